Background: an optimization exercise with open tools, aiming at small area and a short achievable clock period. Do not read the settings as production practice. Only simulation tests tie the RTL to the original design; equivalence was not proved. The runs stand in the order in which they began. Some may have run side by side, so a run need not build on the results above it, and the first need not be the original design. The series may have gaps, and a smaller design here may also do less where the tests do not look. No activity file was given, so power comes from the tool's default toggle rates.

<file path="flow/constraint.sdc">
create_clock -name core_clock -period 70.0 [get_ports {clk}]
set_input_delay 14.0000 -clock core_clock [delete_from_list [all_inputs] [get_ports {clk}]]
set_output_delay 14.0000 -clock core_clock [all_outputs]
set_load 0.01 [all_outputs]
</file>
<file path="flow/config.mk">
export PLATFORM = sky130hd
export DESIGN_NAME = processing_element
export DESIGN_NICKNAME = processing_element
export VERILOG_FILES = /design/flow/design.v
export SDC_FILE = /design/flow/constraint.sdc
export NUM_CORES = 4
export LEC_CHECK = 0
export ABC_AREA = 1
export CAP_MARGIN = 20
export CORE_MARGIN = 2
export CORE_UTILIZATION = 40
export PLACE_DENSITY = 0.6
export SLEW_MARGIN = 20
export SYNTH_HIERARCHICAL = 1
</file>
<file path="flow/run.sh">
#!/bin/bash
# synth_recipe.tcl (not shown) runs the flow's synth.tcl, then flattens the netlist and writes it again
# the make line also repeats each setting of config.mk as NAME=value (left out here)
make -C /OpenROAD-flow-scripts/flow DESIGN_CONFIG=/design/flow/config.mk WORK_HOME=/design/flow/orfs CLKGATE_MAP_FILE= SYNTH_SCRIPT=/design/flow/synth_recipe.tcl finish
</file>
<file path="flow/design.v">
module fa (input a, input b, input c, output s, output co);
    assign s = a ^ b ^ c;
    assign co = (a & b) | (a & c) | (b & c);
endmodule
module ha (input a, input b, output s, output co);
    assign s = a ^ b;
    assign co = a & b;
endmodule
module mul32lo (
    input  [31:0] x,
    input  [31:0] y,
    output [31:0] p
);
    wire one0 = y[0] ^ 1'b0;
    wire two0 = (y[1] & ~y[0] & ~1'b0) | (~y[1] & y[0] & 1'b0);
    wire neg0 = y[1];
    wire pp0_0 = (one0 & x[0]) ^ neg0;
    wire pp0_1 = ((one0 & x[1]) | (two0 & x[0])) ^ neg0;
    wire pp0_2 = ((one0 & x[2]) | (two0 & x[1])) ^ neg0;
    wire pp0_3 = ((one0 & x[3]) | (two0 & x[2])) ^ neg0;
    wire pp0_4 = ((one0 & x[4]) | (two0 & x[3])) ^ neg0;
    wire pp0_5 = ((one0 & x[5]) | (two0 & x[4])) ^ neg0;
    wire pp0_6 = ((one0 & x[6]) | (two0 & x[5])) ^ neg0;
    wire pp0_7 = ((one0 & x[7]) | (two0 & x[6])) ^ neg0;
    wire pp0_8 = ((one0 & x[8]) | (two0 & x[7])) ^ neg0;
    wire pp0_9 = ((one0 & x[9]) | (two0 & x[8])) ^ neg0;
    wire pp0_10 = ((one0 & x[10]) | (two0 & x[9])) ^ neg0;
    wire pp0_11 = ((one0 & x[11]) | (two0 & x[10])) ^ neg0;
    wire pp0_12 = ((one0 & x[12]) | (two0 & x[11])) ^ neg0;
    wire pp0_13 = ((one0 & x[13]) | (two0 & x[12])) ^ neg0;
    wire pp0_14 = ((one0 & x[14]) | (two0 & x[13])) ^ neg0;
    wire pp0_15 = ((one0 & x[15]) | (two0 & x[14])) ^ neg0;
    wire pp0_16 = ((one0 & x[16]) | (two0 & x[15])) ^ neg0;
    wire pp0_17 = ((one0 & x[17]) | (two0 & x[16])) ^ neg0;
    wire pp0_18 = ((one0 & x[18]) | (two0 & x[17])) ^ neg0;
    wire pp0_19 = ((one0 & x[19]) | (two0 & x[18])) ^ neg0;
    wire pp0_20 = ((one0 & x[20]) | (two0 & x[19])) ^ neg0;
    wire pp0_21 = ((one0 & x[21]) | (two0 & x[20])) ^ neg0;
    wire pp0_22 = ((one0 & x[22]) | (two0 & x[21])) ^ neg0;
    wire pp0_23 = ((one0 & x[23]) | (two0 & x[22])) ^ neg0;
    wire pp0_24 = ((one0 & x[24]) | (two0 & x[23])) ^ neg0;
    wire pp0_25 = ((one0 & x[25]) | (two0 & x[24])) ^ neg0;
    wire pp0_26 = ((one0 & x[26]) | (two0 & x[25])) ^ neg0;
    wire pp0_27 = ((one0 & x[27]) | (two0 & x[26])) ^ neg0;
    wire pp0_28 = ((one0 & x[28]) | (two0 & x[27])) ^ neg0;
    wire pp0_29 = ((one0 & x[29]) | (two0 & x[28])) ^ neg0;
    wire pp0_30 = ((one0 & x[30]) | (two0 & x[29])) ^ neg0;
    wire pp0_31 = ((one0 & x[31]) | (two0 & x[30])) ^ neg0;
    wire one1 = y[2] ^ y[1];
    wire two1 = (y[3] & ~y[2] & ~y[1]) | (~y[3] & y[2] & y[1]);
    wire neg1 = y[3];
    wire pp1_0 = (one1 & x[0]) ^ neg1;
    wire pp1_1 = ((one1 & x[1]) | (two1 & x[0])) ^ neg1;
    wire pp1_2 = ((one1 & x[2]) | (two1 & x[1])) ^ neg1;
    wire pp1_3 = ((one1 & x[3]) | (two1 & x[2])) ^ neg1;
    wire pp1_4 = ((one1 & x[4]) | (two1 & x[3])) ^ neg1;
    wire pp1_5 = ((one1 & x[5]) | (two1 & x[4])) ^ neg1;
    wire pp1_6 = ((one1 & x[6]) | (two1 & x[5])) ^ neg1;
    wire pp1_7 = ((one1 & x[7]) | (two1 & x[6])) ^ neg1;
    wire pp1_8 = ((one1 & x[8]) | (two1 & x[7])) ^ neg1;
    wire pp1_9 = ((one1 & x[9]) | (two1 & x[8])) ^ neg1;
    wire pp1_10 = ((one1 & x[10]) | (two1 & x[9])) ^ neg1;
    wire pp1_11 = ((one1 & x[11]) | (two1 & x[10])) ^ neg1;
    wire pp1_12 = ((one1 & x[12]) | (two1 & x[11])) ^ neg1;
    wire pp1_13 = ((one1 & x[13]) | (two1 & x[12])) ^ neg1;
    wire pp1_14 = ((one1 & x[14]) | (two1 & x[13])) ^ neg1;
    wire pp1_15 = ((one1 & x[15]) | (two1 & x[14])) ^ neg1;
    wire pp1_16 = ((one1 & x[16]) | (two1 & x[15])) ^ neg1;
    wire pp1_17 = ((one1 & x[17]) | (two1 & x[16])) ^ neg1;
    wire pp1_18 = ((one1 & x[18]) | (two1 & x[17])) ^ neg1;
    wire pp1_19 = ((one1 & x[19]) | (two1 & x[18])) ^ neg1;
    wire pp1_20 = ((one1 & x[20]) | (two1 & x[19])) ^ neg1;
    wire pp1_21 = ((one1 & x[21]) | (two1 & x[20])) ^ neg1;
    wire pp1_22 = ((one1 & x[22]) | (two1 & x[21])) ^ neg1;
    wire pp1_23 = ((one1 & x[23]) | (two1 & x[22])) ^ neg1;
    wire pp1_24 = ((one1 & x[24]) | (two1 & x[23])) ^ neg1;
    wire pp1_25 = ((one1 & x[25]) | (two1 & x[24])) ^ neg1;
    wire pp1_26 = ((one1 & x[26]) | (two1 & x[25])) ^ neg1;
    wire pp1_27 = ((one1 & x[27]) | (two1 & x[26])) ^ neg1;
    wire pp1_28 = ((one1 & x[28]) | (two1 & x[27])) ^ neg1;
    wire pp1_29 = ((one1 & x[29]) | (two1 & x[28])) ^ neg1;
    wire one2 = y[4] ^ y[3];
    wire two2 = (y[5] & ~y[4] & ~y[3]) | (~y[5] & y[4] & y[3]);
    wire neg2 = y[5];
    wire pp2_0 = (one2 & x[0]) ^ neg2;
    wire pp2_1 = ((one2 & x[1]) | (two2 & x[0])) ^ neg2;
    wire pp2_2 = ((one2 & x[2]) | (two2 & x[1])) ^ neg2;
    wire pp2_3 = ((one2 & x[3]) | (two2 & x[2])) ^ neg2;
    wire pp2_4 = ((one2 & x[4]) | (two2 & x[3])) ^ neg2;
    wire pp2_5 = ((one2 & x[5]) | (two2 & x[4])) ^ neg2;
    wire pp2_6 = ((one2 & x[6]) | (two2 & x[5])) ^ neg2;
    wire pp2_7 = ((one2 & x[7]) | (two2 & x[6])) ^ neg2;
    wire pp2_8 = ((one2 & x[8]) | (two2 & x[7])) ^ neg2;
    wire pp2_9 = ((one2 & x[9]) | (two2 & x[8])) ^ neg2;
    wire pp2_10 = ((one2 & x[10]) | (two2 & x[9])) ^ neg2;
    wire pp2_11 = ((one2 & x[11]) | (two2 & x[10])) ^ neg2;
    wire pp2_12 = ((one2 & x[12]) | (two2 & x[11])) ^ neg2;
    wire pp2_13 = ((one2 & x[13]) | (two2 & x[12])) ^ neg2;
    wire pp2_14 = ((one2 & x[14]) | (two2 & x[13])) ^ neg2;
    wire pp2_15 = ((one2 & x[15]) | (two2 & x[14])) ^ neg2;
    wire pp2_16 = ((one2 & x[16]) | (two2 & x[15])) ^ neg2;
    wire pp2_17 = ((one2 & x[17]) | (two2 & x[16])) ^ neg2;
    wire pp2_18 = ((one2 & x[18]) | (two2 & x[17])) ^ neg2;
    wire pp2_19 = ((one2 & x[19]) | (two2 & x[18])) ^ neg2;
    wire pp2_20 = ((one2 & x[20]) | (two2 & x[19])) ^ neg2;
    wire pp2_21 = ((one2 & x[21]) | (two2 & x[20])) ^ neg2;
    wire pp2_22 = ((one2 & x[22]) | (two2 & x[21])) ^ neg2;
    wire pp2_23 = ((one2 & x[23]) | (two2 & x[22])) ^ neg2;
    wire pp2_24 = ((one2 & x[24]) | (two2 & x[23])) ^ neg2;
    wire pp2_25 = ((one2 & x[25]) | (two2 & x[24])) ^ neg2;
    wire pp2_26 = ((one2 & x[26]) | (two2 & x[25])) ^ neg2;
    wire pp2_27 = ((one2 & x[27]) | (two2 & x[26])) ^ neg2;
    wire one3 = y[6] ^ y[5];
    wire two3 = (y[7] & ~y[6] & ~y[5]) | (~y[7] & y[6] & y[5]);
    wire neg3 = y[7];
    wire pp3_0 = (one3 & x[0]) ^ neg3;
    wire pp3_1 = ((one3 & x[1]) | (two3 & x[0])) ^ neg3;
    wire pp3_2 = ((one3 & x[2]) | (two3 & x[1])) ^ neg3;
    wire pp3_3 = ((one3 & x[3]) | (two3 & x[2])) ^ neg3;
    wire pp3_4 = ((one3 & x[4]) | (two3 & x[3])) ^ neg3;
    wire pp3_5 = ((one3 & x[5]) | (two3 & x[4])) ^ neg3;
    wire pp3_6 = ((one3 & x[6]) | (two3 & x[5])) ^ neg3;
    wire pp3_7 = ((one3 & x[7]) | (two3 & x[6])) ^ neg3;
    wire pp3_8 = ((one3 & x[8]) | (two3 & x[7])) ^ neg3;
    wire pp3_9 = ((one3 & x[9]) | (two3 & x[8])) ^ neg3;
    wire pp3_10 = ((one3 & x[10]) | (two3 & x[9])) ^ neg3;
    wire pp3_11 = ((one3 & x[11]) | (two3 & x[10])) ^ neg3;
    wire pp3_12 = ((one3 & x[12]) | (two3 & x[11])) ^ neg3;
    wire pp3_13 = ((one3 & x[13]) | (two3 & x[12])) ^ neg3;
    wire pp3_14 = ((one3 & x[14]) | (two3 & x[13])) ^ neg3;
    wire pp3_15 = ((one3 & x[15]) | (two3 & x[14])) ^ neg3;
    wire pp3_16 = ((one3 & x[16]) | (two3 & x[15])) ^ neg3;
    wire pp3_17 = ((one3 & x[17]) | (two3 & x[16])) ^ neg3;
    wire pp3_18 = ((one3 & x[18]) | (two3 & x[17])) ^ neg3;
    wire pp3_19 = ((one3 & x[19]) | (two3 & x[18])) ^ neg3;
    wire pp3_20 = ((one3 & x[20]) | (two3 & x[19])) ^ neg3;
    wire pp3_21 = ((one3 & x[21]) | (two3 & x[20])) ^ neg3;
    wire pp3_22 = ((one3 & x[22]) | (two3 & x[21])) ^ neg3;
    wire pp3_23 = ((one3 & x[23]) | (two3 & x[22])) ^ neg3;
    wire pp3_24 = ((one3 & x[24]) | (two3 & x[23])) ^ neg3;
    wire pp3_25 = ((one3 & x[25]) | (two3 & x[24])) ^ neg3;
    wire one4 = y[8] ^ y[7];
    wire two4 = (y[9] & ~y[8] & ~y[7]) | (~y[9] & y[8] & y[7]);
    wire neg4 = y[9];
    wire pp4_0 = (one4 & x[0]) ^ neg4;
    wire pp4_1 = ((one4 & x[1]) | (two4 & x[0])) ^ neg4;
    wire pp4_2 = ((one4 & x[2]) | (two4 & x[1])) ^ neg4;
    wire pp4_3 = ((one4 & x[3]) | (two4 & x[2])) ^ neg4;
    wire pp4_4 = ((one4 & x[4]) | (two4 & x[3])) ^ neg4;
    wire pp4_5 = ((one4 & x[5]) | (two4 & x[4])) ^ neg4;
    wire pp4_6 = ((one4 & x[6]) | (two4 & x[5])) ^ neg4;
    wire pp4_7 = ((one4 & x[7]) | (two4 & x[6])) ^ neg4;
    wire pp4_8 = ((one4 & x[8]) | (two4 & x[7])) ^ neg4;
    wire pp4_9 = ((one4 & x[9]) | (two4 & x[8])) ^ neg4;
    wire pp4_10 = ((one4 & x[10]) | (two4 & x[9])) ^ neg4;
    wire pp4_11 = ((one4 & x[11]) | (two4 & x[10])) ^ neg4;
    wire pp4_12 = ((one4 & x[12]) | (two4 & x[11])) ^ neg4;
    wire pp4_13 = ((one4 & x[13]) | (two4 & x[12])) ^ neg4;
    wire pp4_14 = ((one4 & x[14]) | (two4 & x[13])) ^ neg4;
    wire pp4_15 = ((one4 & x[15]) | (two4 & x[14])) ^ neg4;
    wire pp4_16 = ((one4 & x[16]) | (two4 & x[15])) ^ neg4;
    wire pp4_17 = ((one4 & x[17]) | (two4 & x[16])) ^ neg4;
    wire pp4_18 = ((one4 & x[18]) | (two4 & x[17])) ^ neg4;
    wire pp4_19 = ((one4 & x[19]) | (two4 & x[18])) ^ neg4;
    wire pp4_20 = ((one4 & x[20]) | (two4 & x[19])) ^ neg4;
    wire pp4_21 = ((one4 & x[21]) | (two4 & x[20])) ^ neg4;
    wire pp4_22 = ((one4 & x[22]) | (two4 & x[21])) ^ neg4;
    wire pp4_23 = ((one4 & x[23]) | (two4 & x[22])) ^ neg4;
    wire one5 = y[10] ^ y[9];
    wire two5 = (y[11] & ~y[10] & ~y[9]) | (~y[11] & y[10] & y[9]);
    wire neg5 = y[11];
    wire pp5_0 = (one5 & x[0]) ^ neg5;
    wire pp5_1 = ((one5 & x[1]) | (two5 & x[0])) ^ neg5;
    wire pp5_2 = ((one5 & x[2]) | (two5 & x[1])) ^ neg5;
    wire pp5_3 = ((one5 & x[3]) | (two5 & x[2])) ^ neg5;
    wire pp5_4 = ((one5 & x[4]) | (two5 & x[3])) ^ neg5;
    wire pp5_5 = ((one5 & x[5]) | (two5 & x[4])) ^ neg5;
    wire pp5_6 = ((one5 & x[6]) | (two5 & x[5])) ^ neg5;
    wire pp5_7 = ((one5 & x[7]) | (two5 & x[6])) ^ neg5;
    wire pp5_8 = ((one5 & x[8]) | (two5 & x[7])) ^ neg5;
    wire pp5_9 = ((one5 & x[9]) | (two5 & x[8])) ^ neg5;
    wire pp5_10 = ((one5 & x[10]) | (two5 & x[9])) ^ neg5;
    wire pp5_11 = ((one5 & x[11]) | (two5 & x[10])) ^ neg5;
    wire pp5_12 = ((one5 & x[12]) | (two5 & x[11])) ^ neg5;
    wire pp5_13 = ((one5 & x[13]) | (two5 & x[12])) ^ neg5;
    wire pp5_14 = ((one5 & x[14]) | (two5 & x[13])) ^ neg5;
    wire pp5_15 = ((one5 & x[15]) | (two5 & x[14])) ^ neg5;
    wire pp5_16 = ((one5 & x[16]) | (two5 & x[15])) ^ neg5;
    wire pp5_17 = ((one5 & x[17]) | (two5 & x[16])) ^ neg5;
    wire pp5_18 = ((one5 & x[18]) | (two5 & x[17])) ^ neg5;
    wire pp5_19 = ((one5 & x[19]) | (two5 & x[18])) ^ neg5;
    wire pp5_20 = ((one5 & x[20]) | (two5 & x[19])) ^ neg5;
    wire pp5_21 = ((one5 & x[21]) | (two5 & x[20])) ^ neg5;
    wire one6 = y[12] ^ y[11];
    wire two6 = (y[13] & ~y[12] & ~y[11]) | (~y[13] & y[12] & y[11]);
    wire neg6 = y[13];
    wire pp6_0 = (one6 & x[0]) ^ neg6;
    wire pp6_1 = ((one6 & x[1]) | (two6 & x[0])) ^ neg6;
    wire pp6_2 = ((one6 & x[2]) | (two6 & x[1])) ^ neg6;
    wire pp6_3 = ((one6 & x[3]) | (two6 & x[2])) ^ neg6;
    wire pp6_4 = ((one6 & x[4]) | (two6 & x[3])) ^ neg6;
    wire pp6_5 = ((one6 & x[5]) | (two6 & x[4])) ^ neg6;
    wire pp6_6 = ((one6 & x[6]) | (two6 & x[5])) ^ neg6;
    wire pp6_7 = ((one6 & x[7]) | (two6 & x[6])) ^ neg6;
    wire pp6_8 = ((one6 & x[8]) | (two6 & x[7])) ^ neg6;
    wire pp6_9 = ((one6 & x[9]) | (two6 & x[8])) ^ neg6;
    wire pp6_10 = ((one6 & x[10]) | (two6 & x[9])) ^ neg6;
    wire pp6_11 = ((one6 & x[11]) | (two6 & x[10])) ^ neg6;
    wire pp6_12 = ((one6 & x[12]) | (two6 & x[11])) ^ neg6;
    wire pp6_13 = ((one6 & x[13]) | (two6 & x[12])) ^ neg6;
    wire pp6_14 = ((one6 & x[14]) | (two6 & x[13])) ^ neg6;
    wire pp6_15 = ((one6 & x[15]) | (two6 & x[14])) ^ neg6;
    wire pp6_16 = ((one6 & x[16]) | (two6 & x[15])) ^ neg6;
    wire pp6_17 = ((one6 & x[17]) | (two6 & x[16])) ^ neg6;
    wire pp6_18 = ((one6 & x[18]) | (two6 & x[17])) ^ neg6;
    wire pp6_19 = ((one6 & x[19]) | (two6 & x[18])) ^ neg6;
    wire one7 = y[14] ^ y[13];
    wire two7 = (y[15] & ~y[14] & ~y[13]) | (~y[15] & y[14] & y[13]);
    wire neg7 = y[15];
    wire pp7_0 = (one7 & x[0]) ^ neg7;
    wire pp7_1 = ((one7 & x[1]) | (two7 & x[0])) ^ neg7;
    wire pp7_2 = ((one7 & x[2]) | (two7 & x[1])) ^ neg7;
    wire pp7_3 = ((one7 & x[3]) | (two7 & x[2])) ^ neg7;
    wire pp7_4 = ((one7 & x[4]) | (two7 & x[3])) ^ neg7;
    wire pp7_5 = ((one7 & x[5]) | (two7 & x[4])) ^ neg7;
    wire pp7_6 = ((one7 & x[6]) | (two7 & x[5])) ^ neg7;
    wire pp7_7 = ((one7 & x[7]) | (two7 & x[6])) ^ neg7;
    wire pp7_8 = ((one7 & x[8]) | (two7 & x[7])) ^ neg7;
    wire pp7_9 = ((one7 & x[9]) | (two7 & x[8])) ^ neg7;
    wire pp7_10 = ((one7 & x[10]) | (two7 & x[9])) ^ neg7;
    wire pp7_11 = ((one7 & x[11]) | (two7 & x[10])) ^ neg7;
    wire pp7_12 = ((one7 & x[12]) | (two7 & x[11])) ^ neg7;
    wire pp7_13 = ((one7 & x[13]) | (two7 & x[12])) ^ neg7;
    wire pp7_14 = ((one7 & x[14]) | (two7 & x[13])) ^ neg7;
    wire pp7_15 = ((one7 & x[15]) | (two7 & x[14])) ^ neg7;
    wire pp7_16 = ((one7 & x[16]) | (two7 & x[15])) ^ neg7;
    wire pp7_17 = ((one7 & x[17]) | (two7 & x[16])) ^ neg7;
    wire one8 = y[16] ^ y[15];
    wire two8 = (y[17] & ~y[16] & ~y[15]) | (~y[17] & y[16] & y[15]);
    wire neg8 = y[17];
    wire pp8_0 = (one8 & x[0]) ^ neg8;
    wire pp8_1 = ((one8 & x[1]) | (two8 & x[0])) ^ neg8;
    wire pp8_2 = ((one8 & x[2]) | (two8 & x[1])) ^ neg8;
    wire pp8_3 = ((one8 & x[3]) | (two8 & x[2])) ^ neg8;
    wire pp8_4 = ((one8 & x[4]) | (two8 & x[3])) ^ neg8;
    wire pp8_5 = ((one8 & x[5]) | (two8 & x[4])) ^ neg8;
    wire pp8_6 = ((one8 & x[6]) | (two8 & x[5])) ^ neg8;
    wire pp8_7 = ((one8 & x[7]) | (two8 & x[6])) ^ neg8;
    wire pp8_8 = ((one8 & x[8]) | (two8 & x[7])) ^ neg8;
    wire pp8_9 = ((one8 & x[9]) | (two8 & x[8])) ^ neg8;
    wire pp8_10 = ((one8 & x[10]) | (two8 & x[9])) ^ neg8;
    wire pp8_11 = ((one8 & x[11]) | (two8 & x[10])) ^ neg8;
    wire pp8_12 = ((one8 & x[12]) | (two8 & x[11])) ^ neg8;
    wire pp8_13 = ((one8 & x[13]) | (two8 & x[12])) ^ neg8;
    wire pp8_14 = ((one8 & x[14]) | (two8 & x[13])) ^ neg8;
    wire pp8_15 = ((one8 & x[15]) | (two8 & x[14])) ^ neg8;
    wire one9 = y[18] ^ y[17];
    wire two9 = (y[19] & ~y[18] & ~y[17]) | (~y[19] & y[18] & y[17]);
    wire neg9 = y[19];
    wire pp9_0 = (one9 & x[0]) ^ neg9;
    wire pp9_1 = ((one9 & x[1]) | (two9 & x[0])) ^ neg9;
    wire pp9_2 = ((one9 & x[2]) | (two9 & x[1])) ^ neg9;
    wire pp9_3 = ((one9 & x[3]) | (two9 & x[2])) ^ neg9;
    wire pp9_4 = ((one9 & x[4]) | (two9 & x[3])) ^ neg9;
    wire pp9_5 = ((one9 & x[5]) | (two9 & x[4])) ^ neg9;
    wire pp9_6 = ((one9 & x[6]) | (two9 & x[5])) ^ neg9;
    wire pp9_7 = ((one9 & x[7]) | (two9 & x[6])) ^ neg9;
    wire pp9_8 = ((one9 & x[8]) | (two9 & x[7])) ^ neg9;
    wire pp9_9 = ((one9 & x[9]) | (two9 & x[8])) ^ neg9;
    wire pp9_10 = ((one9 & x[10]) | (two9 & x[9])) ^ neg9;
    wire pp9_11 = ((one9 & x[11]) | (two9 & x[10])) ^ neg9;
    wire pp9_12 = ((one9 & x[12]) | (two9 & x[11])) ^ neg9;
    wire pp9_13 = ((one9 & x[13]) | (two9 & x[12])) ^ neg9;
    wire one10 = y[20] ^ y[19];
    wire two10 = (y[21] & ~y[20] & ~y[19]) | (~y[21] & y[20] & y[19]);
    wire neg10 = y[21];
    wire pp10_0 = (one10 & x[0]) ^ neg10;
    wire pp10_1 = ((one10 & x[1]) | (two10 & x[0])) ^ neg10;
    wire pp10_2 = ((one10 & x[2]) | (two10 & x[1])) ^ neg10;
    wire pp10_3 = ((one10 & x[3]) | (two10 & x[2])) ^ neg10;
    wire pp10_4 = ((one10 & x[4]) | (two10 & x[3])) ^ neg10;
    wire pp10_5 = ((one10 & x[5]) | (two10 & x[4])) ^ neg10;
    wire pp10_6 = ((one10 & x[6]) | (two10 & x[5])) ^ neg10;
    wire pp10_7 = ((one10 & x[7]) | (two10 & x[6])) ^ neg10;
    wire pp10_8 = ((one10 & x[8]) | (two10 & x[7])) ^ neg10;
    wire pp10_9 = ((one10 & x[9]) | (two10 & x[8])) ^ neg10;
    wire pp10_10 = ((one10 & x[10]) | (two10 & x[9])) ^ neg10;
    wire pp10_11 = ((one10 & x[11]) | (two10 & x[10])) ^ neg10;
    wire one11 = y[22] ^ y[21];
    wire two11 = (y[23] & ~y[22] & ~y[21]) | (~y[23] & y[22] & y[21]);
    wire neg11 = y[23];
    wire pp11_0 = (one11 & x[0]) ^ neg11;
    wire pp11_1 = ((one11 & x[1]) | (two11 & x[0])) ^ neg11;
    wire pp11_2 = ((one11 & x[2]) | (two11 & x[1])) ^ neg11;
    wire pp11_3 = ((one11 & x[3]) | (two11 & x[2])) ^ neg11;
    wire pp11_4 = ((one11 & x[4]) | (two11 & x[3])) ^ neg11;
    wire pp11_5 = ((one11 & x[5]) | (two11 & x[4])) ^ neg11;
    wire pp11_6 = ((one11 & x[6]) | (two11 & x[5])) ^ neg11;
    wire pp11_7 = ((one11 & x[7]) | (two11 & x[6])) ^ neg11;
    wire pp11_8 = ((one11 & x[8]) | (two11 & x[7])) ^ neg11;
    wire pp11_9 = ((one11 & x[9]) | (two11 & x[8])) ^ neg11;
    wire one12 = y[24] ^ y[23];
    wire two12 = (y[25] & ~y[24] & ~y[23]) | (~y[25] & y[24] & y[23]);
    wire neg12 = y[25];
    wire pp12_0 = (one12 & x[0]) ^ neg12;
    wire pp12_1 = ((one12 & x[1]) | (two12 & x[0])) ^ neg12;
    wire pp12_2 = ((one12 & x[2]) | (two12 & x[1])) ^ neg12;
    wire pp12_3 = ((one12 & x[3]) | (two12 & x[2])) ^ neg12;
    wire pp12_4 = ((one12 & x[4]) | (two12 & x[3])) ^ neg12;
    wire pp12_5 = ((one12 & x[5]) | (two12 & x[4])) ^ neg12;
    wire pp12_6 = ((one12 & x[6]) | (two12 & x[5])) ^ neg12;
    wire pp12_7 = ((one12 & x[7]) | (two12 & x[6])) ^ neg12;
    wire one13 = y[26] ^ y[25];
    wire two13 = (y[27] & ~y[26] & ~y[25]) | (~y[27] & y[26] & y[25]);
    wire neg13 = y[27];
    wire pp13_0 = (one13 & x[0]) ^ neg13;
    wire pp13_1 = ((one13 & x[1]) | (two13 & x[0])) ^ neg13;
    wire pp13_2 = ((one13 & x[2]) | (two13 & x[1])) ^ neg13;
    wire pp13_3 = ((one13 & x[3]) | (two13 & x[2])) ^ neg13;
    wire pp13_4 = ((one13 & x[4]) | (two13 & x[3])) ^ neg13;
    wire pp13_5 = ((one13 & x[5]) | (two13 & x[4])) ^ neg13;
    wire one14 = y[28] ^ y[27];
    wire two14 = (y[29] & ~y[28] & ~y[27]) | (~y[29] & y[28] & y[27]);
    wire neg14 = y[29];
    wire pp14_0 = (one14 & x[0]) ^ neg14;
    wire pp14_1 = ((one14 & x[1]) | (two14 & x[0])) ^ neg14;
    wire pp14_2 = ((one14 & x[2]) | (two14 & x[1])) ^ neg14;
    wire pp14_3 = ((one14 & x[3]) | (two14 & x[2])) ^ neg14;
    wire one15 = y[30] ^ y[29];
    wire two15 = (y[31] & ~y[30] & ~y[29]) | (~y[31] & y[30] & y[29]);
    wire neg15 = y[31];
    wire pp15_0 = (one15 & x[0]) ^ neg15;
    wire pp15_1 = ((one15 & x[1]) | (two15 & x[0])) ^ neg15;
    wire w1, w2;
    ha uw1 (.a(pp0_24), .b(pp1_22), .s(w1), .co(w2));
    wire w3, w4;
    ha uw3 (.a(pp0_25), .b(pp1_23), .s(w3), .co(w4));
    wire w5, w6;
    fa uw5 (.a(pp0_26), .b(pp1_24), .c(pp2_22), .s(w5), .co(w6));
    wire w7, w8;
    ha uw7 (.a(pp3_20), .b(pp4_18), .s(w7), .co(w8));
    wire w9, w10;
    fa uw9 (.a(pp0_27), .b(pp1_25), .c(pp2_23), .s(w9), .co(w10));
    wire w11, w12;
    ha uw11 (.a(pp3_21), .b(pp4_19), .s(w11), .co(w12));
    wire w13, w14;
    fa uw13 (.a(pp0_28), .b(pp1_26), .c(pp2_24), .s(w13), .co(w14));
    wire w15, w16;
    fa uw15 (.a(pp3_22), .b(pp4_20), .c(pp5_18), .s(w15), .co(w16));
    wire w17, w18;
    ha uw17 (.a(pp6_16), .b(pp7_14), .s(w17), .co(w18));
    wire w19, w20;
    fa uw19 (.a(pp0_29), .b(pp1_27), .c(pp2_25), .s(w19), .co(w20));
    wire w21, w22;
    fa uw21 (.a(pp3_23), .b(pp4_21), .c(pp5_19), .s(w21), .co(w22));
    wire w23, w24;
    ha uw23 (.a(pp6_17), .b(pp7_15), .s(w23), .co(w24));
    wire w25, w26;
    fa uw25 (.a(pp0_30), .b(pp1_28), .c(pp2_26), .s(w25), .co(w26));
    wire w27, w28;
    fa uw27 (.a(pp3_24), .b(pp4_22), .c(pp5_20), .s(w27), .co(w28));
    wire w29, w30;
    fa uw29 (.a(pp6_18), .b(pp7_16), .c(pp8_14), .s(w29), .co(w30));
    wire w31, w32;
    ha uw31 (.a(pp9_12), .b(pp10_10), .s(w31), .co(w32));
    wire w33 = pp0_31 ^ pp1_29 ^ pp2_27;
    wire w34 = pp3_25 ^ pp4_23 ^ pp5_21;
    wire w35 = pp6_19 ^ pp7_17 ^ pp8_15;
    wire w36 = pp9_13 ^ pp10_11;
    wire w37, w38;
    ha uw37 (.a(pp0_16), .b(pp1_14), .s(w37), .co(w38));
    wire w39, w40;
    ha uw39 (.a(pp0_17), .b(pp1_15), .s(w39), .co(w40));
    wire w41, w42;
    fa uw41 (.a(pp0_18), .b(pp1_16), .c(pp2_14), .s(w41), .co(w42));
    wire w43, w44;
    ha uw43 (.a(pp3_12), .b(pp4_10), .s(w43), .co(w44));
    wire w45, w46;
    fa uw45 (.a(pp0_19), .b(pp1_17), .c(pp2_15), .s(w45), .co(w46));
    wire w47, w48;
    ha uw47 (.a(pp3_13), .b(pp4_11), .s(w47), .co(w48));
    wire w49, w50;
    fa uw49 (.a(pp0_20), .b(pp1_18), .c(pp2_16), .s(w49), .co(w50));
    wire w51, w52;
    fa uw51 (.a(pp3_14), .b(pp4_12), .c(pp5_10), .s(w51), .co(w52));
    wire w53, w54;
    ha uw53 (.a(pp6_8), .b(pp7_6), .s(w53), .co(w54));
    wire w55, w56;
    fa uw55 (.a(pp0_21), .b(pp1_19), .c(pp2_17), .s(w55), .co(w56));
    wire w57, w58;
    fa uw57 (.a(pp3_15), .b(pp4_13), .c(pp5_11), .s(w57), .co(w58));
    wire w59, w60;
    ha uw59 (.a(pp6_9), .b(pp7_7), .s(w59), .co(w60));
    wire w61, w62;
    fa uw61 (.a(pp0_22), .b(pp1_20), .c(pp2_18), .s(w61), .co(w62));
    wire w63, w64;
    fa uw63 (.a(pp3_16), .b(pp4_14), .c(pp5_12), .s(w63), .co(w64));
    wire w65, w66;
    fa uw65 (.a(pp6_10), .b(pp7_8), .c(pp8_6), .s(w65), .co(w66));
    wire w67, w68;
    ha uw67 (.a(pp9_4), .b(pp10_2), .s(w67), .co(w68));
    wire w69, w70;
    fa uw69 (.a(pp0_23), .b(pp1_21), .c(pp2_19), .s(w69), .co(w70));
    wire w71, w72;
    fa uw71 (.a(pp3_17), .b(pp4_15), .c(pp5_13), .s(w71), .co(w72));
    wire w73, w74;
    fa uw73 (.a(pp6_11), .b(pp7_9), .c(pp8_7), .s(w73), .co(w74));
    wire w75, w76;
    ha uw75 (.a(pp9_5), .b(pp10_3), .s(w75), .co(w76));
    wire w77, w78;
    fa uw77 (.a(pp2_20), .b(pp3_18), .c(pp4_16), .s(w77), .co(w78));
    wire w79, w80;
    fa uw79 (.a(pp5_14), .b(pp6_12), .c(pp7_10), .s(w79), .co(w80));
    wire w81, w82;
    fa uw81 (.a(pp8_8), .b(pp9_6), .c(pp10_4), .s(w81), .co(w82));
    wire w83, w84;
    fa uw83 (.a(pp11_2), .b(pp12_0), .c(neg12), .s(w83), .co(w84));
    wire w85, w86;
    fa uw85 (.a(pp2_21), .b(pp3_19), .c(pp4_17), .s(w85), .co(w86));
    wire w87, w88;
    fa uw87 (.a(pp5_15), .b(pp6_13), .c(pp7_11), .s(w87), .co(w88));
    wire w89, w90;
    fa uw89 (.a(pp8_9), .b(pp9_7), .c(pp10_5), .s(w89), .co(w90));
    wire w91, w92;
    fa uw91 (.a(pp11_3), .b(pp12_1), .c(w3), .s(w91), .co(w92));
    wire w93, w94;
    fa uw93 (.a(pp5_16), .b(pp6_14), .c(pp7_12), .s(w93), .co(w94));
    wire w95, w96;
    fa uw95 (.a(pp8_10), .b(pp9_8), .c(pp10_6), .s(w95), .co(w96));
    wire w97, w98;
    fa uw97 (.a(pp11_4), .b(pp12_2), .c(pp13_0), .s(w97), .co(w98));
    wire w99, w100;
    fa uw99 (.a(neg13), .b(w5), .c(w7), .s(w99), .co(w100));
    wire w101, w102;
    fa uw101 (.a(pp5_17), .b(pp6_15), .c(pp7_13), .s(w101), .co(w102));
    wire w103, w104;
    fa uw103 (.a(pp8_11), .b(pp9_9), .c(pp10_7), .s(w103), .co(w104));
    wire w105, w106;
    fa uw105 (.a(pp11_5), .b(pp12_3), .c(pp13_1), .s(w105), .co(w106));
    wire w107, w108;
    fa uw107 (.a(w9), .b(w11), .c(w6), .s(w107), .co(w108));
    wire w109, w110;
    fa uw109 (.a(pp8_12), .b(pp9_10), .c(pp10_8), .s(w109), .co(w110));
    wire w111, w112;
    fa uw111 (.a(pp11_6), .b(pp12_4), .c(pp13_2), .s(w111), .co(w112));
    wire w113, w114;
    fa uw113 (.a(pp14_0), .b(neg14), .c(w13), .s(w113), .co(w114));
    wire w115, w116;
    fa uw115 (.a(w15), .b(w17), .c(w10), .s(w115), .co(w116));
    wire w117, w118;
    fa uw117 (.a(pp8_13), .b(pp9_11), .c(pp10_9), .s(w117), .co(w118));
    wire w119, w120;
    fa uw119 (.a(pp11_7), .b(pp12_5), .c(pp13_3), .s(w119), .co(w120));
    wire w121, w122;
    fa uw121 (.a(pp14_1), .b(w19), .c(w21), .s(w121), .co(w122));
    wire w123, w124;
    fa uw123 (.a(w23), .b(w14), .c(w16), .s(w123), .co(w124));
    wire w125, w126;
    fa uw125 (.a(pp11_8), .b(pp12_6), .c(pp13_4), .s(w125), .co(w126));
    wire w127, w128;
    fa uw127 (.a(pp14_2), .b(pp15_0), .c(neg15), .s(w127), .co(w128));
    wire w129, w130;
    fa uw129 (.a(w25), .b(w27), .c(w29), .s(w129), .co(w130));
    wire w131, w132;
    fa uw131 (.a(w31), .b(w20), .c(w22), .s(w131), .co(w132));
    wire w133 = pp11_9 ^ pp12_7 ^ pp13_5;
    wire w134 = pp14_3 ^ pp15_1 ^ w33;
    wire w135 = w34 ^ w35 ^ w36;
    wire w136 = w26 ^ w28 ^ w30;
    wire w137, w138;
    ha uw137 (.a(pp0_10), .b(pp1_8), .s(w137), .co(w138));
    wire w139, w140;
    ha uw139 (.a(pp0_11), .b(pp1_9), .s(w139), .co(w140));
    wire w141, w142;
    fa uw141 (.a(pp0_12), .b(pp1_10), .c(pp2_8), .s(w141), .co(w142));
    wire w143, w144;
    ha uw143 (.a(pp3_6), .b(pp4_4), .s(w143), .co(w144));
    wire w145, w146;
    fa uw145 (.a(pp0_13), .b(pp1_11), .c(pp2_9), .s(w145), .co(w146));
    wire w147, w148;
    ha uw147 (.a(pp3_7), .b(pp4_5), .s(w147), .co(w148));
    wire w149, w150;
    fa uw149 (.a(pp0_14), .b(pp1_12), .c(pp2_10), .s(w149), .co(w150));
    wire w151, w152;
    fa uw151 (.a(pp3_8), .b(pp4_6), .c(pp5_4), .s(w151), .co(w152));
    wire w153, w154;
    ha uw153 (.a(pp6_2), .b(pp7_0), .s(w153), .co(w154));
    wire w155, w156;
    fa uw155 (.a(pp0_15), .b(pp1_13), .c(pp2_11), .s(w155), .co(w156));
    wire w157, w158;
    fa uw157 (.a(pp3_9), .b(pp4_7), .c(pp5_5), .s(w157), .co(w158));
    wire w159, w160;
    ha uw159 (.a(pp6_3), .b(pp7_1), .s(w159), .co(w160));
    wire w161, w162;
    fa uw161 (.a(pp2_12), .b(pp3_10), .c(pp4_8), .s(w161), .co(w162));
    wire w163, w164;
    fa uw163 (.a(pp5_6), .b(pp6_4), .c(pp7_2), .s(w163), .co(w164));
    wire w165, w166;
    fa uw165 (.a(pp8_0), .b(neg8), .c(w37), .s(w165), .co(w166));
    wire w167, w168;
    fa uw167 (.a(pp2_13), .b(pp3_11), .c(pp4_9), .s(w167), .co(w168));
    wire w169, w170;
    fa uw169 (.a(pp5_7), .b(pp6_5), .c(pp7_3), .s(w169), .co(w170));
    wire w171, w172;
    fa uw171 (.a(pp8_1), .b(w39), .c(w38), .s(w171), .co(w172));
    wire w173, w174;
    fa uw173 (.a(pp5_8), .b(pp6_6), .c(pp7_4), .s(w173), .co(w174));
    wire w175, w176;
    fa uw175 (.a(pp8_2), .b(pp9_0), .c(neg9), .s(w175), .co(w176));
    wire w177, w178;
    fa uw177 (.a(w41), .b(w43), .c(w40), .s(w177), .co(w178));
    wire w179, w180;
    fa uw179 (.a(pp5_9), .b(pp6_7), .c(pp7_5), .s(w179), .co(w180));
    wire w181, w182;
    fa uw181 (.a(pp8_3), .b(pp9_1), .c(w45), .s(w181), .co(w182));
    wire w183, w184;
    fa uw183 (.a(w47), .b(w42), .c(w44), .s(w183), .co(w184));
    wire w185, w186;
    fa uw185 (.a(pp8_4), .b(pp9_2), .c(pp10_0), .s(w185), .co(w186));
    wire w187, w188;
    fa uw187 (.a(neg10), .b(w49), .c(w51), .s(w187), .co(w188));
    wire w189, w190;
    fa uw189 (.a(w53), .b(w46), .c(w48), .s(w189), .co(w190));
    wire w191, w192;
    fa uw191 (.a(pp8_5), .b(pp9_3), .c(pp10_1), .s(w191), .co(w192));
    wire w193, w194;
    fa uw193 (.a(w55), .b(w57), .c(w59), .s(w193), .co(w194));
    wire w195, w196;
    fa uw195 (.a(w50), .b(w52), .c(w54), .s(w195), .co(w196));
    wire w197, w198;
    fa uw197 (.a(pp11_0), .b(neg11), .c(w61), .s(w197), .co(w198));
    wire w199, w200;
    fa uw199 (.a(w63), .b(w65), .c(w67), .s(w199), .co(w200));
    wire w201, w202;
    fa uw201 (.a(w56), .b(w58), .c(w60), .s(w201), .co(w202));
    wire w203, w204;
    fa uw203 (.a(pp11_1), .b(w69), .c(w71), .s(w203), .co(w204));
    wire w205, w206;
    fa uw205 (.a(w73), .b(w75), .c(w62), .s(w205), .co(w206));
    wire w207, w208;
    fa uw207 (.a(w64), .b(w66), .c(w68), .s(w207), .co(w208));
    wire w209, w210;
    fa uw209 (.a(w1), .b(w77), .c(w79), .s(w209), .co(w210));
    wire w211, w212;
    fa uw211 (.a(w81), .b(w83), .c(w70), .s(w211), .co(w212));
    wire w213, w214;
    fa uw213 (.a(w72), .b(w74), .c(w76), .s(w213), .co(w214));
    wire w215, w216;
    fa uw215 (.a(w2), .b(w85), .c(w87), .s(w215), .co(w216));
    wire w217, w218;
    fa uw217 (.a(w89), .b(w91), .c(w78), .s(w217), .co(w218));
    wire w219, w220;
    fa uw219 (.a(w80), .b(w82), .c(w84), .s(w219), .co(w220));
    wire w221, w222;
    fa uw221 (.a(w4), .b(w93), .c(w95), .s(w221), .co(w222));
    wire w223, w224;
    fa uw223 (.a(w97), .b(w99), .c(w86), .s(w223), .co(w224));
    wire w225, w226;
    fa uw225 (.a(w88), .b(w90), .c(w92), .s(w225), .co(w226));
    wire w227, w228;
    fa uw227 (.a(w8), .b(w101), .c(w103), .s(w227), .co(w228));
    wire w229, w230;
    fa uw229 (.a(w105), .b(w107), .c(w94), .s(w229), .co(w230));
    wire w231, w232;
    fa uw231 (.a(w96), .b(w98), .c(w100), .s(w231), .co(w232));
    wire w233, w234;
    fa uw233 (.a(w12), .b(w109), .c(w111), .s(w233), .co(w234));
    wire w235, w236;
    fa uw235 (.a(w113), .b(w115), .c(w102), .s(w235), .co(w236));
    wire w237, w238;
    fa uw237 (.a(w104), .b(w106), .c(w108), .s(w237), .co(w238));
    wire w239, w240;
    fa uw239 (.a(w18), .b(w117), .c(w119), .s(w239), .co(w240));
    wire w241, w242;
    fa uw241 (.a(w121), .b(w123), .c(w110), .s(w241), .co(w242));
    wire w243, w244;
    fa uw243 (.a(w112), .b(w114), .c(w116), .s(w243), .co(w244));
    wire w245, w246;
    fa uw245 (.a(w24), .b(w125), .c(w127), .s(w245), .co(w246));
    wire w247, w248;
    fa uw247 (.a(w129), .b(w131), .c(w118), .s(w247), .co(w248));
    wire w249, w250;
    fa uw249 (.a(w120), .b(w122), .c(w124), .s(w249), .co(w250));
    wire w251 = w32 ^ w133 ^ w134;
    wire w252 = w135 ^ w136 ^ w126;
    wire w253 = w128 ^ w130 ^ w132;
    wire w254, w255;
    ha uw254 (.a(pp0_6), .b(pp1_4), .s(w254), .co(w255));
    wire w256, w257;
    ha uw256 (.a(pp0_7), .b(pp1_5), .s(w256), .co(w257));
    wire w258, w259;
    fa uw258 (.a(pp0_8), .b(pp1_6), .c(pp2_4), .s(w258), .co(w259));
    wire w260, w261;
    ha uw260 (.a(pp3_2), .b(pp4_0), .s(w260), .co(w261));
    wire w262, w263;
    fa uw262 (.a(pp0_9), .b(pp1_7), .c(pp2_5), .s(w262), .co(w263));
    wire w264, w265;
    ha uw264 (.a(pp3_3), .b(pp4_1), .s(w264), .co(w265));
    wire w266, w267;
    fa uw266 (.a(pp2_6), .b(pp3_4), .c(pp4_2), .s(w266), .co(w267));
    wire w268, w269;
    fa uw268 (.a(pp5_0), .b(neg5), .c(w137), .s(w268), .co(w269));
    wire w270, w271;
    fa uw270 (.a(pp2_7), .b(pp3_5), .c(pp4_3), .s(w270), .co(w271));
    wire w272, w273;
    fa uw272 (.a(pp5_1), .b(w139), .c(w138), .s(w272), .co(w273));
    wire w274, w275;
    fa uw274 (.a(pp5_2), .b(pp6_0), .c(neg6), .s(w274), .co(w275));
    wire w276, w277;
    fa uw276 (.a(w141), .b(w143), .c(w140), .s(w276), .co(w277));
    wire w278, w279;
    fa uw278 (.a(pp5_3), .b(pp6_1), .c(w145), .s(w278), .co(w279));
    wire w280, w281;
    fa uw280 (.a(w147), .b(w142), .c(w144), .s(w280), .co(w281));
    wire w282, w283;
    fa uw282 (.a(neg7), .b(w149), .c(w151), .s(w282), .co(w283));
    wire w284, w285;
    fa uw284 (.a(w153), .b(w146), .c(w148), .s(w284), .co(w285));
    wire w286, w287;
    fa uw286 (.a(w155), .b(w157), .c(w159), .s(w286), .co(w287));
    wire w288, w289;
    fa uw288 (.a(w150), .b(w152), .c(w154), .s(w288), .co(w289));
    wire w290, w291;
    fa uw290 (.a(w161), .b(w163), .c(w165), .s(w290), .co(w291));
    wire w292, w293;
    fa uw292 (.a(w156), .b(w158), .c(w160), .s(w292), .co(w293));
    wire w294, w295;
    fa uw294 (.a(w167), .b(w169), .c(w171), .s(w294), .co(w295));
    wire w296, w297;
    fa uw296 (.a(w162), .b(w164), .c(w166), .s(w296), .co(w297));
    wire w298, w299;
    fa uw298 (.a(w173), .b(w175), .c(w177), .s(w298), .co(w299));
    wire w300, w301;
    fa uw300 (.a(w168), .b(w170), .c(w172), .s(w300), .co(w301));
    wire w302, w303;
    fa uw302 (.a(w179), .b(w181), .c(w183), .s(w302), .co(w303));
    wire w304, w305;
    fa uw304 (.a(w174), .b(w176), .c(w178), .s(w304), .co(w305));
    wire w306, w307;
    fa uw306 (.a(w185), .b(w187), .c(w189), .s(w306), .co(w307));
    wire w308, w309;
    fa uw308 (.a(w180), .b(w182), .c(w184), .s(w308), .co(w309));
    wire w310, w311;
    fa uw310 (.a(w191), .b(w193), .c(w195), .s(w310), .co(w311));
    wire w312, w313;
    fa uw312 (.a(w186), .b(w188), .c(w190), .s(w312), .co(w313));
    wire w314, w315;
    fa uw314 (.a(w197), .b(w199), .c(w201), .s(w314), .co(w315));
    wire w316, w317;
    fa uw316 (.a(w192), .b(w194), .c(w196), .s(w316), .co(w317));
    wire w318, w319;
    fa uw318 (.a(w203), .b(w205), .c(w207), .s(w318), .co(w319));
    wire w320, w321;
    fa uw320 (.a(w198), .b(w200), .c(w202), .s(w320), .co(w321));
    wire w322, w323;
    fa uw322 (.a(w209), .b(w211), .c(w213), .s(w322), .co(w323));
    wire w324, w325;
    fa uw324 (.a(w204), .b(w206), .c(w208), .s(w324), .co(w325));
    wire w326, w327;
    fa uw326 (.a(w215), .b(w217), .c(w219), .s(w326), .co(w327));
    wire w328, w329;
    fa uw328 (.a(w210), .b(w212), .c(w214), .s(w328), .co(w329));
    wire w330, w331;
    fa uw330 (.a(w221), .b(w223), .c(w225), .s(w330), .co(w331));
    wire w332, w333;
    fa uw332 (.a(w216), .b(w218), .c(w220), .s(w332), .co(w333));
    wire w334, w335;
    fa uw334 (.a(w227), .b(w229), .c(w231), .s(w334), .co(w335));
    wire w336, w337;
    fa uw336 (.a(w222), .b(w224), .c(w226), .s(w336), .co(w337));
    wire w338, w339;
    fa uw338 (.a(w233), .b(w235), .c(w237), .s(w338), .co(w339));
    wire w340, w341;
    fa uw340 (.a(w228), .b(w230), .c(w232), .s(w340), .co(w341));
    wire w342, w343;
    fa uw342 (.a(w239), .b(w241), .c(w243), .s(w342), .co(w343));
    wire w344, w345;
    fa uw344 (.a(w234), .b(w236), .c(w238), .s(w344), .co(w345));
    wire w346, w347;
    fa uw346 (.a(w245), .b(w247), .c(w249), .s(w346), .co(w347));
    wire w348, w349;
    fa uw348 (.a(w240), .b(w242), .c(w244), .s(w348), .co(w349));
    wire w350 = w251 ^ w252 ^ w253;
    wire w351 = w246 ^ w248 ^ w250;
    wire w352, w353;
    ha uw352 (.a(pp0_4), .b(pp1_2), .s(w352), .co(w353));
    wire w354, w355;
    ha uw354 (.a(pp0_5), .b(pp1_3), .s(w354), .co(w355));
    wire w356, w357;
    fa uw356 (.a(pp2_2), .b(pp3_0), .c(neg3), .s(w356), .co(w357));
    wire w358, w359;
    fa uw358 (.a(pp2_3), .b(pp3_1), .c(w256), .s(w358), .co(w359));
    wire w360, w361;
    fa uw360 (.a(neg4), .b(w258), .c(w260), .s(w360), .co(w361));
    wire w362, w363;
    fa uw362 (.a(w262), .b(w264), .c(w259), .s(w362), .co(w363));
    wire w364, w365;
    fa uw364 (.a(w266), .b(w268), .c(w263), .s(w364), .co(w365));
    wire w366, w367;
    fa uw366 (.a(w270), .b(w272), .c(w267), .s(w366), .co(w367));
    wire w368, w369;
    fa uw368 (.a(w274), .b(w276), .c(w271), .s(w368), .co(w369));
    wire w370, w371;
    fa uw370 (.a(w278), .b(w280), .c(w275), .s(w370), .co(w371));
    wire w372, w373;
    fa uw372 (.a(w282), .b(w284), .c(w279), .s(w372), .co(w373));
    wire w374, w375;
    fa uw374 (.a(w286), .b(w288), .c(w283), .s(w374), .co(w375));
    wire w376, w377;
    fa uw376 (.a(w290), .b(w292), .c(w287), .s(w376), .co(w377));
    wire w378, w379;
    fa uw378 (.a(w294), .b(w296), .c(w291), .s(w378), .co(w379));
    wire w380, w381;
    fa uw380 (.a(w298), .b(w300), .c(w295), .s(w380), .co(w381));
    wire w382, w383;
    fa uw382 (.a(w302), .b(w304), .c(w299), .s(w382), .co(w383));
    wire w384, w385;
    fa uw384 (.a(w306), .b(w308), .c(w303), .s(w384), .co(w385));
    wire w386, w387;
    fa uw386 (.a(w310), .b(w312), .c(w307), .s(w386), .co(w387));
    wire w388, w389;
    fa uw388 (.a(w314), .b(w316), .c(w311), .s(w388), .co(w389));
    wire w390, w391;
    fa uw390 (.a(w318), .b(w320), .c(w315), .s(w390), .co(w391));
    wire w392, w393;
    fa uw392 (.a(w322), .b(w324), .c(w319), .s(w392), .co(w393));
    wire w394, w395;
    fa uw394 (.a(w326), .b(w328), .c(w323), .s(w394), .co(w395));
    wire w396, w397;
    fa uw396 (.a(w330), .b(w332), .c(w327), .s(w396), .co(w397));
    wire w398, w399;
    fa uw398 (.a(w334), .b(w336), .c(w331), .s(w398), .co(w399));
    wire w400, w401;
    fa uw400 (.a(w338), .b(w340), .c(w335), .s(w400), .co(w401));
    wire w402, w403;
    fa uw402 (.a(w342), .b(w344), .c(w339), .s(w402), .co(w403));
    wire w404, w405;
    fa uw404 (.a(w346), .b(w348), .c(w343), .s(w404), .co(w405));
    wire w406 = w350 ^ w351 ^ w347;
    wire w407, w408;
    ha uw407 (.a(pp0_2), .b(pp1_0), .s(w407), .co(w408));
    wire w409, w410;
    ha uw409 (.a(pp0_3), .b(pp1_1), .s(w409), .co(w410));
    wire w411, w412;
    fa uw411 (.a(pp2_0), .b(neg2), .c(w352), .s(w411), .co(w412));
    wire w413, w414;
    fa uw413 (.a(pp2_1), .b(w354), .c(w353), .s(w413), .co(w414));
    wire w415, w416;
    fa uw415 (.a(w254), .b(w356), .c(w355), .s(w415), .co(w416));
    wire w417, w418;
    fa uw417 (.a(w255), .b(w358), .c(w357), .s(w417), .co(w418));
    wire w419, w420;
    fa uw419 (.a(w257), .b(w360), .c(w359), .s(w419), .co(w420));
    wire w421, w422;
    fa uw421 (.a(w261), .b(w362), .c(w361), .s(w421), .co(w422));
    wire w423, w424;
    fa uw423 (.a(w265), .b(w364), .c(w363), .s(w423), .co(w424));
    wire w425, w426;
    fa uw425 (.a(w269), .b(w366), .c(w365), .s(w425), .co(w426));
    wire w427, w428;
    fa uw427 (.a(w273), .b(w368), .c(w367), .s(w427), .co(w428));
    wire w429, w430;
    fa uw429 (.a(w277), .b(w370), .c(w369), .s(w429), .co(w430));
    wire w431, w432;
    fa uw431 (.a(w281), .b(w372), .c(w371), .s(w431), .co(w432));
    wire w433, w434;
    fa uw433 (.a(w285), .b(w374), .c(w373), .s(w433), .co(w434));
    wire w435, w436;
    fa uw435 (.a(w289), .b(w376), .c(w375), .s(w435), .co(w436));
    wire w437, w438;
    fa uw437 (.a(w293), .b(w378), .c(w377), .s(w437), .co(w438));
    wire w439, w440;
    fa uw439 (.a(w297), .b(w380), .c(w379), .s(w439), .co(w440));
    wire w441, w442;
    fa uw441 (.a(w301), .b(w382), .c(w381), .s(w441), .co(w442));
    wire w443, w444;
    fa uw443 (.a(w305), .b(w384), .c(w383), .s(w443), .co(w444));
    wire w445, w446;
    fa uw445 (.a(w309), .b(w386), .c(w385), .s(w445), .co(w446));
    wire w447, w448;
    fa uw447 (.a(w313), .b(w388), .c(w387), .s(w447), .co(w448));
    wire w449, w450;
    fa uw449 (.a(w317), .b(w390), .c(w389), .s(w449), .co(w450));
    wire w451, w452;
    fa uw451 (.a(w321), .b(w392), .c(w391), .s(w451), .co(w452));
    wire w453, w454;
    fa uw453 (.a(w325), .b(w394), .c(w393), .s(w453), .co(w454));
    wire w455, w456;
    fa uw455 (.a(w329), .b(w396), .c(w395), .s(w455), .co(w456));
    wire w457, w458;
    fa uw457 (.a(w333), .b(w398), .c(w397), .s(w457), .co(w458));
    wire w459, w460;
    fa uw459 (.a(w337), .b(w400), .c(w399), .s(w459), .co(w460));
    wire w461, w462;
    fa uw461 (.a(w341), .b(w402), .c(w401), .s(w461), .co(w462));
    wire w463, w464;
    fa uw463 (.a(w345), .b(w404), .c(w403), .s(w463), .co(w464));
    wire w465 = w349 ^ w406 ^ w405;
    wire w466, w467;
    ha uw466 (.a(pp0_0), .b(neg0), .s(w466), .co(w467));
    wire w468, w469;
    ha uw468 (.a(pp0_1), .b(w467), .s(w468), .co(w469));
    wire w470, w471;
    fa uw470 (.a(neg1), .b(w407), .c(w469), .s(w470), .co(w471));
    wire w472, w473;
    fa uw472 (.a(w409), .b(w408), .c(w471), .s(w472), .co(w473));
    wire w474, w475;
    fa uw474 (.a(w411), .b(w410), .c(w473), .s(w474), .co(w475));
    wire w476, w477;
    fa uw476 (.a(w413), .b(w412), .c(w475), .s(w476), .co(w477));
    wire w478, w479;
    fa uw478 (.a(w415), .b(w414), .c(w477), .s(w478), .co(w479));
    wire w480, w481;
    fa uw480 (.a(w417), .b(w416), .c(w479), .s(w480), .co(w481));
    wire w482, w483;
    fa uw482 (.a(w419), .b(w418), .c(w481), .s(w482), .co(w483));
    wire w484, w485;
    fa uw484 (.a(w421), .b(w420), .c(w483), .s(w484), .co(w485));
    wire w486, w487;
    fa uw486 (.a(w423), .b(w422), .c(w485), .s(w486), .co(w487));
    wire w488, w489;
    fa uw488 (.a(w425), .b(w424), .c(w487), .s(w488), .co(w489));
    wire w490, w491;
    fa uw490 (.a(w427), .b(w426), .c(w489), .s(w490), .co(w491));
    wire w492, w493;
    fa uw492 (.a(w429), .b(w428), .c(w491), .s(w492), .co(w493));
    wire w494, w495;
    fa uw494 (.a(w431), .b(w430), .c(w493), .s(w494), .co(w495));
    wire w496, w497;
    fa uw496 (.a(w433), .b(w432), .c(w495), .s(w496), .co(w497));
    wire w498, w499;
    fa uw498 (.a(w435), .b(w434), .c(w497), .s(w498), .co(w499));
    wire w500, w501;
    fa uw500 (.a(w437), .b(w436), .c(w499), .s(w500), .co(w501));
    wire w502, w503;
    fa uw502 (.a(w439), .b(w438), .c(w501), .s(w502), .co(w503));
    wire w504, w505;
    fa uw504 (.a(w441), .b(w440), .c(w503), .s(w504), .co(w505));
    wire w506, w507;
    fa uw506 (.a(w443), .b(w442), .c(w505), .s(w506), .co(w507));
    wire w508, w509;
    fa uw508 (.a(w445), .b(w444), .c(w507), .s(w508), .co(w509));
    wire w510, w511;
    fa uw510 (.a(w447), .b(w446), .c(w509), .s(w510), .co(w511));
    wire w512, w513;
    fa uw512 (.a(w449), .b(w448), .c(w511), .s(w512), .co(w513));
    wire w514, w515;
    fa uw514 (.a(w451), .b(w450), .c(w513), .s(w514), .co(w515));
    wire w516, w517;
    fa uw516 (.a(w453), .b(w452), .c(w515), .s(w516), .co(w517));
    wire w518, w519;
    fa uw518 (.a(w455), .b(w454), .c(w517), .s(w518), .co(w519));
    wire w520, w521;
    fa uw520 (.a(w457), .b(w456), .c(w519), .s(w520), .co(w521));
    wire w522, w523;
    fa uw522 (.a(w459), .b(w458), .c(w521), .s(w522), .co(w523));
    wire w524, w525;
    fa uw524 (.a(w461), .b(w460), .c(w523), .s(w524), .co(w525));
    wire w526, w527;
    fa uw526 (.a(w463), .b(w462), .c(w525), .s(w526), .co(w527));
    wire w528 = w465 ^ w464 ^ w527;
    assign p = {w528, w526, w524, w522, w520, w518, w516, w514, w512, w510, w508, w506, w504, w502, w500, w498, w496, w494, w492, w490, w488, w486, w484, w482, w480, w478, w476, w474, w472, w470, w468, w466};
endmodule
module processing_element (
    input clk,
    input [31:0] PCin,
    input [31:0] instruction,
    input mem_ack,
    input data_Ready,
    input [31:0] AmuxIn,
    input [31:0] BmuxIn,
    input        reset,
    output [31:0] mem_address,
    output reg reg_select,
    output reg mem_read,
    output [4:0] rs1Out,
    output [4:0] rs2Out,
    output [4:0] rdOut,
    output reg rdWrite,
    output reg mem_write,
    output [31:0] result_out,
    output reg read_en,
    output reg [31:0] PCout,
    output reg execution_complete
);
    reg        first;       
    reg        go;          
    reg [31:7] ir;
    reg cLD, cIMM, cOP, cLUI, cST, cBR, cJAL;
    always @(posedge clk or posedge reset) begin
        if (reset) begin
            first <= 1'b1;
            go    <= 1'b0;
            {cLD, cIMM, cOP, cLUI, cST, cBR, cJAL} <= 7'b0;
        end else begin
            first <= 1'b0;
            go    <= ~first;
            if (first) begin
                cLD  <= instruction[6:0] == 7'b0000011;
                cIMM <= instruction[6:0] == 7'b0010011;
                cOP  <= instruction[6:0] == 7'b0110011;
                cLUI <= instruction[6:0] == 7'b0110111;
                cST  <= instruction[6:0] == 7'b0100011;
                cBR  <= instruction[6:0] == 7'b1100011;
                cJAL <= instruction[6:0] == 7'b1101111;
            end
        end
    end
    always @(posedge clk)
        if (first) ir <= instruction[31:7];
    wire [4:0] rd  = ir[11:7];
    wire [2:0] f3  = ir[14:12];
    wire [4:0] rs1 = ir[19:15];
    wire [4:0] rs2 = ir[24:20];
    wire [6:0] f7  = ir[31:25];
    wire shimm = (f3 == 3'b001) || (f3 == 3'b101);
    wire [31:0] imm_i = {{20{ir[31]}}, ir[31:20]};
    wire [31:0] imm_s = {{20{ir[31]}}, ir[31:25], ir[11:7]};
    wire [31:0] imm_b = {{20{ir[31]}}, ir[7], ir[30:25], ir[11:8], 1'b0};
    wire [31:0] imm_u = {ir[31:12], 12'b0};
    wire [31:0] imm_j = {{12{ir[31]}}, ir[19:12], ir[20], ir[30:21], 1'b0};
    wire [31:0] immv = cLUI ? imm_u :
                       cST  ? imm_s :
                       cBR  ? imm_b :
                       cJAL ? imm_j :
                       (cIMM & shimm) ? {27'b0, ir[24:20]} : imm_i;
    reg        drs;         
    reg        acs;         
    reg        brtk;        
    reg        Aen, Ben;
    reg        osA, osB;    
    reg        st_rs2;
    reg [4:0]  ALUsel;
    reg        bimmf;       
    reg        brta;        
    reg [31:0] A, ALU_Out;
    reg        ac;
    reg  [31:0] Breg;
    wire st_nz = |Breg;
    wire ta_nz = cST ? st_nz : brta;
    wire brcond = (f3 == 3'b000) ? ALU_Out[0] :
                  (f3 == 3'b001) ? ~ALU_Out[0] : 1'b0;
    wire taken = cBR & drs & acs & ~ta_nz & brcond;
    reg [4:0] ldop, imop, rrop, stop;
    always @(*) begin
        case (f3)
            3'b000: ldop = 5'b10000;
            3'b001: ldop = 5'b10001;
            3'b100: ldop = 5'b10010;
            3'b101: ldop = 5'b10011;
            default: ldop = 5'b00000;
        endcase
        case (f3)
            3'b000: imop = 5'b00000;
            3'b001: imop = 5'b00100;
            3'b010: imop = 5'b01110;
            3'b011: imop = 5'b01101;
            3'b100: imop = 5'b01010;
            3'b101: imop = (f7 == 7'b0000000) ? 5'b00101 :
                           (f7 == 7'b0100000) ? 5'b01111 : ALUsel;
            3'b110: imop = 5'b01001;
            default: imop = 5'b01000;
        endcase
        case (f3)
            3'b000: rrop = (f7 == 7'b0000000) ? 5'b00000 :
                           (f7 == 7'b0100000) ? 5'b00001 :
                           (f7 == 7'b0000001) ? 5'b00010 : ALUsel;
            3'b001: rrop = 5'b00100;
            3'b010: rrop = 5'b01110;
            3'b011: rrop = 5'b01101;
            3'b100: rrop = 5'b01010;
            3'b101: rrop = (f7 == 7'b0000000) ? 5'b00101 :
                           (f7 == 7'b0100000) ? 5'b01111 : ALUsel;
            3'b110: rrop = 5'b01001;
            default: rrop = 5'b01000;
        endcase
        case (f3)
            3'b000: stop = 5'b10010;
            3'b001: stop = 5'b10011;
            3'b010: stop = 5'b10100;
            default: stop = ALUsel;
        endcase
    end
    always @(posedge clk or posedge reset) begin
        if (reset) begin
            drs <= 0; acs <= 0; brtk <= 0; Aen <= 0; Ben <= 0;
            osA <= 0; osB <= 0; st_rs2 <= 0; ALUsel <= 5'b11111; brta <= 0;
            reg_select <= 0; mem_read <= 0; rdWrite <= 0; mem_write <= 0;
            read_en <= 0; PCout <= 0; execution_complete <= 0;
        end else begin
            drs <= data_Ready;
            acs <= ac;
            brtk <= taken;
            read_en <= ((cLD | cIMM | cOP | cST) & ~drs) | cBR;
            reg_select <= cOP | cBR | (cST & ~drs & ta_nz);
            if (cST & ~drs & ta_nz) st_rs2 <= 1'b1;
            if (cLD) begin
                Aen <= drs & (~acs | mem_ack);
                Ben <= drs & ~acs;
                if (drs) begin
                    osA <= acs & mem_ack & (f3 == 3'b010);
                    ALUsel <= (acs & mem_ack) ? ldop : 5'b00000;
                end
                execution_complete <= drs & acs & mem_ack;
                rdWrite <= drs & acs & mem_ack;
                mem_read <= drs & acs & ~mem_ack;
                PCout <= PCin;
            end
            if (cIMM) begin
                Aen <= drs;
                Ben <= drs;
                if (drs) ALUsel <= imop;
                if (drs & acs) execution_complete <= 1'b1;
                rdWrite <= drs & acs;
            end
            if (cOP) begin
                Aen <= drs;
                Ben <= drs;
                if (drs) ALUsel <= rrop;
                execution_complete <= drs & acs;
                rdWrite <= drs & acs;
                PCout <= PCin;
            end
            if (cLUI) begin
                Aen <= mem_ack;
                Ben <= ~mem_ack;
                osA <= mem_ack;
                osB <= ~mem_ack;
                execution_complete <= mem_ack;
                rdWrite <= mem_ack;
                mem_read <= ~mem_ack;
                PCout <= PCin;
            end
            if (cST) begin
                Aen <= drs ^ ta_nz;
                Ben <= drs & ~ta_nz;
                if (~drs) ALUsel <= 5'b11111;
                else if (~ta_nz) ALUsel <= 5'b00000;
                else ALUsel <= stop;
                execution_complete <= drs & ta_nz & acs;
                if (drs & ta_nz & acs) mem_write <= 1'b1;
                PCout <= PCin;
            end
            if (cBR) begin
                Aen <= ~(~drs & acs & ta_nz);
                Ben <= ~(~drs & acs & ta_nz);
                if (drs) ALUsel <= taken ? 5'b00000 : 5'b00110;
                if (taken) brta <= 1'b1;
                execution_complete <= ~drs & acs & ta_nz;
                PCout <= (~drs & acs & ta_nz) ? ALU_Out : PCin;
            end
            if (cJAL) begin
                Aen <= 1'b1;
                Ben <= 1'b1;
                if (drs) ALUsel <= 5'b00000;
                if (drs & acs) osA <= 1'b1;
                execution_complete <= drs & acs;
                rdWrite <= drs & acs;
                PCout <= (drs & acs) ? ALU_Out : PCin;
            end
        end
    end
    wire apc  = cJAL | brtk;
    wire bimm = ~cOP & ~(cBR & ~brtk);
    always @(posedge clk or posedge reset) begin
        if (reset) begin
            A <= 0;
            Breg <= 0;
            bimmf <= 0;
        end else begin
            if (Aen) A <= apc ? PCin : AmuxIn;
            if (Ben) bimmf <= bimm;
            if (cST) begin
                if (drs & ~st_nz & acs) Breg <= ALU_Out;
            end else if (Ben & ~bimm)
                Breg <= BmuxIn;
        end
    end
    wire [31:0] B = bimmf ? immv : Breg;
    wire opADD = ALUsel == 5'b00000;
    wire opSUB = ALUsel == 5'b00001;
    wire opMUL = ALUsel == 5'b00010;
    wire opSLL = ALUsel == 5'b00100;
    wire opSRL = ALUsel == 5'b00101;
    wire opEQ  = ALUsel == 5'b00110;
    wire opAND = ALUsel == 5'b01000;
    wire opOR  = ALUsel == 5'b01001;
    wire opXOR = ALUsel == 5'b01010;
    wire opSLTU= ALUsel == 5'b01101;
    wire opSLT = ALUsel == 5'b01110;
    wire opSRA = ALUsel == 5'b01111;
    wire opSB  = ALUsel == 5'b10000;
    wire opSH  = ALUsel == 5'b10001;
    wire opZB  = ALUsel == 5'b10010;
    wire opZH  = ALUsel == 5'b10011;
    wire opW   = ALUsel == 5'b10100;
    wire        sub = ~opADD;
    wire [32:0] sum = {1'b0, A} + {1'b0, B ^ {32{sub}}} + {32'b0, sub};
    wire ltu = ~sum[32];
    wire lt  = (A[31] != B[31]) ? A[31] : ltu;
    wire [31:0] xr = A ^ B;
    wire [31:0] an = A & B;
    wire eq = ~|xr;
    wire shR   = opSRL | opSRA;
    wire shift = opSLL | shR;
    wire ext   = opSB | opSH | opZB | opZH | opW;
    wire sraA  = opSRA & B[31];
    wire big   = |B[31:5];
    wire [4:0]  samt = (sraA | ext) ? 5'd0 : B[4:0];
    wire [31:0] oh = 32'b1 << samt;
    wire        zeroY = shift & big & ~sraA;
    reg  [31:0] Arev;
    integer k;
    always @(*) for (k = 0; k < 32; k = k + 1) Arev[k] = A[31-k];
    wire [31:0] X = shR ? Arev : A;
    wire [31:0] Y = opMUL ? B : ((shift | ext) & ~zeroY) ? oh : 32'b0;
    wire [31:0] P;
    mul32lo mul (.x(X), .y(Y), .p(P));
    reg  [31:0] Prev;
    always @(*) for (k = 0; k < 32; k = k + 1) Prev[k] = P[31-k];
    wire fillbit = opSRA ? A[31] : opSB ? A[7] : A[15];
    reg  [31:0] fillmask, pmask;
    always @(*) begin
        for (k = 0; k < 32; k = k + 1) begin
            fillmask[k] = (opSRA & ~B[31] & (big | (k >= 32 - B[4:0]) & (B[4:0] != 0)))
                        | (opSB & (k >= 8)) | (opSH & (k >= 16));
            pmask[k] = opMUL | opSLL | opW | ((opSB | opZB) & (k < 8))
                     | ((opSH | opZH) & (k < 16));
        end
    end
    wire [31:0] alu_y = (pmask & P) | ({32{shR}} & Prev) | ({32{fillbit}} & fillmask)
                      | ({32{opADD | opSUB}} & sum[31:0])
                      | ({32{opXOR | opOR}} & xr) | ({32{opAND | opOR}} & an)
                      | {31'b0, (opEQ & eq) | (opSLTU & ltu) | (opSLT & lt)};
    always @(posedge clk or posedge reset) begin
        if (reset) begin
            ALU_Out <= 0;
            ac <= 0;
        end else begin
            ALU_Out <= alu_y;
            ac <= (ALUsel != 5'b11111);
        end
    end
    assign result_out  = osA ? A : osB ? B : ALU_Out;
    assign mem_address = mem_write ? Breg : 32'b0;
    assign rdOut  = rdWrite ? rd : 5'b0;
    assign rs1Out = (go & (cLD | cIMM | cOP | cST | cBR)) ? rs1 : 5'b0;
    assign rs2Out = ((go & (cOP | cBR)) | st_rs2) ? rs2 : 5'b0;
endmodule
</file>
==> results.yml, run 1 <==
run_status:
  outcome: "timing/DRC/antenna clean"
critical_path:
  crit_family: "adder cells"
  crit_type: "flop to flop"
  r2r_slack_ns: 51.41
  cp_num_cells: 65
  rr_endpoint: "ALU_Out[0]"
  cp_max_fo: 69
  cpPeakStageDelay_ns: 0.69
  r2r_start: "cST"
  path_common_cell: "fa_1"
  worstSetupStartpointType: "flop"
  crit_slowest_cell: "dfrtp_1"
  critPathArrivalTime_ns: 18.95
  reg2reg_depth: 65
  required_ns: 70.36
  cp_num_buf_inv: 8
  end_kind: "flop"
placed_design:
  io_buffers: 248
  gp_congestion: 1.09
  hpwlAfterDp_um: 116000
  dp_cells: 4752
drt:
  firstDrtPassIters: 7
  drt_iter0_markers: 4203
  dr_total_vias: 29300
  drc_errors: 0
  avgViaCountPerCell: 6.13
  wl_per_cell_um: 30.3
  ant_nets: 0
  wl_um: 145000
synthesis:
  synth-main-ff-cell: "dfrtp_1"
  ys_async_sr_fraction_pct: 86.4
  syn_area_mm2: 0.0276
  yosys-top-cells-area: "fa_1 16%, dfrtp_1 14%, nand2_1 10%"
  yosysUniqueCellTypes: 73
  synth_edf_count: 25
  syn_inst: 3820
  avgSynthCellArea_um2: 7.24
  yosys_warnings: 7
  yosysTopAreaCellShare_pct: 16.4
  synth-seq-area-share_pct: 17.1
  ys_seq_elements: 184
  yosys.area.top_type: "fa_1"
die:
  io_pins: 249
  die_h_um: 267
  core_region_area_mm2: 0.0685
  rows: 96
  die_x_um: 267
  fp.dieArea_mm2: 0.0712
  start_util_pct: 40.4
final_layout:
  fin_nets: 4351
  layout-drive-gt1-share_pct: 6.36
  area_delta_synth_final_pct: 12.7
  fin_cells: 4787
timing:
  fin_worst_skew_ns: 0.0200
  setup_violations: 0
  slew_violations: 0
  tightest_slew_ns: 1.12
  fmax_mhz: 53.8
  finalSetupTns_ns: 0
  rsz0062_at_grt: "false"
  slew_headroom_pct: 24.4
  hold_viol: 0
  fin_crit_sh_pct: 26.6
  fin_crit_ns: 18.59
global_route:
  antenna_found_initial: 13
  grt_pass1_vias: 27700
  grt_first_pass_wirelength_um: 205000
  grt_start_max_net_pins: 71
  track_usage_pct: 40.3
  overflow: 0
clocking:
  numClockSinks: 184
  ctsHoldBuffers: 0
  cts-root-buf: "clkbuf_16"
  clock_insertion_delay_worst_skew_ns: 0.51
  cts_tree: "built"
  ctsResizeCount: 0
  numCtsBuffers: 17
  path_clk_slew_ns: 0.09
  postCtsSetupBuffers: 0
  htree_levels: 4
  cts_max_path_buffers: 2
hold_path:
  holdPathStages: 0
  min_to: "acs"
  min_from: "ac"
  min_path_type: "flop to flop"
job:
  drv_cap: 0
synthesized netlist by cell type, types with 5 or more instances:
cell type  instances
nand2_1          741
inv_1            437
xor2_1           292
o22ai_1          285
o21ai_0          267
nor2_1           239
fa_1             226
a21oi_1          200
clkbuf_1         162
nand3_1          157
dfrtp_1          153
ha_1             104
nand4_1           71
buf_4             43
o21ai_2           41
inv_2             31
nor3_1            28
buf_1             26
edfxtp_1          25
nand2_2           20
a221oi_1          19
buf_2             19
nand3b_1          16
nor4_1            16
buf_6             13
a31oi_1           12
a21o_1            11
a22oi_1           11
o21ai_1           11
a22o_1            10
clkinv_1          10
o211ai_1          10
o21a_1            10
nor2_2             8
and2_1             7
dfstp_2            6
xnor2_1            6
a211oi_1           5
nand2_4            5
nor2_4             5
per-stage QoR:
stage	utilization, %	hold WS, ns	cell area (um2)	setup slack [ns]
CTS	45.5	0.358	31200	51.57
global route	45.5	0.374	31200	50.48
global placement	44.6	0.336	30500	51.82
detailed placement	44.6	0.339	30500	51.61
floorplan	-	0.331	27600	51.72
finish	45.5	0.357	31200	51.41
how the worst max path moves through the flow:
stage               slack, ns  startpoint          to
finish                  51.41         cST  ALU_Out[0]
global route            50.48         cST  ALU_Out[0]
CTS                     51.57         cST  ALU_Out[0]
detailed placement      51.61         cST  ALU_Out[0]
global placement        51.82         cST  ALU_Out[0]
floorplan               51.72       reset  ALU_Out[0]
per-layer routing:
| metal | share of wire (%) | global-route usage (%) |
|---|---|---|
| met5 | 0.066 | 0 |
| met3 | 9.9 | 8.05 |
| met2 | 43 | 60.6 |
| met4 | 5.9 | 20.3 |
| met1 | 41 | 55.0 |
registers in the layout, indices dropped and copies added (netlist names), 5 cells and up:
name / cells
ALU_Out: 32
A: 32
Breg: 32
PCout: 32
ir: 25
ALUsel: 5
cells in the final DEF (no fill, tap or decap), types with 8 or more instances in the layout:
cell type	n
o211ai_1	10
nor3_1	28
clkbuf_16	18
nor2_2	11
inv_2	31
o21ai_2	36
edfxtp_1	25
nor4_1	16
clkinv_1	10
dfrtp_1	152
nand2_1	740
o21ai_0	265
nand4_1	71
a31oi_1	12
nand3b_1	16
o22ai_1	285
a21o_1	11
ha_1	104
a22o_1	10
clkdlybuf4s50_1	248
nand3_1	155
a22oi_1	11
o21ai_1	12
o21ai_4	8
inv_1	436
nand2_2	21
o21a_1	10
xor2_1	292
nor2_1	236
buf_4	65
a21oi_1	200
fa_1	226
a221oi_1	19
cells by family (layout without fill, tap and decap cells):
group	Yosys count	in the layout	synth area share [%]
compound gates	921	921	19.9
flops	184	184	17.1
other cells	1	4	0.0136
xor+xnor	299	299	9.50
buf+inv	744	826	11.1
mux	4	4	0.145
simple gates	1337	1337	21.1
fa+ha+maj	330	330	21.1
modules after synthesis, one instance, submodules excluded:
module              copies in the design  cells
mul32lo                                1   1021
processing_element                     1   2543
ha                                    31      1
fa                                   225      1
layout make-up:
class | count | area [um2]
clock inverters | 13 | 148
inverters | 481 | 1820
clock buffers | 19 | 464
flip-flops and latches | 184 | 4740
well taps | 882 | 1100
repair buffers | 313 | 2970
fillers | 7131 | 37300
multi-input cells | 2892 | 19900
diodes | 3 | 7.51
worst register-to-register path, delay by kind of cell (launching register included):
family	cells	cell delay [ns]
fa+ha+maj	30	11.96
simple gates	20	2.77
buf+inv	8	1.78
compound gates	5	0.90
flops	1	0.69
xor+xnor	2	0.34
Power of run 1 is not shown: the default activity estimate is doubtful for this run.
==> run 2: changes to the inputs <==
--- a/flow/design.v
+++ b/flow/design.v
@@ -8,2 +8,157 @@
 endmodule
+module add32 (input [31:0] a, input [31:0] b, input cin, output [31:0] s, output cout);
+    wire [31:0] p = a ^ b;
+    wire [31:0] g = a & b;
+    wire G0 = g[0] | (p[0] & cin);
+    wire G1 = g[2] | (p[2] & g[1]);
+    wire P1 = p[2] & p[1];
+    wire G2 = g[4] | (p[4] & g[3]);
+    wire P2 = p[4] & p[3];
+    wire G3 = g[6] | (p[6] & g[5]);
+    wire P3 = p[6] & p[5];
+    wire G4 = g[8] | (p[8] & g[7]);
+    wire P4 = p[8] & p[7];
+    wire G5 = g[10] | (p[10] & g[9]);
+    wire P5 = p[10] & p[9];
+    wire G6 = g[12] | (p[12] & g[11]);
+    wire P6 = p[12] & p[11];
+    wire G7 = g[14] | (p[14] & g[13]);
+    wire P7 = p[14] & p[13];
+    wire G8 = g[16] | (p[16] & g[15]);
+    wire P8 = p[16] & p[15];
+    wire G9 = g[18] | (p[18] & g[17]);
+    wire P9 = p[18] & p[17];
+    wire G10 = g[20] | (p[20] & g[19]);
+    wire P10 = p[20] & p[19];
+    wire G11 = g[22] | (p[22] & g[21]);
+    wire P11 = p[22] & p[21];
+    wire G12 = g[24] | (p[24] & g[23]);
+    wire P12 = p[24] & p[23];
+    wire G13 = g[26] | (p[26] & g[25]);
+    wire P13 = p[26] & p[25];
+    wire G14 = g[28] | (p[28] & g[27]);
+    wire P14 = p[28] & p[27];
+    wire G15 = g[30] | (p[30] & g[29]);
+    wire P15 = p[30] & p[29];
+    wire G16 = G1 | (P1 & G0);
+    wire G17 = G3 | (P3 & G2);
+    wire P17 = P3 & P2;
+    wire G18 = G5 | (P5 & G4);
+    wire P18 = P5 & P4;
+    wire G19 = G7 | (P7 & G6);
+    wire P19 = P7 & P6;
+    wire G20 = G9 | (P9 & G8);
+    wire P20 = P9 & P8;
+    wire G21 = G11 | (P11 & G10);
+    wire P21 = P11 & P10;
+    wire G22 = G13 | (P13 & G12);
+    wire P22 = P13 & P12;
+    wire G23 = G15 | (P15 & G14);
+    wire P23 = P15 & P14;
+    wire G24 = G17 | (P17 & G16);
+    wire G25 = G19 | (P19 & G18);
+    wire P25 = P19 & P18;
+    wire G26 = G21 | (P21 & G20);
+    wire P26 = P21 & P20;
+    wire G27 = G23 | (P23 & G22);
+    wire P27 = P23 & P22;
+    wire G28 = G25 | (P25 & G24);
+    wire G29 = G27 | (P27 & G26);
+    wire P29 = P27 & P26;
+    wire G30 = G29 | (P29 & G28);
+    wire G31 = G26 | (P26 & G28);
+    wire G32 = G18 | (P18 & G24);
+    wire G33 = G20 | (P20 & G28);
+    wire G34 = G22 | (P22 & G31);
+    wire G35 = G2 | (P2 & G16);
+    wire G36 = G4 | (P4 & G24);
+    wire G37 = G6 | (P6 & G32);
+    wire G38 = G8 | (P8 & G28);
+    wire G39 = G10 | (P10 & G33);
+    wire G40 = G12 | (P12 & G31);
+    wire G41 = G14 | (P14 & G34);
+    wire G42 = g[1] | (p[1] & G0);
+    wire G43 = g[3] | (p[3] & G16);
+    wire G44 = g[5] | (p[5] & G35);
+    wire G45 = g[7] | (p[7] & G24);
+    wire G46 = g[9] | (p[9] & G36);
+    wire G47 = g[11] | (p[11] & G32);
+    wire G48 = g[13] | (p[13] & G37);
+    wire G49 = g[15] | (p[15] & G28);
+    wire G50 = g[17] | (p[17] & G38);
+    wire G51 = g[19] | (p[19] & G33);
+    wire G52 = g[21] | (p[21] & G39);
+    wire G53 = g[23] | (p[23] & G31);
+    wire G54 = g[25] | (p[25] & G40);
+    wire G55 = g[27] | (p[27] & G34);
+    wire G56 = g[29] | (p[29] & G41);
+    wire G57 = g[31] | (p[31] & G30);
+    assign s = {p[31] ^ G30, p[30] ^ G56, p[29] ^ G41, p[28] ^ G55, p[27] ^ G34, p[26] ^ G54, p[25] ^ G40, p[24] ^ G53, p[23] ^ G31, p[22] ^ G52, p[21] ^ G39, p[20] ^ G51, p[19] ^ G33, p[18] ^ G50, p[17] ^ G38, p[16] ^ G49, p[15] ^ G28, p[14] ^ G48, p[13] ^ G37, p[12] ^ G47, p[11] ^ G32, p[10] ^ G46, p[9] ^ G36, p[8] ^ G45, p[7] ^ G24, p[6] ^ G44, p[5] ^ G35, p[4] ^ G43, p[3] ^ G16, p[2] ^ G42, p[1] ^ G0, p[0] ^ cin};
+    assign cout = G57;
+endmodule
+module alu32 (
+    input  [31:0] A,
+    input  [31:0] B,
+    input  [31:0] Bm,      
+    input  [4:0]  sel,
+    output [31:0] y
+);
+    wire opADD = sel == 5'b00000;
+    wire opSUB = sel == 5'b00001;
+    wire opMUL = sel == 5'b00010;
+    wire opSLL = sel == 5'b00100;
+    wire opSRL = sel == 5'b00101;
+    wire opEQ  = sel == 5'b00110;
+    wire opAND = sel == 5'b01000;
+    wire opOR  = sel == 5'b01001;
+    wire opXOR = sel == 5'b01010;
+    wire opSLTU= sel == 5'b01101;
+    wire opSLT = sel == 5'b01110;
+    wire opSRA = sel == 5'b01111;
+    wire opSB  = sel == 5'b10000;
+    wire opSH  = sel == 5'b10001;
+    wire opZB  = sel == 5'b10010;
+    wire opZH  = sel == 5'b10011;
+    wire opW   = sel == 5'b10100;
+    wire [31:0] sum;
+    wire        cout;
+    wire        sub = ~opADD;
+    add32 add (.a(A), .b(B ^ {32{sub}}), .cin(sub), .s(sum), .cout(cout));
+    wire ltu = ~cout;
+    wire lt  = (A[31] != B[31]) ? A[31] : ltu;
+    wire [31:0] xr = A ^ B;
+    wire [31:0] an = A & B;
+    wire eq = ~|xr;
+    wire shR   = opSRL | opSRA;
+    wire shift = opSLL | shR;
+    wire ext   = opSB | opSH | opZB | opZH | opW;
+    wire sraA  = opSRA & B[31];
+    wire big   = |B[31:5];
+    wire [4:0]  samt = (sraA | ext) ? 5'd0 : B[4:0];
+    wire [31:0] oh = 32'b1 << samt;
+    wire        zeroY = shift & big & ~sraA;
+    reg  [31:0] Arev;
+    integer k;
+    always @(*) for (k = 0; k < 32; k = k + 1) Arev[k] = A[31-k];
+    wire [31:0] X = shR ? Arev : A;
+    wire [31:0] Y = opMUL ? Bm : ((shift | ext) & ~zeroY) ? oh : 32'b0;
+    wire [31:0] P;
+    mul32lo mul (.x(X), .y(Y), .p(P));
+    reg  [31:0] Prev;
+    always @(*) for (k = 0; k < 32; k = k + 1) Prev[k] = P[31-k];
+    wire fillbit = opSRA ? A[31] : opSB ? A[7] : A[15];
+    reg  [31:0] fillmask, pmask;
+    always @(*) begin
+        for (k = 0; k < 32; k = k + 1) begin
+            fillmask[k] = (opSRA & ~B[31] & (big | (k >= 32 - B[4:0]) & (B[4:0] != 0)))
+                        | (opSB & (k >= 8)) | (opSH & (k >= 16));
+            pmask[k] = opMUL | opSLL | opW | ((opSB | opZB) & (k < 8))
+                     | ((opSH | opZH) & (k < 16));
+        end
+    end
+    assign y = (pmask & P) | ({32{shR}} & Prev) | ({32{fillbit}} & fillmask)
+             | ({32{opADD | opSUB}} & sum)
+             | ({32{opXOR | opOR}} & xr) | ({32{opAND | opOR}} & an)
+             | {31'b0, (opEQ & eq) | (opSLTU & ltu) | (opSLT & lt)};
+endmodule
 module mul32lo (
@@ -798,66 +953,8 @@
     wire w465 = w349 ^ w406 ^ w405;
-    wire w466, w467;
-    ha uw466 (.a(pp0_0), .b(neg0), .s(w466), .co(w467));
-    wire w468, w469;
-    ha uw468 (.a(pp0_1), .b(w467), .s(w468), .co(w469));
-    wire w470, w471;
-    fa uw470 (.a(neg1), .b(w407), .c(w469), .s(w470), .co(w471));
-    wire w472, w473;
-    fa uw472 (.a(w409), .b(w408), .c(w471), .s(w472), .co(w473));
-    wire w474, w475;
-    fa uw474 (.a(w411), .b(w410), .c(w473), .s(w474), .co(w475));
-    wire w476, w477;
-    fa uw476 (.a(w413), .b(w412), .c(w475), .s(w476), .co(w477));
-    wire w478, w479;
-    fa uw478 (.a(w415), .b(w414), .c(w477), .s(w478), .co(w479));
-    wire w480, w481;
-    fa uw480 (.a(w417), .b(w416), .c(w479), .s(w480), .co(w481));
-    wire w482, w483;
-    fa uw482 (.a(w419), .b(w418), .c(w481), .s(w482), .co(w483));
-    wire w484, w485;
-    fa uw484 (.a(w421), .b(w420), .c(w483), .s(w484), .co(w485));
-    wire w486, w487;
-    fa uw486 (.a(w423), .b(w422), .c(w485), .s(w486), .co(w487));
-    wire w488, w489;
-    fa uw488 (.a(w425), .b(w424), .c(w487), .s(w488), .co(w489));
-    wire w490, w491;
-    fa uw490 (.a(w427), .b(w426), .c(w489), .s(w490), .co(w491));
-    wire w492, w493;
-    fa uw492 (.a(w429), .b(w428), .c(w491), .s(w492), .co(w493));
-    wire w494, w495;
-    fa uw494 (.a(w431), .b(w430), .c(w493), .s(w494), .co(w495));
-    wire w496, w497;
-    fa uw496 (.a(w433), .b(w432), .c(w495), .s(w496), .co(w497));
-    wire w498, w499;
-    fa uw498 (.a(w435), .b(w434), .c(w497), .s(w498), .co(w499));
-    wire w500, w501;
-    fa uw500 (.a(w437), .b(w436), .c(w499), .s(w500), .co(w501));
-    wire w502, w503;
-    fa uw502 (.a(w439), .b(w438), .c(w501), .s(w502), .co(w503));
-    wire w504, w505;
-    fa uw504 (.a(w441), .b(w440), .c(w503), .s(w504), .co(w505));
-    wire w506, w507;
-    fa uw506 (.a(w443), .b(w442), .c(w505), .s(w506), .co(w507));
-    wire w508, w509;
-    fa uw508 (.a(w445), .b(w444), .c(w507), .s(w508), .co(w509));
-    wire w510, w511;
-    fa uw510 (.a(w447), .b(w446), .c(w509), .s(w510), .co(w511));
-    wire w512, w513;
-    fa uw512 (.a(w449), .b(w448), .c(w511), .s(w512), .co(w513));
-    wire w514, w515;
-    fa uw514 (.a(w451), .b(w450), .c(w513), .s(w514), .co(w515));
-    wire w516, w517;
-    fa uw516 (.a(w453), .b(w452), .c(w515), .s(w516), .co(w517));
-    wire w518, w519;
-    fa uw518 (.a(w455), .b(w454), .c(w517), .s(w518), .co(w519));
-    wire w520, w521;
-    fa uw520 (.a(w457), .b(w456), .c(w519), .s(w520), .co(w521));
-    wire w522, w523;
-    fa uw522 (.a(w459), .b(w458), .c(w521), .s(w522), .co(w523));
-    wire w524, w525;
-    fa uw524 (.a(w461), .b(w460), .c(w523), .s(w524), .co(w525));
-    wire w526, w527;
-    fa uw526 (.a(w463), .b(w462), .c(w525), .s(w526), .co(w527));
-    wire w528 = w465 ^ w464 ^ w527;
-    assign p = {w528, w526, w524, w522, w520, w518, w516, w514, w512, w510, w508, w506, w504, w502, w500, w498, w496, w494, w492, w490, w488, w486, w484, w482, w480, w478, w476, w474, w472, w470, w468, w466};
+    wire [31:0] ra = {w465, w463, w461, w459, w457, w455, w453, w451, w449, w447, w445, w443, w441, w439, w437, w435, w433, w431, w429, w427, w425, w423, w421, w419, w417, w415, w413, w411, w409, neg1, pp0_1, pp0_0};
+    wire [31:0] rb = {w464, w462, w460, w458, w456, w454, w452, w450, w448, w446, w444, w442, w440, w438, w436, w434, w432, w430, w428, w426, w424, w422, w420, w418, w416, w414, w412, w410, w408, w407, 1'b0, neg0};
+    wire [31:0] rs;
+    wire rco;
+    add32 fin (.a(ra), .b(rb), .cin(1'b0), .s(rs), .cout(rco));
+    assign p = rs;
 endmodule
@@ -885,27 +982,19 @@
 );
-    reg        first;       
-    reg        go;          
+    reg first;
+    always @(posedge clk or posedge reset)
+        if (reset) first <= 1'b1;
+        else       first <= 1'b0;
     reg [31:7] ir;
     reg cLD, cIMM, cOP, cLUI, cST, cBR, cJAL;
-    always @(posedge clk or posedge reset) begin
-        if (reset) begin
-            first <= 1'b1;
-            go    <= 1'b0;
-            {cLD, cIMM, cOP, cLUI, cST, cBR, cJAL} <= 7'b0;
-        end else begin
-            first <= 1'b0;
-            go    <= ~first;
-            if (first) begin
-                cLD  <= instruction[6:0] == 7'b0000011;
-                cIMM <= instruction[6:0] == 7'b0010011;
-                cOP  <= instruction[6:0] == 7'b0110011;
-                cLUI <= instruction[6:0] == 7'b0110111;
-                cST  <= instruction[6:0] == 7'b0100011;
-                cBR  <= instruction[6:0] == 7'b1100011;
-                cJAL <= instruction[6:0] == 7'b1101111;
-            end
-        end
-    end
     always @(posedge clk)
-        if (first) ir <= instruction[31:7];
+        if (first) begin
+            ir   <= instruction[31:7];
+            cLD  <= instruction[6:0] == 7'b0000011;
+            cIMM <= instruction[6:0] == 7'b0010011;
+            cOP  <= instruction[6:0] == 7'b0110011;
+            cLUI <= instruction[6:0] == 7'b0110111;
+            cST  <= instruction[6:0] == 7'b0100011;
+            cBR  <= instruction[6:0] == 7'b1100011;
+            cJAL <= instruction[6:0] == 7'b1101111;
+        end
     wire [4:0] rd  = ir[11:7];
@@ -926,19 +1015,22 @@
                        (cIMM & shimm) ? {27'b0, ir[24:20]} : imm_i;
+    reg        go;          
     reg        drs;         
+    reg        ac;          
     reg        acs;         
     reg        brtk;        
+    reg        brta;        
     reg        Aen, Ben;
-    reg        osA, osB;    
-    reg        st_rs2;
-    reg [4:0]  ALUsel;
     reg        bimmf;       
-    reg        brta;        
-    reg [31:0] A, ALU_Out;
-    reg        ac;
-    reg  [31:0] Breg;
+    reg        osA;         
+    reg        rs1en, rs2en;
+    reg [4:0]  ALUsel;
+    reg [31:0] A;
+    reg [31:0] Breg;
+    reg [31:0] R;           
+    wire [31:0] B = bimmf ? immv : Breg;
     wire st_nz = |Breg;
     wire ta_nz = cST ? st_nz : brta;
-    wire brcond = (f3 == 3'b000) ? ALU_Out[0] :
-                  (f3 == 3'b001) ? ~ALU_Out[0] : 1'b0;
-    wire taken = cBR & drs & acs & ~ta_nz & brcond;
+    wire brcond = (f3 == 3'b000) ? R[0] :
+                  (f3 == 3'b001) ? ~R[0] : 1'b0;
+    wire taken = cBR & drs & acs & ~brta & brcond;
     reg [4:0] ldop, imop, rrop, stop;
@@ -983,79 +1075,71 @@
     end
-    always @(posedge clk or posedge reset) begin
-        if (reset) begin
-            drs <= 0; acs <= 0; brtk <= 0; Aen <= 0; Ben <= 0;
-            osA <= 0; osB <= 0; st_rs2 <= 0; ALUsel <= 5'b11111; brta <= 0;
-            reg_select <= 0; mem_read <= 0; rdWrite <= 0; mem_write <= 0;
-            read_en <= 0; PCout <= 0; execution_complete <= 0;
-        end else begin
-            drs <= data_Ready;
-            acs <= ac;
-            brtk <= taken;
-            read_en <= ((cLD | cIMM | cOP | cST) & ~drs) | cBR;
-            reg_select <= cOP | cBR | (cST & ~drs & ta_nz);
-            if (cST & ~drs & ta_nz) st_rs2 <= 1'b1;
-            if (cLD) begin
-                Aen <= drs & (~acs | mem_ack);
-                Ben <= drs & ~acs;
-                if (drs) begin
-                    osA <= acs & mem_ack & (f3 == 3'b010);
-                    ALUsel <= (acs & mem_ack) ? ldop : 5'b00000;
-                end
-                execution_complete <= drs & acs & mem_ack;
-                rdWrite <= drs & acs & mem_ack;
-                mem_read <= drs & acs & ~mem_ack;
-                PCout <= PCin;
-            end
-            if (cIMM) begin
-                Aen <= drs;
-                Ben <= drs;
-                if (drs) ALUsel <= imop;
-                if (drs & acs) execution_complete <= 1'b1;
-                rdWrite <= drs & acs;
-            end
-            if (cOP) begin
-                Aen <= drs;
-                Ben <= drs;
-                if (drs) ALUsel <= rrop;
-                execution_complete <= drs & acs;
-                rdWrite <= drs & acs;
-                PCout <= PCin;
-            end
-            if (cLUI) begin
-                Aen <= mem_ack;
-                Ben <= ~mem_ack;
-                osA <= mem_ack;
-                osB <= ~mem_ack;
-                execution_complete <= mem_ack;
-                rdWrite <= mem_ack;
-                mem_read <= ~mem_ack;
-                PCout <= PCin;
-            end
-            if (cST) begin
-                Aen <= drs ^ ta_nz;
-                Ben <= drs & ~ta_nz;
-                if (~drs) ALUsel <= 5'b11111;
-                else if (~ta_nz) ALUsel <= 5'b00000;
-                else ALUsel <= stop;
-                execution_complete <= drs & ta_nz & acs;
-                if (drs & ta_nz & acs) mem_write <= 1'b1;
-                PCout <= PCin;
-            end
-            if (cBR) begin
-                Aen <= ~(~drs & acs & ta_nz);
-                Ben <= ~(~drs & acs & ta_nz);
-                if (drs) ALUsel <= taken ? 5'b00000 : 5'b00110;
-                if (taken) brta <= 1'b1;
-                execution_complete <= ~drs & acs & ta_nz;
-                PCout <= (~drs & acs & ta_nz) ? ALU_Out : PCin;
-            end
-            if (cJAL) begin
-                Aen <= 1'b1;
-                Ben <= 1'b1;
-                if (drs) ALUsel <= 5'b00000;
-                if (drs & acs) osA <= 1'b1;
-                execution_complete <= drs & acs;
-                rdWrite <= drs & acs;
-                PCout <= (drs & acs) ? ALU_Out : PCin;
+    wire [31:0] alu_y;
+    alu32 alu (.A(A), .B(B), .Bm(Breg), .sel(ALUsel), .y(alu_y));
+    reg        n_Aen, n_Ben, n_osA, n_rdWrite, n_mem_read, n_exec;
+    reg [4:0]  n_ALUsel;
+    reg [1:0]  pcsel;       
+    always @(*) begin
+        n_Aen = Aen; n_Ben = Ben; n_osA = osA; n_ALUsel = ALUsel;
+        n_rdWrite = rdWrite; n_mem_read = mem_read; n_exec = execution_complete;
+        pcsel = 2'd0;
+        if (cLD) begin
+            n_Aen = drs & (~acs | mem_ack);
+            n_Ben = drs & ~acs;
+            if (drs) begin
+                n_osA = acs & mem_ack & (f3 == 3'b010);
+                n_ALUsel = (acs & mem_ack) ? ldop : 5'b00000;
             end
+            n_exec = drs & acs & mem_ack;
+            n_rdWrite = drs & acs & mem_ack;
+            n_mem_read = drs & acs & ~mem_ack;
+            pcsel = 2'd1;
+        end
+        if (cIMM) begin
+            n_Aen = drs;
+            n_Ben = drs;
+            if (drs) n_ALUsel = imop;
+            if (drs & acs) n_exec = 1'b1;
+            n_rdWrite = drs & acs;
+        end
+        if (cOP) begin
+            n_Aen = drs;
+            n_Ben = drs;
+            if (drs) n_ALUsel = rrop;
+            n_exec = drs & acs;
+            n_rdWrite = drs & acs;
+            pcsel = 2'd1;
+        end
+        if (cLUI) begin
+            n_Aen = mem_ack;
+            n_Ben = ~mem_ack;
+            n_osA = mem_ack;
+            n_exec = mem_ack;
+            n_rdWrite = mem_ack;
+            n_mem_read = ~mem_ack;
+            pcsel = 2'd1;
+        end
+        if (cST) begin
+            n_Aen = drs ^ ta_nz;
+            n_Ben = drs & ~ta_nz;
+            if (~drs) n_ALUsel = 5'b11111;
+            else if (~ta_nz) n_ALUsel = 5'b00000;
+            else n_ALUsel = stop;
+            n_exec = drs & ta_nz & acs;
+            pcsel = 2'd1;
+        end
+        if (cBR) begin
+            n_Aen = ~(~drs & acs & ta_nz);
+            n_Ben = ~(~drs & acs & ta_nz);
+            if (drs) n_ALUsel = taken ? 5'b00000 : 5'b00110;
+            n_exec = ~drs & acs & ta_nz;
+            pcsel = (~drs & acs & ta_nz) ? 2'd2 : 2'd1;
+        end
+        if (cJAL) begin
+            n_Aen = 1'b1;
+            n_Ben = 1'b1;
+            if (drs) n_ALUsel = 5'b00000;
+            if (drs & acs) n_osA = 1'b1;
+            n_exec = drs & acs;
+            n_rdWrite = drs & acs;
+            pcsel = (drs & acs) ? 2'd3 : 2'd1;
         end
@@ -1064,86 +1148,52 @@
     wire bimm = ~cOP & ~(cBR & ~brtk);
-    always @(posedge clk or posedge reset) begin
-        if (reset) begin
-            A <= 0;
-            Breg <= 0;
-            bimmf <= 0;
+    wire [31:0] n_A = Aen ? (apc ? PCin : AmuxIn) : A;
+    wire osBI = cLUI & ~mem_ack & (bimmf | Ben);
+    always @(posedge clk) begin
+        drs <= data_Ready;
+        acs <= ac;
+        go  <= ~first;
+        ac  <= ~first & (ALUsel != 5'b11111);
+        R   <= (~first & n_osA) ? n_A : (({32{~first & osBI}} & imm_u) | alu_y);
+        if (first) begin
+            brtk <= 0; brta <= 0; Aen <= 0; Ben <= 0; bimmf <= 0; osA <= 0;
+            rs1en <= 0; rs2en <= 0; ALUsel <= 5'b11111;
+            reg_select <= 0; mem_read <= 0; rdWrite <= 0; mem_write <= 0;
+            read_en <= 0; execution_complete <= 0;
+            A <= 0; Breg <= 0; PCout <= 0;
         end else begin
-            if (Aen) A <= apc ? PCin : AmuxIn;
+            brtk <= taken;
+            if (taken) brta <= 1'b1;
+            Aen <= n_Aen;
+            Ben <= n_Ben;
             if (Ben) bimmf <= bimm;
+            osA <= n_osA;
+            rs1en <= cLD | cIMM | cOP | cST | cBR;
+            if ((cOP | cBR) | (cST & ~drs & ta_nz)) rs2en <= 1'b1;
+            ALUsel <= n_ALUsel;
+            reg_select <= cOP | cBR | (cST & ~drs & ta_nz);
+            mem_read <= n_mem_read;
+            rdWrite <= n_rdWrite;
+            if (cST & drs & ta_nz & acs) mem_write <= 1'b1;
+            read_en <= ((cLD | cIMM | cOP | cST) & ~drs) | cBR;
+            execution_complete <= n_exec;
+            A <= n_A;
             if (cST) begin
-                if (drs & ~st_nz & acs) Breg <= ALU_Out;
-            end else if (Ben & ~bimm)
+                if (drs & ~st_nz & acs) Breg <= R;
+            end else if (cJAL)
+                Breg <= alu_y;
+            else if (Ben & ~bimm)
                 Breg <= BmuxIn;
+            case (pcsel)
+                2'd0: PCout <= 32'b0;
+                2'd1: PCout <= PCin;
+                2'd2: PCout <= R;
+                default: PCout <= Breg;
+            endcase
         end
     end
-    wire [31:0] B = bimmf ? immv : Breg;
-    wire opADD = ALUsel == 5'b00000;
-    wire opSUB = ALUsel == 5'b00001;
-    wire opMUL = ALUsel == 5'b00010;
-    wire opSLL = ALUsel == 5'b00100;
-    wire opSRL = ALUsel == 5'b00101;
-    wire opEQ  = ALUsel == 5'b00110;
-    wire opAND = ALUsel == 5'b01000;
-    wire opOR  = ALUsel == 5'b01001;
-    wire opXOR = ALUsel == 5'b01010;
-    wire opSLTU= ALUsel == 5'b01101;
-    wire opSLT = ALUsel == 5'b01110;
-    wire opSRA = ALUsel == 5'b01111;
-    wire opSB  = ALUsel == 5'b10000;
-    wire opSH  = ALUsel == 5'b10001;
-    wire opZB  = ALUsel == 5'b10010;
-    wire opZH  = ALUsel == 5'b10011;
-    wire opW   = ALUsel == 5'b10100;
-    wire        sub = ~opADD;
-    wire [32:0] sum = {1'b0, A} + {1'b0, B ^ {32{sub}}} + {32'b0, sub};
-    wire ltu = ~sum[32];
-    wire lt  = (A[31] != B[31]) ? A[31] : ltu;
-    wire [31:0] xr = A ^ B;
-    wire [31:0] an = A & B;
-    wire eq = ~|xr;
-    wire shR   = opSRL | opSRA;
-    wire shift = opSLL | shR;
-    wire ext   = opSB | opSH | opZB | opZH | opW;
-    wire sraA  = opSRA & B[31];
-    wire big   = |B[31:5];
-    wire [4:0]  samt = (sraA | ext) ? 5'd0 : B[4:0];
-    wire [31:0] oh = 32'b1 << samt;
-    wire        zeroY = shift & big & ~sraA;
-    reg  [31:0] Arev;
-    integer k;
-    always @(*) for (k = 0; k < 32; k = k + 1) Arev[k] = A[31-k];
-    wire [31:0] X = shR ? Arev : A;
-    wire [31:0] Y = opMUL ? B : ((shift | ext) & ~zeroY) ? oh : 32'b0;
-    wire [31:0] P;
-    mul32lo mul (.x(X), .y(Y), .p(P));
-    reg  [31:0] Prev;
-    always @(*) for (k = 0; k < 32; k = k + 1) Prev[k] = P[31-k];
-    wire fillbit = opSRA ? A[31] : opSB ? A[7] : A[15];
-    reg  [31:0] fillmask, pmask;
-    always @(*) begin
-        for (k = 0; k < 32; k = k + 1) begin
-            fillmask[k] = (opSRA & ~B[31] & (big | (k >= 32 - B[4:0]) & (B[4:0] != 0)))
-                        | (opSB & (k >= 8)) | (opSH & (k >= 16));
-            pmask[k] = opMUL | opSLL | opW | ((opSB | opZB) & (k < 8))
-                     | ((opSH | opZH) & (k < 16));
-        end
-    end
-    wire [31:0] alu_y = (pmask & P) | ({32{shR}} & Prev) | ({32{fillbit}} & fillmask)
-                      | ({32{opADD | opSUB}} & sum[31:0])
-                      | ({32{opXOR | opOR}} & xr) | ({32{opAND | opOR}} & an)
-                      | {31'b0, (opEQ & eq) | (opSLTU & ltu) | (opSLT & lt)};
-    always @(posedge clk or posedge reset) begin
-        if (reset) begin
-            ALU_Out <= 0;
-            ac <= 0;
-        end else begin
-            ALU_Out <= alu_y;
-            ac <= (ALUsel != 5'b11111);
-        end
-    end
-    assign result_out  = osA ? A : osB ? B : ALU_Out;
+    assign result_out  = R;
     assign mem_address = mem_write ? Breg : 32'b0;
     assign rdOut  = rdWrite ? rd : 5'b0;
-    assign rs1Out = (go & (cLD | cIMM | cOP | cST | cBR)) ? rs1 : 5'b0;
-    assign rs2Out = ((go & (cOP | cBR)) | st_rs2) ? rs2 : 5'b0;
+    assign rs1Out = rs1en ? rs1 : 5'b0;
+    assign rs2Out = rs2en ? rs2 : 5'b0;
 endmodule
==> results.yml, run 2 <==
critical_path:
  reg2reg_depth: 42
  end_kind: "primary output"
  rr_endpoint: "Breg[0]"
  cpPeakStageDelay_ns: 0.74
  r2r_slack_ns: 57.51
  worstSetupStartpointType: "flop"
  cp_max_fo: 34
  crit_type: "flop to primary output"
  required_ns: 56.00
  critPathArrivalTime_ns: 1.96
  crit_slowest_cell: "dfxtp_2"
  r2r_start: "cJAL"
  crit_chain: "nand2_1, inv_1, clkdlybuf4s50_1"
clocking:
  numClockSinks: 183
  cts-root-buf: "clkbuf_16"
  ctsResizeCount: 0
  htree_levels: 4
  cts_max_path_buffers: 2
  clock_insertion_delay_worst_skew_ns: 0.48
  cts_tree: "built"
  numCtsBuffers: 17
  postCtsSetupBuffers: 0
  ctsHoldBuffers: 0
  path_clk_slew_ns: 0.08
synthesis:
  syn_area_mm2: 0.0269
  syn_inst: 3796
  yosys_warnings: 8
  avgSynthCellArea_um2: 7.09
final_layout:
  layout-drive-gt1-share_pct: 6.68
  final_common_cell: "nand2_1"
  area_delta_synth_final_pct: 13.2
  fin_nets: 4367
  mostFrequentLayoutCells: "819 x nand2_1, 408 x inv_1, 300 x xor2_1"
timing:
  rsz0062_at_grt: "false"
  fin_crit_ns: 15.96
  slew_headroom_pct: 26.9
  fmax_mhz: 62.7
  slew_violations: 0
  fin_ws_ns: 54.04
  fin_worst_skew_ns: 0.0205
  fin_hold_ws_ns: 0.331
  fin_crit_sh_pct: 22.8
  finalSetupTns_ns: 0
  hold_viol: 0
  setup_violations: 0
  tightest_slew_ns: 1.09
global_route:
  track_usage_pct: 34.7
  overflow: 0
  grt_start_max_net_pins: 69
  grt_first_pass_wirelength_um: 179000
  grt_pass1_vias: 26700
  antenna_found_initial: 7
drt:
  wl_met2_um: 56600
  drt-met1-wl_um: 47600
  wl_um: 123000
  firstDrtPassIters: 7
  drt_iter0_markers: 3392
  dr_total_vias: 28000
  wl_per_cell_um: 25.7
  dr_wl_met3_um: 10800
  drc_errors: 0
  ant_nets: 0
  highest_layer: "met4"
  avgViaCountPerCell: 5.87
run_status:
  outcome: "timing/DRC/antenna clean"
placed_design:
  pre_cts_ws_ns: 53.61
  gp_congestion: 1.01
  io_buffers: 248
  hpwlAfterDp_um: 93800
die:
  io_pins: 249
  die_h_um: 263
  core_region_area_mm2: 0.0669
  fp.dieArea_mm2: 0.0694
  rows: 95
  die_x_um: 263
  start_util_pct: 40.2
hold_path:
  min_path_type: "flop to flop"
  holdPathStages: 0
  min_from: "ac"
  min_to: "acs"
power:
  powerDensity_mw_per_mm2: 9.34
  power_uw: 284
  p_leak_uw: 0.0156
  vdd_drop_max_mv: 0.0193
job:
  drv_cap: 0
==> run 2: routing by layer <==
metal / track usage, % / vias up
met2: 56.7 / 1628
met1: 44.0 / 13400
met4: 18.9 / 0
met5: 0 / -
li1: - / 12600
met3: 5.28 / 329
==> run 2: critical path, delay by kind of cell (launching register included) <==
family / cells / cell delay (ns)
and+or+nand+nor: 1 / 0.12
buffers and inverters: 2 / 0.61
DFF: 1 / 0.74
==> run 2: stage by stage <==
| stage | cells | cell area (um2) | util [%] |
|---|---|---|---|
| CTS | 4763 | 30400 | 45.5 |
| global route | 4769 | 30500 | 45.5 |
| global placement | 4731 | 29800 | 44.6 |
| floorplan | 3798 | 26900 | - |
| detailed placement | 4731 | 29800 | 44.6 |
| finish | 4769 | 30500 | 45.5 |
==> run 2: worst max path at each step <==
stage | from | depth (start not counted) | to
after floorplan | mem_ack | 11 | R[16]
after global placement | mem_ack | 10 | R[24]
after detailed placement | mem_ack | 10 | R[21]
after CTS | mem_write | 3 | mem_address[13]
after global routing | mem_write | 3 | mem_address[6]
final | mem_write | 3 | mem_address[13]
==> run 2: report_power, final <==
group / switching [uW] / total, uW / internal [uW]
sequential: 6.85 / 116 / 110
clock: 51.2 / 103 / 51.6
combinational: 40.8 / 65.2 / 24.4
==> run 2: area by class of cell <==
type / count / area (um2)
Antenna cell: 6 / 15.0
Fill cell: 7001 / 36500
Tap cell: 873 / 1090
Sequential cell: 183 / 4000
Multi-Input combinational cell: 2915 / 20100
Inverter: 461 / 1730
Clock buffer: 18 / 429
Clock inverter: 14 / 176
Timing Repair Buffer: 299 / 2870
==> run 3: changes to the inputs <==
--- a/flow/design.v
+++ b/flow/design.v
@@ -122,11 +122,4 @@
     wire opW   = sel == 5'b10100;
-    wire [31:0] sum;
-    wire        cout;
-    wire        sub = ~opADD;
-    add32 add (.a(A), .b(B ^ {32{sub}}), .cin(sub), .s(sum), .cout(cout));
-    wire ltu = ~cout;
-    wire lt  = (A[31] != B[31]) ? A[31] : ltu;
-    wire [31:0] xr = A ^ B;
-    wire [31:0] an = A & B;
-    wire eq = ~|xr;
+    wire sub   = opSUB | opEQ | opSLT | opSLTU;
+    wire arith = opADD | sub;
     wire shR   = opSRL | opSRA;
@@ -136,3 +129,3 @@
     wire big   = |B[31:5];
-    wire [4:0]  samt = (sraA | ext) ? 5'd0 : B[4:0];
+    wire [4:0]  samt = shift & ~sraA ? B[4:0] : 5'd0;
     wire [31:0] oh = 32'b1 << samt;
@@ -143,7 +136,13 @@
     wire [31:0] X = shR ? Arev : A;
-    wire [31:0] Y = opMUL ? Bm : ((shift | ext) & ~zeroY) ? oh : 32'b0;
+    wire [31:0] Y = opMUL ? Bm : ((shift | ext | arith) & ~zeroY) ? oh : 32'b0;
+    wire [31:0] C = {32{arith}} & (B ^ {32{sub}});
     wire [31:0] P;
-    mul32lo mul (.x(X), .y(Y), .p(P));
+    mul32lo mul (.x(X), .y(Y), .c(C), .cin(sub), .p(P));
     reg  [31:0] Prev;
     always @(*) for (k = 0; k < 32; k = k + 1) Prev[k] = P[31-k];
+    wire ltu = (A[31] != B[31]) ? B[31] : P[31];
+    wire lt  = (A[31] != B[31]) ? A[31] : P[31];
+    wire eq  = ~|P;
+    wire [31:0] xr = A ^ B;
+    wire [31:0] an = A & B;
     wire fillbit = opSRA ? A[31] : opSB ? A[7] : A[15];
@@ -154,4 +153,4 @@
                         | (opSB & (k >= 8)) | (opSH & (k >= 16));
-            pmask[k] = opMUL | opSLL | opW | ((opSB | opZB) & (k < 8))
-                     | ((opSH | opZH) & (k < 16));
+            pmask[k] = opMUL | opSLL | opW | opADD | opSUB
+                     | ((opSB | opZB) & (k < 8)) | ((opSH | opZH) & (k < 16));
         end
@@ -159,3 +158,2 @@
     assign y = (pmask & P) | ({32{shR}} & Prev) | ({32{fillbit}} & fillmask)
-             | ({32{opADD | opSUB}} & sum)
              | ({32{opXOR | opOR}} & xr) | ({32{opAND | opOR}} & an)
@@ -166,2 +164,4 @@
     input  [31:0] y,
+    input  [31:0] c,
+    input         cin,
     output [31:0] p
@@ -489,468 +489,533 @@
     wire w1, w2;
-    ha uw1 (.a(pp0_24), .b(pp1_22), .s(w1), .co(w2));
+    ha uw1 (.a(c[22]), .b(pp0_22), .s(w1), .co(w2));
     wire w3, w4;
-    ha uw3 (.a(pp0_25), .b(pp1_23), .s(w3), .co(w4));
+    ha uw3 (.a(c[23]), .b(pp0_23), .s(w3), .co(w4));
     wire w5, w6;
-    fa uw5 (.a(pp0_26), .b(pp1_24), .c(pp2_22), .s(w5), .co(w6));
+    fa uw5 (.a(c[24]), .b(pp0_24), .c(pp1_22), .s(w5), .co(w6));
     wire w7, w8;
-    ha uw7 (.a(pp3_20), .b(pp4_18), .s(w7), .co(w8));
+    ha uw7 (.a(pp2_20), .b(pp3_18), .s(w7), .co(w8));
     wire w9, w10;
-    fa uw9 (.a(pp0_27), .b(pp1_25), .c(pp2_23), .s(w9), .co(w10));
+    fa uw9 (.a(c[25]), .b(pp0_25), .c(pp1_23), .s(w9), .co(w10));
     wire w11, w12;
-    ha uw11 (.a(pp3_21), .b(pp4_19), .s(w11), .co(w12));
+    ha uw11 (.a(pp2_21), .b(pp3_19), .s(w11), .co(w12));
     wire w13, w14;
-    fa uw13 (.a(pp0_28), .b(pp1_26), .c(pp2_24), .s(w13), .co(w14));
+    fa uw13 (.a(c[26]), .b(pp0_26), .c(pp1_24), .s(w13), .co(w14));
     wire w15, w16;
-    fa uw15 (.a(pp3_22), .b(pp4_20), .c(pp5_18), .s(w15), .co(w16));
+    fa uw15 (.a(pp2_22), .b(pp3_20), .c(pp4_18), .s(w15), .co(w16));
     wire w17, w18;
-    ha uw17 (.a(pp6_16), .b(pp7_14), .s(w17), .co(w18));
+    ha uw17 (.a(pp5_16), .b(pp6_14), .s(w17), .co(w18));
     wire w19, w20;
-    fa uw19 (.a(pp0_29), .b(pp1_27), .c(pp2_25), .s(w19), .co(w20));
+    fa uw19 (.a(c[27]), .b(pp0_27), .c(pp1_25), .s(w19), .co(w20));
     wire w21, w22;
-    fa uw21 (.a(pp3_23), .b(pp4_21), .c(pp5_19), .s(w21), .co(w22));
+    fa uw21 (.a(pp2_23), .b(pp3_21), .c(pp4_19), .s(w21), .co(w22));
     wire w23, w24;
-    ha uw23 (.a(pp6_17), .b(pp7_15), .s(w23), .co(w24));
+    ha uw23 (.a(pp5_17), .b(pp6_15), .s(w23), .co(w24));
     wire w25, w26;
-    fa uw25 (.a(pp0_30), .b(pp1_28), .c(pp2_26), .s(w25), .co(w26));
+    fa uw25 (.a(c[28]), .b(pp0_28), .c(pp1_26), .s(w25), .co(w26));
     wire w27, w28;
-    fa uw27 (.a(pp3_24), .b(pp4_22), .c(pp5_20), .s(w27), .co(w28));
+    fa uw27 (.a(pp2_24), .b(pp3_22), .c(pp4_20), .s(w27), .co(w28));
     wire w29, w30;
-    fa uw29 (.a(pp6_18), .b(pp7_16), .c(pp8_14), .s(w29), .co(w30));
+    fa uw29 (.a(pp5_18), .b(pp6_16), .c(pp7_14), .s(w29), .co(w30));
     wire w31, w32;
-    ha uw31 (.a(pp9_12), .b(pp10_10), .s(w31), .co(w32));
-    wire w33 = pp0_31 ^ pp1_29 ^ pp2_27;
-    wire w34 = pp3_25 ^ pp4_23 ^ pp5_21;
-    wire w35 = pp6_19 ^ pp7_17 ^ pp8_15;
-    wire w36 = pp9_13 ^ pp10_11;
+    ha uw31 (.a(pp8_12), .b(pp9_10), .s(w31), .co(w32));
+    wire w33, w34;
+    fa uw33 (.a(c[29]), .b(pp0_29), .c(pp1_27), .s(w33), .co(w34));
+    wire w35, w36;
+    fa uw35 (.a(pp2_25), .b(pp3_23), .c(pp4_21), .s(w35), .co(w36));
     wire w37, w38;
-    ha uw37 (.a(pp0_16), .b(pp1_14), .s(w37), .co(w38));
+    fa uw37 (.a(pp5_19), .b(pp6_17), .c(pp7_15), .s(w37), .co(w38));
     wire w39, w40;
-    ha uw39 (.a(pp0_17), .b(pp1_15), .s(w39), .co(w40));
+    ha uw39 (.a(pp8_13), .b(pp9_11), .s(w39), .co(w40));
     wire w41, w42;
-    fa uw41 (.a(pp0_18), .b(pp1_16), .c(pp2_14), .s(w41), .co(w42));
+    fa uw41 (.a(c[30]), .b(pp0_30), .c(pp1_28), .s(w41), .co(w42));
     wire w43, w44;
-    ha uw43 (.a(pp3_12), .b(pp4_10), .s(w43), .co(w44));
+    fa uw43 (.a(pp2_26), .b(pp3_24), .c(pp4_22), .s(w43), .co(w44));
     wire w45, w46;
-    fa uw45 (.a(pp0_19), .b(pp1_17), .c(pp2_15), .s(w45), .co(w46));
+    fa uw45 (.a(pp5_20), .b(pp6_18), .c(pp7_16), .s(w45), .co(w46));
     wire w47, w48;
-    ha uw47 (.a(pp3_13), .b(pp4_11), .s(w47), .co(w48));
+    fa uw47 (.a(pp8_14), .b(pp9_12), .c(pp10_10), .s(w47), .co(w48));
     wire w49, w50;
-    fa uw49 (.a(pp0_20), .b(pp1_18), .c(pp2_16), .s(w49), .co(w50));
-    wire w51, w52;
-    fa uw51 (.a(pp3_14), .b(pp4_12), .c(pp5_10), .s(w51), .co(w52));
-    wire w53, w54;
-    ha uw53 (.a(pp6_8), .b(pp7_6), .s(w53), .co(w54));
-    wire w55, w56;
-    fa uw55 (.a(pp0_21), .b(pp1_19), .c(pp2_17), .s(w55), .co(w56));
-    wire w57, w58;
-    fa uw57 (.a(pp3_15), .b(pp4_13), .c(pp5_11), .s(w57), .co(w58));
-    wire w59, w60;
-    ha uw59 (.a(pp6_9), .b(pp7_7), .s(w59), .co(w60));
-    wire w61, w62;
-    fa uw61 (.a(pp0_22), .b(pp1_20), .c(pp2_18), .s(w61), .co(w62));
-    wire w63, w64;
-    fa uw63 (.a(pp3_16), .b(pp4_14), .c(pp5_12), .s(w63), .co(w64));
-    wire w65, w66;
-    fa uw65 (.a(pp6_10), .b(pp7_8), .c(pp8_6), .s(w65), .co(w66));
-    wire w67, w68;
-    ha uw67 (.a(pp9_4), .b(pp10_2), .s(w67), .co(w68));
-    wire w69, w70;
-    fa uw69 (.a(pp0_23), .b(pp1_21), .c(pp2_19), .s(w69), .co(w70));
-    wire w71, w72;
-    fa uw71 (.a(pp3_17), .b(pp4_15), .c(pp5_13), .s(w71), .co(w72));
-    wire w73, w74;
-    fa uw73 (.a(pp6_11), .b(pp7_9), .c(pp8_7), .s(w73), .co(w74));
-    wire w75, w76;
-    ha uw75 (.a(pp9_5), .b(pp10_3), .s(w75), .co(w76));
-    wire w77, w78;
-    fa uw77 (.a(pp2_20), .b(pp3_18), .c(pp4_16), .s(w77), .co(w78));
-    wire w79, w80;
-    fa uw79 (.a(pp5_14), .b(pp6_12), .c(pp7_10), .s(w79), .co(w80));
-    wire w81, w82;
-    fa uw81 (.a(pp8_8), .b(pp9_6), .c(pp10_4), .s(w81), .co(w82));
-    wire w83, w84;
-    fa uw83 (.a(pp11_2), .b(pp12_0), .c(neg12), .s(w83), .co(w84));
-    wire w85, w86;
-    fa uw85 (.a(pp2_21), .b(pp3_19), .c(pp4_17), .s(w85), .co(w86));
-    wire w87, w88;
-    fa uw87 (.a(pp5_15), .b(pp6_13), .c(pp7_11), .s(w87), .co(w88));
-    wire w89, w90;
-    fa uw89 (.a(pp8_9), .b(pp9_7), .c(pp10_5), .s(w89), .co(w90));
-    wire w91, w92;
-    fa uw91 (.a(pp11_3), .b(pp12_1), .c(w3), .s(w91), .co(w92));
-    wire w93, w94;
-    fa uw93 (.a(pp5_16), .b(pp6_14), .c(pp7_12), .s(w93), .co(w94));
-    wire w95, w96;
-    fa uw95 (.a(pp8_10), .b(pp9_8), .c(pp10_6), .s(w95), .co(w96));
-    wire w97, w98;
-    fa uw97 (.a(pp11_4), .b(pp12_2), .c(pp13_0), .s(w97), .co(w98));
-    wire w99, w100;
-    fa uw99 (.a(neg13), .b(w5), .c(w7), .s(w99), .co(w100));
-    wire w101, w102;
-    fa uw101 (.a(pp5_17), .b(pp6_15), .c(pp7_13), .s(w101), .co(w102));
-    wire w103, w104;
-    fa uw103 (.a(pp8_11), .b(pp9_9), .c(pp10_7), .s(w103), .co(w104));
-    wire w105, w106;
-    fa uw105 (.a(pp11_5), .b(pp12_3), .c(pp13_1), .s(w105), .co(w106));
-    wire w107, w108;
-    fa uw107 (.a(w9), .b(w11), .c(w6), .s(w107), .co(w108));
-    wire w109, w110;
-    fa uw109 (.a(pp8_12), .b(pp9_10), .c(pp10_8), .s(w109), .co(w110));
-    wire w111, w112;
-    fa uw111 (.a(pp11_6), .b(pp12_4), .c(pp13_2), .s(w111), .co(w112));
-    wire w113, w114;
-    fa uw113 (.a(pp14_0), .b(neg14), .c(w13), .s(w113), .co(w114));
-    wire w115, w116;
-    fa uw115 (.a(w15), .b(w17), .c(w10), .s(w115), .co(w116));
-    wire w117, w118;
-    fa uw117 (.a(pp8_13), .b(pp9_11), .c(pp10_9), .s(w117), .co(w118));
-    wire w119, w120;
-    fa uw119 (.a(pp11_7), .b(pp12_5), .c(pp13_3), .s(w119), .co(w120));
-    wire w121, w122;
-    fa uw121 (.a(pp14_1), .b(w19), .c(w21), .s(w121), .co(w122));
-    wire w123, w124;
-    fa uw123 (.a(w23), .b(w14), .c(w16), .s(w123), .co(w124));
-    wire w125, w126;
-    fa uw125 (.a(pp11_8), .b(pp12_6), .c(pp13_4), .s(w125), .co(w126));
-    wire w127, w128;
-    fa uw127 (.a(pp14_2), .b(pp15_0), .c(neg15), .s(w127), .co(w128));
-    wire w129, w130;
-    fa uw129 (.a(w25), .b(w27), .c(w29), .s(w129), .co(w130));
-    wire w131, w132;
-    fa uw131 (.a(w31), .b(w20), .c(w22), .s(w131), .co(w132));
-    wire w133 = pp11_9 ^ pp12_7 ^ pp13_5;
-    wire w134 = pp14_3 ^ pp15_1 ^ w33;
-    wire w135 = w34 ^ w35 ^ w36;
-    wire w136 = w26 ^ w28 ^ w30;
-    wire w137, w138;
-    ha uw137 (.a(pp0_10), .b(pp1_8), .s(w137), .co(w138));
-    wire w139, w140;
-    ha uw139 (.a(pp0_11), .b(pp1_9), .s(w139), .co(w140));
-    wire w141, w142;
-    fa uw141 (.a(pp0_12), .b(pp1_10), .c(pp2_8), .s(w141), .co(w142));
-    wire w143, w144;
-    ha uw143 (.a(pp3_6), .b(pp4_4), .s(w143), .co(w144));
-    wire w145, w146;
-    fa uw145 (.a(pp0_13), .b(pp1_11), .c(pp2_9), .s(w145), .co(w146));
-    wire w147, w148;
-    ha uw147 (.a(pp3_7), .b(pp4_5), .s(w147), .co(w148));
-    wire w149, w150;
-    fa uw149 (.a(pp0_14), .b(pp1_12), .c(pp2_10), .s(w149), .co(w150));
-    wire w151, w152;
-    fa uw151 (.a(pp3_8), .b(pp4_6), .c(pp5_4), .s(w151), .co(w152));
-    wire w153, w154;
-    ha uw153 (.a(pp6_2), .b(pp7_0), .s(w153), .co(w154));
-    wire w155, w156;
-    fa uw155 (.a(pp0_15), .b(pp1_13), .c(pp2_11), .s(w155), .co(w156));
-    wire w157, w158;
-    fa uw157 (.a(pp3_9), .b(pp4_7), .c(pp5_5), .s(w157), .co(w158));
-    wire w159, w160;
-    ha uw159 (.a(pp6_3), .b(pp7_1), .s(w159), .co(w160));
-    wire w161, w162;
-    fa uw161 (.a(pp2_12), .b(pp3_10), .c(pp4_8), .s(w161), .co(w162));
-    wire w163, w164;
-    fa uw163 (.a(pp5_6), .b(pp6_4), .c(pp7_2), .s(w163), .co(w164));
-    wire w165, w166;
-    fa uw165 (.a(pp8_0), .b(neg8), .c(w37), .s(w165), .co(w166));
-    wire w167, w168;
-    fa uw167 (.a(pp2_13), .b(pp3_11), .c(pp4_9), .s(w167), .co(w168));
-    wire w169, w170;
-    fa uw169 (.a(pp5_7), .b(pp6_5), .c(pp7_3), .s(w169), .co(w170));
-    wire w171, w172;
-    fa uw171 (.a(pp8_1), .b(w39), .c(w38), .s(w171), .co(w172));
-    wire w173, w174;
-    fa uw173 (.a(pp5_8), .b(pp6_6), .c(pp7_4), .s(w173), .co(w174));
-    wire w175, w176;
-    fa uw175 (.a(pp8_2), .b(pp9_0), .c(neg9), .s(w175), .co(w176));
-    wire w177, w178;
-    fa uw177 (.a(w41), .b(w43), .c(w40), .s(w177), .co(w178));
-    wire w179, w180;
-    fa uw179 (.a(pp5_9), .b(pp6_7), .c(pp7_5), .s(w179), .co(w180));
-    wire w181, w182;
-    fa uw181 (.a(pp8_3), .b(pp9_1), .c(w45), .s(w181), .co(w182));
-    wire w183, w184;
-    fa uw183 (.a(w47), .b(w42), .c(w44), .s(w183), .co(w184));
-    wire w185, w186;
-    fa uw185 (.a(pp8_4), .b(pp9_2), .c(pp10_0), .s(w185), .co(w186));
-    wire w187, w188;
-    fa uw187 (.a(neg10), .b(w49), .c(w51), .s(w187), .co(w188));
-    wire w189, w190;
-    fa uw189 (.a(w53), .b(w46), .c(w48), .s(w189), .co(w190));
-    wire w191, w192;
-    fa uw191 (.a(pp8_5), .b(pp9_3), .c(pp10_1), .s(w191), .co(w192));
-    wire w193, w194;
-    fa uw193 (.a(w55), .b(w57), .c(w59), .s(w193), .co(w194));
-    wire w195, w196;
-    fa uw195 (.a(w50), .b(w52), .c(w54), .s(w195), .co(w196));
-    wire w197, w198;
-    fa uw197 (.a(pp11_0), .b(neg11), .c(w61), .s(w197), .co(w198));
-    wire w199, w200;
-    fa uw199 (.a(w63), .b(w65), .c(w67), .s(w199), .co(w200));
-    wire w201, w202;
-    fa uw201 (.a(w56), .b(w58), .c(w60), .s(w201), .co(w202));
-    wire w203, w204;
-    fa uw203 (.a(pp11_1), .b(w69), .c(w71), .s(w203), .co(w204));
-    wire w205, w206;
-    fa uw205 (.a(w73), .b(w75), .c(w62), .s(w205), .co(w206));
-    wire w207, w208;
-    fa uw207 (.a(w64), .b(w66), .c(w68), .s(w207), .co(w208));
-    wire w209, w210;
-    fa uw209 (.a(w1), .b(w77), .c(w79), .s(w209), .co(w210));
-    wire w211, w212;
-    fa uw211 (.a(w81), .b(w83), .c(w70), .s(w211), .co(w212));
-    wire w213, w214;
-    fa uw213 (.a(w72), .b(w74), .c(w76), .s(w213), .co(w214));
-    wire w215, w216;
-    fa uw215 (.a(w2), .b(w85), .c(w87), .s(w215), .co(w216));
-    wire w217, w218;
-    fa uw217 (.a(w89), .b(w91), .c(w78), .s(w217), .co(w218));
-    wire w219, w220;
-    fa uw219 (.a(w80), .b(w82), .c(w84), .s(w219), .co(w220));
-    wire w221, w222;
-    fa uw221 (.a(w4), .b(w93), .c(w95), .s(w221), .co(w222));
-    wire w223, w224;
-    fa uw223 (.a(w97), .b(w99), .c(w86), .s(w223), .co(w224));
-    wire w225, w226;
-    fa uw225 (.a(w88), .b(w90), .c(w92), .s(w225), .co(w226));
-    wire w227, w228;
-    fa uw227 (.a(w8), .b(w101), .c(w103), .s(w227), .co(w228));
-    wire w229, w230;
-    fa uw229 (.a(w105), .b(w107), .c(w94), .s(w229), .co(w230));
-    wire w231, w232;
-    fa uw231 (.a(w96), .b(w98), .c(w100), .s(w231), .co(w232));
-    wire w233, w234;
-    fa uw233 (.a(w12), .b(w109), .c(w111), .s(w233), .co(w234));
-    wire w235, w236;
-    fa uw235 (.a(w113), .b(w115), .c(w102), .s(w235), .co(w236));
-    wire w237, w238;
-    fa uw237 (.a(w104), .b(w106), .c(w108), .s(w237), .co(w238));
-    wire w239, w240;
-    fa uw239 (.a(w18), .b(w117), .c(w119), .s(w239), .co(w240));
-    wire w241, w242;
-    fa uw241 (.a(w121), .b(w123), .c(w110), .s(w241), .co(w242));
-    wire w243, w244;
-    fa uw243 (.a(w112), .b(w114), .c(w116), .s(w243), .co(w244));
-    wire w245, w246;
-    fa uw245 (.a(w24), .b(w125), .c(w127), .s(w245), .co(w246));
-    wire w247, w248;
-    fa uw247 (.a(w129), .b(w131), .c(w118), .s(w247), .co(w248));
-    wire w249, w250;
-    fa uw249 (.a(w120), .b(w122), .c(w124), .s(w249), .co(w250));
-    wire w251 = w32 ^ w133 ^ w134;
-    wire w252 = w135 ^ w136 ^ w126;
-    wire w253 = w128 ^ w130 ^ w132;
+    ha uw49 (.a(pp11_8), .b(pp12_6), .s(w49), .co(w50));
+    wire w51 = c[31] ^ pp0_31 ^ pp1_29;
+    wire w52 = pp2_27 ^ pp3_25 ^ pp4_23;
+    wire w53 = pp5_21 ^ pp6_19 ^ pp7_17;
+    wire w54 = pp8_15 ^ pp9_13 ^ pp10_11;
+    wire w55 = pp11_9 ^ pp12_7;
+    wire w56, w57;
+    ha uw56 (.a(c[14]), .b(pp0_14), .s(w56), .co(w57));
+    wire w58, w59;
+    ha uw58 (.a(c[15]), .b(pp0_15), .s(w58), .co(w59));
+    wire w60, w61;
+    fa uw60 (.a(c[16]), .b(pp0_16), .c(pp1_14), .s(w60), .co(w61));
+    wire w62, w63;
+    ha uw62 (.a(pp2_12), .b(pp3_10), .s(w62), .co(w63));
+    wire w64, w65;
+    fa uw64 (.a(c[17]), .b(pp0_17), .c(pp1_15), .s(w64), .co(w65));
+    wire w66, w67;
+    ha uw66 (.a(pp2_13), .b(pp3_11), .s(w66), .co(w67));
+    wire w68, w69;
+    fa uw68 (.a(c[18]), .b(pp0_18), .c(pp1_16), .s(w68), .co(w69));
+    wire w70, w71;
+    fa uw70 (.a(pp2_14), .b(pp3_12), .c(pp4_10), .s(w70), .co(w71));
+    wire w72, w73;
+    ha uw72 (.a(pp5_8), .b(pp6_6), .s(w72), .co(w73));
+    wire w74, w75;
+    fa uw74 (.a(c[19]), .b(pp0_19), .c(pp1_17), .s(w74), .co(w75));
+    wire w76, w77;
+    fa uw76 (.a(pp2_15), .b(pp3_13), .c(pp4_11), .s(w76), .co(w77));
+    wire w78, w79;
+    ha uw78 (.a(pp5_9), .b(pp6_7), .s(w78), .co(w79));
+    wire w80, w81;
+    fa uw80 (.a(c[20]), .b(pp0_20), .c(pp1_18), .s(w80), .co(w81));
+    wire w82, w83;
+    fa uw82 (.a(pp2_16), .b(pp3_14), .c(pp4_12), .s(w82), .co(w83));
+    wire w84, w85;
+    fa uw84 (.a(pp5_10), .b(pp6_8), .c(pp7_6), .s(w84), .co(w85));
+    wire w86, w87;
+    ha uw86 (.a(pp8_4), .b(pp9_2), .s(w86), .co(w87));
+    wire w88, w89;
+    fa uw88 (.a(c[21]), .b(pp0_21), .c(pp1_19), .s(w88), .co(w89));
+    wire w90, w91;
+    fa uw90 (.a(pp2_17), .b(pp3_15), .c(pp4_13), .s(w90), .co(w91));
+    wire w92, w93;
+    fa uw92 (.a(pp5_11), .b(pp6_9), .c(pp7_7), .s(w92), .co(w93));
+    wire w94, w95;
+    ha uw94 (.a(pp8_5), .b(pp9_3), .s(w94), .co(w95));
+    wire w96, w97;
+    fa uw96 (.a(pp1_20), .b(pp2_18), .c(pp3_16), .s(w96), .co(w97));
+    wire w98, w99;
+    fa uw98 (.a(pp4_14), .b(pp5_12), .c(pp6_10), .s(w98), .co(w99));
+    wire w100, w101;
+    fa uw100 (.a(pp7_8), .b(pp8_6), .c(pp9_4), .s(w100), .co(w101));
+    wire w102, w103;
+    fa uw102 (.a(pp10_2), .b(pp11_0), .c(neg11), .s(w102), .co(w103));
+    wire w104, w105;
+    fa uw104 (.a(pp1_21), .b(pp2_19), .c(pp3_17), .s(w104), .co(w105));
+    wire w106, w107;
+    fa uw106 (.a(pp4_15), .b(pp5_13), .c(pp6_11), .s(w106), .co(w107));
+    wire w108, w109;
+    fa uw108 (.a(pp7_9), .b(pp8_7), .c(pp9_5), .s(w108), .co(w109));
+    wire w110, w111;
+    fa uw110 (.a(pp10_3), .b(pp11_1), .c(w3), .s(w110), .co(w111));
+    wire w112, w113;
+    fa uw112 (.a(pp4_16), .b(pp5_14), .c(pp6_12), .s(w112), .co(w113));
+    wire w114, w115;
+    fa uw114 (.a(pp7_10), .b(pp8_8), .c(pp9_6), .s(w114), .co(w115));
+    wire w116, w117;
+    fa uw116 (.a(pp10_4), .b(pp11_2), .c(pp12_0), .s(w116), .co(w117));
+    wire w118, w119;
+    fa uw118 (.a(neg12), .b(w5), .c(w7), .s(w118), .co(w119));
+    wire w120, w121;
+    fa uw120 (.a(pp4_17), .b(pp5_15), .c(pp6_13), .s(w120), .co(w121));
+    wire w122, w123;
+    fa uw122 (.a(pp7_11), .b(pp8_9), .c(pp9_7), .s(w122), .co(w123));
+    wire w124, w125;
+    fa uw124 (.a(pp10_5), .b(pp11_3), .c(pp12_1), .s(w124), .co(w125));
+    wire w126, w127;
+    fa uw126 (.a(w9), .b(w11), .c(w6), .s(w126), .co(w127));
+    wire w128, w129;
+    fa uw128 (.a(pp7_12), .b(pp8_10), .c(pp9_8), .s(w128), .co(w129));
+    wire w130, w131;
+    fa uw130 (.a(pp10_6), .b(pp11_4), .c(pp12_2), .s(w130), .co(w131));
+    wire w132, w133;
+    fa uw132 (.a(pp13_0), .b(neg13), .c(w13), .s(w132), .co(w133));
+    wire w134, w135;
+    fa uw134 (.a(w15), .b(w17), .c(w10), .s(w134), .co(w135));
+    wire w136, w137;
+    fa uw136 (.a(pp7_13), .b(pp8_11), .c(pp9_9), .s(w136), .co(w137));
+    wire w138, w139;
+    fa uw138 (.a(pp10_7), .b(pp11_5), .c(pp12_3), .s(w138), .co(w139));
+    wire w140, w141;
+    fa uw140 (.a(pp13_1), .b(w19), .c(w21), .s(w140), .co(w141));
+    wire w142, w143;
+    fa uw142 (.a(w23), .b(w14), .c(w16), .s(w142), .co(w143));
+    wire w144, w145;
+    fa uw144 (.a(pp10_8), .b(pp11_6), .c(pp12_4), .s(w144), .co(w145));
+    wire w146, w147;
+    fa uw146 (.a(pp13_2), .b(pp14_0), .c(neg14), .s(w146), .co(w147));
+    wire w148, w149;
+    fa uw148 (.a(w25), .b(w27), .c(w29), .s(w148), .co(w149));
+    wire w150, w151;
+    fa uw150 (.a(w31), .b(w20), .c(w22), .s(w150), .co(w151));
+    wire w152, w153;
+    fa uw152 (.a(pp10_9), .b(pp11_7), .c(pp12_5), .s(w152), .co(w153));
+    wire w154, w155;
+    fa uw154 (.a(pp13_3), .b(pp14_1), .c(w33), .s(w154), .co(w155));
+    wire w156, w157;
+    fa uw156 (.a(w35), .b(w37), .c(w39), .s(w156), .co(w157));
+    wire w158, w159;
+    fa uw158 (.a(w26), .b(w28), .c(w30), .s(w158), .co(w159));
+    wire w160, w161;
+    fa uw160 (.a(pp13_4), .b(pp14_2), .c(pp15_0), .s(w160), .co(w161));
+    wire w162, w163;
+    fa uw162 (.a(neg15), .b(w41), .c(w43), .s(w162), .co(w163));
+    wire w164, w165;
+    fa uw164 (.a(w45), .b(w47), .c(w49), .s(w164), .co(w165));
+    wire w166, w167;
+    fa uw166 (.a(w34), .b(w36), .c(w38), .s(w166), .co(w167));
+    wire w168 = pp13_5 ^ pp14_3 ^ pp15_1;
+    wire w169 = w51 ^ w52 ^ w53;
+    wire w170 = w54 ^ w55 ^ w42;
+    wire w171 = w44 ^ w46 ^ w48;
+    wire w172, w173;
+    ha uw172 (.a(c[8]), .b(pp0_8), .s(w172), .co(w173));
+    wire w174, w175;
+    ha uw174 (.a(c[9]), .b(pp0_9), .s(w174), .co(w175));
+    wire w176, w177;
+    fa uw176 (.a(c[10]), .b(pp0_10), .c(pp1_8), .s(w176), .co(w177));
+    wire w178, w179;
+    ha uw178 (.a(pp2_6), .b(pp3_4), .s(w178), .co(w179));
+    wire w180, w181;
+    fa uw180 (.a(c[11]), .b(pp0_11), .c(pp1_9), .s(w180), .co(w181));
+    wire w182, w183;
+    ha uw182 (.a(pp2_7), .b(pp3_5), .s(w182), .co(w183));
+    wire w184, w185;
+    fa uw184 (.a(c[12]), .b(pp0_12), .c(pp1_10), .s(w184), .co(w185));
+    wire w186, w187;
+    fa uw186 (.a(pp2_8), .b(pp3_6), .c(pp4_4), .s(w186), .co(w187));
+    wire w188, w189;
+    ha uw188 (.a(pp5_2), .b(pp6_0), .s(w188), .co(w189));
+    wire w190, w191;
+    fa uw190 (.a(c[13]), .b(pp0_13), .c(pp1_11), .s(w190), .co(w191));
+    wire w192, w193;
+    fa uw192 (.a(pp2_9), .b(pp3_7), .c(pp4_5), .s(w192), .co(w193));
+    wire w194, w195;
+    ha uw194 (.a(pp5_3), .b(pp6_1), .s(w194), .co(w195));
+    wire w196, w197;
+    fa uw196 (.a(pp1_12), .b(pp2_10), .c(pp3_8), .s(w196), .co(w197));
+    wire w198, w199;
+    fa uw198 (.a(pp4_6), .b(pp5_4), .c(pp6_2), .s(w198), .co(w199));
+    wire w200, w201;
+    fa uw200 (.a(pp7_0), .b(neg7), .c(w56), .s(w200), .co(w201));
+    wire w202, w203;
+    fa uw202 (.a(pp1_13), .b(pp2_11), .c(pp3_9), .s(w202), .co(w203));
+    wire w204, w205;
+    fa uw204 (.a(pp4_7), .b(pp5_5), .c(pp6_3), .s(w204), .co(w205));
+    wire w206, w207;
+    fa uw206 (.a(pp7_1), .b(w58), .c(w57), .s(w206), .co(w207));
+    wire w208, w209;
+    fa uw208 (.a(pp4_8), .b(pp5_6), .c(pp6_4), .s(w208), .co(w209));
+    wire w210, w211;
+    fa uw210 (.a(pp7_2), .b(pp8_0), .c(neg8), .s(w210), .co(w211));
+    wire w212, w213;
+    fa uw212 (.a(w60), .b(w62), .c(w59), .s(w212), .co(w213));
+    wire w214, w215;
+    fa uw214 (.a(pp4_9), .b(pp5_7), .c(pp6_5), .s(w214), .co(w215));
+    wire w216, w217;
+    fa uw216 (.a(pp7_3), .b(pp8_1), .c(w64), .s(w216), .co(w217));
+    wire w218, w219;
+    fa uw218 (.a(w66), .b(w61), .c(w63), .s(w218), .co(w219));
+    wire w220, w221;
+    fa uw220 (.a(pp7_4), .b(pp8_2), .c(pp9_0), .s(w220), .co(w221));
+    wire w222, w223;
+    fa uw222 (.a(neg9), .b(w68), .c(w70), .s(w222), .co(w223));
+    wire w224, w225;
+    fa uw224 (.a(w72), .b(w65), .c(w67), .s(w224), .co(w225));
+    wire w226, w227;
+    fa uw226 (.a(pp7_5), .b(pp8_3), .c(pp9_1), .s(w226), .co(w227));
+    wire w228, w229;
+    fa uw228 (.a(w74), .b(w76), .c(w78), .s(w228), .co(w229));
+    wire w230, w231;
+    fa uw230 (.a(w69), .b(w71), .c(w73), .s(w230), .co(w231));
+    wire w232, w233;
+    fa uw232 (.a(pp10_0), .b(neg10), .c(w80), .s(w232), .co(w233));
+    wire w234, w235;
+    fa uw234 (.a(w82), .b(w84), .c(w86), .s(w234), .co(w235));
+    wire w236, w237;
+    fa uw236 (.a(w75), .b(w77), .c(w79), .s(w236), .co(w237));
+    wire w238, w239;
+    fa uw238 (.a(pp10_1), .b(w88), .c(w90), .s(w238), .co(w239));
+    wire w240, w241;
+    fa uw240 (.a(w92), .b(w94), .c(w81), .s(w240), .co(w241));
+    wire w242, w243;
+    fa uw242 (.a(w83), .b(w85), .c(w87), .s(w242), .co(w243));
+    wire w244, w245;
+    fa uw244 (.a(w1), .b(w96), .c(w98), .s(w244), .co(w245));
+    wire w246, w247;
+    fa uw246 (.a(w100), .b(w102), .c(w89), .s(w246), .co(w247));
+    wire w248, w249;
+    fa uw248 (.a(w91), .b(w93), .c(w95), .s(w248), .co(w249));
+    wire w250, w251;
+    fa uw250 (.a(w2), .b(w104), .c(w106), .s(w250), .co(w251));
+    wire w252, w253;
+    fa uw252 (.a(w108), .b(w110), .c(w97), .s(w252), .co(w253));
     wire w254, w255;
-    ha uw254 (.a(pp0_6), .b(pp1_4), .s(w254), .co(w255));
+    fa uw254 (.a(w99), .b(w101), .c(w103), .s(w254), .co(w255));
     wire w256, w257;
-    ha uw256 (.a(pp0_7), .b(pp1_5), .s(w256), .co(w257));
+    fa uw256 (.a(w4), .b(w112), .c(w114), .s(w256), .co(w257));
     wire w258, w259;
-    fa uw258 (.a(pp0_8), .b(pp1_6), .c(pp2_4), .s(w258), .co(w259));
+    fa uw258 (.a(w116), .b(w118), .c(w105), .s(w258), .co(w259));
     wire w260, w261;
-    ha uw260 (.a(pp3_2), .b(pp4_0), .s(w260), .co(w261));
+    fa uw260 (.a(w107), .b(w109), .c(w111), .s(w260), .co(w261));
     wire w262, w263;
-    fa uw262 (.a(pp0_9), .b(pp1_7), .c(pp2_5), .s(w262), .co(w263));
+    fa uw262 (.a(w8), .b(w120), .c(w122), .s(w262), .co(w263));
     wire w264, w265;
-    ha uw264 (.a(pp3_3), .b(pp4_1), .s(w264), .co(w265));
+    fa uw264 (.a(w124), .b(w126), .c(w113), .s(w264), .co(w265));
     wire w266, w267;
-    fa uw266 (.a(pp2_6), .b(pp3_4), .c(pp4_2), .s(w266), .co(w267));
+    fa uw266 (.a(w115), .b(w117), .c(w119), .s(w266), .co(w267));
     wire w268, w269;
-    fa uw268 (.a(pp5_0), .b(neg5), .c(w137), .s(w268), .co(w269));
+    fa uw268 (.a(w12), .b(w128), .c(w130), .s(w268), .co(w269));
     wire w270, w271;
-    fa uw270 (.a(pp2_7), .b(pp3_5), .c(pp4_3), .s(w270), .co(w271));
+    fa uw270 (.a(w132), .b(w134), .c(w121), .s(w270), .co(w271));
     wire w272, w273;
-    fa uw272 (.a(pp5_1), .b(w139), .c(w138), .s(w272), .co(w273));
+    fa uw272 (.a(w123), .b(w125), .c(w127), .s(w272), .co(w273));
     wire w274, w275;
-    fa uw274 (.a(pp5_2), .b(pp6_0), .c(neg6), .s(w274), .co(w275));
+    fa uw274 (.a(w18), .b(w136), .c(w138), .s(w274), .co(w275));
     wire w276, w277;
-    fa uw276 (.a(w141), .b(w143), .c(w140), .s(w276), .co(w277));
+    fa uw276 (.a(w140), .b(w142), .c(w129), .s(w276), .co(w277));
     wire w278, w279;
-    fa uw278 (.a(pp5_3), .b(pp6_1), .c(w145), .s(w278), .co(w279));
+    fa uw278 (.a(w131), .b(w133), .c(w135), .s(w278), .co(w279));
     wire w280, w281;
-    fa uw280 (.a(w147), .b(w142), .c(w144), .s(w280), .co(w281));
+    fa uw280 (.a(w24), .b(w144), .c(w146), .s(w280), .co(w281));
     wire w282, w283;
-    fa uw282 (.a(neg7), .b(w149), .c(w151), .s(w282), .co(w283));
+    fa uw282 (.a(w148), .b(w150), .c(w137), .s(w282), .co(w283));
     wire w284, w285;
-    fa uw284 (.a(w153), .b(w146), .c(w148), .s(w284), .co(w285));
+    fa uw284 (.a(w139), .b(w141), .c(w143), .s(w284), .co(w285));
     wire w286, w287;
-    fa uw286 (.a(w155), .b(w157), .c(w159), .s(w286), .co(w287));
+    fa uw286 (.a(w32), .b(w152), .c(w154), .s(w286), .co(w287));
     wire w288, w289;
-    fa uw288 (.a(w150), .b(w152), .c(w154), .s(w288), .co(w289));
+    fa uw288 (.a(w156), .b(w158), .c(w145), .s(w288), .co(w289));
     wire w290, w291;
-    fa uw290 (.a(w161), .b(w163), .c(w165), .s(w290), .co(w291));
+    fa uw290 (.a(w147), .b(w149), .c(w151), .s(w290), .co(w291));
     wire w292, w293;
-    fa uw292 (.a(w156), .b(w158), .c(w160), .s(w292), .co(w293));
+    fa uw292 (.a(w40), .b(w160), .c(w162), .s(w292), .co(w293));
     wire w294, w295;
-    fa uw294 (.a(w167), .b(w169), .c(w171), .s(w294), .co(w295));
+    fa uw294 (.a(w164), .b(w166), .c(w153), .s(w294), .co(w295));
     wire w296, w297;
-    fa uw296 (.a(w162), .b(w164), .c(w166), .s(w296), .co(w297));
-    wire w298, w299;
-    fa uw298 (.a(w173), .b(w175), .c(w177), .s(w298), .co(w299));
-    wire w300, w301;
-    fa uw300 (.a(w168), .b(w170), .c(w172), .s(w300), .co(w301));
-    wire w302, w303;
-    fa uw302 (.a(w179), .b(w181), .c(w183), .s(w302), .co(w303));
-    wire w304, w305;
-    fa uw304 (.a(w174), .b(w176), .c(w178), .s(w304), .co(w305));
-    wire w306, w307;
-    fa uw306 (.a(w185), .b(w187), .c(w189), .s(w306), .co(w307));
-    wire w308, w309;
-    fa uw308 (.a(w180), .b(w182), .c(w184), .s(w308), .co(w309));
-    wire w310, w311;
-    fa uw310 (.a(w191), .b(w193), .c(w195), .s(w310), .co(w311));
-    wire w312, w313;
-    fa uw312 (.a(w186), .b(w188), .c(w190), .s(w312), .co(w313));
-    wire w314, w315;
-    fa uw314 (.a(w197), .b(w199), .c(w201), .s(w314), .co(w315));
-    wire w316, w317;
-    fa uw316 (.a(w192), .b(w194), .c(w196), .s(w316), .co(w317));
-    wire w318, w319;
-    fa uw318 (.a(w203), .b(w205), .c(w207), .s(w318), .co(w319));
-    wire w320, w321;
-    fa uw320 (.a(w198), .b(w200), .c(w202), .s(w320), .co(w321));
-    wire w322, w323;
-    fa uw322 (.a(w209), .b(w211), .c(w213), .s(w322), .co(w323));
-    wire w324, w325;
-    fa uw324 (.a(w204), .b(w206), .c(w208), .s(w324), .co(w325));
-    wire w326, w327;
-    fa uw326 (.a(w215), .b(w217), .c(w219), .s(w326), .co(w327));
-    wire w328, w329;
-    fa uw328 (.a(w210), .b(w212), .c(w214), .s(w328), .co(w329));
-    wire w330, w331;
-    fa uw330 (.a(w221), .b(w223), .c(w225), .s(w330), .co(w331));
-    wire w332, w333;
-    fa uw332 (.a(w216), .b(w218), .c(w220), .s(w332), .co(w333));
-    wire w334, w335;
-    fa uw334 (.a(w227), .b(w229), .c(w231), .s(w334), .co(w335));
-    wire w336, w337;
-    fa uw336 (.a(w222), .b(w224), .c(w226), .s(w336), .co(w337));
-    wire w338, w339;
-    fa uw338 (.a(w233), .b(w235), .c(w237), .s(w338), .co(w339));
-    wire w340, w341;
-    fa uw340 (.a(w228), .b(w230), .c(w232), .s(w340), .co(w341));
-    wire w342, w343;
-    fa uw342 (.a(w239), .b(w241), .c(w243), .s(w342), .co(w343));
-    wire w344, w345;
-    fa uw344 (.a(w234), .b(w236), .c(w238), .s(w344), .co(w345));
-    wire w346, w347;
-    fa uw346 (.a(w245), .b(w247), .c(w249), .s(w346), .co(w347));
-    wire w348, w349;
-    fa uw348 (.a(w240), .b(w242), .c(w244), .s(w348), .co(w349));
-    wire w350 = w251 ^ w252 ^ w253;
-    wire w351 = w246 ^ w248 ^ w250;
-    wire w352, w353;
-    ha uw352 (.a(pp0_4), .b(pp1_2), .s(w352), .co(w353));
-    wire w354, w355;
-    ha uw354 (.a(pp0_5), .b(pp1_3), .s(w354), .co(w355));
-    wire w356, w357;
-    fa uw356 (.a(pp2_2), .b(pp3_0), .c(neg3), .s(w356), .co(w357));
-    wire w358, w359;
-    fa uw358 (.a(pp2_3), .b(pp3_1), .c(w256), .s(w358), .co(w359));
-    wire w360, w361;
-    fa uw360 (.a(neg4), .b(w258), .c(w260), .s(w360), .co(w361));
-    wire w362, w363;
-    fa uw362 (.a(w262), .b(w264), .c(w259), .s(w362), .co(w363));
-    wire w364, w365;
-    fa uw364 (.a(w266), .b(w268), .c(w263), .s(w364), .co(w365));
-    wire w366, w367;
-    fa uw366 (.a(w270), .b(w272), .c(w267), .s(w366), .co(w367));
-    wire w368, w369;
-    fa uw368 (.a(w274), .b(w276), .c(w271), .s(w368), .co(w369));
-    wire w370, w371;
-    fa uw370 (.a(w278), .b(w280), .c(w275), .s(w370), .co(w371));
-    wire w372, w373;
-    fa uw372 (.a(w282), .b(w284), .c(w279), .s(w372), .co(w373));
-    wire w374, w375;
-    fa uw374 (.a(w286), .b(w288), .c(w283), .s(w374), .co(w375));
-    wire w376, w377;
-    fa uw376 (.a(w290), .b(w292), .c(w287), .s(w376), .co(w377));
-    wire w378, w379;
-    fa uw378 (.a(w294), .b(w296), .c(w291), .s(w378), .co(w379));
-    wire w380, w381;
-    fa uw380 (.a(w298), .b(w300), .c(w295), .s(w380), .co(w381));
-    wire w382, w383;
-    fa uw382 (.a(w302), .b(w304), .c(w299), .s(w382), .co(w383));
-    wire w384, w385;
-    fa uw384 (.a(w306), .b(w308), .c(w303), .s(w384), .co(w385));
-    wire w386, w387;
-    fa uw386 (.a(w310), .b(w312), .c(w307), .s(w386), .co(w387));
-    wire w388, w389;
-    fa uw388 (.a(w314), .b(w316), .c(w311), .s(w388), .co(w389));
-    wire w390, w391;
-    fa uw390 (.a(w318), .b(w320), .c(w315), .s(w390), .co(w391));
-    wire w392, w393;
-    fa uw392 (.a(w322), .b(w324), .c(w319), .s(w392), .co(w393));
-    wire w394, w395;
-    fa uw394 (.a(w326), .b(w328), .c(w323), .s(w394), .co(w395));
-    wire w396, w397;
-    fa uw396 (.a(w330), .b(w332), .c(w327), .s(w396), .co(w397));
-    wire w398, w399;
-    fa uw398 (.a(w334), .b(w336), .c(w331), .s(w398), .co(w399));
-    wire w400, w401;
-    fa uw400 (.a(w338), .b(w340), .c(w335), .s(w400), .co(w401));
-    wire w402, w403;
-    fa uw402 (.a(w342), .b(w344), .c(w339), .s(w402), .co(w403));
-    wire w404, w405;
-    fa uw404 (.a(w346), .b(w348), .c(w343), .s(w404), .co(w405));
-    wire w406 = w350 ^ w351 ^ w347;
+    fa uw296 (.a(w155), .b(w157), .c(w159), .s(w296), .co(w297));
+    wire w298 = w50 ^ w168 ^ w169;
+    wire w299 = w170 ^ w171 ^ w161;
+    wire w300 = w163 ^ w165 ^ w167;
+    wire w301, w302;
+    ha uw301 (.a(c[4]), .b(pp0_4), .s(w301), .co(w302));
+    wire w303, w304;
+    ha uw303 (.a(c[5]), .b(pp0_5), .s(w303), .co(w304));
+    wire w305, w306;
+    fa uw305 (.a(c[6]), .b(pp0_6), .c(pp1_4), .s(w305), .co(w306));
+    wire w307, w308;
+    ha uw307 (.a(pp2_2), .b(pp3_0), .s(w307), .co(w308));
+    wire w309, w310;
+    fa uw309 (.a(c[7]), .b(pp0_7), .c(pp1_5), .s(w309), .co(w310));
+    wire w311, w312;
+    ha uw311 (.a(pp2_3), .b(pp3_1), .s(w311), .co(w312));
+    wire w313, w314;
+    fa uw313 (.a(pp1_6), .b(pp2_4), .c(pp3_2), .s(w313), .co(w314));
+    wire w315, w316;
+    fa uw315 (.a(pp4_0), .b(neg4), .c(w172), .s(w315), .co(w316));
+    wire w317, w318;
+    fa uw317 (.a(pp1_7), .b(pp2_5), .c(pp3_3), .s(w317), .co(w318));
+    wire w319, w320;
+    fa uw319 (.a(pp4_1), .b(w174), .c(w173), .s(w319), .co(w320));
+    wire w321, w322;
+    fa uw321 (.a(pp4_2), .b(pp5_0), .c(neg5), .s(w321), .co(w322));
+    wire w323, w324;
+    fa uw323 (.a(w176), .b(w178), .c(w175), .s(w323), .co(w324));
+    wire w325, w326;
+    fa uw325 (.a(pp4_3), .b(pp5_1), .c(w180), .s(w325), .co(w326));
+    wire w327, w328;
+    fa uw327 (.a(w182), .b(w177), .c(w179), .s(w327), .co(w328));
+    wire w329, w330;
+    fa uw329 (.a(neg6), .b(w184), .c(w186), .s(w329), .co(w330));
+    wire w331, w332;
+    fa uw331 (.a(w188), .b(w181), .c(w183), .s(w331), .co(w332));
+    wire w333, w334;
+    fa uw333 (.a(w190), .b(w192), .c(w194), .s(w333), .co(w334));
+    wire w335, w336;
+    fa uw335 (.a(w185), .b(w187), .c(w189), .s(w335), .co(w336));
+    wire w337, w338;
+    fa uw337 (.a(w196), .b(w198), .c(w200), .s(w337), .co(w338));
+    wire w339, w340;
+    fa uw339 (.a(w191), .b(w193), .c(w195), .s(w339), .co(w340));
+    wire w341, w342;
+    fa uw341 (.a(w202), .b(w204), .c(w206), .s(w341), .co(w342));
+    wire w343, w344;
+    fa uw343 (.a(w197), .b(w199), .c(w201), .s(w343), .co(w344));
+    wire w345, w346;
+    fa uw345 (.a(w208), .b(w210), .c(w212), .s(w345), .co(w346));
+    wire w347, w348;
+    fa uw347 (.a(w203), .b(w205), .c(w207), .s(w347), .co(w348));
+    wire w349, w350;
+    fa uw349 (.a(w214), .b(w216), .c(w218), .s(w349), .co(w350));
+    wire w351, w352;
+    fa uw351 (.a(w209), .b(w211), .c(w213), .s(w351), .co(w352));
+    wire w353, w354;
+    fa uw353 (.a(w220), .b(w222), .c(w224), .s(w353), .co(w354));
+    wire w355, w356;
+    fa uw355 (.a(w215), .b(w217), .c(w219), .s(w355), .co(w356));
+    wire w357, w358;
+    fa uw357 (.a(w226), .b(w228), .c(w230), .s(w357), .co(w358));
+    wire w359, w360;
+    fa uw359 (.a(w221), .b(w223), .c(w225), .s(w359), .co(w360));
+    wire w361, w362;
+    fa uw361 (.a(w232), .b(w234), .c(w236), .s(w361), .co(w362));
+    wire w363, w364;
+    fa uw363 (.a(w227), .b(w229), .c(w231), .s(w363), .co(w364));
+    wire w365, w366;
+    fa uw365 (.a(w238), .b(w240), .c(w242), .s(w365), .co(w366));
+    wire w367, w368;
+    fa uw367 (.a(w233), .b(w235), .c(w237), .s(w367), .co(w368));
+    wire w369, w370;
+    fa uw369 (.a(w244), .b(w246), .c(w248), .s(w369), .co(w370));
+    wire w371, w372;
+    fa uw371 (.a(w239), .b(w241), .c(w243), .s(w371), .co(w372));
+    wire w373, w374;
+    fa uw373 (.a(w250), .b(w252), .c(w254), .s(w373), .co(w374));
+    wire w375, w376;
+    fa uw375 (.a(w245), .b(w247), .c(w249), .s(w375), .co(w376));
+    wire w377, w378;
+    fa uw377 (.a(w256), .b(w258), .c(w260), .s(w377), .co(w378));
+    wire w379, w380;
+    fa uw379 (.a(w251), .b(w253), .c(w255), .s(w379), .co(w380));
+    wire w381, w382;
+    fa uw381 (.a(w262), .b(w264), .c(w266), .s(w381), .co(w382));
+    wire w383, w384;
+    fa uw383 (.a(w257), .b(w259), .c(w261), .s(w383), .co(w384));
+    wire w385, w386;
+    fa uw385 (.a(w268), .b(w270), .c(w272), .s(w385), .co(w386));
+    wire w387, w388;
+    fa uw387 (.a(w263), .b(w265), .c(w267), .s(w387), .co(w388));
+    wire w389, w390;
+    fa uw389 (.a(w274), .b(w276), .c(w278), .s(w389), .co(w390));
+    wire w391, w392;
+    fa uw391 (.a(w269), .b(w271), .c(w273), .s(w391), .co(w392));
+    wire w393, w394;
+    fa uw393 (.a(w280), .b(w282), .c(w284), .s(w393), .co(w394));
+    wire w395, w396;
+    fa uw395 (.a(w275), .b(w277), .c(w279), .s(w395), .co(w396));
+    wire w397, w398;
+    fa uw397 (.a(w286), .b(w288), .c(w290), .s(w397), .co(w398));
+    wire w399, w400;
+    fa uw399 (.a(w281), .b(w283), .c(w285), .s(w399), .co(w400));
+    wire w401, w402;
+    fa uw401 (.a(w292), .b(w294), .c(w296), .s(w401), .co(w402));
+    wire w403, w404;
+    fa uw403 (.a(w287), .b(w289), .c(w291), .s(w403), .co(w404));
+    wire w405 = w298 ^ w299 ^ w300;
+    wire w406 = w293 ^ w295 ^ w297;
     wire w407, w408;
-    ha uw407 (.a(pp0_2), .b(pp1_0), .s(w407), .co(w408));
+    ha uw407 (.a(c[0]), .b(cin), .s(w407), .co(w408));
     wire w409, w410;
-    ha uw409 (.a(pp0_3), .b(pp1_1), .s(w409), .co(w410));
+    ha uw409 (.a(c[2]), .b(pp0_2), .s(w409), .co(w410));
     wire w411, w412;
-    fa uw411 (.a(pp2_0), .b(neg2), .c(w352), .s(w411), .co(w412));
+    ha uw411 (.a(c[3]), .b(pp0_3), .s(w411), .co(w412));
     wire w413, w414;
-    fa uw413 (.a(pp2_1), .b(w354), .c(w353), .s(w413), .co(w414));
+    fa uw413 (.a(pp1_2), .b(pp2_0), .c(neg2), .s(w413), .co(w414));
     wire w415, w416;
-    fa uw415 (.a(w254), .b(w356), .c(w355), .s(w415), .co(w416));
+    fa uw415 (.a(pp1_3), .b(pp2_1), .c(w303), .s(w415), .co(w416));
     wire w417, w418;
-    fa uw417 (.a(w255), .b(w358), .c(w357), .s(w417), .co(w418));
+    fa uw417 (.a(neg3), .b(w305), .c(w307), .s(w417), .co(w418));
     wire w419, w420;
-    fa uw419 (.a(w257), .b(w360), .c(w359), .s(w419), .co(w420));
+    fa uw419 (.a(w309), .b(w311), .c(w306), .s(w419), .co(w420));
     wire w421, w422;
-    fa uw421 (.a(w261), .b(w362), .c(w361), .s(w421), .co(w422));
+    fa uw421 (.a(w313), .b(w315), .c(w310), .s(w421), .co(w422));
     wire w423, w424;
-    fa uw423 (.a(w265), .b(w364), .c(w363), .s(w423), .co(w424));
+    fa uw423 (.a(w317), .b(w319), .c(w314), .s(w423), .co(w424));
     wire w425, w426;
-    fa uw425 (.a(w269), .b(w366), .c(w365), .s(w425), .co(w426));
+    fa uw425 (.a(w321), .b(w323), .c(w318), .s(w425), .co(w426));
     wire w427, w428;
-    fa uw427 (.a(w273), .b(w368), .c(w367), .s(w427), .co(w428));
+    fa uw427 (.a(w325), .b(w327), .c(w322), .s(w427), .co(w428));
     wire w429, w430;
-    fa uw429 (.a(w277), .b(w370), .c(w369), .s(w429), .co(w430));
+    fa uw429 (.a(w329), .b(w331), .c(w326), .s(w429), .co(w430));
     wire w431, w432;
-    fa uw431 (.a(w281), .b(w372), .c(w371), .s(w431), .co(w432));
+    fa uw431 (.a(w333), .b(w335), .c(w330), .s(w431), .co(w432));
     wire w433, w434;
-    fa uw433 (.a(w285), .b(w374), .c(w373), .s(w433), .co(w434));
+    fa uw433 (.a(w337), .b(w339), .c(w334), .s(w433), .co(w434));
     wire w435, w436;
-    fa uw435 (.a(w289), .b(w376), .c(w375), .s(w435), .co(w436));
+    fa uw435 (.a(w341), .b(w343), .c(w338), .s(w435), .co(w436));
     wire w437, w438;
-    fa uw437 (.a(w293), .b(w378), .c(w377), .s(w437), .co(w438));
+    fa uw437 (.a(w345), .b(w347), .c(w342), .s(w437), .co(w438));
     wire w439, w440;
-    fa uw439 (.a(w297), .b(w380), .c(w379), .s(w439), .co(w440));
+    fa uw439 (.a(w349), .b(w351), .c(w346), .s(w439), .co(w440));
     wire w441, w442;
-    fa uw441 (.a(w301), .b(w382), .c(w381), .s(w441), .co(w442));
+    fa uw441 (.a(w353), .b(w355), .c(w350), .s(w441), .co(w442));
     wire w443, w444;
-    fa uw443 (.a(w305), .b(w384), .c(w383), .s(w443), .co(w444));
+    fa uw443 (.a(w357), .b(w359), .c(w354), .s(w443), .co(w444));
     wire w445, w446;
-    fa uw445 (.a(w309), .b(w386), .c(w385), .s(w445), .co(w446));
+    fa uw445 (.a(w361), .b(w363), .c(w358), .s(w445), .co(w446));
     wire w447, w448;
-    fa uw447 (.a(w313), .b(w388), .c(w387), .s(w447), .co(w448));
+    fa uw447 (.a(w365), .b(w367), .c(w362), .s(w447), .co(w448));
     wire w449, w450;
-    fa uw449 (.a(w317), .b(w390), .c(w389), .s(w449), .co(w450));
+    fa uw449 (.a(w369), .b(w371), .c(w366), .s(w449), .co(w450));
     wire w451, w452;
-    fa uw451 (.a(w321), .b(w392), .c(w391), .s(w451), .co(w452));
+    fa uw451 (.a(w373), .b(w375), .c(w370), .s(w451), .co(w452));
     wire w453, w454;
-    fa uw453 (.a(w325), .b(w394), .c(w393), .s(w453), .co(w454));
+    fa uw453 (.a(w377), .b(w379), .c(w374), .s(w453), .co(w454));
     wire w455, w456;
-    fa uw455 (.a(w329), .b(w396), .c(w395), .s(w455), .co(w456));
+    fa uw455 (.a(w381), .b(w383), .c(w378), .s(w455), .co(w456));
     wire w457, w458;
-    fa uw457 (.a(w333), .b(w398), .c(w397), .s(w457), .co(w458));
+    fa uw457 (.a(w385), .b(w387), .c(w382), .s(w457), .co(w458));
     wire w459, w460;
-    fa uw459 (.a(w337), .b(w400), .c(w399), .s(w459), .co(w460));
+    fa uw459 (.a(w389), .b(w391), .c(w386), .s(w459), .co(w460));
     wire w461, w462;
-    fa uw461 (.a(w341), .b(w402), .c(w401), .s(w461), .co(w462));
+    fa uw461 (.a(w393), .b(w395), .c(w390), .s(w461), .co(w462));
     wire w463, w464;
-    fa uw463 (.a(w345), .b(w404), .c(w403), .s(w463), .co(w464));
-    wire w465 = w349 ^ w406 ^ w405;
-    wire [31:0] ra = {w465, w463, w461, w459, w457, w455, w453, w451, w449, w447, w445, w443, w441, w439, w437, w435, w433, w431, w429, w427, w425, w423, w421, w419, w417, w415, w413, w411, w409, neg1, pp0_1, pp0_0};
-    wire [31:0] rb = {w464, w462, w460, w458, w456, w454, w452, w450, w448, w446, w444, w442, w440, w438, w436, w434, w432, w430, w428, w426, w424, w422, w420, w418, w416, w414, w412, w410, w408, w407, 1'b0, neg0};
+    fa uw463 (.a(w397), .b(w399), .c(w394), .s(w463), .co(w464));
+    wire w465, w466;
+    fa uw465 (.a(w401), .b(w403), .c(w398), .s(w465), .co(w466));
+    wire w467 = w405 ^ w406 ^ w402;
+    wire w468, w469;
+    ha uw468 (.a(pp0_0), .b(neg0), .s(w468), .co(w469));
+    wire w470, w471;
+    fa uw470 (.a(c[1]), .b(pp0_1), .c(w408), .s(w470), .co(w471));
+    wire w472, w473;
+    fa uw472 (.a(pp1_0), .b(neg1), .c(w409), .s(w472), .co(w473));
+    wire w474, w475;
+    fa uw474 (.a(pp1_1), .b(w411), .c(w410), .s(w474), .co(w475));
+    wire w476, w477;
+    fa uw476 (.a(w301), .b(w413), .c(w412), .s(w476), .co(w477));
+    wire w478, w479;
+    fa uw478 (.a(w302), .b(w415), .c(w414), .s(w478), .co(w479));
+    wire w480, w481;
+    fa uw480 (.a(w304), .b(w417), .c(w416), .s(w480), .co(w481));
+    wire w482, w483;
+    fa uw482 (.a(w308), .b(w419), .c(w418), .s(w482), .co(w483));
+    wire w484, w485;
+    fa uw484 (.a(w312), .b(w421), .c(w420), .s(w484), .co(w485));
+    wire w486, w487;
+    fa uw486 (.a(w316), .b(w423), .c(w422), .s(w486), .co(w487));
+    wire w488, w489;
+    fa uw488 (.a(w320), .b(w425), .c(w424), .s(w488), .co(w489));
+    wire w490, w491;
+    fa uw490 (.a(w324), .b(w427), .c(w426), .s(w490), .co(w491));
+    wire w492, w493;
+    fa uw492 (.a(w328), .b(w429), .c(w428), .s(w492), .co(w493));
+    wire w494, w495;
+    fa uw494 (.a(w332), .b(w431), .c(w430), .s(w494), .co(w495));
+    wire w496, w497;
+    fa uw496 (.a(w336), .b(w433), .c(w432), .s(w496), .co(w497));
+    wire w498, w499;
+    fa uw498 (.a(w340), .b(w435), .c(w434), .s(w498), .co(w499));
+    wire w500, w501;
+    fa uw500 (.a(w344), .b(w437), .c(w436), .s(w500), .co(w501));
+    wire w502, w503;
+    fa uw502 (.a(w348), .b(w439), .c(w438), .s(w502), .co(w503));
+    wire w504, w505;
+    fa uw504 (.a(w352), .b(w441), .c(w440), .s(w504), .co(w505));
+    wire w506, w507;
+    fa uw506 (.a(w356), .b(w443), .c(w442), .s(w506), .co(w507));
+    wire w508, w509;
+    fa uw508 (.a(w360), .b(w445), .c(w444), .s(w508), .co(w509));
+    wire w510, w511;
+    fa uw510 (.a(w364), .b(w447), .c(w446), .s(w510), .co(w511));
+    wire w512, w513;
+    fa uw512 (.a(w368), .b(w449), .c(w448), .s(w512), .co(w513));
+    wire w514, w515;
+    fa uw514 (.a(w372), .b(w451), .c(w450), .s(w514), .co(w515));
+    wire w516, w517;
+    fa uw516 (.a(w376), .b(w453), .c(w452), .s(w516), .co(w517));
+    wire w518, w519;
+    fa uw518 (.a(w380), .b(w455), .c(w454), .s(w518), .co(w519));
+    wire w520, w521;
+    fa uw520 (.a(w384), .b(w457), .c(w456), .s(w520), .co(w521));
+    wire w522, w523;
+    fa uw522 (.a(w388), .b(w459), .c(w458), .s(w522), .co(w523));
+    wire w524, w525;
+    fa uw524 (.a(w392), .b(w461), .c(w460), .s(w524), .co(w525));
+    wire w526, w527;
+    fa uw526 (.a(w396), .b(w463), .c(w462), .s(w526), .co(w527));
+    wire w528, w529;
+    fa uw528 (.a(w400), .b(w465), .c(w464), .s(w528), .co(w529));
+    wire w530 = w404 ^ w467 ^ w466;
+    wire [31:0] ra = {w530, w528, w526, w524, w522, w520, w518, w516, w514, w512, w510, w508, w506, w504, w502, w500, w498, w496, w494, w492, w490, w488, w486, w484, w482, w480, w478, w476, w474, w472, w470, w407};
+    wire [31:0] rb = {w529, w527, w525, w523, w521, w519, w517, w515, w513, w511, w509, w507, w505, w503, w501, w499, w497, w495, w493, w491, w489, w487, w485, w483, w481, w479, w477, w475, w473, w471, w469, w468};
     wire [31:0] rs;
==> flow/flow/run.sh (new file) <==
#!/bin/bash
# The standard layout, with the input and output port buffers made of
# the smallest buffer cell instead of the one buffer_ports picks by itself.
set -euo pipefail
export BUFFER_PORTS_ARGS="-buffer_cell sky130_fd_sc_hd__buf_1"
bash standard.sh > standard.log 2>&1
==> flow/standard.sh (new file) <==
#!/bin/bash
# synth_recipe.tcl (not shown) runs the flow's synth.tcl, then flattens the netlist and writes it again
# the make line also repeats each setting of config.mk as NAME=value (left out here)
make -C /OpenROAD-flow-scripts/flow DESIGN_CONFIG=/design/flow/config.mk WORK_HOME=/design/flow/orfs CLKGATE_MAP_FILE= SYNTH_SCRIPT=/design/flow/synth_recipe.tcl "${@:-finish}"
removed: flow/run.sh
==> results.yml, run 3 <==
timing:
  finalSetupTns_ns: 0
  tightest_slew_ns: 1.23
  fin_worst_skew_ns: 0.0178
  fmax_mhz: 64.3
  fin_crit_ns: 15.54
  slew_headroom_pct: 18.1
  slew_violations: 0
  fin_crit_sh_pct: 22.2
  setup_violations: 0
  fin_hold_ws_ns: 0.329
  rsz0062_at_grt: "false"
  hold_viol: 0
final_layout:
  mostFrequentLayoutCells: "810 x nand2_1, 327 x inv_1, 268 x xor2_1"
  fin_cells: 4529
  fin_nets: 4141
  layout-drive-gt1-share_pct: 6.20
  area_delta_synth_final_pct: 8.46
  final_common_cell: "nand2_1"
placed_design:
  io_buffers: 248
  dp_cells: 4492
  hpwlAfterDp_um: 89200
  gp_congestion: 1.09
critical_path:
  crit_family: "flip-flops"
  cp_num_buf_inv: 2
  crit_start: "mem_write"
  end_kind: "primary output"
  crit_type: "flop to primary output"
  worstSetupStartpointType: "flop"
  cpPeakStageDelay_ns: 0.70
  critPathArrivalTime_ns: 1.54
  r2r_start: "cJAL"
  cp_max_fo: 34
  crit_slowest_cell: "dfxtp_2"
  required_ns: 56.00
  crit_chain: "nand2_1, inv_1, buf_1"
drt:
  wl_um: 115000
  dr_total_vias: 26900
  avgViaCountPerCell: 5.93
  drc_errors: 0
  firstDrtPassIters: 6
  drt_iter0_markers: 3100
  ant_nets: 0
  wl_per_cell_um: 25.5
die:
  die_h_um: 256
  die_x_um: 256
  core_region_area_mm2: 0.0631
  fp.dieArea_mm2: 0.0658
  io_pins: 249
  start_util_pct: 40.4
  rows: 92
global_route:
  grt_start_max_net_pins: 70
  overflow: 0
  antenna_found_initial: 2
  grt_pass1_vias: 25800
  track_usage_pct: 34.4
  grt_first_pass_wirelength_um: 169000
clocking:
  path_clk_slew_ns: 0.08
  ctsResizeCount: 0
  postCtsSetupBuffers: 0
  cts_max_path_buffers: 2
  numCtsBuffers: 17
  htree_levels: 4
  ctsHoldBuffers: 0
  cts_tree: "built"
  clock_insertion_delay_worst_skew_ns: 0.45
  cts-root-buf: "clkbuf_16"
  numClockSinks: 183
synthesis:
  yosys_warnings: 8
  syn_area_mm2: 0.0255
  avgSynthCellArea_um2: 7.14
  syn_inst: 3568
hold_path:
  min_path_type: "flop to flop"
  min_from: "ac"
run_status:
  outcome: "timing/DRC/antenna clean"
power:
  p_leak_uw: 0.0143
  powerDensity_mw_per_mm2: 9.14
  vdd_drop_max_mv: 0.0150
job:
  drv_cap: 0
[run 3: layer usage]
| metal | GRT usage [%] | up-vias | routed length (um) |
|---|---|---|---|
| li1 | - | 12000 | - |
| met1 | 43.7 | 12700 | 43900 |
| met5 | 0 | - | 12 |
| met2 | 53.8 | 1800 | 50300 |
| met3 | 6.57 | 399 | 11900 |
| met4 | 22.0 | 2 | 9170 |
[run 3: worst paths after layout]
path                              endpoint  cells past startpoint  slack (ns)
max                        mem_address[21]                      3       54.46
min                                    acs                      0        0.33
max reg2reg                        Breg[0]                     46       56.54
min reg2reg                            acs                      0        0.33
max in group asynchronous            first                      2       56.47
min in group asynchronous            first                      2       13.51
[run 3: where the power goes]
part	total, uW	internal [uW]	leakage (uW)	switching [uW]
registers	116	110	0.00155	6.15
clock network	99.4	53.4	0.000288	46.0
logic	37.6	9.83	0.0125	27.7
[run 3: layout make-up]
class | instances | area (um2)
Fill cell | 6712 | 35400
Multi-Input combinational cell | 2783 | 19200
Sequential cell | 183 | 4000
Timing Repair Buffer | 317 | 1450
Inverter | 364 | 1370
Tap cell | 846 | 1060
Clock buffer | 17 | 425
Clock inverter | 15 | 161
Antenna cell | 4 | 10.0
[run 3: worst register-to-register path, delay by kind of cell (launching register included)]
family | cells | cell delay (ns)
compound gates | 10 | 3.24
xor+xnor | 1 | 0.21
fa+ha+maj | 8 | 3.85
buf+inv | 6 | 1.60
flops | 1 | 0.36
simple gates | 21 | 4.14
[run 3: through the flow]
step / total power [uW] / area (um2) / setup slack [ns] / util, %
2_1_floorplan: 135 / 25500 / 54.91 / -
4_1_cts: 251 / 27600 / 54.12 / 43.8
3_5_place_dp: 154 / 27000 / 53.97 / 42.9
6_report: 253 / 27600 / 54.46 / 43.8
5_1_grt: 259 / 27600 / 54.32 / 43.8
3_3_place_gp: 154 / 27000 / 54.03 / 42.9
==> run 4: changes to the inputs <==
--- a/flow/design.v
+++ b/flow/design.v
@@ -98,2 +98,5 @@
 endmodule
+module mx2 (input s, input a, input b, output y);
+    assign y = s ? a : b;
+endmodule
 module alu32 (
@@ -1041,3 +1044,3 @@
     output reg rdWrite,
-    output reg mem_write,
+    output mem_write,
     output [31:0] result_out,
@@ -1142,70 +1145,94 @@
     alu32 alu (.A(A), .B(B), .Bm(Breg), .sel(ALUsel), .y(alu_y));
-    reg        n_Aen, n_Ben, n_osA, n_rdWrite, n_mem_read, n_exec;
-    reg [4:0]  n_ALUsel;
-    reg [1:0]  pcsel;       
+    reg [11:0] nx1, nx0;
+    reg        n_Aen_c, n_Ben_c, n_osA_c, n_rdWrite_c, n_mem_read_c, n_exec_c, n_osBI_c;
+    reg [4:0]  n_ALUsel_c;
+    integer    ai;
     always @(*) begin
-        n_Aen = Aen; n_Ben = Ben; n_osA = osA; n_ALUsel = ALUsel;
-        n_rdWrite = rdWrite; n_mem_read = mem_read; n_exec = execution_complete;
-        pcsel = 2'd0;
-        if (cLD) begin
-            n_Aen = drs & (~acs | mem_ack);
-            n_Ben = drs & ~acs;
-            if (drs) begin
-                n_osA = acs & mem_ack & (f3 == 3'b010);
-                n_ALUsel = (acs & mem_ack) ? ldop : 5'b00000;
-            end
-            n_exec = drs & acs & mem_ack;
-            n_rdWrite = drs & acs & mem_ack;
-            n_mem_read = drs & acs & ~mem_ack;
-            pcsel = 2'd1;
-        end
-        if (cIMM) begin
-            n_Aen = drs;
-            n_Ben = drs;
-            if (drs) n_ALUsel = imop;
-            if (drs & acs) n_exec = 1'b1;
-            n_rdWrite = drs & acs;
-        end
-        if (cOP) begin
-            n_Aen = drs;
-            n_Ben = drs;
-            if (drs) n_ALUsel = rrop;
-            n_exec = drs & acs;
-            n_rdWrite = drs & acs;
-            pcsel = 2'd1;
-        end
-        if (cLUI) begin
-            n_Aen = mem_ack;
-            n_Ben = ~mem_ack;
-            n_osA = mem_ack;
-            n_exec = mem_ack;
-            n_rdWrite = mem_ack;
-            n_mem_read = ~mem_ack;
-            pcsel = 2'd1;
+        nx1 = 12'b0;
+        nx0 = 12'b0;
+        for (ai = 0; ai < 2; ai = ai + 1) begin
+                n_Aen_c = Aen; n_Ben_c = Ben; n_osA_c = osA; n_ALUsel_c = ALUsel;
+                n_rdWrite_c = rdWrite; n_mem_read_c = mem_read; n_exec_c = execution_complete;
+                n_osBI_c = cLUI & ~ai[0] & (bimmf | Ben);
+                if (cLD) begin
+                    n_Aen_c = drs & (~acs | ai[0]);
+                    n_Ben_c = drs & ~acs;
+                    if (drs) begin
+                        n_osA_c = acs & ai[0] & (f3 == 3'b010);
+                        n_ALUsel_c = (acs & ai[0]) ? ldop : 5'b00000;
+                    end
+                    n_exec_c = drs & acs & ai[0];
+                    n_rdWrite_c = drs & acs & ai[0];
+                    n_mem_read_c = drs & acs & ~ai[0];
+                end
+                if (cIMM) begin
+                    n_Aen_c = drs;
+                    n_Ben_c = drs;
+                    if (drs) n_ALUsel_c = imop;
+                    if (drs & acs) n_exec_c = 1'b1;
+                    n_rdWrite_c = drs & acs;
+                end
+                if (cOP) begin
+                    n_Aen_c = drs;
+                    n_Ben_c = drs;
+                    if (drs) n_ALUsel_c = rrop;
+                    n_exec_c = drs & acs;
+                    n_rdWrite_c = drs & acs;
+                end
+                if (cLUI) begin
+                    n_Aen_c = ai[0];
+                    n_Ben_c = ~ai[0];
+                    n_osA_c = ai[0];
+                    n_exec_c = ai[0];
+                    n_rdWrite_c = ai[0];
+                    n_mem_read_c = ~ai[0];
+                end
+                if (cST) begin
+                    n_Aen_c = drs ^ ta_nz;
+                    n_Ben_c = drs & ~ta_nz;
+                    if (~drs) n_ALUsel_c = 5'b11111;
+                    else if (~ta_nz) n_ALUsel_c = 5'b00000;
+                    else n_ALUsel_c = stop;
+                    n_exec_c = drs & ta_nz & acs;
+                end
+                if (cBR) begin
+                    n_Aen_c = ~(~drs & acs & ta_nz);
+                    n_Ben_c = ~(~drs & acs & ta_nz);
+                    if (drs) n_ALUsel_c = taken ? 5'b00000 : 5'b00110;
+                    n_exec_c = ~drs & acs & ta_nz;
+                end
+                if (cJAL) begin
+                    n_Aen_c = 1'b1;
+                    n_Ben_c = 1'b1;
+                    if (drs) n_ALUsel_c = 5'b00000;
+                    if (drs & acs) n_osA_c = 1'b1;
+                    n_exec_c = drs & acs;
+                    n_rdWrite_c = drs & acs;
+                end
+                if (first) begin
+                    n_Aen_c = 0; n_Ben_c = 0; n_osA_c = 0; n_ALUsel_c = 5'b11111;
+                    n_rdWrite_c = 0; n_mem_read_c = 0; n_exec_c = 0; n_osBI_c = 0;
+                end
+                if (ai == 1)
+                    nx1 = {n_Aen_c, n_Ben_c, n_osA_c, n_ALUsel_c, n_rdWrite_c, n_mem_read_c, n_exec_c, n_osBI_c};
+                else
+                    nx0 = {n_Aen_c, n_Ben_c, n_osA_c, n_ALUsel_c, n_rdWrite_c, n_mem_read_c, n_exec_c, n_osBI_c};
         end
-        if (cST) begin
-            n_Aen = drs ^ ta_nz;
-            n_Ben = drs & ~ta_nz;
-            if (~drs) n_ALUsel = 5'b11111;
-            else if (~ta_nz) n_ALUsel = 5'b00000;
-            else n_ALUsel = stop;
-            n_exec = drs & ta_nz & acs;
-            pcsel = 2'd1;
-        end
-        if (cBR) begin
-            n_Aen = ~(~drs & acs & ta_nz);
-            n_Ben = ~(~drs & acs & ta_nz);
-            if (drs) n_ALUsel = taken ? 5'b00000 : 5'b00110;
-            n_exec = ~drs & acs & ta_nz;
-            pcsel = (~drs & acs & ta_nz) ? 2'd2 : 2'd1;
-        end
-        if (cJAL) begin
-            n_Aen = 1'b1;
-            n_Ben = 1'b1;
-            if (drs) n_ALUsel = 5'b00000;
-            if (drs & acs) n_osA = 1'b1;
-            n_exec = drs & acs;
-            n_rdWrite = drs & acs;
-            pcsel = (drs & acs) ? 2'd3 : 2'd1;
+    end
+    wire [11:0] nx;
+    genvar gi;
+    generate
+        for (gi = 0; gi < 12; gi = gi + 1) begin : ackmux
+            mx2 m (.s(mem_ack), .a(nx1[gi]), .b(nx0[gi]), .y(nx[gi]));
         end
+    endgenerate
+    wire       n_Aen = nx[11], n_Ben = nx[10], n_osA = nx[9];
+    wire [4:0] n_ALUsel = nx[8:4];
+    wire       n_rdWrite = nx[3], n_mem_read = nx[2], n_exec = nx[1], osBI = nx[0];
+    reg [1:0] pcsel;        
+    always @(*) begin
+        pcsel = 2'd0;
+        if (cLD | cOP | cLUI | cST) pcsel = 2'd1;
+        if (cBR) pcsel = (~drs & acs & ta_nz) ? 2'd2 : 2'd1;
+        if (cJAL) pcsel = (drs & acs) ? 2'd3 : 2'd1;
     end
@@ -1214,3 +1241,4 @@
     wire [31:0] n_A = Aen ? (apc ? PCin : AmuxIn) : A;
-    wire osBI = cLUI & ~mem_ack & (bimmf | Ben);
+    reg  [3:0] mw;
+    wire       mw_set = cST & drs & ta_nz & acs;
     always @(posedge clk) begin
@@ -1220,8 +1248,18 @@
         ac  <= ~first & (ALUsel != 5'b11111);
-        R   <= (~first & n_osA) ? n_A : (({32{~first & osBI}} & imm_u) | alu_y);
+        R   <= n_osA ? n_A : (({32{osBI}} & imm_u) | alu_y);
+        ALUsel <= n_ALUsel;
+        Aen <= n_Aen;
+        Ben <= n_Ben;
+        osA <= n_osA;
+        mem_read <= n_mem_read;
+        rdWrite <= n_rdWrite;
+        execution_complete <= n_exec;
+        mw[0] <= ~first & (mw[0] | mw_set);
+        mw[1] <= ~first & (mw[1] | mw_set);
+        mw[2] <= ~first & (mw[2] | mw_set);
+        mw[3] <= ~first & (mw[3] | mw_set);
         if (first) begin
-            brtk <= 0; brta <= 0; Aen <= 0; Ben <= 0; bimmf <= 0; osA <= 0;
-            rs1en <= 0; rs2en <= 0; ALUsel <= 5'b11111;
-            reg_select <= 0; mem_read <= 0; rdWrite <= 0; mem_write <= 0;
-            read_en <= 0; execution_complete <= 0;
+            brtk <= 0; brta <= 0; bimmf <= 0;
+            rs1en <= 0; rs2en <= 0;
+            reg_select <= 0; read_en <= 0;
             A <= 0; Breg <= 0; PCout <= 0;
@@ -1230,15 +1268,7 @@
             if (taken) brta <= 1'b1;
-            Aen <= n_Aen;
-            Ben <= n_Ben;
             if (Ben) bimmf <= bimm;
-            osA <= n_osA;
             rs1en <= cLD | cIMM | cOP | cST | cBR;
             if ((cOP | cBR) | (cST & ~drs & ta_nz)) rs2en <= 1'b1;
-            ALUsel <= n_ALUsel;
             reg_select <= cOP | cBR | (cST & ~drs & ta_nz);
-            mem_read <= n_mem_read;
-            rdWrite <= n_rdWrite;
-            if (cST & drs & ta_nz & acs) mem_write <= 1'b1;
             read_en <= ((cLD | cIMM | cOP | cST) & ~drs) | cBR;
-            execution_complete <= n_exec;
             A <= n_A;
@@ -1259,3 +1289,5 @@
     assign result_out  = R;
-    assign mem_address = mem_write ? Breg : 32'b0;
+    assign mem_write   = mw[0];
+    assign mem_address = {{8{mw[3]}} & Breg[31:24], {8{mw[2]}} & Breg[23:16],
+                          {8{mw[1]}} & Breg[15:8],  {8{mw[0]}} & Breg[7:0]};
     assign rdOut  = rdWrite ? rd : 5'b0;
==> results.yml, run 4 <==
run_status:
  outcome: "timing/DRC/antenna clean"
placed_design:
  hpwlAfterDp_um: 84100
  gp_congestion: 0.998
  post_dp_cell_area_mm2: 0.0273
  io_buffers: 248
clocking:
  cts-root-buf: "clkbuf_16"
  ctsResizeCount: 0
  htree_levels: 4
  postCtsSetupBuffers: 0
  numClockSinks: 186
  path_clk_slew_ns: 0.08
  numCtsBuffers: 17
  ctsHoldBuffers: 0
  cts_max_path_buffers: 2
  cts_tree: "built"
  clock_insertion_delay_worst_skew_ns: 0.47
timing:
  fin_worst_skew_ns: 0.0215
  tightest_slew_ns: 1.10
  rsz0062_at_grt: "false"
  fin_crit_sh_pct: 22.1
  finalSetupTns_ns: 0
  setup_violations: 0
  fin_crit_ns: 15.49
  hold_viol: 0
  fmax_mhz: 64.6
  slew_violations: 0
  slew_headroom_pct: 26.7
final_layout:
  mostFrequentLayoutCells: "842 x nand2_1, 353 x inv_1, 268 x xor2_1"
  fin_nets: 4215
  area_delta_synth_final_pct: 7.87
  layout-drive-gt1-share_pct: 5.49
  final_common_cell: "nand2_1"
  post-route-util_pct: 43.5
  final_cell_area_mm2: 0.0279
critical_path:
  cp_num_buf_inv: 2
  end_kind: "primary output"
  crit_type: "flop to primary output"
  crit_chain: "nand2_1, inv_1, buf_1"
  worstSetupStartpointType: "flop"
  required_ns: 56.00
  crit_slowest_cell: "edfxtp_1"
  cpPeakStageDelay_ns: 0.63
  critPathArrivalTime_ns: 1.49
  crit_family: "flip-flops"
  r2r_slack_ns: 56.59
  cp_max_fo: 4
power:
  clkPwrFrac_pct: 33.9
  p_leak_uw: 0.0143
  vdd_drop_max_mv: 0.0174
  swShare_pct: 37.5
  p_switching_uw: 110
  comb_power_share_pct: 25.0
  powerDensity_mw_per_mm2: 10.5
  seqPwrFrac_pct: 41.1
  p_int_uw: 183
  power_uw: 293
die:
  start_util_pct: 40.3
  die_h_um: 258
  io_pins: 249
  core_region_area_mm2: 0.0641
  die_x_um: 258
  fp.dieArea_mm2: 0.0667
  rows: 93
synthesis:
  syn_area_mm2: 0.0258
  avgSynthCellArea_um2: 7.09
  yosys_warnings: 8
  syn_inst: 3647
drt:
  avgViaCountPerCell: 5.73
  wl_per_cell_um: 23.5
  drt_iter0_markers: 2689
  dr_total_vias: 26400
  ant_nets: 0
  firstDrtPassIters: 7
  drc_errors: 0
  wl_um: 108000
hold_path:
  min_path_type: "flop to flop"
global_route:
  grt_start_max_net_pins: 74
  track_usage_pct: 32.0
  overflow: 0
  grt_pass1_vias: 25200
  grt_first_pass_wirelength_um: 161000
  antenna_found_initial: 1
job:
  drv_cap: 0
[run 4: final cells by class]
cell class / count / area, um2
clock inverter: 13 / 136
timing repair buffer: 297 / 1300
multi-input combinational: 2837 / 19400
sequential: 186 / 4060
tap: 855 / 1070
fill: 6771 / 36200
clock buffer: 19 / 444
inverter: 401 / 1510
antenna: 1 / 2.50
[run 4: through the flow]
step,instances,hold slack (ns),setup WS (ns)
6_report,4609,0.332,54.51
5_1_grt,4608,0.340,54.51
4_1_cts,4608,0.333,54.52
3_5_place_dp,4576,0.319,54.32
3_3_place_gp,4576,0.311,54.33
2_1_floorplan,3648,0.310,55.00
[run 4: power by group through the flow]
| stage | logic [uW] | registers [uW] | clock network, uW |
|---|---|---|---|
| after CTS | 71.6 | 120 | 99.4 |
| after detailed placement | 71.2 | 122 | 0 |
| after global routing | 79.5 | 120 | 104 |
| after floorplan | 45.6 | 119 | 0 |
| after global placement | 71.2 | 122 | 0 |
| final | 73.2 | 120 | 99.2 |
[run 4: layer usage]
layer | vias to the layer above | wire (um) | GRT usage, %
met5 | - | 0 | 0
met4 | 0 | 6090 | 16.1
met3 | 272 | 9990 | 5.24
met2 | 1518 | 47900 | 50.2
met1 | 12400 | 44400 | 42.6
li1 | 12200 | - | -
[run 4: path summary, 6_finish.rpt]
check / startpoint / endpoint / depth (start not counted)
min in group asynchronous: reset / first / 2
max in group asynchronous: reset / first / 2
worst min register to register: ac / acs / 0
worst min-delay path: ac / acs / 0
worst max-delay path: ir[22] / rs2Out[2] / 3
worst max register to register: cST / Breg[0] / 46
==> run 5: changes to the inputs <==
--- a/flow/config.mk
+++ b/flow/config.mk
@@ -10,4 +10,5 @@
 export CORE_MARGIN = 2
-export CORE_UTILIZATION = 40
-export PLACE_DENSITY = 0.6
+export CORE_UTILIZATION = 60
+export CTS_BUF_LIST = sky130_fd_sc_hd__clkbuf_4 sky130_fd_sc_hd__clkbuf_8
+export PLACE_DENSITY = 0.7
 export SLEW_MARGIN = 20
==> results.yml, run 5 <==
run_status:
  outcome: "timing/DRC/antenna clean"
clocking:
  postCtsSetupBuffers: 0
  htree_levels: 4
  numClockSinks: 186
  ctsHoldBuffers: 0
  numCtsBuffers: 17
  cts_max_path_buffers: 2
  path_clk_slew_ns: 0.11
  cts-root-buf: "clkbuf_8"
  cts_tree: "built"
  clock_insertion_delay_worst_skew_ns: 0.52
  ctsResizeCount: 0
critical_path:
  cp_max_fo: 5
  worstSetupEndpoint: "mem_address[1]"
  critPathArrivalTime_ns: 1.50
  crit_start: "Breg[1]"
  crit_type: "flop to primary output"
  end_kind: "primary output"
  r2r_slack_ns: 56.12
  required_ns: 56.00
  reg2reg_depth: 45
  r2r_start: "cST"
  rr_endpoint: "Breg[0]"
  worstSetupStartpointType: "flop"
job:
  drv_cap: 0
die:
  die_h_um: 212
  start_util_pct: 60.4
  rows: 76
  fp.dieArea_mm2: 0.0448
  core_region_area_mm2: 0.0428
  io_pins: 249
  die_x_um: 212
drt:
  wl_per_cell_um: 26.1
  drc_errors: 0
  drt_iter0_markers: 4615
  ant_nets: 0
  firstDrtPassIters: 8
  wl_um: 112000
  avgViaCountPerCell: 6.62
  dr_total_vias: 28500
placed_design:
  io_buffers: 248
  hpwlAfterDp_um: 84400
  gp_congestion: 1.09
power:
  vdd_drop_max_mv: 0.0214
  p_leak_uw: 0.0142
  powerDensity_mw_per_mm2: 10.0
  power_uw: 273
global_route:
  grt_first_pass_wirelength_um: 166000
  grt_start_max_net_pins: 74
  track_usage_pct: 49.9
  overflow: 0
  grt_pass1_vias: 27300
  antenna_found_initial: 2
synthesis:
  yosys_warnings: 8
  syn_inst: 3647
  syn_area_mm2: 0.0258
  avgSynthCellArea_um2: 7.09
hold_path:
  min_path_type: "flop to flop"
  holdPathStages: 0
final_layout:
  layout-drive-gt1-share_pct: 5.44
  final_common_cell: "nand2_1"
  area_delta_synth_final_pct: 5.64
  fin_nets: 4210
  mostFrequentLayoutCells: "839 x nand2_1, 351 x inv_1, 268 x xor2_1"
timing:
  fmax_mhz: 64.5
  fin_worst_skew_ns: 0.0247
  rsz0062_at_grt: "false"
  tightest_slew_ns: 1.18
  setup_violations: 0
  fin_crit_ns: 15.50
  fin_crit_sh_pct: 22.1
  finalSetupTns_ns: 0
  hold_viol: 0
  slew_violations: 0
  slew_headroom_pct: 21.0
  fin_hold_ws_ns: 0.340
==> run 5: critical path: stages, from the launching register on <==
cell and delay, ns:
dfxtp_1 0.58, nand2_1 0.18, inv_1 0.08, buf_1 0.16
==> run 5: routing by layer <==
layer | up-vias | global-route usage [%] | wire, um
li1 | 12100 | - | -
met1 | 13200 | 62.2 | 39500
met2 | 2470 | 75.3 | 48000
met3 | 625 | 14.6 | 15200
met4 | 2 | 33.0 | 9240
met5 | - | 0 | 15
==> run 5: report_power, final <==
part           leakage [uW]  switching [uW]  internal, uW
combinational        0.0124            53.4          21.1
clock              0.000213            44.5          34.1
sequential          0.00158            7.70           113
total                0.0142             106           168
==> run 5: worst min path at each step <==
| stage | end | start |
|---|---|---|
| after detailed placement | acs | ac |
| after CTS | acs | ac |
| final | acs | ac |
| after global placement | acs | ac |
| after global routing | acs | ac |
| after floorplan | acs | ac |
==> run 5: layout make-up <==
class / count / area [um2]
Multi-Input combinational cell: 2837 / 19400
Sequential cell: 186 / 4060
Antenna cell: 2 / 5.00
Tap cell: 546 / 683
Timing Repair Buffer: 292 / 1280
Inverter: 401 / 1510
Fill cell: 3865 / 15500
Clock inverter: 13 / 155
Clock buffer: 19 / 255
==> run 5: metrics by stage <==
step | util [%] | cells | area, um2 | setup slack (ns)
after global routing | 63.8 | 4294 | 27300 | 54.47
after floorplan | - | 3648 | 25900 | 55.00
final | 63.8 | 4296 | 27300 | 54.50
after CTS | 63.7 | 4292 | 27300 | 54.53
after detailed placement | 62.7 | 4260 | 26800 | 54.33
after global placement | 62.7 | 4260 | 26800 | 54.38
==> run 6: changes to the inputs <==
--- a/flow/config.mk
+++ b/flow/config.mk
@@ -13,3 +13,3 @@
 export PLACE_DENSITY = 0.7
-export SLEW_MARGIN = 20
+export SLEW_MARGIN = 60
 export SYNTH_HIERARCHICAL = 1
==> results.yml, run 6 <==
synthesis:
  avgSynthCellArea_um2: 7.09
  yosys_warnings: 8
  syn_area_mm2: 0.0258
  syn_inst: 3647
drt:
  drt_iter0_markers: 4800
  ant_nets: 0
  firstDrtPassIters: 10
  wl_um: 113000
  wl_per_cell_um: 26.1
  avgViaCountPerCell: 6.64
  dr_total_vias: 28600
  drc_errors: 0
timing:
  rsz0062_at_grt: "false"
  slew_violations: 0
  setup_violations: 0
  hold_viol: 0
  tightest_slew_ns: 0.679
  fin_crit_sh_pct: 22.2
  fmax_mhz: 64.4
  finalSetupTns_ns: 0
  slew_headroom_pct: 54.6
  fin_worst_skew_ns: 0.0152
  fin_crit_ns: 15.53
final_layout:
  final_common_cell: "nand2_1"
  seq_area_mm2: 0.00406
  n_fill_cell: 3772
  layout-drive-gt1-share_pct: 6.96
  multiInputGateArea_mm2: 0.0196
  antennaDiodeCount: 0
  fin_nets: 4224
  mostFrequentLayoutCells: "832 x nand2_1, 339 x inv_1, 267 x xor2_1"
  area_delta_synth_final_pct: 7.23
job:
  drv_cap: 0
critical_path:
  required_ns: 56.00
  reg2reg_depth: 48
  r2r_slack_ns: 57.64
  cp_max_fo: 5
  end_kind: "primary output"
  worstSetupStartpointType: "flop"
  rr_endpoint: "Breg[0]"
  r2r_start: "cST"
  critPathArrivalTime_ns: 1.53
  crit_type: "flop to primary output"
die:
  core_region_area_mm2: 0.0428
  rows: 76
  die_x_um: 212
  start_util_pct: 60.4
  fp.dieArea_mm2: 0.0448
  die_h_um: 212
  io_pins: 249
power:
  powerDensity_mw_per_mm2: 10.2
  power_uw: 282
  p_leak_uw: 0.0144
  vdd_drop_max_mv: 0.0191
global_route:
  track_usage_pct: 50.0
  grt_first_pass_wirelength_um: 167000
  antenna_found_initial: 2
  grt_pass1_vias: 27400
  grt_start_max_net_pins: 74
  overflow: 0
clocking:
  cts_tree: "built"
  postCtsSetupBuffers: 0
  cts_max_path_buffers: 2
  ctsHoldBuffers: 0
  numClockSinks: 186
  clock_insertion_delay_worst_skew_ns: 0.53
  htree_levels: 4
  path_clk_slew_ns: 0.10
  cts-root-buf: "clkbuf_8"
  ctsResizeCount: 0
  numCtsBuffers: 17
hold_path:
  min_from: "ac"
  min_to: "acs"
  holdPathStages: 0
  min_path_type: "flop to flop"
placed_design:
  io_buffers: 248
  gp_congestion: 1.09
  hpwlAfterDp_um: 84800
run_status:
  outcome: "timing/DRC/antenna clean"
## run 6: final cells by class
cell class                      count  area share (%)
Sequential cell                   186            14.6
Tap cell                          546            2.46
Inverter                          401            5.53
Timing Repair Buffer              306            5.18
Multi-Input combinational cell   2837            70.6
Clock buffer                       20           0.971
Clock inverter                     12           0.664
## run 6: layer usage
layer / up-vias / wire length [um] / track usage [%]
met2: 2552 / 48400 / 75.8
met4: 2 / 9370 / 33.5
met1: 13300 / 39500 / 62.2
met5: - / 33 / 0
li1: 12200 / - / -
met3: 602 / 15200 / 14.1
## run 6: worst max-delay path: stages, from the launching register on
cell	delay, ns
dfxtp_1	0.58
nand2_1	0.18
inv_1	0.09
buf_1	0.16
## run 6: through the flow
step	cell area, um2	utilization [%]	worst slack (ns)	hold slack, ns	std cells
floorplan	25900	-	55.00	0.310	3648
global placement	26800	62.7	54.38	0.311	4260
detailed placement	27200	63.5	54.62	0.317	4273
CTS	27600	64.6	54.50	0.340	4305
global route	27700	64.8	54.46	0.343	4308
finish	27700	64.8	54.47	0.338	4308
## run 6: report_power, final
group	switching [uW]	leakage [uW]	internal, uW	total, uW
logic	54.3	0.0126	21.7	76.0
clock network	43.5	0.000235	41.8	85.3
registers	7.62	0.00158	113	120
total	105	0.0144	176	282
## run 6: worst max-delay path by stage
stage,end,from,cells past startpoint
finish,mem_address[1],Breg[1],3
global route,rs2Out[4],ir[24],3
CTS,mem_address[1],Breg[1],3
detailed placement,R[27],mem_ack,7
global placement,R[3],mem_ack,7
floorplan,R[15],mem_ack,6
==> run 7: changes to the inputs <==
==> flow/flow/run.sh (replaced) <==
#!/bin/bash
# The standard layout, with two changes to how it is made:
# - the input and output port buffers are the smallest buffer cell instead of
#   the one buffer_ports picks by itself;
# - ORFS's setup repair (after floorplan, CTS and global routing) works on
#   every path whose slack is under 55 ns, so that it also shortens the
#   paths to and from the ports, instead of stopping at 0 ns slack.
set -euo pipefail
export BUFFER_PORTS_ARGS="-buffer_cell sky130_fd_sc_hd__buf_1"
export SETUP_SLACK_MARGIN=55
bash standard.sh > standard.log 2>&1
--- a/flow/config.mk
+++ b/flow/config.mk
@@ -10,6 +10,5 @@
 export CORE_MARGIN = 2
-export CORE_UTILIZATION = 60
-export CTS_BUF_LIST = sky130_fd_sc_hd__clkbuf_4 sky130_fd_sc_hd__clkbuf_8
-export PLACE_DENSITY = 0.7
-export SLEW_MARGIN = 60
+export CORE_UTILIZATION = 40
+export PLACE_DENSITY = 0.6
+export SLEW_MARGIN = 20
 export SYNTH_HIERARCHICAL = 1
==> results.yml, run 7 <==
critical_path:
  end_kind: "primary output"
  worstSetupStartpointType: "flop"
  cp_num_buf_inv: 2
  r2r_slack_ns: 56.43
  crit_family: "flip-flops"
  crit_chain: "nand2_1, inv_1, buf_1"
  crit_type: "flop to primary output"
  critPathArrivalTime_ns: 1.21
  rr_endpoint: "Breg[0]"
  crit_slowest_cell: "edfxtp_1"
  cp_max_fo: 2
  r2r_start: "cST"
  required_ns: 56.00
  reg2reg_depth: 45
  cp_num_cells: 3
  cpPeakStageDelay_ns: 0.49
hold_path:
  holdPathStages: 0
  min_path_type: "flop to flop"
  min_to: "acs"
  min_from: "ac"
die:
  fp.dieArea_mm2: 0.0667
  die_h_um: 258
  rows: 93
  start_util_pct: 40.3
  io_pins: 249
  die_x_um: 258
  core_region_area_mm2: 0.0641
global_route:
  overflow: 0
  grt_start_max_net_pins: 73
  antenna_found_initial: 0
  grt_first_pass_wirelength_um: 165000
  grt_pass1_vias: 25900
  track_usage_pct: 32.9
placed_design:
  io_buffers: 248
  dp_cells: 4576
  hpwlAfterDp_um: 85100
  post_dp_cell_area_mm2: 0.0273
  gp_congestion: 1.04
final_layout:
  fin_cells: 4649
  final_cell_area_mm2: 0.0285
  fin_nets: 4256
  layout-drive-gt1-share_pct: 10.7
  seq_area_mm2: 0.00422
  antennaDiodeCount: 0
  n_fill_cell: 6647
  post-route-util_pct: 44.5
  final_common_cell: "nand2_1"
  area_delta_synth_final_pct: 10.3
  mostFrequentLayoutCells: "833 x nand2_1, 349 x inv_1, 268 x xor2_1"
  multiInputGateArea_mm2: 0.0194
drt:
  wl_per_cell_um: 23.9
  avgViaCountPerCell: 5.77
  drt_iter0_markers: 2733
  firstDrtPassIters: 6
  drc_errors: 0
  ant_nets: 0
  wl_um: 111000
  dr_total_vias: 26800
timing:
  fmax_mhz: 65.7
  fin_worst_skew_ns: 0.0245
  slew_violations: 0
  finalSetupTns_ns: 0
  setup_violations: 0
  fin_crit_sh_pct: 21.7
  hold_viol: 0
  tightest_slew_ns: 1.17
  slew_headroom_pct: 21.3
  fin_crit_ns: 15.21
  rsz0062_at_grt: "true"
clocking:
  cts_max_path_buffers: 2
  numClockSinks: 186
  htree_levels: 4
  path_clk_slew_ns: 0.07
  ctsHoldBuffers: 0
  cts-root-buf: "clkbuf_16"
  cts_tree: "built"
  numCtsBuffers: 17
  clock_insertion_delay_worst_skew_ns: 0.47
power:
  power_uw: 292
  vdd_drop_max_mv: 0.0152
  p_leak_uw: 0.0149
  powerDensity_mw_per_mm2: 10.2
synthesis:
  avgSynthCellArea_um2: 7.09
  syn_area_mm2: 0.0258
  syn_inst: 3647
  yosys_warnings: 8
job:
  drv_cap: 0
run_status:
  outcome: "timing/DRC/antenna clean"
-- run 7: cell types whose count changed in the layout (fill, tap and decap cells not counted), moves of 7 or more --
cell	delta
dfxtp_1	-69
o21ai_0	+12
dfxtp_2	+39
buf_4	+55
clkinv_2	-14
clkbuf_2	+9
buf_6	-7
clkbuf_16	+17
buf_2	+59
clkbuf_8	-18
o21ai_1	-10
buf_1	-79
inv_1	+10
dfxtp_4	+30
-- run 7: repair_timing --
action                     CTS  global route
pin swaps                   16             1
setup endpoints to repair  114            87
buffers inserted            30            10
cloned                       0             0
gates resized for setup    169            36
-- run 7: layout make-up --
class                           instances  area share, %
Multi-Input combinational cell       2837           68.0
Sequential cell                       186           14.8
Timing Repair Buffer                  338           6.13
Inverter                              401           5.31
Tap cell                              855           3.75
Clock buffer                           19           1.55
Clock inverter                         13          0.443
-- run 7: layer usage --
metal / track usage (%) / share of wire [%] / vias up
met1: 43.7 / 40 / 12700
met4: 15.4 / 5.3 / 0
met2: 52.4 / 45 / 1617
met5: 0 / 0 / -
met3: 5.18 / 9.6 / 282
li1: - / - / 12300
-- run 7: where the power goes --
group	internal [uW]	total, uW	switching, uW
Combinational	22.5	76.0	53.5
Clock	48.1	96.9	48.8
Sequential	112	119	6.80
Total	183	292	109
-- run 7: through the flow --
step	hold WS, ns	setup slack [ns]
after floorplan	0.310	55.11
after global placement	0.310	54.35
after detailed placement	0.320	54.35
after CTS	0.344	54.79
after global routing	0.351	54.77
final	0.344	54.79
-- run 7: how the worst max path moves through the flow --
stage                        from               to
after floorplan           mem_ack            R[25]
after global placement    mem_ack             R[5]
after detailed placement  mem_ack            R[11]
after CTS                  ir[18]        rs1Out[3]
after global routing        mw[1]  mem_address[14]
final                      ir[18]        rs1Out[3]
==> run 8: changes to the inputs <==
--- a/flow/design.v
+++ b/flow/design.v
@@ -98,5 +98,2 @@
 endmodule
-module mx2 (input s, input a, input b, output y);
-    assign y = s ? a : b;
-endmodule
 module alu32 (
@@ -132,2 +129,3 @@
     wire big   = |B[31:5];
+    integer k;
     wire [4:0]  samt = shift & ~sraA ? B[4:0] : 5'd0;
@@ -135,8 +133,10 @@
     wire        zeroY = shift & big & ~sraA;
+    wire [31:0] Y = opMUL ? Bm : ((shift | ext | arith) & ~zeroY) ? oh : 32'b0;
+    wire        sraF = opSRA & ~B[31] & A[31];
     reg  [31:0] Arev;
-    integer k;
     always @(*) for (k = 0; k < 32; k = k + 1) Arev[k] = A[31-k];
     wire [31:0] X = shR ? Arev : A;
-    wire [31:0] Y = opMUL ? Bm : ((shift | ext | arith) & ~zeroY) ? oh : 32'b0;
-    wire [31:0] C = {32{arith}} & (B ^ {32{sub}});
+    reg  [31:0] thermo;
+    always @(*) for (k = 0; k < 32; k = k + 1) thermo[k] = big | (B[4:0] > k);
+    wire [31:0] C = ({32{arith}} & (B ^ {32{sub}})) | ({32{sraF}} & thermo);
     wire [31:0] P;
@@ -150,13 +150,11 @@
     wire [31:0] an = A & B;
-    wire fillbit = opSRA ? A[31] : opSB ? A[7] : A[15];
-    reg  [31:0] fillmask, pmask;
-    always @(*) begin
-        for (k = 0; k < 32; k = k + 1) begin
-            fillmask[k] = (opSRA & ~B[31] & (big | (k >= 32 - B[4:0]) & (B[4:0] != 0)))
-                        | (opSB & (k >= 8)) | (opSH & (k >= 16));
+    wire fb8  = opSB & A[7];
+    wire fb16 = fb8 | (opSH & A[15]);
+    wire [31:0] fill = {{16{fb16}}, {8{fb8}}, 8'b0};
+    reg  [31:0] pmask;
+    always @(*)
+        for (k = 0; k < 32; k = k + 1)
             pmask[k] = opMUL | opSLL | opW | opADD | opSUB
                      | ((opSB | opZB) & (k < 8)) | ((opSH | opZH) & (k < 16));
-        end
-    end
-    assign y = (pmask & P) | ({32{shR}} & Prev) | ({32{fillbit}} & fillmask)
+    assign y = (pmask & P) | ({32{shR}} & Prev) | fill
              | ({32{opXOR | opOR}} & xr) | ({32{opAND | opOR}} & an)
@@ -1044,3 +1042,3 @@
     output reg rdWrite,
-    output mem_write,
+    output reg mem_write,
     output [31:0] result_out,
@@ -1145,94 +1143,70 @@
     alu32 alu (.A(A), .B(B), .Bm(Breg), .sel(ALUsel), .y(alu_y));
-    reg [11:0] nx1, nx0;
-    reg        n_Aen_c, n_Ben_c, n_osA_c, n_rdWrite_c, n_mem_read_c, n_exec_c, n_osBI_c;
-    reg [4:0]  n_ALUsel_c;
-    integer    ai;
+    reg        n_Aen, n_Ben, n_osA, n_rdWrite, n_mem_read, n_exec;
+    reg [4:0]  n_ALUsel;
+    reg [1:0]  pcsel;       
     always @(*) begin
-        nx1 = 12'b0;
-        nx0 = 12'b0;
-        for (ai = 0; ai < 2; ai = ai + 1) begin
-                n_Aen_c = Aen; n_Ben_c = Ben; n_osA_c = osA; n_ALUsel_c = ALUsel;
-                n_rdWrite_c = rdWrite; n_mem_read_c = mem_read; n_exec_c = execution_complete;
-                n_osBI_c = cLUI & ~ai[0] & (bimmf | Ben);
-                if (cLD) begin
-                    n_Aen_c = drs & (~acs | ai[0]);
-                    n_Ben_c = drs & ~acs;
-                    if (drs) begin
-                        n_osA_c = acs & ai[0] & (f3 == 3'b010);
-                        n_ALUsel_c = (acs & ai[0]) ? ldop : 5'b00000;
-                    end
-                    n_exec_c = drs & acs & ai[0];
-                    n_rdWrite_c = drs & acs & ai[0];
-                    n_mem_read_c = drs & acs & ~ai[0];
-                end
-                if (cIMM) begin
-                    n_Aen_c = drs;
-                    n_Ben_c = drs;
-                    if (drs) n_ALUsel_c = imop;
-                    if (drs & acs) n_exec_c = 1'b1;
-                    n_rdWrite_c = drs & acs;
-                end
-                if (cOP) begin
-                    n_Aen_c = drs;
-                    n_Ben_c = drs;
-                    if (drs) n_ALUsel_c = rrop;
-                    n_exec_c = drs & acs;
-                    n_rdWrite_c = drs & acs;
-                end
-                if (cLUI) begin
-                    n_Aen_c = ai[0];
-                    n_Ben_c = ~ai[0];
-                    n_osA_c = ai[0];
-                    n_exec_c = ai[0];
-                    n_rdWrite_c = ai[0];
-                    n_mem_read_c = ~ai[0];
-                end
-                if (cST) begin
-                    n_Aen_c = drs ^ ta_nz;
-                    n_Ben_c = drs & ~ta_nz;
-                    if (~drs) n_ALUsel_c = 5'b11111;
-                    else if (~ta_nz) n_ALUsel_c = 5'b00000;
-                    else n_ALUsel_c = stop;
-                    n_exec_c = drs & ta_nz & acs;
-                end
-                if (cBR) begin
-                    n_Aen_c = ~(~drs & acs & ta_nz);
-                    n_Ben_c = ~(~drs & acs & ta_nz);
-                    if (drs) n_ALUsel_c = taken ? 5'b00000 : 5'b00110;
-                    n_exec_c = ~drs & acs & ta_nz;
-                end
-                if (cJAL) begin
-                    n_Aen_c = 1'b1;
-                    n_Ben_c = 1'b1;
-                    if (drs) n_ALUsel_c = 5'b00000;
-                    if (drs & acs) n_osA_c = 1'b1;
-                    n_exec_c = drs & acs;
-                    n_rdWrite_c = drs & acs;
-                end
-                if (first) begin
-                    n_Aen_c = 0; n_Ben_c = 0; n_osA_c = 0; n_ALUsel_c = 5'b11111;
-                    n_rdWrite_c = 0; n_mem_read_c = 0; n_exec_c = 0; n_osBI_c = 0;
-                end
-                if (ai == 1)
-                    nx1 = {n_Aen_c, n_Ben_c, n_osA_c, n_ALUsel_c, n_rdWrite_c, n_mem_read_c, n_exec_c, n_osBI_c};
-                else
-                    nx0 = {n_Aen_c, n_Ben_c, n_osA_c, n_ALUsel_c, n_rdWrite_c, n_mem_read_c, n_exec_c, n_osBI_c};
+        n_Aen = Aen; n_Ben = Ben; n_osA = osA; n_ALUsel = ALUsel;
+        n_rdWrite = rdWrite; n_mem_read = mem_read; n_exec = execution_complete;
+        pcsel = 2'd0;
+        if (cLD) begin
+            n_Aen = drs & (~acs | mem_ack);
+            n_Ben = drs & ~acs;
+            if (drs) begin
+                n_osA = acs & mem_ack & (f3 == 3'b010);
+                n_ALUsel = (acs & mem_ack) ? ldop : 5'b00000;
+            end
+            n_exec = drs & acs & mem_ack;
+            n_rdWrite = drs & acs & mem_ack;
+            n_mem_read = drs & acs & ~mem_ack;
+            pcsel = 2'd1;
         end
-    end
-    wire [11:0] nx;
-    genvar gi;
-    generate
-        for (gi = 0; gi < 12; gi = gi + 1) begin : ackmux
-            mx2 m (.s(mem_ack), .a(nx1[gi]), .b(nx0[gi]), .y(nx[gi]));
+        if (cIMM) begin
+            n_Aen = drs;
+            n_Ben = drs;
+            if (drs) n_ALUsel = imop;
+            if (drs & acs) n_exec = 1'b1;
+            n_rdWrite = drs & acs;
+        end
+        if (cOP) begin
+            n_Aen = drs;
+            n_Ben = drs;
+            if (drs) n_ALUsel = rrop;
+            n_exec = drs & acs;
+            n_rdWrite = drs & acs;
+            pcsel = 2'd1;
+        end
+        if (cLUI) begin
+            n_Aen = mem_ack;
+            n_Ben = ~mem_ack;
+            n_osA = mem_ack;
+            n_exec = mem_ack;
+            n_rdWrite = mem_ack;
+            n_mem_read = ~mem_ack;
+            pcsel = 2'd1;
+        end
+        if (cST) begin
+            n_Aen = drs ^ ta_nz;
+            n_Ben = drs & ~ta_nz;
+            if (~drs) n_ALUsel = 5'b11111;
+            else if (~ta_nz) n_ALUsel = 5'b00000;
+            else n_ALUsel = stop;
+            n_exec = drs & ta_nz & acs;
+            pcsel = 2'd1;
+        end
+        if (cBR) begin
+            n_Aen = ~(~drs & acs & ta_nz);
+            n_Ben = ~(~drs & acs & ta_nz);
+            if (drs) n_ALUsel = taken ? 5'b00000 : 5'b00110;
+            n_exec = ~drs & acs & ta_nz;
+            pcsel = (~drs & acs & ta_nz) ? 2'd2 : 2'd1;
+        end
+        if (cJAL) begin
+            n_Aen = 1'b1;
+            n_Ben = 1'b1;
+            if (drs) n_ALUsel = 5'b00000;
+            if (drs & acs) n_osA = 1'b1;
+            n_exec = drs & acs;
+            n_rdWrite = drs & acs;
+            pcsel = (drs & acs) ? 2'd3 : 2'd1;
         end
-    endgenerate
-    wire       n_Aen = nx[11], n_Ben = nx[10], n_osA = nx[9];
-    wire [4:0] n_ALUsel = nx[8:4];
-    wire       n_rdWrite = nx[3], n_mem_read = nx[2], n_exec = nx[1], osBI = nx[0];
-    reg [1:0] pcsel;        
-    always @(*) begin
-        pcsel = 2'd0;
-        if (cLD | cOP | cLUI | cST) pcsel = 2'd1;
-        if (cBR) pcsel = (~drs & acs & ta_nz) ? 2'd2 : 2'd1;
-        if (cJAL) pcsel = (drs & acs) ? 2'd3 : 2'd1;
     end
@@ -1241,4 +1215,3 @@
     wire [31:0] n_A = Aen ? (apc ? PCin : AmuxIn) : A;
-    reg  [3:0] mw;
-    wire       mw_set = cST & drs & ta_nz & acs;
+    wire osBI = cLUI & ~mem_ack & (bimmf | Ben);
     always @(posedge clk) begin
@@ -1248,18 +1221,8 @@
         ac  <= ~first & (ALUsel != 5'b11111);
-        R   <= n_osA ? n_A : (({32{osBI}} & imm_u) | alu_y);
-        ALUsel <= n_ALUsel;
-        Aen <= n_Aen;
-        Ben <= n_Ben;
-        osA <= n_osA;
-        mem_read <= n_mem_read;
-        rdWrite <= n_rdWrite;
-        execution_complete <= n_exec;
-        mw[0] <= ~first & (mw[0] | mw_set);
-        mw[1] <= ~first & (mw[1] | mw_set);
-        mw[2] <= ~first & (mw[2] | mw_set);
-        mw[3] <= ~first & (mw[3] | mw_set);
+        R   <= (~first & n_osA) ? n_A : (({32{~first & osBI}} & imm_u) | alu_y);
         if (first) begin
-            brtk <= 0; brta <= 0; bimmf <= 0;
-            rs1en <= 0; rs2en <= 0;
-            reg_select <= 0; read_en <= 0;
+            brtk <= 0; brta <= 0; Aen <= 0; Ben <= 0; bimmf <= 0; osA <= 0;
+            rs1en <= 0; rs2en <= 0; ALUsel <= 5'b11111;
+            reg_select <= 0; mem_read <= 0; rdWrite <= 0; mem_write <= 0;
+            read_en <= 0; execution_complete <= 0;
             A <= 0; Breg <= 0; PCout <= 0;
@@ -1268,7 +1231,15 @@
             if (taken) brta <= 1'b1;
+            Aen <= n_Aen;
+            Ben <= n_Ben;
             if (Ben) bimmf <= bimm;
+            osA <= n_osA;
             rs1en <= cLD | cIMM | cOP | cST | cBR;
             if ((cOP | cBR) | (cST & ~drs & ta_nz)) rs2en <= 1'b1;
+            ALUsel <= n_ALUsel;
             reg_select <= cOP | cBR | (cST & ~drs & ta_nz);
+            mem_read <= n_mem_read;
+            rdWrite <= n_rdWrite;
+            if (cST & drs & ta_nz & acs) mem_write <= 1'b1;
             read_en <= ((cLD | cIMM | cOP | cST) & ~drs) | cBR;
+            execution_complete <= n_exec;
             A <= n_A;
@@ -1289,5 +1260,3 @@
     assign result_out  = R;
-    assign mem_write   = mw[0];
-    assign mem_address = {{8{mw[3]}} & Breg[31:24], {8{mw[2]}} & Breg[23:16],
-                          {8{mw[1]}} & Breg[15:8],  {8{mw[0]}} & Breg[7:0]};
+    assign mem_address = mem_write ? Breg : 32'b0;
     assign rdOut  = rdWrite ? rd : 5'b0;
==> flow/flow/run.sh (replaced) <==
#!/bin/bash
# The standard layout, with the input and output port buffers made of
# the smallest buffer cell instead of the one buffer_ports picks by itself.
set -euo pipefail
export BUFFER_PORTS_ARGS="-buffer_cell sky130_fd_sc_hd__buf_1"
bash standard.sh > standard.log 2>&1
--- a/flow/config.mk
+++ b/flow/config.mk
@@ -11,2 +11,3 @@
 export CORE_UTILIZATION = 40
+export CTS_BUF_LIST = sky130_fd_sc_hd__clkbuf_4 sky130_fd_sc_hd__clkbuf_8
 export PLACE_DENSITY = 0.6
==> results.yml, run 8 <==
run_status:
  outcome: "timing/DRC/antenna clean"
drt:
  ant_nets: 0
  drt_iter0_markers: 3328
  firstDrtPassIters: 12
  avgViaCountPerCell: 5.87
  dr_total_vias: 26500
  wl_per_cell_um: 25.1
  drc_errors: 0
  wl_um: 113000
critical_path:
  cpPeakStageDelay_ns: 0.35
  crit_chain: "buf_4, nand2_1, inv_1, buf_1"
  crit_slowest_cell: "buf_4"
  cp_max_fo: 33
  required_ns: 56.00
  crit_start: "mem_write"
  end_kind: "primary output"
  crit_type: "flop to primary output"
  worstSetupStartpointType: "flop"
  r2r_start: "cST"
  critPathArrivalTime_ns: 1.58
die:
  die_x_um: 257
  rows: 92
  fp.dieArea_mm2: 0.0661
  die_h_um: 257
  start_util_pct: 40.6
  core_region_area_mm2: 0.0632
  io_pins: 249
timing:
  slew_headroom_pct: 20.8
  slew_violations: 0
  fmax_mhz: 64.2
  hold_viol: 0
  tightest_slew_ns: 1.19
  setup_violations: 0
  fin_crit_ns: 15.58
  fin_crit_sh_pct: 22.3
  fin_worst_skew_ns: 0.0223
  finalSetupTns_ns: 0
  rsz0062_at_grt: "false"
power:
  swShare_pct: 34.6
  vdd_drop_max_mv: 0.0130
  p_leak_uw: 0.0141
  seqPwrFrac_pct: 49.3
  p_int_uw: 153
  p_switching_uw: 80.8
  clkPwrFrac_pct: 33.6
  comb_power_share_pct: 17.1
  powerDensity_mw_per_mm2: 8.49
global_route:
  track_usage_pct: 33.9
  antenna_found_initial: 1
  grt_first_pass_wirelength_um: 168000
  grt_pass1_vias: 25000
  grt_start_max_net_pins: 69
  overflow: 0
final_layout:
  mostFrequentLayoutCells: "792 x nand2_1, 339 x inv_1, 268 x xor2_1"
  multiInputGateArea_mm2: 0.0192
  area_delta_synth_final_pct: 7.31
  seq_area_mm2: 0.00400
  fin_cells: 4517
  final_common_cell: "nand2_1"
  fin_nets: 4127
  n_fill_cell: 6628
  final_cell_area_mm2: 0.0275
  layout-drive-gt1-share_pct: 6.24
job:
  drv_cap: 0
hold_path:
  min_path_type: "flop to flop"
  min_from: "ac"
clocking:
  clock_insertion_delay_worst_skew_ns: 0.51
  ctsResizeCount: 0
  numCtsBuffers: 17
  path_clk_slew_ns: 0.11
  ctsHoldBuffers: 0
  htree_levels: 4
  cts_tree: "built"
  cts-root-buf: "clkbuf_8"
  numClockSinks: 183
  cts_max_path_buffers: 2
  postCtsSetupBuffers: 0
placed_design:
  gp_congestion: 0.999
  io_buffers: 248
  dp_cells: 4483
  hpwlAfterDp_um: 88100
  post_dp_cell_area_mm2: 0.0271
synthesis:
  yosys_warnings: 8
  syn_inst: 3564
  avgSynthCellArea_um2: 7.19
  syn_area_mm2: 0.0256
-- run 8: layout make-up --
cell class                      instances  share of cell area (%)
Clock buffer                           20                    1.00
Clock inverter                         12                   0.482
Inverter                              375                    5.15
Tap cell                              846                    3.85
Multi-Input combinational cell       2767                    69.8
Antenna cell                            1                 0.00910
Timing Repair Buffer                  313                    5.20
Sequential cell                       183                    14.5
-- run 8: final timing paths --
kind                                   end  depth (start not counted)  slack [ns]
setup / recovery           mem_address[12]                          4       54.42
hold / removal                         acs                          0        0.34
setup reg to reg                  Breg[31]                         39       57.06
hold reg to reg                        acs                          0        0.34
max in group asynchronous            first                          2       56.54
min in group asynchronous            first                          2       13.44
-- run 8: critical path: cells and delay by family, from the launching register on --
| family | cells | cell delay (ns) |
|---|---|---|
| buffers and inverters | 3 | 0.57 |
| flip-flops | 1 | 0.34 |
| AND/OR/NAND/NOR | 1 | 0.13 |
-- run 8: power by group through the flow --
stage	combinational [uW]	clock [uW]	sequential [uW]
floorplan	22.7	0	114
global placement	38.4	0	117
detailed placement	38.1	0	117
CTS	38.4	77.7	115
global route	42.8	82.2	115
finish	40.0	78.3	115
-- run 8: per-layer routing --
layer / up-vias / part of all wire (%) / global-route usage, %
li1: 12000 / - / -
met2: 1681 / 42 / 49.4
met1: 12600 / 41 / 47.2
met4: 4 / 4.2 / 12.4
met5: - / 0.091 / 0.439
met3: 220 / 12 / 10.0
-- run 8: stage by stage --
step	total power, uW	setup slack, ns	hold slack (ns)	utilization [%]
finish	233	54.42	0.341	43.5
global route	240	54.32	0.355	43.5
CTS	231	54.41	0.343	43.5
detailed placement	155	53.97	0.320	42.8
global placement	156	54.08	0.311	42.8
floorplan	137	54.92	0.310	-
==> run 9: changes to the inputs <==
==> flow/flow/run.sh (replaced) <==
#!/bin/bash
# The standard layout, with two changes to how it is made:
# - the input and output port buffers are the smallest buffer cell instead of
#   the one buffer_ports picks by itself;
# - ORFS's setup repair (after floorplan, CTS and global routing) works on
#   the paths whose slack is under 55 ns, so that it also shortens the worst
#   paths to and from the ports instead of stopping at 0 ns slack; it repairs
#   only the worst 20% of those endpoints.
set -euo pipefail
export BUFFER_PORTS_ARGS="-buffer_cell sky130_fd_sc_hd__buf_1"
export SETUP_SLACK_MARGIN=55
export TNS_END_PERCENT=20
bash standard.sh > standard.log 2>&1
==> results.yml, run 9 <==
global_route:
  overflow: 0
  grt_start_max_net_pins: 68
  grt_pass1_vias: 24900
  antenna_found_initial: 4
  track_usage_pct: 33.4
  grt_first_pass_wirelength_um: 166000
critical_path:
  crit_start: "mem_write"
  r2r_start: "cST"
  crit_slowest_cell: "dfxtp_4"
  cp_num_buf_inv: 3
  end_kind: "primary output"
  crit_family: "buffers and inverters"
  crit_type: "flop to primary output"
  critPathArrivalTime_ns: 1.46
  worstSetupStartpointType: "flop"
  required_ns: 56.00
  cpPeakStageDelay_ns: 0.43
  crit_chain: "clkbuf_16, nand2_1, inv_1, buf_1"
  cp_max_fo: 16
drt:
  wl_met2_um: 47800
  dr_total_vias: 26700
  wl_per_cell_um: 25.0
  dr_wl_met3_um: 14000
  ant_nets: 0
  drt-met1-wl_um: 46800
  avgViaCountPerCell: 5.91
  firstDrtPassIters: 9
  drc_errors: 0
  wl_um: 113000
  highest_layer: "met5"
  drt_iter0_markers: 3562
clocking:
  numClockSinks: 183
  clock_insertion_delay_worst_skew_ns: 0.53
  cts-root-buf: "clkbuf_8"
  path_clk_slew_ns: 0.11
  htree_levels: 4
  numCtsBuffers: 17
  cts_tree: "built"
  cts_max_path_buffers: 2
die:
  start_util_pct: 40.6
  core_region_area_mm2: 0.0632
  rows: 92
  fp.dieArea_mm2: 0.0661
  io_pins: 249
  die_x_um: 257
  die_h_um: 257
power:
  powerDensity_mw_per_mm2: 8.32
  vdd_drop_max_mv: 0.0143
  p_leak_uw: 0.0141
placed_design:
  gp_congestion: 1.04
  hpwlAfterDp_um: 87800
  io_buffers: 248
final_layout:
  n_fill_cell: 6669
  post-route-util_pct: 43.6
  fin_nets: 4127
  layout-drive-gt1-share_pct: 6.70
  area_delta_synth_final_pct: 7.56
  mostFrequentLayoutCells: "792 x nand2_1, 339 x inv_1, 268 x xor2_1"
  final_common_cell: "nand2_1"
timing:
  rsz0062_at_grt: "true"
  fin_hold_ws_ns: 0.345
  fmax_mhz: 64.7
  fin_worst_skew_ns: 0.0203
  finalSetupTns_ns: 0
  hold_viol: 0
  slew_headroom_pct: 23.6
  slew_violations: 0
  tightest_slew_ns: 1.15
  fin_crit_sh_pct: 22.1
  setup_violations: 0
  fin_crit_ns: 15.46
hold_path:
  min_from: "ac"
  min_path_type: "flop to flop"
synthesis:
  yosys_warnings: 8
  syn_area_mm2: 0.0256
  syn_inst: 3564
  avgSynthCellArea_um2: 7.19
job:
  drv_cap: 0
run_status:
  outcome: "timing/DRC/antenna clean"
run 9: timing repair:
action                     CTS  global route
hold buffers                 0             0
setup buffers                1             3
cloned                       0             1
pin swaps                    0             3
setup endpoints to repair  143           143
resized for setup            9            12
run 9: cell type report:
type | count | area [um2] | share of cell area (%)
antenna | 3 | 7.51 | 0.0272
clock buffer | 21 | 270 | 0.980
clock inverter | 11 | 115 | 0.418
inverter | 375 | 1420 | 5.14
multi-input combinational | 2767 | 19200 | 69.6
sequential | 183 | 4010 | 14.6
tap | 846 | 1060 | 3.84
timing repair buffer | 313 | 1490 | 5.39
run 9: final timing paths:
| path | endpoint | slack, ns | cells after the start |
|---|---|---|---|
| max in group asynchronous | first | 56.57 | 2 |
| setup reg to reg | Breg[31] | 57.34 | 39 |
| hold / removal | acs | 0.35 | 0 |
| min in group asynchronous | first | 13.41 | 2 |
| setup / recovery | mem_address[3] | 54.54 | 4 |
| hold reg to reg | acs | 0.35 | 0 |
run 9: metrics by stage:
| stage | total power (uW) | cells | area, um2 | worst slack, ns |
|---|---|---|---|---|
| 2_1_floorplan | 137 | 3564 | 25600 | 54.99 |
| 6_report | 229 | 4519 | 27600 | 54.54 |
| 4_1_cts | 227 | 4510 | 27400 | 54.54 |
| 5_1_grt | 237 | 4517 | 27600 | 54.49 |
| 3_3_place_gp | 155 | 4476 | 27000 | 54.15 |
| 3_5_place_dp | 155 | 4477 | 27000 | 54.05 |
run 9: where the power goes:
| group | internal (uW) | switching [uW] | total (uW) | leakage (uW) |
|---|---|---|---|---|
| clock | 31.0 | 43.5 | 74.6 | 0.000195 |
| sequential | 109 | 4.95 | 114 | 0.00156 |
| combinational | 10.7 | 29.8 | 40.5 | 0.0123 |
| total | 151 | 78.3 | 229 | 0.0141 |
run 9: layer usage:
metal	track usage [%]	up-vias
met5	0	-
met4	11.8	2
met3	9.54	238
met2	49.0	1746
met1	46.7	12800
li1	-	12000
==> run 10: changes to the inputs <==
--- a/flow/design.v
+++ b/flow/design.v
@@ -140,3 +140,8 @@
     always @(*) for (k = 0; k < 32; k = k + 1) thermo[k] = big | (B[4:0] > k);
-    wire [31:0] C = ({32{arith}} & (B ^ {32{sub}})) | ({32{sraF}} & thermo);
+    wire [31:0] xr = A ^ B;
+    wire [31:0] an = A & B;
+    wire        lx = opXOR | opOR;
+    wire        la = opAND | opOR;
+    wire [31:0] C = ({32{arith}} & (B ^ {32{sub}})) | ({32{sraF}} & thermo)
+                  | ({32{lx}} & xr) | ({32{la}} & an);
     wire [31:0] P;
@@ -148,4 +153,2 @@
     wire eq  = ~|P;
-    wire [31:0] xr = A ^ B;
-    wire [31:0] an = A & B;
     wire fb8  = opSB & A[7];
@@ -156,6 +159,5 @@
         for (k = 0; k < 32; k = k + 1)
-            pmask[k] = opMUL | opSLL | opW | opADD | opSUB
+            pmask[k] = opMUL | opSLL | opW | opADD | opSUB | lx | la
                      | ((opSB | opZB) & (k < 8)) | ((opSH | opZH) & (k < 16));
     assign y = (pmask & P) | ({32{shR}} & Prev) | fill
-             | ({32{opXOR | opOR}} & xr) | ({32{opAND | opOR}} & an)
              | {31'b0, (opEQ & eq) | (opSLTU & ltu) | (opSLT & lt)};
@@ -1053,14 +1055,24 @@
     reg [31:7] ir;
-    reg cLD, cIMM, cOP, cLUI, cST, cBR, cJAL;
+    reg [2:0] cls;
     always @(posedge clk)
         if (first) begin
-            ir   <= instruction[31:7];
-            cLD  <= instruction[6:0] == 7'b0000011;
-            cIMM <= instruction[6:0] == 7'b0010011;
-            cOP  <= instruction[6:0] == 7'b0110011;
-            cLUI <= instruction[6:0] == 7'b0110111;
-            cST  <= instruction[6:0] == 7'b0100011;
-            cBR  <= instruction[6:0] == 7'b1100011;
-            cJAL <= instruction[6:0] == 7'b1101111;
+            ir <= instruction[31:7];
+            case (instruction[6:0])
+                7'b0000011: cls <= 3'd1;
+                7'b0010011: cls <= 3'd2;
+                7'b0110011: cls <= 3'd3;
+                7'b0110111: cls <= 3'd4;
+                7'b0100011: cls <= 3'd5;
+                7'b1100011: cls <= 3'd6;
+                7'b1101111: cls <= 3'd7;
+                default:    cls <= 3'd0;
+            endcase
         end
+    wire cLD  = cls == 3'd1;
+    wire cIMM = cls == 3'd2;
+    wire cOP  = cls == 3'd3;
+    wire cLUI = cls == 3'd4;
+    wire cST  = cls == 3'd5;
+    wire cBR  = cls == 3'd6;
+    wire cJAL = cls == 3'd7;
     wire [4:0] rd  = ir[11:7];
==> flow/flow/run.sh (replaced) <==
#!/bin/bash
# The standard layout, with the input and output port buffers made of
# the smallest buffer cell instead of the one buffer_ports picks by itself.
set -euo pipefail
export BUFFER_PORTS_ARGS="-buffer_cell sky130_fd_sc_hd__buf_1"
bash standard.sh > standard.log 2>&1
==> results.yml, run 10 <==
drt:
  firstDrtPassIters: 6
  wl_per_cell_um: 24.0
  avgViaCountPerCell: 5.78
  dr_total_vias: 26200
  drc_errors: 0
  drt_iter0_markers: 3159
  ant_nets: 0
  wl_um: 109000
final_layout:
  mostFrequentLayoutCells: "835 x nand2_1, 359 x inv_1, 268 x xor2_1"
  area_delta_synth_final_pct: 6.82
  post-route-util_pct: 42.9
  antennaDiodeCount: 0
  final_cell_area_mm2: 0.0269
  layout-drive-gt1-share_pct: 4.90
  fin_nets: 4148
  final_common_cell: "nand2_1"
clocking:
  ctsHoldBuffers: 0
  clock_insertion_delay_worst_skew_ns: 0.50
  numCtsBuffers: 17
  cts_tree: "built"
  htree_levels: 4
  numClockSinks: 179
  cts-root-buf: "clkbuf_8"
  path_clk_slew_ns: 0.11
  ctsResizeCount: 0
  cts_max_path_buffers: 2
  postCtsSetupBuffers: 0
run_status:
  outcome: "timing/DRC/antenna clean"
power:
  power_uw: 226
  vdd_drop_max_mv: 0.0111
  powerDensity_mw_per_mm2: 8.39
  p_leak_uw: 0.0140
global_route:
  track_usage_pct: 33.3
  overflow: 0
  antenna_found_initial: 5
  grt_first_pass_wirelength_um: 161000
  grt_start_max_net_pins: 66
  grt_pass1_vias: 25000
timing:
  slew_violations: 0
  finalSetupTns_ns: 0
  setup_violations: 0
  hold_viol: 0
  tightest_slew_ns: 1.13
  fin_crit_sh_pct: 22.6
  slew_headroom_pct: 24.4
  rsz0062_at_grt: "false"
  fin_crit_ns: 15.82
  fmax_mhz: 63.2
  fin_worst_skew_ns: 0.0229
placed_design:
  io_buffers: 248
  post_dp_cell_area_mm2: 0.0266
  hpwlAfterDp_um: 85800
  gp_congestion: 0.998
critical_path:
  crit_type: "flop to primary output"
  cp_max_fo: 27
  worstSetupStartpointType: "flop"
  end_kind: "primary output"
  required_ns: 56.00
  critPathArrivalTime_ns: 1.82
synthesis:
  syn_inst: 3585
  avgSynthCellArea_um2: 7.04
  syn_area_mm2: 0.0252
  yosys_warnings: 8
die:
  start_util_pct: 40.2
  die_x_um: 255
  io_pins: 249
  fp.dieArea_mm2: 0.0651
  rows: 92
  die_h_um: 255
  core_region_area_mm2: 0.0627
job:
  drv_cap: 0
hold_path:
  min_path_type: "flop to flop"
## run 10: final cells by class
type / count / area [um2]
clock buffer: 19 / 249
inverter: 405 / 1520
tap: 846 / 1060
timing repair buffer: 297 / 1300
clock inverter: 13 / 109
fill: 6725 / 35800
sequential: 179 / 3870
multi-input combinational: 2778 / 18800
## run 10: worst max-delay path: stages, from the launching register on
cell,delay (ns)
dfxtp_1,0.51
buf_4,0.44
nand2_1,0.15
inv_1,0.07
buf_1,0.14
## run 10: stage by stage
step	hold slack (ns)	instances	setup slack, ns
floorplan	0.310	3585	54.90
global placement	0.326	4505	54.11
detailed placement	0.323	4505	54.06
CTS	0.355	4537	54.17
global route	0.361	4537	54.11
finish	0.353	4537	54.18
## run 10: power breakdown
part	internal (uW)	total, uW	switching (uW)
combinational	11.0	41.3	30.3
sequential	107	113	5.43
clock	26.6	72.2	45.6
total	145	226	81.3
## run 10: worst paths after layout
check | to | depth (start not counted) | startpoint | slack (ns)
min reg2reg | acs | 0 | ac | 0.35
max in group asynchronous | first | 2 | reset | 56.52
min in group asynchronous | first | 2 | reset | 13.46
max | mem_address[29] | 4 | mem_write | 54.18
min | acs | 0 | ac | 0.35
max reg2reg | Breg[0] | 45 | cls[0] | 55.63
## run 10: routing by layer
metal	vias to the layer above	share of wire (%)	track usage (%)
met5	-	0.032	0
met4	6	5.7	15.8
met3	261	10	7.43
met2	1492	44	51.8
met1	12600	40	44.0
li1	11900	-	-
==> run 11: changes to the inputs <==
--- a/flow/design.v
+++ b/flow/design.v
@@ -1044,3 +1044,3 @@
     output reg rdWrite,
-    output reg mem_write,
+    output mem_write,
     output [31:0] result_out,
@@ -1106,2 +1106,3 @@
     reg [31:0] Breg;
+    reg [3:0]  mw;
     reg [31:0] R;           
@@ -1230,2 +1231,6 @@
         drs <= data_Ready;
+        mw[0] <= ~first & (mw[0] | (cST & drs & ta_nz & acs));
+        mw[1] <= ~first & (mw[1] | (cST & drs & ta_nz & acs));
+        mw[2] <= ~first & (mw[2] | (cST & drs & ta_nz & acs));
+        mw[3] <= ~first & (mw[3] | (cST & drs & ta_nz & acs));
         acs <= ac;
@@ -1237,3 +1242,3 @@
             rs1en <= 0; rs2en <= 0; ALUsel <= 5'b11111;
-            reg_select <= 0; mem_read <= 0; rdWrite <= 0; mem_write <= 0;
+            reg_select <= 0; mem_read <= 0; rdWrite <= 0;
             read_en <= 0; execution_complete <= 0;
@@ -1253,3 +1258,2 @@
             rdWrite <= n_rdWrite;
-            if (cST & drs & ta_nz & acs) mem_write <= 1'b1;
             read_en <= ((cLD | cIMM | cOP | cST) & ~drs) | cBR;
@@ -1272,3 +1276,5 @@
     assign result_out  = R;
-    assign mem_address = mem_write ? Breg : 32'b0;
+    assign mem_write   = mw[0];
+    assign mem_address = {{8{mw[3]}} & Breg[31:24], {8{mw[2]}} & Breg[23:16],
+                          {8{mw[1]}} & Breg[15:8],  {8{mw[0]}} & Breg[7:0]};
     assign rdOut  = rdWrite ? rd : 5'b0;
==> flow/flow/run.sh (replaced) <==
#!/bin/bash
# The standard layout, with two changes to how it is made:
# - the input and output port buffers are the smallest buffer cell instead of
#   the one buffer_ports picks by itself;
# - ORFS's setup repair (after floorplan, CTS and global routing) works on
#   the paths whose slack is under 55 ns, so that it also shortens the worst
#   paths to and from the ports instead of stopping at 0 ns slack; it repairs
#   only the worst 20% of those endpoints.
set -euo pipefail
export BUFFER_PORTS_ARGS="-buffer_cell sky130_fd_sc_hd__buf_1"
export SETUP_SLACK_MARGIN=55
export TNS_END_PERCENT=20
bash standard.sh > standard.log 2>&1
==> results.yml, run 11 <==
run_status:
  outcome: "timing/DRC/antenna clean"
critical_path:
  required_ns: 56.00
  crit_type: "flop to primary output"
  worstSetupEndpoint: "mem_address[19]"
  cp_max_fo: 5
  worstSetupStartpointType: "flop"
  r2r_slack_ns: 57.69
  end_kind: "primary output"
  r2r_start: "cls[0]"
  crit_start: "mw[2]"
  critPathArrivalTime_ns: 1.28
  rr_endpoint: "Breg[0]"
  reg2reg_depth: 47
timing:
  slew_violations: 0
  finalSetupTns_ns: 0
  setup_violations: 0
  tightest_slew_ns: 1.03
  slew_headroom_pct: 31.3
  fin_ws_ns: 54.72
  fin_crit_sh_pct: 21.8
  fmax_mhz: 65.4
  fin_crit_ns: 15.28
  hold_viol: 0
  fin_worst_skew_ns: 0.0268
  rsz0062_at_grt: "true"
clocking:
  cts_tree: "built"
  ctsHoldBuffers: 0
  path_clk_slew_ns: 0.13
  htree_levels: 4
  cts_max_path_buffers: 2
  numCtsBuffers: 17
  numClockSinks: 182
  cts-root-buf: "clkbuf_8"
  clock_insertion_delay_worst_skew_ns: 0.55
placed_design:
  pre_cts_ws_ns: 54.37
  gp_congestion: 1.00
  io_buffers: 248
  hpwlAfterDp_um: 87100
die:
  core_region_area_mm2: 0.0632
  die_x_um: 257
  die_h_um: 257
  start_util_pct: 40.5
  rows: 92
  fp.dieArea_mm2: 0.0661
  io_pins: 249
global_route:
  grt_start_max_net_pins: 97
  grt_pass1_vias: 25900
  track_usage_pct: 34.6
  overflow: 0
  grt_first_pass_wirelength_um: 170000
  antenna_found_initial: 3
power:
  power_uw: 235
  p_leak_uw: 0.0148
  powerDensity_mw_per_mm2: 8.28
  vdd_drop_max_mv: 0.0261
synthesis:
  syn_area_mm2: 0.0256
  syn_inst: 3605
  yosys_warnings: 8
  avgSynthCellArea_um2: 7.11
final_layout:
  area_delta_synth_final_pct: 10.6
  fin_nets: 4228
  multiInputGateArea_mm2: 0.0192
  post-route-util_pct: 44.8
  layout-drive-gt1-share_pct: 9.49
  final_common_cell: "nand2_1"
  seq_area_mm2: 0.00404
  mostFrequentLayoutCells: "785 x nand2_1, 343 x inv_1, 272 x nor2_1"
  n_fill_cell: 6661
drt:
  wl_per_cell_um: 25.1
  drt_iter0_markers: 3146
  drc_errors: 0
  avgViaCountPerCell: 5.82
  dr_total_vias: 26900
  wl_um: 116000
  ant_nets: 0
  firstDrtPassIters: 7
job:
  drv_cap: 0
hold_path:
  min_path_type: "flop to flop"
==> run 11: cell type report <==
type | instances | area share, %
inverters | 401 | 5.33
clock buffers | 17 | 0.826
diodes | 1 | 0.00883
clock inverters | 15 | 0.653
flip-flops and latches | 182 | 14.3
repair buffers | 369 | 7.40
multi-input cells | 2787 | 67.8
well taps | 846 | 3.74
==> run 11: critical path: stages (launching register included) <==
cell,delay (ns)
dfxtp_4,0.39
buf_6,0.13
nand2_4,0.05
inv_4,0.05
buf_6,0.09
==> run 11: power breakdown <==
group | total, uW | internal (uW) | switching, uW
Combinational | 43.0 | 12.0 | 31.0
Clock | 78.5 | 30.5 | 48.0
Sequential | 113 | 108 | 5.10
==> run 11: worst min-delay path by stage <==
| stage | startpoint | to | slack, ns | depth (start not counted) |
|---|---|---|---|---|
| after floorplan | ac | acs | 0.31 | 0 |
| after global placement | ac | acs | 0.31 | 0 |
| after detailed placement | ac | acs | 0.31 | 0 |
| after CTS | ac | acs | 0.34 | 0 |
| after global routing | ac | acs | 0.34 | 0 |
| final | ac | acs | 0.33 | 0 |
==> run 11: routing by layer <==
metal | up-vias | wire length, um | track usage, %
li1 | 12200 | - | -
met1 | 12800 | 43400 | 42.0
met2 | 1509 | 51400 | 54.8
met3 | 403 | 9770 | 5.80
met4 | 4 | 11300 | 26.6
met5 | - | 29 | 0
==> run 11: through the flow <==
stage / hold WS [ns] / area [um2] / std cells
after global routing: 0.339 / 28300 / 4617
after global placement: 0.310 / 27100 / 4541
after floorplan: 0.310 / 25600 / 3605
after CTS: 0.335 / 28000 / 4602
final: 0.331 / 28300 / 4618
after detailed placement: 0.314 / 27200 / 4542
==> run 11: repair_timing <==
item | 4_1_cts | 5_1_grt
endpoints found under the hold margin | 0 | 0
gates resized for setup | 116 | 76
setup buffers | 28 | 15
gates cloned | 0 | 0
setup endpoints to repair | 139 | 144
pin swaps | 1 | 18
==> run 12: changes to the inputs <==
==> flow/flow/run.sh (replaced) <==
#!/bin/bash
# The standard layout, with the input and output port buffers made of
# the smallest buffer cell instead of the one buffer_ports picks by itself.
set -euo pipefail
export BUFFER_PORTS_ARGS="-buffer_cell sky130_fd_sc_hd__buf_1"
bash standard.sh > standard.log 2>&1
--- a/flow/config.mk
+++ b/flow/config.mk
@@ -11,3 +11,3 @@
 export CORE_UTILIZATION = 40
-export CTS_BUF_LIST = sky130_fd_sc_hd__clkbuf_4 sky130_fd_sc_hd__clkbuf_8
+export CTS_BUF_LIST = sky130_fd_sc_hd__clkbuf_8
 export PLACE_DENSITY = 0.6
==> results.yml, run 12 <==
power:
  p_switching_uw: 79.1
  p_leak_uw: 0.0142
  swShare_pct: 34.4
  powerDensity_mw_per_mm2: 8.36
  vdd_drop_max_mv: 0.0209
  comb_power_share_pct: 18.3
  p_int_uw: 151
  clkPwrFrac_pct: 32.0
  seqPwrFrac_pct: 49.7
drt:
  dr_total_vias: 26600
  drc_errors: 0
  wl_um: 112000
  avgViaCountPerCell: 5.81
  firstDrtPassIters: 6
  drt_iter0_markers: 2973
  wl_per_cell_um: 24.6
  ant_nets: 0
timing:
  fin_crit_ns: 15.50
  tightest_slew_ns: 1.09
  fin_crit_sh_pct: 22.1
  finalSetupTns_ns: 0
  fin_worst_skew_ns: 0.0269
  hold_viol: 0
  slew_violations: 0
  fmax_mhz: 64.5
  rsz0062_at_grt: "false"
  setup_violations: 0
  slew_headroom_pct: 26.6
clocking:
  path_clk_slew_ns: 0.09
  ctsResizeCount: 0
  cts-root-buf: "clkbuf_8"
  ctsHoldBuffers: 0
  numClockSinks: 182
  numCtsBuffers: 17
  cts_tree: "built"
  clock_insertion_delay_worst_skew_ns: 0.53
  cts_max_path_buffers: 2
  htree_levels: 4
  postCtsSetupBuffers: 0
job:
  drv_cap: 0
critical_path:
  crit_type: "flop to primary output"
  cpPeakStageDelay_ns: 0.61
  cp_max_fo: 5
  required_ns: 56.00
  crit_start: "Breg[8]"
  end_kind: "primary output"
  r2r_start: "cls[0]"
  crit_chain: "nand2_1, inv_1, buf_1"
  cp_num_buf_inv: 2
  crit_family: "flip-flops"
  critPathArrivalTime_ns: 1.50
  crit_slowest_cell: "dfxtp_1"
  reg2reg_depth: 50
  worstSetupStartpointType: "flop"
  cp_num_cells: 3
final_layout:
  mostFrequentLayoutCells: "802 x nand2_1, 361 x inv_1, 272 x nor2_1"
  final_common_cell: "nand2_1"
  fin_nets: 4182
  antennaDiodeCount: 0
  layout-drive-gt1-share_pct: 5.32
  fin_cells: 4569
  area_delta_synth_final_pct: 7.29
  n_fill_cell: 6728
die:
  die_x_um: 257
  rows: 92
  core_region_area_mm2: 0.0632
  start_util_pct: 40.5
  die_h_um: 257
  fp.dieArea_mm2: 0.0661
  io_pins: 249
placed_design:
  gp_congestion: 1.00
  dp_cells: 4539
  io_buffers: 248
  hpwlAfterDp_um: 86900
synthesis:
  avgSynthCellArea_um2: 7.11
  yosys_warnings: 8
  syn_inst: 3605
  syn_area_mm2: 0.0256
run_status:
  outcome: "timing/DRC/antenna clean"
global_route:
  antenna_found_initial: 1
  grt_pass1_vias: 25600
  track_usage_pct: 33.5
  grt_start_max_net_pins: 97
  overflow: 0
  grt_first_pass_wirelength_um: 166000
hold_path:
  min_from: "ac"
  holdPathStages: 0
  min_path_type: "flop to flop"
[run 12: path summary, 6_finish.rpt]
kind / slack [ns] / to
setup / recovery: 54.50 / mem_address[8]
hold / removal: 0.33 / acs
setup reg to reg: 57.68 / Breg[0]
hold reg to reg: 0.33 / acs
max in group asynchronous: 56.55 / first
min in group asynchronous: 13.43 / first
[run 12: routing by layer]
metal / share of wire, % / GRT usage [%]
met4: 7.4 / 20.7
met1: 39 / 42.3
met3: 8.2 / 5.06
met5: 0.0071 / 0
met2: 46 / 53.9
[run 12: final cells by class]
type                       instances  area, um2  area share (%)
sequential                       182       3940            14.3
tap                              846       1060            3.85
inverter                         401       1510            5.49
timing repair buffer             323       1490            5.43
multi-input combinational       2787      19100            69.6
clock buffer                      19        262           0.951
clock inverter                    11        111           0.405
[run 12: power groups by stage]
stage / clock [uW] / combinational (uW) / sequential, uW
final: 73.6 / 42.0 / 114
after global routing: 78.3 / 44.9 / 114
after CTS: 74.6 / 40.8 / 114
after detailed placement: 0 / 40.6 / 116
after global placement: 0 / 40.7 / 116
after floorplan: 0 / 24.5 / 113
[run 12: metrics by stage]
stage | utilization, % | hold slack, ns | instance area (um2) | power, uW | setup WS (ns)
after global routing | 43.5 | 0.349 | 27500 | 237 | 54.46
after floorplan | - | 0.310 | 25600 | 138 | 54.83
after CTS | 43.5 | 0.335 | 27500 | 229 | 54.48
final | 43.5 | 0.332 | 27500 | 230 | 54.50
after global placement | 42.9 | 0.315 | 27100 | 157 | 54.34
after detailed placement | 42.9 | 0.315 | 27100 | 157 | 54.33
[run 12: worst reg2reg max path, delay by kind of cell (launching register included)]
family,cells,cell delay [ns]
adders and majority gates,7,3.31
buffers and inverters,5,1.06
and+or+nand+nor,31,4.84
AOI/OAI and AO/OA,5,1.66
xor gates and xnor gates,2,0.74
DFF,1,0.63
==> run 13: changes to the inputs <==
==> flow/flow/run.sh (replaced) <==
#!/bin/bash
# The standard layout, with two changes to how it is made:
# - the input and output port buffers are the smallest buffer cell instead of
#   the one buffer_ports picks by itself;
# - ORFS's setup repair (after floorplan, CTS and global routing) works on
#   the paths whose slack is under 55 ns, so that it also shortens the worst
#   paths to and from the ports instead of stopping at 0 ns slack; it repairs
#   only the worst 5% of those endpoints.
set -euo pipefail
export BUFFER_PORTS_ARGS="-buffer_cell sky130_fd_sc_hd__buf_1"
export SETUP_SLACK_MARGIN=55
export TNS_END_PERCENT=5
bash standard.sh > standard.log 2>&1
==> results.yml, run 13 <==
timing:
  fin_crit_sh_pct: 21.8
  finalSetupTns_ns: 0
  setup_violations: 0
  fin_worst_skew_ns: 0.0277
  slew_headroom_pct: 28.8
  fmax_mhz: 65.4
  slew_violations: 0
  hold_viol: 0
  rsz0062_at_grt: "true"
  fin_crit_ns: 15.28
  tightest_slew_ns: 1.07
clocking:
  path_clk_slew_ns: 0.13
  cts_tree: "built"
  numCtsBuffers: 17
  cts_max_path_buffers: 2
  cts-root-buf: "clkbuf_8"
  numClockSinks: 182
  ctsHoldBuffers: 0
  clock_insertion_delay_worst_skew_ns: 0.55
  htree_levels: 4
power:
  vdd_drop_max_mv: 0.0260
  p_leak_uw: 0.0146
  power_uw: 234
  powerDensity_mw_per_mm2: 8.35
hold_path:
  holdPathStages: 0
  min_from: "ac"
  min_path_type: "flop to flop"
global_route:
  track_usage_pct: 34.4
  grt_first_pass_wirelength_um: 170000
  grt_start_max_net_pins: 97
  antenna_found_initial: 3
  overflow: 0
  grt_pass1_vias: 25800
drt:
  avgViaCountPerCell: 5.85
  wl_um: 116000
  firstDrtPassIters: 6
  drt_iter0_markers: 3008
  drc_errors: 0
  dr_total_vias: 26900
  ant_nets: 0
  wl_per_cell_um: 25.1
critical_path:
  worstSetupEndpoint: "mem_address[22]"
  critPathArrivalTime_ns: 1.28
  worstSetupStartpointType: "flop"
  reg2reg_depth: 47
  cp_max_fo: 6
  rr_endpoint: "Breg[0]"
  r2r_slack_ns: 57.61
  cpPeakStageDelay_ns: 0.40
  crit_chain: "buf_6, nand2_2, inv_2, buf_6"
  crit_slowest_cell: "dfxtp_4"
  end_kind: "primary output"
  required_ns: 56.00
  r2r_start: "cls[0]"
  crit_start: "mw[2]"
  crit_type: "flop to primary output"
  path_common_cell: "buf_6"
placed_design:
  hpwlAfterDp_um: 87100
  io_buffers: 248
  post_dp_cell_area_mm2: 0.0272
  gp_congestion: 1.00
die:
  io_pins: 249
  rows: 92
  die_x_um: 257
  core_region_area_mm2: 0.0632
  fp.dieArea_mm2: 0.0661
  start_util_pct: 40.5
  die_h_um: 257
final_layout:
  seq_area_mm2: 0.00403
  fin_nets: 4214
  post-route-util_pct: 44.4
  final_common_cell: "nand2_1"
  multiInputGateArea_mm2: 0.0192
  area_delta_synth_final_pct: 9.50
  n_fill_cell: 6677
  mostFrequentLayoutCells: "794 x nand2_1, 353 x inv_1, 272 x nor2_1"
  layout-drive-gt1-share_pct: 8.06
  final_cell_area_mm2: 0.0281
synthesis:
  syn_inst: 3605
  syn_area_mm2: 0.0256
  yosys_warnings: 8
  avgSynthCellArea_um2: 7.11
job:
  drv_cap: 0
run_status:
  outcome: "timing/DRC/antenna clean"
run 13: per-stage QoR:
step | instances | setup slack, ns | hold slack (ns)
2_1_floorplan | 3605 | 55.00 | 0.310
4_1_cts | 4599 | 54.72 | 0.335
5_1_grt | 4603 | 54.67 | 0.339
3_3_place_gp | 4541 | 54.10 | 0.310
3_5_place_dp | 4542 | 54.37 | 0.314
6_report | 4606 | 54.72 | 0.331
run 13: how the worst min path moves through the flow:
stage           to  slack, ns
3_5_place_dp   acs       0.31
4_1_cts        acs       0.34
2_1_floorplan  acs       0.31
6_report       acs       0.33
3_3_place_gp   acs       0.31
5_1_grt        acs       0.34
run 13: repair_timing:
action	in CTS	in global routing
setup endpoints to repair	139	144
pin swaps	0	3
setup buffers	25	4
resized for setup	87	31
run 13: worst max-delay path, delay by kind of cell (launching register included):
kind | cells | cell delay (ns)
flip-flops | 1 | 0.40
AND/OR/NAND/NOR | 1 | 0.05
buffers and inverters | 3 | 0.29
run 13: area by class of cell:
class	instances	area share [%]
sequential	182	14.4
tap	846	3.77
antenna	3	0.0268
inverter	401	5.37
timing repair buffer	355	6.68
multi-input combinational	2787	68.3
clock inverter	15	0.660
clock buffer	17	0.834
run 13: metal layers:
layer / GRT usage [%] / routed length [um] / up-vias / part of all wire (%)
met5: 0 / 13 / - / 0.011
met2: 54.4 / 51800 / 1496 / 45
met4: 26.9 / 10700 / 2 / 9.3
met3: 6.15 / 9800 / 382 / 8.5
met1: 41.5 / 43200 / 12900 / 37
li1: - / - / 12200 / -
run 13: report_power, final:
part	internal, uW	switching (uW)
Sequential	108	5.14
Clock	30.6	47.7
Combinational	11.7	31.0
==> run 14: changes to the inputs <==
--- a/flow/design.v
+++ b/flow/design.v
@@ -1044,3 +1044,3 @@
     output reg rdWrite,
-    output mem_write,
+    output reg mem_write,
     output [31:0] result_out,
@@ -1106,3 +1106,2 @@
     reg [31:0] Breg;
-    reg [3:0]  mw;
     reg [31:0] R;           
@@ -1231,6 +1230,2 @@
         drs <= data_Ready;
-        mw[0] <= ~first & (mw[0] | (cST & drs & ta_nz & acs));
-        mw[1] <= ~first & (mw[1] | (cST & drs & ta_nz & acs));
-        mw[2] <= ~first & (mw[2] | (cST & drs & ta_nz & acs));
-        mw[3] <= ~first & (mw[3] | (cST & drs & ta_nz & acs));
         acs <= ac;
@@ -1242,3 +1237,3 @@
             rs1en <= 0; rs2en <= 0; ALUsel <= 5'b11111;
-            reg_select <= 0; mem_read <= 0; rdWrite <= 0;
+            reg_select <= 0; mem_read <= 0; rdWrite <= 0; mem_write <= 0;
             read_en <= 0; execution_complete <= 0;
@@ -1258,2 +1253,3 @@
             rdWrite <= n_rdWrite;
+            if (cST & drs & ta_nz & acs) mem_write <= 1'b1;
             read_en <= ((cLD | cIMM | cOP | cST) & ~drs) | cBR;
@@ -1276,5 +1272,3 @@
     assign result_out  = R;
-    assign mem_write   = mw[0];
-    assign mem_address = {{8{mw[3]}} & Breg[31:24], {8{mw[2]}} & Breg[23:16],
-                          {8{mw[1]}} & Breg[15:8],  {8{mw[0]}} & Breg[7:0]};
+    assign mem_address = mem_write ? Breg : 32'b0;
     assign rdOut  = rdWrite ? rd : 5'b0;
--- a/flow/flow/run.sh
+++ b/flow/flow/run.sh
@@ -7,3 +7,3 @@
 #   paths to and from the ports instead of stopping at 0 ns slack; it repairs
-#   only the worst 5% of those endpoints.
+#   only the worst 20% of those endpoints.
 set -euo pipefail
@@ -11,3 +11,3 @@
 export SETUP_SLACK_MARGIN=55
-export TNS_END_PERCENT=5
+export TNS_END_PERCENT=20
 bash standard.sh > standard.log 2>&1
--- a/flow/config.mk
+++ b/flow/config.mk
@@ -11,3 +11,3 @@
 export CORE_UTILIZATION = 40
-export CTS_BUF_LIST = sky130_fd_sc_hd__clkbuf_8
+export CTS_BUF_LIST = sky130_fd_sc_hd__clkbuf_4 sky130_fd_sc_hd__clkbuf_8
 export PLACE_DENSITY = 0.6
==> results.yml, run 14 <==
final_layout:
  final_common_cell: "nand2_1"
  area_delta_synth_final_pct: 8.52
  layout-drive-gt1-share_pct: 6.96
  fin_nets: 4162
  final_cell_area_mm2: 0.0274
  mostFrequentLayoutCells: "821 x nand2_1, 346 x inv_1, 268 x xor2_1"
  antennaDiodeCount: 0
  fin_cells: 4551
clocking:
  cts_tree: "built"
  path_clk_slew_ns: 0.11
  cts_max_path_buffers: 2
  cts-root-buf: "clkbuf_8"
  ctsHoldBuffers: 0
  clock_insertion_delay_worst_skew_ns: 0.53
  htree_levels: 4
  numCtsBuffers: 17
  numClockSinks: 179
global_route:
  grt_start_max_net_pins: 66
  grt_use_met1_pct: 44.5
  track_usage_pct: 33.7
  grt_use_met2_pct: 52.4
  grt_pass1_vias: 24800
  grtUsageMet3_pct: 7.15
  overflow: 0
  antenna_found_initial: 3
  busiest_layer: "met2"
  grt_first_pass_wirelength_um: 162000
die:
  die_h_um: 255
  die_x_um: 255
  start_util_pct: 40.2
  io_pins: 249
  fp.dieArea_mm2: 0.0651
  core_region_area_mm2: 0.0627
  rows: 92
critical_path:
  crit_slowest_cell: "dfxtp_4"
  cp_max_fo: 7
  crit_type: "flop to primary output"
  critPathArrivalTime_ns: 1.46
  required_ns: 56.00
  worstSetupStartpointType: "flop"
  cp_num_buf_inv: 4
  reg2reg_depth: 45
  crit_start: "mem_write"
  cp_num_cells: 5
  r2r_start: "ir[12]"
  rr_endpoint: "Breg[0]"
  end_kind: "primary output"
  crit_chain: "buf_12, buf_16, nand2_2, inv_1, buf_2"
  crit_family: "buffers and inverters"
  r2r_slack_ns: 55.80
  cpPeakStageDelay_ns: 0.44
  worstSetupEndpoint: "mem_address[30]"
synthesis:
  syn_inst: 3585
  yosys_warnings: 8
  syn_area_mm2: 0.0252
  avgSynthCellArea_um2: 7.04
power:
  powerDensity_mw_per_mm2: 8.57
  p_leak_uw: 0.0143
  vdd_drop_max_mv: 0.0107
timing:
  hold_viol: 0
  fin_ws_ns: 54.54
  finalSetupTns_ns: 0
  tightest_slew_ns: 1.16
  fin_crit_sh_pct: 22.1
  rsz0062_at_grt: "true"
  fin_crit_ns: 15.46
  fmax_mhz: 64.7
  slew_headroom_pct: 22.4
  fin_worst_skew_ns: 0.0247
  slew_violations: 0
  setup_violations: 0
drt:
  ant_nets: 0
  drc_errors: 0
  wl_um: 111000
  drt_iter0_markers: 3318
  dr_total_vias: 26400
  wl_per_cell_um: 24.3
  avgViaCountPerCell: 5.81
  firstDrtPassIters: 6
placed_design:
  pre_cts_ws_ns: 54.45
  dp_cells: 4513
  gp_congestion: 1.03
  hpwlAfterDp_um: 86300
  io_buffers: 248
  post_dp_cell_area_mm2: 0.0266
job:
  drv_cap: 0
hold_path:
  min_path_type: "flop to flop"
run_status:
  outcome: "timing/DRC/antenna clean"
run 14: cell count changes in the layout (fill, tap and decap cells not counted), moves of 24 or more:
cell / delta
o21ai_0: +24
a21oi_1: -27
nor2_1: -26
nand2_1: +27
o21ai_1: +31
o2111ai_1: -34
buf_4: -32
run 14: worst min-delay path by stage:
stage	startpoint	depth (start not counted)	end
global placement	ac	0	acs
detailed placement	ac	0	acs
global route	ac	0	acs
CTS	ac	0	acs
floorplan	ac	0	acs
finish	ac	0	acs
run 14: report_power, final:
group	switching, uW	internal (uW)	total (uW)
Combinational	31.2	11.1	42.3
Sequential	5.23	107	112
Clock	49.4	30.7	80.1
run 14: layout make-up:
cell class,count,area (um2)
Clock buffer,17,234
Clock inverter,15,186
Fill cell,6617,35400
Inverter,405,1520
Multi-Input combinational cell,2778,18900
Sequential cell,179,3890
Tap cell,846,1060
Timing Repair Buffer,311,1580
run 14: layer usage:
layer	vias up	routed length (um)
li1	12000	-
met1	12600	43800
met2	1586	48600
met3	270	11700
met4	4	6450
met5	-	23
run 14: what timing repair did:
item	4_1_cts	5_1_grt
setup buffers	2	2
endpoints found under the setup margin	116	150
resized for setup	34	59
gates cloned	2	0
pin swaps	0	5
run 14: stage by stage:
step / hold WS, ns / power (uW) / util (%)
2_1_floorplan: 0.310 / 136 / -
3_3_place_gp: 0.314 / 155 / 42.5
3_5_place_dp: 0.319 / 155 / 42.5
4_1_cts: 0.354 / 233 / 43.4
5_1_grt: 0.358 / 241 / 43.6
6_report: 0.353 / 235 / 43.6
==> run 15: changes to the inputs <==
--- a/flow/flow/run.sh
+++ b/flow/flow/run.sh
@@ -7,3 +7,3 @@
 #   paths to and from the ports instead of stopping at 0 ns slack; it repairs
-#   only the worst 20% of those endpoints.
+#   only the worst 50% of those endpoints.
 set -euo pipefail
@@ -11,3 +11,3 @@
 export SETUP_SLACK_MARGIN=55
-export TNS_END_PERCENT=20
+export TNS_END_PERCENT=50
 bash standard.sh > standard.log 2>&1
==> results.yml, run 15 <==
run_status:
  outcome: "timing/DRC/antenna clean"
final_layout:
  post-route-util_pct: 44.5
  final_cell_area_mm2: 0.0279
  n_fill_cell: 6566
  mostFrequentLayoutCells: "818 x nand2_1, 345 x inv_1, 268 x xor2_1"
  final_common_cell: "nand2_1"
  area_delta_synth_final_pct: 10.7
  layout-drive-gt1-share_pct: 9.56
  fin_nets: 4192
global_route:
  grt_first_pass_wirelength_um: 163000
  track_usage_pct: 33.9
  grt_pass1_vias: 25000
  overflow: 0
  grt_start_max_net_pins: 66
  antenna_found_initial: 3
critical_path:
  worstSetupEndpoint: "mem_address[30]"
  reg2reg_depth: 47
  crit_chain: "buf_12, buf_16, nand2_2, inv_1, buf_2"
  cp_num_buf_inv: 4
  required_ns: 56.00
  critPathArrivalTime_ns: 1.46
  r2r_start: "ir[12]"
  crit_family: "flip-flops"
  cp_max_fo: 7
  r2r_slack_ns: 55.81
  end_kind: "primary output"
  crit_start: "mem_write"
  crit_slowest_cell: "dfxtp_4"
  cp_num_cells: 5
  worstSetupStartpointType: "flop"
  rr_endpoint: "Breg[0]"
  cpPeakStageDelay_ns: 0.45
  crit_type: "flop to primary output"
timing:
  rsz0062_at_grt: "true"
  fin_worst_skew_ns: 0.0261
  fin_crit_ns: 15.46
  setup_violations: 0
  fin_ws_ns: 54.54
  slew_headroom_pct: 26.3
  fin_crit_sh_pct: 22.1
  tightest_slew_ns: 1.10
  finalSetupTns_ns: 0
  slew_violations: 0
  hold_viol: 0
  fmax_mhz: 64.7
drt:
  drc_errors: 0
  ant_nets: 0
  wl_per_cell_um: 24.2
  wl_um: 111000
  firstDrtPassIters: 6
  avgViaCountPerCell: 5.78
  drt_iter0_markers: 3168
  dr_total_vias: 26500
clocking:
  cts-root-buf: "clkbuf_8"
  clock_insertion_delay_worst_skew_ns: 0.53
  ctsHoldBuffers: 0
  numClockSinks: 179
  cts_tree: "built"
  cts_max_path_buffers: 2
  htree_levels: 4
  numCtsBuffers: 17
  path_clk_slew_ns: 0.12
power:
  p_leak_uw: 0.0146
  vdd_drop_max_mv: 0.0106
  powerDensity_mw_per_mm2: 8.41
die:
  fp.dieArea_mm2: 0.0651
  die_x_um: 255
  io_pins: 249
  rows: 92
  start_util_pct: 40.2
  die_h_um: 255
  core_region_area_mm2: 0.0627
hold_path:
  min_path_type: "flop to flop"
  min_from: "ac"
job:
  drv_cap: 0
placed_design:
  hpwlAfterDp_um: 86300
  post_dp_cell_area_mm2: 0.0266
  io_buffers: 248
  pre_cts_ws_ns: 54.45
  gp_congestion: 1.03
synthesis:
  syn_area_mm2: 0.0252
  syn_inst: 3585
  yosys_warnings: 8
  avgSynthCellArea_um2: 7.04
-- run 15: metrics by stage --
step                total power, uW  std cells  hold slack, ns
floorplan                       136       3585           0.310
global placement                155       4513           0.314
detailed placement              155       4513           0.319
CTS                             233       4572           0.354
global route                    241       4581           0.358
finish                          235       4582           0.353
-- run 15: timing repair --
item | CTS | global route
pin swaps | 15 | 8
cloned | 2 | 0
buffers inserted | 25 | 9
endpoints found under the setup margin | 116 | 150
gates resized for setup | 96 | 127
-- run 15: how the worst min path moves through the flow --
stage          slack [ns]  end  cells past startpoint
5_1_grt              0.36  acs                      0
2_1_floorplan        0.31  acs                      0
4_1_cts              0.35  acs                      0
3_5_place_dp         0.32  acs                      0
3_3_place_gp         0.31  acs                      0
6_report             0.35  acs                      0
-- run 15: metal layers --
metal	up-vias	wire length [um]	global-route usage (%)
met5	-	32	0
met4	4	6520	17.2
met3	279	11900	7.72
met2	1512	48800	52.4
met1	12700	43800	44.3
li1	12000	-	-
-- run 15: power breakdown --
part	switching [uW]	leakage [uW]	internal, uW
Clock	49.3	0.000215	30.7
Combinational	31.4	0.0129	11.8
Sequential	4.99	0.00153	107
Total	85.7	0.0146	149
-- run 15: final cells by class --
type                       count  area (um2)  area share, %
timing repair buffer         341        2030           7.28
antenna                        1        2.50        0.00897
inverter                     405        1520           5.46
clock inverter                15         186          0.668
multi-input combinational   2778       18900           67.8
tap                          846        1060           3.79
clock buffer                  17         234          0.838
sequential                   179        3960           14.2

==> static timing again, ports no longer ideal <==
The results above use ideal ports. As a check the final layouts listed here were re-extracted and re-timed, cells and wires unchanged.
Step 1 sets driving cells, clkbuf_16 on the clock port and buf_2 on the other inputs (assumed; they add their load-dependent delay and slew).
Step 2 moves the port delays by t, midway between the first and last clock arrival at a register: inputs arrive t later, outputs are due t later. That takes back most of the time a late clock gives input paths.
Slacks: ideal / step 1 / step 2; pairs: ideal / step 1.
run	t (ns)	slack for setup (ns)	worst setup path at the end	worst data-port slew with drivers (ns)
run 1	0.556	51.414 / 51.414 / 51.414	register to register	0.09
run 2	0.530	54.043 / 53.982 / 53.817	input to register	0.10
run 3	0.490	54.457 / 54.411 / 54.225	input to register	0.05
run 4	0.516	54.515 / 54.459 / 54.270	input to register	0.06
run 5	0.556	54.495 / 54.445 / 54.279	input to register	0.06
run 6	0.571	54.471 / 54.421 / 54.615	input to register	0.05
run 7	0.516	54.787 / 54.730 / 54.664	input to register	0.08
run 8	0.546	54.418 / 54.372 / 54.270	input to register	0.09
run 9	0.564	54.541 / 54.494 / 54.367	input to register	0.12
run 10	0.536	54.177 / 54.131 / 54.312	input to register	0.08
run 11	0.591	54.720 / 54.669 / 54.325	input to register	0.07
run 12	0.567	54.502 / 54.455 / 54.283	input to register	0.07
run 13	0.582	54.719 / 54.670 / 54.323	input to register	0.07
run 14	0.564	54.537 / 54.491 / 54.364	input to register	0.06
run 15	0.559	54.539 / 54.492 / 54.587	input to register	0.06
After both steps every run listed still meets setup and hold. The setup slack of run 13, which loses most, moves by -0.049 ns with the drivers and by -0.396 ns with both steps.
